This design comes from an exercise in tuning for small area and a short achievable clock period on the open sky130 flow, not from production work. At most, simulation tests tie the RTL to the original design; equivalence was not proved. Order is by start time. A run may have started before the one above it ended, and the first run may already hold edits. The series may have gaps, and a smaller design here may also do less where the tests do not look. No functional check of the RTL was part of runs 4, 7 to 9, 12 and 15. Power is estimated from default activity; no workload was simulated.

==> flow/design.v <==
module CPU (
    input wire clk,
    input wire rst_n,
    input wire [8-1:0] int_flag,
    output wire [16-1:0] inst_addr,
    input  wire [16-1:0] inst_data,
    output wire [16-1:0] mem_addr,
    output wire [16-1:0] mem_wd,
    input  wire [16-1:0] mem_rd,
    output wire            mem_ctrl
);
    reg [15:0] pc;
    reg [15:0] id_inst, id_addr;
    reg [15:0] ex_a, ex_b;      
    reg [ 7:0] ex_imm;          
    reg [ 2:0] ex_rd;
    reg [ 2:0] ex_op;           
    reg [ 1:0] ex_rwsel;        
    reg        ex_we;           
    reg        ex_mem;          
    reg        ex_sw;           
    reg        ex_csrw;         
    reg        ex_jal, ex_jr;
    reg        ex_beq, ex_ble;
    reg [15:0] rf [1:7];
    reg [ 7:1] rf_v;
    reg [31:0] cycle;
    reg [15:0] mtvec, mcause, mepc, mie, mstatus, mscratch;
    reg        s_write, s_mret;    
    reg        i_entry, i_ret;     
    reg        int_en;
    reg        gie_q;
    wire        sub     = (ex_op == 3'b001);
    wire [15:0] add_b   = ex_sw ? {8'b0, ex_imm} : ex_b;
    wire [15:0] sum     = ex_a + (add_b ^ {16{sub}}) + {15'b0, sub};
    wire [15:0] prod    = ex_a * ex_b;
    wire [15:0] sll_o   = (|ex_b[15:4]) ? 16'b0 : (ex_a << ex_b[3:0]);
    wire [15:0] srl_o   = (|ex_b[15:4]) ? 16'b0 : (ex_a >> ex_b[3:0]);
    reg [15:0] alu;
    always @(*) begin
        case (ex_op)
            3'b000, 3'b001: alu = sum;
            3'b010: alu = prod;
            3'b011: alu = ex_a & ex_b;
            3'b100:  alu = ex_a | ex_b;
            3'b101: alu = ex_a ^ ex_b;
            3'b110: alu = sll_o;
            default: alu = srl_o;
        endcase
    end
    wire eq = (ex_a == ex_b);
    wire lt = ($signed(ex_a) < $signed(ex_b));
    wire int_assert = i_entry | i_ret;
    wire jump_flag  = int_assert | ex_jal | ex_jr | (ex_beq & eq) | (ex_ble & lt);
    wire [15:0] jump_pc = int_assert ? (i_entry ? mtvec : mepc) :
                          ex_jr ? sum : {8'b0, ex_imm};
    reg [15:0] csr_rdata;
    always @(*) begin
        case (ex_imm[4:0])
            5'd0: csr_rdata = cycle[15:0];
            5'd1: csr_rdata = cycle[31:16];
            5'd2: csr_rdata = mtvec;
            5'd3: csr_rdata = mcause;
            5'd4: csr_rdata = mepc;
            5'd5: csr_rdata = mie;
            5'd6: csr_rdata = mstatus;
            5'd7: csr_rdata = mscratch;
            default: csr_rdata = 16'b0;
        endcase
    end
    wire [15:0] wb = (ex_rwsel == 2'b01) ? mem_rd :
                     (ex_rwsel == 2'b10) ? csr_rdata : alu;
    assign mem_addr = sum;
    assign mem_wd   = ex_b;
    assign mem_ctrl = ex_mem;
    wire int_any  = (int_flag != 8'h00) & mstatus[3];
    wire mret_en  = (id_inst == 16'h0000) & int_en & ~gie_q;
    wire idle     = ~s_write & ~s_mret;
    wire take     = idle & mstatus[3] & (int_flag == 8'b00000001);
    wire clear    = int_any | mret_en | ~idle | jump_flag;
    wire [15:0] cap_addr = jump_flag ? (int_assert ? 16'b0 : {8'b0, ex_imm}) : id_addr;
    always @(posedge clk) gie_q <= mstatus[3];
    always @(posedge clk or negedge rst_n) begin
        if (~rst_n) begin
            s_write <= 1'b0;
            s_mret  <= 1'b0;
            i_entry <= 1'b0;
            i_ret   <= 1'b0;
            int_en  <= 1'b0;
        end else begin
            s_write <= take;
            s_mret  <= idle & ~int_any & mret_en;
            i_entry <= s_write;
            i_ret   <= s_mret;
            if (idle & int_any) int_en <= 1'b1;
            else if (idle & mret_en) int_en <= 1'b0;
        end
    end
    wire csr_we = ex_csrw;
    wire [4:0] csr_wa = ex_imm[4:0];
    always @(posedge clk or negedge rst_n) begin
        if (~rst_n) cycle <= 32'b0;
        else cycle <= cycle + 1'b1;
    end
    always @(posedge clk or negedge rst_n) begin
        if (~rst_n) begin
            mtvec <= 16'b0;
            mcause <= 16'b0;
            mepc <= 16'b0;
            mie <= 16'b0;
            mstatus <= 16'b0;
            mscratch <= 16'b0;
        end else begin
            if (csr_we && csr_wa == 5'd2) mtvec <= ex_a;
            if (take) mcause <= 16'h0004;
            else if (csr_we && csr_wa == 5'd3) mcause <= ex_a;
            if (take) mepc <= cap_addr;
            else if (csr_we && csr_wa == 5'd4) mepc <= ex_a;
            if (csr_we && csr_wa == 5'd5) mie <= ex_a;
            if (csr_we && csr_wa == 5'd6) mstatus <= ex_a;
            else if (i_entry) mstatus[3] <= 1'b0;
            else if (i_ret) mstatus[3] <= mstatus[7];
            if (csr_we && csr_wa == 5'd7) mscratch <= ex_a;
        end
    end
    assign inst_addr = pc;
    always @(posedge clk) begin
        if (~rst_n) pc <= 16'b0;
        else if (jump_flag) pc <= jump_pc;
        else if (clear) pc <= pc;
        else if (pc == 1024 - 1 || inst_data == 16'b0) pc <= pc;
        else pc <= pc + 1'b1;
    end
    always @(posedge clk) begin
        if (~rst_n | clear) begin
            id_inst <= 16'b0;
            id_addr <= 16'b0;
        end else begin
            id_inst <= inst_data;
            id_addr <= pc;
        end
    end
    wire [4:0] op = id_inst[4:0];
    wire [2:0] rd = id_inst[7:5];
    wire [2:0] rs = id_inst[10:8];
    wire d_alu  = (op[4:3] == 2'b00);             
    wire d_alui = (op[4:3] == 2'b10);             
    wire d_lw   = (op == 5'b11000);
    wire d_sw   = (op == 5'b11001);
    wire d_csrr = (op == 5'b11010);
    wire d_csrw = (op == 5'b11011);
    wire d_jal  = (op == 5'b11100);
    wire d_jr   = (op == 5'b11101);
    wire d_li   = (op == 5'b11110);
    wire d_rc   = (op == 5'b11111);
    wire d_beq  = (op == 5'b01000);
    wire d_ble  = (op == 5'b01001);
    wire d_immsel = d_jal | d_jr | d_li;
    wire d_immop  = d_alui | d_lw | d_sw | d_csrr | d_csrw | d_jal | d_jr | d_li;
    wire d_we     = d_alu | d_alui | d_lw | d_csrr | d_jal | d_li;
    wire [2:0] d_op = (d_alu | d_alui) ? op[2:0] : 3'b000;
    wire [1:0] d_rwsel = d_lw ? 2'b01 : d_csrr ? 2'b10 : 2'b00;
    wire [7:0] d_imm = d_immsel ? id_inst[15:8] : {3'b0, id_inst[15:11]};
    wire       absel = d_lw | d_sw;
    wire [2:0] ra = absel ? rs : rd;
    wire [2:0] rb = d_sw ? rd : rs;
    wire fwd_a = ex_we & (ra == ex_rd);
    wire fwd_b = ex_we & (rb == ex_rd);
    reg [15:0] rf_a, rf_b;
    integer k;
    always @(*) begin
        rf_a = 16'b0;
        rf_b = 16'b0;
        for (k = 1; k < 8; k = k + 1) begin
            if (ra == k && rf_v[k]) rf_a = rf[k];
            if (rb == k && rf_v[k]) rf_b = rf[k];
        end
    end
    wire [15:0] a_next = fwd_a ? wb : rf_a;
    wire [15:0] b_next = (d_immop & ~d_sw) ? {8'b0, d_imm} : fwd_b ? wb : rf_b;
    always @(posedge clk) begin
        ex_a   <= a_next;
        ex_b   <= b_next;
        ex_imm <= d_imm;
        ex_rd  <= rd;
        ex_op  <= d_op;
        ex_rwsel <= d_rwsel;
        ex_sw  <= d_sw;
        if (~rst_n | clear) begin
            ex_we   <= 1'b0;
            ex_mem  <= 1'b0;
            ex_csrw <= 1'b0;
            ex_jal  <= 1'b0;
            ex_jr   <= 1'b0;
            ex_beq  <= 1'b0;
            ex_ble  <= 1'b0;
        end else begin
            ex_we   <= d_we;
            ex_mem  <= d_sw;
            ex_csrw <= d_csrw;
            ex_jal  <= d_jal;
            ex_jr   <= d_jr;
            ex_beq  <= d_beq;
            ex_ble  <= d_ble;
        end
    end
    always @(posedge clk) begin
        if (~rst_n | d_rc) rf_v <= 7'b0;
        else if (ex_we && ex_rd != 3'd0) rf_v[ex_rd] <= 1'b1;
    end
    always @(posedge clk) begin
        if (ex_we && ex_rd != 3'd0) rf[ex_rd] <= wb;
    end
endmodule
==> flow/run.sh <==
#!/bin/bash
# synth_recipe.tcl (not shown) runs the flow's synth.tcl, then flattens the netlist and writes it again
# the make line also repeats each setting of config.mk as NAME=value (left out here)
make -C /OpenROAD-flow-scripts/flow DESIGN_CONFIG=/design/flow/config.mk WORK_HOME=/design/flow/orfs CLKGATE_MAP_FILE= SYNTH_SCRIPT=/design/flow/synth_recipe.tcl finish
==> flow/config.mk <==
export PLATFORM = sky130hd
export DESIGN_NAME = CPU
export DESIGN_NICKNAME = CPU
export VERILOG_FILES = /design/flow/design.v
export SDC_FILE = /design/flow/constraint.sdc
export NUM_CORES = 4
export LEC_CHECK = 0
export CAP_MARGIN = 20
export CORE_MARGIN = 2
export CORE_UTILIZATION = 40
export SLEW_MARGIN = 20
==> flow/constraint.sdc <==
create_clock -name core_clock -period 10.5 [get_ports {clk}]
set_input_delay 2.1000 -clock core_clock [delete_from_list [all_inputs] [get_ports {clk}]]
set_output_delay 2.1000 -clock core_clock [all_outputs]
set_load 0.01 [all_outputs]
==> out/metrics.cfg, run 1 <==
[outcome]
status=finished clean

[layout]
fin_area_um2=26800
drive_above_1_share=0.0792
nNetsFinal=2805
area_delta_synth_final_pct=12.4

[synthesis]
synth.distinct_cells=105
ys_ff_latch=357
syn_nets=2779
ys_seq_area_frac=0.374
syn-cell-area_um2=23900
synthCells=2533
synth_top_area_frac=0.141
yosys_warnings=1
async_flop_share=0.373
synth_flop_cell=dfrtp_1
yosysTopAreaCell=edfxtp_1
synth-edff-count=112
synth_area_leaders=edfxtp_1, dfrtp_1, dfxtp_1, fa_1, ha_1
synth_area_per_cell_um2=9.43

[die]
dieHeight_um=248
fp.coreArea_um2=59000
dieArea_um2=61700
row_count=89
fp.dieW_um=248
ioPinCount=91
start_util=0.405

[hold_path]
min-delay-path-class=flip-flop to flip-flop
hold_start=s_mret
worst_hold_path.num_cells=0
min_to=i_ret

[detailed_routing]
vias_per_cell=6.07
wl_um=88100
first_iter_violations=2238
avgRoutedWirePerCell_um=26.2
drc_errors=0
vias=20400
firstDrtPassIters=7
drtAntennaViolNets=0

[timing]
finalHoldViolCount=0
setup-tns-final_ns=0
fin_crit_sh=0.706
rsz0062_at_grt=false
min_period_ns=7.41
tightest_slew_ns=1.15
relSlewSlack=0.232
setup_viol=0
fin_worst_skew_ns=0.0172
fmax_ghz=0.135
drv_slew=0

[global_route]
grt_pass1_wl_um=130000
grt_max_degree=81
grt_pass1_vias=20000
track_usage=0.285
grt.overflow.total=0
antenna_found_initial=1

[run]
maxCapViolCount=0

[power_and_ir_drop]
pwr-share-seq=0.432
p_sw_frac=0.282
vdd_drop_max_v=0.000144
power_frac_comb=0.164
p_per_area_nw_per_um2=131
power.clock.fraction=0.404
power_leakage_nw=10.9
p_sw_w=0.000993
p_int_w=0.00253

[clock_tree]
cts.sinks=357
htree_num_levels=2
cts_buffer_depth=3
clock_latency_ns=0.57
post-cts-setup-buffer-count=0
path_clk_slew_ns=0.06
cts_buffers=39
cts_resized=0
holdBufCountCts=0
cts_root_buffer=clkbuf_16
cts_tree=done

[worst_setup_path]
r2r_slack_ns=3.09
crit_start=ex_op[0]
cp.arrival_ns=5.31
timing.rr.start=ex_a[0]
critical_path_class=flip-flop to output port
start_kind=flip-flop
end_kind=output port
r2r_end=ex_b[7]
worstPathRequired_ns=8.40
cp_max_fo=54
reg2reg_depth=23

[place]
portBuffers=90
gp_congestion=0.974
dpl.hpwl_um=63300
dpl-instance-area_um2=25500

==> power groups by stage <==
stage               registers (W)  clock network [W]  logic, W
floorplan                 0.00152                  0  0.000331
global placement          0.00155                  0  0.000559
detailed placement        0.00155                  0  0.000566
CTS                       0.00152            0.00144  0.000569
global route              0.00152            0.00150  0.000613
finish                    0.00152            0.00142  0.000578
==> cells by family after synthesis <==
logic type	share of synthesized area
multiplexers	0.0532
AO/OA/AOI/OAI	0.173
adder cells (fa/ha/maj)	0.135
XOR/XNOR	0.0431
flip-flops	0.374
buffers and inverters	0.0575
AND/OR/NAND/NOR	0.164
==> layer usage <==
layer	vias to the layer above	global-route usage	routed length, um
met2	976	0.454	40500
met4	0	0.109	3490
met3	187	0.0462	6960
li1	9075	-	-
met5	-	0	0
met1	10200	0.388	37100
==> sequential cells by signal, summed over array words and instances (netlist names), 2 cells and up <==
signal,cells
mepc,16
ex_b,16
rf_v,7
ex_imm,8
ex_op,3
mtvec,16
mstatus,16
mie,16
id_addr,16
mscratch,16
mcause,16
cycle,32
ex_a,16
rf,112
id_inst,16
pc,16
ex_rwsel,2
ex_rd,3
==> cell type report <==
type / count / area, um^2
Antenna cell: 1 / 2.50
Clock buffer: 55 / 1130
Clock inverter: 16 / 203
Fill cell: 5650 / 32200
Inverter: 171 / 642
Multi-Input combinational cell: 1842 / 13600
Sequential cell: 357 / 8940
Tap cell: 773 / 967
Timing Repair Buffer: 148 / 1340
==> synth_stat cells, types with 7 or more instances <==
cell type and n:
dfrtp_1 133, edfxtp_1 112, mux2i_1 48, a221oi_1 16, nand2b_1 12, mux2_2 12
nor4_1 15, clkinv_1 8, o22ai_1 10, and4_1 8, inv_1 161, a211oi_1 13
and3_1 35, clkbuf_1 104, a221o_1 14, and2_1 55, a21oi_1 82, a22oi_1 125
o21ai_0 172, a211o_1 9, mux4_2 26, ha_1 123, xor2_1 37, nand2_1 300
buf_6 7, nand3_1 59, o21ai_1 23, dfxtp_1 112, o21a_1 12, a222oi_1 20
a2111oi_0 8, fa_1 81, nor3_1 25, o211ai_1 9, nor2b_1 14, a21o_1 9
xnor2_1 78, nand4_1 19, buf_2 34, buf_1 11, nor2_1 209, a31oi_1 26
a22o_1 7
==> worst max path at each step <==
stage,to,slack [ns],depth (start not counted)
6_report,mem_addr[15],3.09,11
5_1_grt,mem_addr[15],2.78,11
4_1_cts,mem_addr[15],3.08,11
3_5_place_dp,ex_b[7],3.27,23
3_3_place_gp,rf[4][12],3.32,19
2_1_floorplan,ex_a[15],3.85,24
==> cell usage in the layout (no fill, tap or decap), drive strengths merged, types with 57 or more instances in the layout <==
| cell type | n |
|---|---|
| clkdlybuf4s50 | 89 |
| nand2 | 300 |
| a22oi | 125 |
| o21ai | 195 |
| edfxtp | 112 |
| fa | 81 |
| buf | 59 |
| a21oi | 87 |
| and2 | 57 |
| nand3 | 60 |
| xnor2 | 78 |
| nor2 | 209 |
| inv | 165 |
| dfrtp | 133 |
| dfxtp | 112 |
| ha | 123 |
==> stage by stage <==
| stage | utilization | setup WS (ns) | power, W | hold slack, ns | std cells |
|---|---|---|---|---|---|
| floorplan | - | 3.85 | 0.00185 | 0.329 | 2533 |
| global placement | 0.432 | 3.32 | 0.00211 | 0.411 | 3290 |
| global route | 0.455 | 2.78 | 0.00364 | 0.455 | 3362 |
| detailed placement | 0.432 | 3.27 | 0.00212 | 0.422 | 3290 |
| finish | 0.455 | 3.09 | 0.00352 | 0.439 | 3363 |
| CTS | 0.454 | 3.08 | 0.00353 | 0.436 | 3361 |
==> critical path, cell delays in order (launching register included) <==
cell             delay [ns]
dfxtp_2                0.31
buf_4                  0.46
nand2_1                0.71
xor2_1                 0.36
ha_1                   0.44
o21ai_0                0.19
a2111oi_0              0.41
o21ai_1                0.19
o22ai_1                0.24
o21ai_0                0.14
a21oi_1                0.62
clkdlybuf4s50_1        0.67
==> run 2: changes to the inputs <==
--- a/flow/config.mk
+++ b/flow/config.mk
@@ -5,6 +5,7 @@
 export SDC_FILE = /design/flow/constraint.sdc
 export NUM_CORES = 4
 export LEC_CHECK = 0
+export ABC_AREA = 1
 export CAP_MARGIN = 20
 export CORE_MARGIN = 2
 export CORE_UTILIZATION = 40
==> run 2 against run 1 <==
  * Highest routed layer is now met5
  * Final cell count is 19% higher
  * Sequential power about the same
  * Design area grew 2.5%
  * Clock power increased by 11%
  * Die area grew 1.9%
  * Routed wire length is 2.1% lower
  * Area after synthesis rose by 2.0%
  * Still clean on timing, DRC and antenna
  * Critical path depth decreased by 2
  * Utilization up 0.17 points
  * Synthesized cell count grew 24%
  * Sequential cell count unchanged
  * Critical path type unchanged
==> out/metrics.cfg, run 2 <==
[outcome]
status=finished clean

[detailed_routing]
dr_wl_met3_um=6450  ; -7.3%
firstDrtPassIters=6  ; -1
wl_met1_um=37400  ; +0.83%
vias=21800  ; +7.0%
avgRoutedWirePerCell_um=21.5  ; -18%
drc_errors=0  ; unchanged
wl_um=86200  ; -2.1%
vias_per_cell=5.45  ; -10%
drtAntennaViolNets=0  ; unchanged
first_iter_violations=2176  ; -2.8%
wl_met2_um=39000  ; -3.8%
routed.top_layer=met5

[global_route]
grt_pass1_wl_um=131000  ; +0.24%
antenna_found_initial=3  ; +2
track_usage=0.273  ; -0.0115
grt_pass1_vias=20800  ; +4.1%
grt.overflow.total=0  ; unchanged
grt_max_degree=63  ; -22%

[synthesis]
synth-edff-count=112  ; unchanged
synth_flop_cell=dfrtp_1
synth_top_area_frac=0.138  ; -0.00271
syn-cell-area_um2=24400  ; +2.0%
ys_ff_latch=357  ; unchanged
yosysMostFrequentCell=nand2_1
syn_nets=3395  ; +22%
ys_top_cells_by_count=nand2_1, inv_1, o21ai_0
yosys_warnings=1  ; unchanged
async_flop_share=0.373  ; unchanged
synth.distinct_cells=63  ; -40%
synthCells=3149  ; +24%
yosysTopAreaCell=edfxtp_1
synth_area_per_cell_um2=7.73  ; -18%
ys_seq_area_frac=0.367  ; -0.00719
synth_area_leaders=edfxtp_1, dfrtp_1, nand2_1, dfxtp_1, inv_1

[timing]
fin_worst_skew_ns=0.0297  ; +0.0125 ns
setup-tns-final_ns=0  ; unchanged
setup_viol=0  ; unchanged
finalHoldViolCount=0  ; unchanged
min_period_ns=6.51  ; -0.901 ns
tightest_slew_ns=1.06  ; -0.0880 ns
fin_crit_sh=0.620  ; -0.0858
drv_slew=0  ; unchanged
relSlewSlack=0.289  ; +0.0569
rsz0062_at_grt=false
fmax_ghz=0.154  ; +14%

[layout]
reg_top3=rf (112), cycle (32)
seq_area_um2=8930  ; about the same
final_util=0.456  ; +0.00173
final_common_cell=nand2_1
area_delta_synth_final_pct=12.9
layout_common_cells=nand2_1, inv_1, o21ai_0
fill_cells=6056  ; +7.2%
nNetsFinal=3438  ; +23%
largest_register_ffs=112  ; unchanged
drive_above_1_share=0.0546  ; -0.0246
multi_input_comb_area_um2=13000  ; -4.7%
largest-register=rf

[clock_tree]
htree_num_levels=2  ; unchanged
cts_resized=0  ; unchanged
path_clk_slew_ns=0.06  ; about the same
cts_tree=done
cts_buffer_depth=3  ; unchanged
cts.sinks=357  ; unchanged
post-cts-setup-buffer-count=0  ; unchanged
holdBufCountCts=0  ; unchanged
cts_buffers=41  ; +5.1%
cts_root_buffer=clkbuf_16
clock_latency_ns=0.57  ; about the same

[worst_setup_path]
end_kind=output port
cp_slowest_cell=xor2_1
cp_num_buf_inv=1  ; -1
path_delay_family=XOR/XNOR gates
cp_max_fo=17  ; -69%
timing.rr.start=ex_a[5]
r2r_slack_ns=4.08  ; +0.99 ns
critical_path_class=flip-flop to output port
cp.arrival_ns=4.41  ; -0.90 ns
start_kind=flip-flop
max_stage_delay_ns=0.82  ; +0.11 ns
worstPathRequired_ns=8.40  ; about the same
crit_chain=nor2_4 > nand2_4 > xnor2_1 > ha_1 > nand2_1 > o21ai_0 > a21o_1 > xor2_1 > clkdlybuf4s50_1
crit_start=ex_op[2]

[die]
fp.coreArea_um2=60200  ; +2.1%
ioPinCount=91  ; unchanged
start_util=0.404  ; -0.000469
dieArea_um2=62900  ; +1.9%
fp.dieW_um=251  ; +0.96%
row_count=90  ; +1.1%
dieHeight_um=251  ; +0.96%

[run]
maxCapViolCount=0  ; unchanged

[power_and_ir_drop]
power_leakage_nw=12.9  ; +18%
vdd_drop_max_v=0.000134  ; -6.6%
p_per_area_nw_per_um2=132  ; +0.63%

[place]
gp_congestion=0.986  ; +1.2%
dpl.hpwl_um=63800  ; +0.85%
portBuffers=90  ; unchanged

[hold_path]
min-delay-path-class=flip-flop to flip-flop
hold_start=s_write

## run 2: changes by cell type after synthesis, sizes merged, moves of 35 or more
cell    before  now
and2        57    4
o21ai      195  270
mux2i       50    2
and3        35    0
nand3       60  147
a22oi      125   21
inv        163  503
xnor2       78   19
o211ai       9   46
nand2      300  785
## run 2: path summary, 6_finish.rpt
path                                to  cells after the start
min reg2reg                    i_entry                      0
max reg2reg                  rf[5][14]                     21
min                            i_entry                      0
max in group asynchronous    cycle[15]                      3
min in group asynchronous  mscratch[9]                      1
max                        mem_addr[6]                      9
## run 2: layout make-up
| type | count | area share |
|---|---|---|
| Multi-Input combinational cell | 2158 | 0.472 |
| Sequential cell | 357 | 0.325 |
| Inverter | 506 | 0.0692 |
| Clock buffer | 64 | 0.0469 |
| Timing Repair Buffer | 128 | 0.0435 |
| Tap cell | 782 | 0.0356 |
| Clock inverter | 12 | 0.00810 |
| Antenna cell | 1 | 0.0000910 |
## run 2: where the power goes
| part | internal (W) | switching (W) |
|---|---|---|
| Clock | 0.000977 | 0.000607 |
| Sequential | 0.00148 | 0.0000386 |
| Combinational | 0.000158 | 0.000377 |
## run 2: kinds of logic (layout without fill, tap and decap cells)
logic type,count (synthesis),in the layout,share of synthesized area
and+or+nand+nor,1271,1271,0.223
buffers and inverters,634,710,0.102
DFF,357,357,0.367
adders and majority gates,204,204,0.130
AOI/OAI and AO/OA,600,600,0.149
other,0,1,0
xor gates and xnor gates,81,81,0.0294
muxes,2,2,0.000822
## run 2: per-layer routing
metal / vias to the layer above / track usage
met5: - / 0
met4: 2 / 0.102
met3: 161 / 0.0448
met2: 913 / 0.434
met1: 10400 / 0.375
li1: 10400 / -
## run 2: per-stage QoR
step           total power [W]  instances  setup slack, ns  hold slack [ns]  cell area, um^2
3_3_place_gp           0.00206       3929             4.27            0.371            26000
6_report               0.00363       4008             3.99            0.384            27500
3_5_place_dp           0.00206       3930             4.20            0.370            26000
2_1_floorplan          0.00182       3149             4.28            0.351            24400
4_1_cts                0.00363       4006             4.05            0.384            27500
5_1_grt                0.00374       4007             3.73            0.404            27500
==> run 3: changes to the inputs <==
--- a/flow/config.mk
+++ b/flow/config.mk
@@ -5,8 +5,8 @@
 export SDC_FILE = /design/flow/constraint.sdc
 export NUM_CORES = 4
 export LEC_CHECK = 0
-export ABC_AREA = 1
 export CAP_MARGIN = 20
 export CORE_MARGIN = 2
 export CORE_UTILIZATION = 40
+export SETUP_SLACK_MARGIN = 5
 export SLEW_MARGIN = 20
==> run 3 against run 2 <==
  * Design area grew 8.7%
  * Global-route usage is 3.8 points higher
  * First-iteration DRC count up 30%
  * Utilization up 5.0 points
  * Final cell count decreased by 12%
  * Critical path depth is 17 higher
  * Setup slack improved by 0.65 ns
  * Critical path type is now flip-flop to flip-flop
  * Largest power group is now sequential cells
==> out/metrics.cfg, run 3 <==
[synthesis]
yosys_warnings=1  ; unchanged
synth_area_per_cell_um2=9.43  ; +22%
synth_top_area_frac=0.141  ; +0.00271
synthCells=2533  ; -20%
synth-simple-area-share=0.164  ; -0.0590
ys_top_cells_by_count=nand2_1, nor2_1, o21ai_0
syn-cell-area_um2=23900  ; -1.9%
yosysMostFrequentCell=nand2_1
synth_flop_cell=dfrtp_1
synth_mux_area_frac=0.0532  ; +0.0523
synth-adder-area-share=0.135  ; +0.00516
synthXorXnorAreaFrac=0.0431  ; +0.0137
ys_ff_latch=357  ; unchanged
synth_area_leaders=edfxtp_1, dfrtp_1, dfxtp_1, fa_1, ha_1
synth.distinct_cells=105  ; +67%
yosysTopAreaCell=edfxtp_1
syn_nets=2779  ; -18%
synth_top_family_by_area=compound AO/OA/AOI/OAI gates
async_flop_share=0.373  ; unchanged
synth_compound_area_frac=0.173  ; +0.0247
synth-edff-count=112  ; unchanged
ys_seq_area_frac=0.374  ; +0.00719

[detailed_routing]
avgRoutedWirePerCell_um=27.7  ; +29%
firstDrtPassIters=7  ; +1
vias_per_cell=6.13  ; +12%
wl_um=97800  ; +13%
drtAntennaViolNets=0  ; unchanged
vias=21700  ; -0.83%
drc_errors=0  ; unchanged
first_iter_violations=2820  ; +30%

[die]
row_count=89  ; -1.1%
fp.coreArea_um2=59000  ; -2.0%
ioPinCount=91  ; unchanged
dieArea_um2=61700  ; -1.9%
start_util=0.405  ; +0.000469
dieHeight_um=248  ; -0.95%
fp.dieW_um=248  ; -0.95%

[power_and_ir_drop]
p_int_w=0.00258  ; -1.3%
p_sw_w=0.00108  ; +6.0%
power.clock.fraction=0.369  ; -0.067
power_frac_comb=0.217  ; +0.070
p_sw_frac=0.296  ; +0.0145
pwr-share-seq=0.414  ; -0.003
power_w=0.00366  ; +0.75%
p_per_area_nw_per_um2=123  ; -7.3%
vdd_drop_max_v=0.000138  ; +3.1%
power_leakage_nw=12.1  ; -6.4%

[timing]
min_period_ns=5.86  ; -0.649 ns
fmax_ghz=0.171  ; +11%
finalHoldViolCount=0  ; unchanged
tightest_slew_ns=1.19  ; +0.128 ns
fin_worst_skew_ns=0.0338  ; +0.00411 ns
relSlewSlack=0.197  ; -0.0920
setup_viol=0  ; unchanged
drv_slew=0  ; unchanged
fin_crit_sh=0.559  ; -0.0619
rsz0062_at_grt=true
setup-tns-final_ns=0  ; unchanged

[place]
place_inst=3288  ; -16%
gp_congestion=0.978  ; -0.81%
dpl.hpwl_um=64200  ; +0.55%
portBuffers=90  ; unchanged
dpl-instance-area_um2=25600  ; -1.4%

[layout]
final_util=0.506  ; +0.0498
largest-register=rf
drive_above_1_share=0.208  ; +0.154
final_common_cell=nand2_1
reg_top3=rf (112), cycle (32)
largest_register_ffs=112  ; unchanged
fin_area_um2=29900  ; +8.7%
stdcell_count=3534  ; -12%
layout_common_cells=nand2_1, nor2_1, buf_4
nNetsFinal=2975  ; -13%
area_delta_synth_final_pct=25.1

[worst_setup_path]
worstPathRequired_ns=10.96  ; +2.56 ns
start_kind=flip-flop
cp_max_fo=11  ; -6
end_kind=flip-flop
cp.arrival_ns=6.33  ; +1.92 ns
critical_path_class=flip-flop to flip-flop

[clock_tree]
cts_root_buffer=clkbuf_16
clock_latency_ns=0.58  ; about the same
cts_buffer_depth=3  ; unchanged
cts_buffers=39  ; -4.9%
htree_num_levels=2  ; unchanged
cts_tree=done
path_clk_slew_ns=0.06  ; about the same
cts.sinks=357  ; unchanged

[global_route]
grt_pass1_vias=21100  ; +1.5%
track_usage=0.312  ; +0.0385
grt_pass1_wl_um=141000  ; +7.9%
antenna_found_initial=1  ; -2
grt.overflow.total=0  ; unchanged
grt_max_degree=74  ; +17%

[hold_path]
min-delay-path-class=flip-flop to flip-flop

[outcome]
status=finished clean

[run]
maxCapViolCount=0  ; unchanged

-- run 3: changes by cell type after synthesis, moves of 46 or more --
| cell | before | now |
|---|---|---|
| a22oi_1 | 21 | 125 |
| and2_1 | 4 | 55 |
| inv_1 | 491 | 161 |
| mux2i_1 | 2 | 48 |
| nand2_1 | 779 | 300 |
| nand3_1 | 145 | 59 |
| o21ai_0 | 249 | 172 |
| xnor2_1 | 19 | 78 |
-- run 3: metrics by stage --
| stage | setup slack (ns) | hold slack [ns] |
|---|---|---|
| final | 4.64 | 0.430 |
| after global routing | 4.50 | 0.449 |
| after CTS | 4.60 | 0.430 |
| after detailed placement | 3.32 | 0.413 |
| after global placement | 3.43 | 0.413 |
| after floorplan | 4.83 | 0.329 |
-- run 3: layout make-up --
cell class / instances / area (um^2)
Clock buffer: 54 / 1070
Sequential cell: 357 / 9000
Multi-Input combinational cell: 1842 / 14600
Inverter: 171 / 754
Fill cell: 5371 / 29100
Timing Repair Buffer: 318 / 3330
Antenna cell: 3 / 7.51
Tap cell: 773 / 967
Clock inverter: 16 / 175
-- run 3: final timing paths --
check	from	to	slack, ns	cells after the start
min in group asynchronous	rst_n	cycle[31]	1.41	1
worst min-delay path	s_mret	i_ret	0.43	0
worst max register to register	ex_a[3]	ex_a[15]	4.64	26
worst max-delay path	ex_a[3]	ex_a[15]	4.64	26
worst min register to register	s_mret	i_ret	0.43	0
max in group asynchronous	rst_n	mcause[11]	7.84	2
-- run 3: cells by family (layout without fill, tap and decap cells) --
| kind of cell | Yosys count | in the layout |
|---|---|---|
| mux | 91 | 91 |
| flops | 357 | 357 |
| compound gates | 616 | 616 |
| other cells | 0 | 3 |
| buf+inv | 334 | 559 |
| simple gates | 809 | 809 |
| xor+xnor | 116 | 116 |
| fa+ha+maj | 210 | 210 |
-- run 3: what timing repair did --
action	in CTS	in global routing
setup buffers	111	51
resized for setup	247	125
endpoints found under the setup margin	115	102
pin swaps	96	93
hold buffers	0	0
gates cloned	8	2
-- run 3: power by group through the flow --
stage	clock network [W]	registers, W	logic (W)
3_3_place_gp	0	0.00155	0.000571
6_report	0.00135	0.00152	0.000794
5_1_grt	0.00142	0.00152	0.000823
4_1_cts	0.00137	0.00152	0.000716
3_5_place_dp	0	0.00155	0.000578
2_1_floorplan	0	0.00152	0.000345
-- run 3: layer usage --
metal	global-route usage	vias up	part of all wire
li1	-	9410	-
met1	0.413	10700	0.40
met2	0.481	1255	0.45
met4	0.168	0	0.060
met3	0.0595	298	0.094
met5	0	-	0
-- run 3: worst max-delay path, stage by stage (launching register included) --
cell and delay, ns:
dfxtp_2 0.39, buf_12 0.19, clkinvlp_4 0.13, buf_6 0.17, nor2_2 0.13, fa_1 0.43
ha_1 0.29, ha_1 0.14, inv_1 0.05, fa_1 0.54, inv_1 0.05, ha_1 0.26
inv_1 0.05, fa_1 0.53, inv_1 0.06, ha_4 0.26, o21a_1 0.16, o31a_1 0.15
buf_4 0.17, a2111oi_4 0.33, o21bai_1 0.12, a21oi_2 0.24, xnor2_2 0.13, a221oi_2 0.23
buf_4 0.19, nor2_4 0.06, mux2_4 0.29
==> run 4: changes to the inputs <==
--- a/flow/design.v
+++ b/flow/design.v
@@ -10,7 +10,8 @@
     output wire            mem_ctrl
 );
     reg [15:0] pc;
-    reg [15:0] id_inst, id_addr;
+    reg [15:0] id_inst;
+    reg        id_valid, id_inc;    
     reg [15:0] ex_a, ex_b;      
     reg [ 7:0] ex_imm;          
     reg [ 2:0] ex_rd;
@@ -19,6 +20,8 @@
     reg        ex_we;           
     reg        ex_mem;          
     reg        ex_sw;           
+    reg        ex_sub;          
+    reg        ex_mul;          
     reg        ex_csrw;         
     reg        ex_jal, ex_jr;
     reg        ex_beq, ex_ble;
@@ -30,12 +33,17 @@
     reg        i_entry, i_ret;     
     reg        int_en;
     reg        gie_q;
-    wire        sub     = (ex_op == 3'b001);
+    wire        sub     = ex_sub;
     wire [15:0] add_b   = ex_sw ? {8'b0, ex_imm} : ex_b;
     wire [15:0] sum     = ex_a + (add_b ^ {16{sub}}) + {15'b0, sub};
     wire [15:0] prod    = ex_a * ex_b;
-    wire [15:0] sll_o   = (|ex_b[15:4]) ? 16'b0 : (ex_a << ex_b[3:0]);
-    wire [15:0] srl_o   = (|ex_b[15:4]) ? 16'b0 : (ex_a >> ex_b[3:0]);
+    wire        shr     = ex_op[0];
+    reg  [15:0] sh_in, srl_o;
+    integer n;
+    always @(*) for (n = 0; n < 16; n = n + 1) sh_in[n] = shr ? ex_a[15-n] : ex_a[n];
+    wire [15:0] sh_o    = (|ex_b[15:4]) ? 16'b0 : (sh_in << ex_b[3:0]);
+    always @(*) for (n = 0; n < 16; n = n + 1) srl_o[n] = sh_o[15-n];
+    wire [15:0] sll_o   = sh_o;
     reg [15:0] alu;
     always @(*) begin
         case (ex_op)
@@ -68,8 +76,9 @@
             default: csr_rdata = 16'b0;
         endcase
     end
-    wire [15:0] wb = (ex_rwsel == 2'b01) ? mem_rd :
-                     (ex_rwsel == 2'b10) ? csr_rdata : alu;
+    wire [15:0] wb_o = (ex_rwsel == 2'b01) ? mem_rd :
+                       (ex_rwsel == 2'b10) ? csr_rdata : alu;
+    wire [15:0] wb = ex_mul ? prod : wb_o;
     assign mem_addr = sum;
     assign mem_wd   = ex_b;
     assign mem_ctrl = ex_mem;
@@ -78,7 +87,8 @@
     wire idle     = ~s_write & ~s_mret;
     wire take     = idle & mstatus[3] & (int_flag == 8'b00000001);
     wire clear    = int_any | mret_en | ~idle | jump_flag;
-    wire [15:0] cap_addr = jump_flag ? (int_assert ? 16'b0 : {8'b0, ex_imm}) : id_addr;
+    wire [15:0] id_addr = id_valid ? pc - {15'b0, id_inc} : 16'b0;
+    wire [15:0] cap_addr = jump_flag ? {8'b0, ex_imm} : id_addr;
     always @(posedge clk) gie_q <= mstatus[3];
     always @(posedge clk or negedge rst_n) begin
         if (~rst_n) begin
@@ -124,21 +134,22 @@
         end
     end
     assign inst_addr = pc;
+    wire pc_stall = (pc == 1024 - 1) || (inst_data == 16'b0);
     always @(posedge clk) begin
         if (~rst_n) pc <= 16'b0;
         else if (jump_flag) pc <= jump_pc;
-        else if (clear) pc <= pc;
-        else if (pc == 1024 - 1 || inst_data == 16'b0) pc <= pc;
+        else if (clear | pc_stall) pc <= pc;
         else pc <= pc + 1'b1;
     end
     always @(posedge clk) begin
         if (~rst_n | clear) begin
-            id_inst <= 16'b0;
-            id_addr <= 16'b0;
-        end else begin
-            id_inst <= inst_data;
-            id_addr <= pc;
-        end
+            id_inst  <= 16'b0;
+            id_valid <= 1'b0;
+        end else begin
+            id_inst  <= inst_data;
+            id_valid <= 1'b1;
+        end
+        id_inc <= ~pc_stall;
     end
     wire [4:0] op = id_inst[4:0];
     wire [2:0] rd = id_inst[7:5];
@@ -176,8 +187,12 @@
             if (rb == k && rf_v[k]) rf_b = rf[k];
         end
     end
-    wire [15:0] a_next = fwd_a ? wb : rf_a;
-    wire [15:0] b_next = (d_immop & ~d_sw) ? {8'b0, d_imm} : fwd_b ? wb : rf_b;
+    wire [15:0] a_o    = fwd_a ? wb_o : rf_a;
+    wire [15:0] b_o    = (d_immop & ~d_sw) ? {8'b0, d_imm} : fwd_b ? wb_o : rf_b;
+    wire        a_prod = fwd_a & ex_mul;
+    wire        b_prod = fwd_b & ex_mul & ~(d_immop & ~d_sw);
+    wire [15:0] a_next = a_prod ? prod : a_o;
+    wire [15:0] b_next = b_prod ? prod : b_o;
     always @(posedge clk) begin
         ex_a   <= a_next;
         ex_b   <= b_next;
@@ -186,6 +201,8 @@
         ex_op  <= d_op;
         ex_rwsel <= d_rwsel;
         ex_sw  <= d_sw;
+        ex_sub <= (d_alu | d_alui) & (op[2:0] == 3'b001);
+        ex_mul <= (d_alu | d_alui) & (op[2:0] == 3'b010);
         if (~rst_n | clear) begin
             ex_we   <= 1'b0;
             ex_mem  <= 1'b0;
--- a/flow/config.mk
+++ b/flow/config.mk
@@ -5,6 +5,7 @@
 export SDC_FILE = /design/flow/constraint.sdc
 export NUM_CORES = 4
 export LEC_CHECK = 0
+export ABC_AREA = 1
 export CAP_MARGIN = 20
 export CORE_MARGIN = 2
 export CORE_UTILIZATION = 40
==> run 4 against run 3 <==
  * Critical path type unchanged
  * Utilization decreased by 2.4 points
  * Critical endpoint is now rf[1][13]
  * Non-clock buffer count is 82 lower
  * Clock-buffer cell count is 5 lower
  * Design area down 2.9%
==> out/metrics.cfg, run 4 <==
[layout]
nNetsFinal=3606  ; +21%
largest_register_ffs=112  ; unchanged
seq_area_um2=8760  ; -2.7%
drive_above_1_share=0.127  ; -0.0810
reg_top3=rf (112), cycle (32)
multi_input_comb_area_um2=13800  ; -5.4%
layout_common_cells=nand2_1, inv_1, nor2_1
area_delta_synth_final_pct=19.8
largest-register=rf
fill_cells=5929  ; +10%
final_common_cell=nand2_1

[synthesis]
syn-cell-area_um2=24200  ; +1.4%
async_flop_share=0.386  ; +0.0130
yosysMostFrequentCell=nand2_1
synth-edff-count=112  ; unchanged
ys_seq_area_frac=0.359  ; -0.0149
yosys_warnings=1  ; unchanged
synth.distinct_cells=67  ; -36%
synth_top_area_frac=0.139  ; -0.00189
yosysTopAreaCell=edfxtp_1
synth_flop_cell=dfrtp_1
synth_area_per_cell_um2=7.56  ; -20%
synthCells=3201  ; +26%
ys_top_cells_by_count=nand2_1, inv_1, o21ai_0
ys_ff_latch=345  ; -3.4%
syn_nets=3445  ; +24%
synth_area_leaders=edfxtp_1, nand2_1, dfrtp_1, dfxtp_1, inv_1

[detailed_routing]
vias_per_cell=5.47  ; -11%
drc_errors=0  ; unchanged
wl_um=90400  ; -7.6%
firstDrtPassIters=6  ; -1
avgRoutedWirePerCell_um=21.7  ; -22%
drtAntennaViolNets=0  ; unchanged
vias=22900  ; +5.5%
first_iter_violations=2463  ; -13%

[global_route]
grt_pass1_wl_um=134000  ; -4.6%
antenna_found_initial=1  ; unchanged
grt_max_degree=61  ; -18%
grt_pass1_vias=21700  ; +2.9%
grt.overflow.total=0  ; unchanged
track_usage=0.283  ; -0.0290

[place]
dpl.hpwl_um=65600  ; +2.2%
place_ws_ns=4.22  ; +0.900 ns
gp_congestion=1.04  ; +6.6%
portBuffers=90  ; unchanged

[die]
dieArea_um2=62500  ; +1.3%
fp.coreArea_um2=60100  ; +1.9%
ioPinCount=91  ; unchanged
dieHeight_um=250  ; +0.67%
row_count=90  ; +1.1%
fp.dieW_um=250  ; +0.67%
start_util=0.403  ; -0.00208

[clock_tree]
cts_tree=done
cts_root_buffer=clkbuf_16
cts.sinks=345  ; -3.4%
clock_latency_ns=0.55  ; -0.03 ns
path_clk_slew_ns=0.07  ; about the same
cts_buffers=37  ; -5.1%
cts_buffer_depth=3  ; unchanged
htree_num_levels=2  ; unchanged

[timing]
fmax_ghz=0.174  ; +2.1%
fin_worst_skew_ns=0.0150  ; -0.0189 ns
rsz0062_at_grt=true
drv_slew=0  ; unchanged
fin_crit_sh=0.547  ; -0.0113
fin_ws_ns=4.75  ; +0.119 ns
relSlewSlack=0.292  ; +0.0952
tightest_slew_ns=1.05  ; -0.141 ns
setup-tns-final_ns=0  ; unchanged
finalHoldViolCount=0  ; unchanged
min_period_ns=5.75  ; -0.119 ns
setup_viol=0  ; unchanged

[worst_setup_path]
critical_path_class=flip-flop to flip-flop
start_kind=flip-flop
max_stage_delay_ns=0.58  ; +0.04 ns
end_kind=flip-flop
cp.arrival_ns=6.03  ; -0.30 ns
cp_max_fo=7  ; -4
worstPathRequired_ns=10.79  ; -0.17 ns
cp_slowest_cell=fa_1

[outcome]
status=finished clean

[run]
maxCapViolCount=0  ; unchanged

[power_and_ir_drop]
p_per_area_nw_per_um2=124  ; +1.3%
vdd_drop_max_v=0.000122  ; -12%
power_leakage_nw=13.5  ; +12%

[hold_path]
min-delay-path-class=flip-flop to flip-flop

-- run 4: area by class of cell --
class / instances / area share
inverter: 503 / 0.0662
tap: 782 / 0.0337
clock inverter: 19 / 0.00647
timing repair inverter: 1 / 0.000172
timing repair buffer: 236 / 0.0782
sequential: 345 / 0.302
multi-input combinational: 2238 / 0.475
clock buffer: 49 / 0.0381
antenna: 2 / 0.000172
-- run 4: through the flow --
stage          total power, W  instance area (um^2)   util  hold slack, ns  instances
3_3_place_gp          0.00212                 26000  0.433           0.362       3999
5_1_grt               0.00371                 29000  0.482           0.375       4173
4_1_cts               0.00356                 28600  0.475           0.373       4152
6_report              0.00360                 29000  0.483           0.374       4175
2_1_floorplan         0.00185                 24400      -           0.354       3201
3_5_place_dp          0.00212                 26000  0.433           0.360       3999
-- run 4: path summary, 6_finish.rpt --
check | end | cells past startpoint | from | slack (ns)
min in group asynchronous | mscratch[14] | 1 | rst_n | 1.43
worst min-delay path | i_ret | 0 | s_mret | 0.37
worst max-delay path | rf[1][13] | 29 | ex_b[5] | 4.75
worst max register to register | rf[1][13] | 29 | ex_b[5] | 4.75
worst min register to register | i_ret | 0 | s_mret | 0.37
max in group asynchronous | mtvec[5] | 3 | rst_n | 7.29
-- run 4: timing repair --
| item | CTS | global route |
|---|---|---|
| resized for setup | 147 | 87 |
| hold buffers | 0 | 0 |
| pin swaps | 55 | 62 |
| cloned | 2 | 0 |
| buffers inserted | 83 | 20 |
| setup endpoints to repair | 103 | 93 |
| hold endpoints to repair | 0 | 0 |
-- run 4: worst max-delay path, delay by kind of cell, from the launching register on --
kind	cells	cell delay [ns]
adder cells (fa/ha/maj)	7	3.03
AND/OR/NAND/NOR	12	1.05
buffers and inverters	8	0.57
AO/OA/AOI/OAI	2	0.48
flip-flops	1	0.36
-- run 4: cells by family (layout without fill, tap and decap cells) --
| family | count (synthesis) | in the layout | share of synthesized area |
|---|---|---|---|
| flops | 345 | 345 | 0.359 |
| other cells | 0 | 2 | 0 |
| mux | 1 | 1 | 0.000413 |
| buf+inv | 618 | 808 | 0.0989 |
| simple gates | 1420 | 1420 | 0.248 |
| fa+ha+maj | 202 | 202 | 0.130 |
| xor+xnor | 88 | 88 | 0.0318 |
| compound gates | 527 | 527 | 0.133 |
-- run 4: metal layers --
layer,global-route usage,routed length (um)
met1,0.363,36900
met2,0.462,41500
met3,0.0439,6650
met4,0.145,5330
met5,0,0
-- run 4: where the power goes --
group          total, W  internal, W  leakage, nW  switching (W)
Combinational  0.000746     0.000261         9.33       0.000485
Clock           0.00138     0.000821        0.649       0.000559
Sequential      0.00147      0.00143         3.52      0.0000420
Total           0.00360      0.00251         13.5        0.00109
==> run 5: changes to the inputs <==
--- a/flow/design.v
+++ b/flow/design.v
@@ -20,8 +20,6 @@
     reg        ex_we;           
     reg        ex_mem;          
     reg        ex_sw;           
-    reg        ex_sub;          
-    reg        ex_mul;          
     reg        ex_csrw;         
     reg        ex_jal, ex_jr;
     reg        ex_beq, ex_ble;
@@ -33,7 +31,7 @@
     reg        i_entry, i_ret;     
     reg        int_en;
     reg        gie_q;
-    wire        sub     = ex_sub;
+    wire        sub     = (ex_op == 3'b001);
     wire [15:0] add_b   = ex_sw ? {8'b0, ex_imm} : ex_b;
     wire [15:0] sum     = ex_a + (add_b ^ {16{sub}}) + {15'b0, sub};
     wire [15:0] prod    = ex_a * ex_b;
@@ -76,9 +74,8 @@
             default: csr_rdata = 16'b0;
         endcase
     end
-    wire [15:0] wb_o = (ex_rwsel == 2'b01) ? mem_rd :
-                       (ex_rwsel == 2'b10) ? csr_rdata : alu;
-    wire [15:0] wb = ex_mul ? prod : wb_o;
+    wire [15:0] wb = (ex_rwsel == 2'b01) ? mem_rd :
+                     (ex_rwsel == 2'b10) ? csr_rdata : alu;
     assign mem_addr = sum;
     assign mem_wd   = ex_b;
     assign mem_ctrl = ex_mem;
@@ -187,12 +184,8 @@
             if (rb == k && rf_v[k]) rf_b = rf[k];
         end
     end
-    wire [15:0] a_o    = fwd_a ? wb_o : rf_a;
-    wire [15:0] b_o    = (d_immop & ~d_sw) ? {8'b0, d_imm} : fwd_b ? wb_o : rf_b;
-    wire        a_prod = fwd_a & ex_mul;
-    wire        b_prod = fwd_b & ex_mul & ~(d_immop & ~d_sw);
-    wire [15:0] a_next = a_prod ? prod : a_o;
-    wire [15:0] b_next = b_prod ? prod : b_o;
+    wire [15:0] a_next = fwd_a ? wb : rf_a;
+    wire [15:0] b_next = (d_immop & ~d_sw) ? {8'b0, d_imm} : fwd_b ? wb : rf_b;
     always @(posedge clk) begin
         ex_a   <= a_next;
         ex_b   <= b_next;
@@ -201,8 +194,6 @@
         ex_op  <= d_op;
         ex_rwsel <= d_rwsel;
         ex_sw  <= d_sw;
-        ex_sub <= (d_alu | d_alui) & (op[2:0] == 3'b001);
-        ex_mul <= (d_alu | d_alui) & (op[2:0] == 3'b010);
         if (~rst_n | clear) begin
             ex_we   <= 1'b0;
             ex_mem  <= 1'b0;
==> run 5 against run 4 <==
  * Maximum frequency rose by 4.0%
  * Clock power rose by 4%
  * Sequential share of layout area fell by 0.24 points
  * Non-clock buffer count fell by 2
  * Routed wire length fell by 1.2%
  * Clock-buffer cell count rose by 5
  * Combinational power fell by 9.0%
  * Utilization rose by 0.11 points
  * Largest cell class unchanged
  * Largest power group unchanged
==> out/metrics.cfg, run 5 <==
[die]
dieHeight_um=251  ; +0.34%
start_util=0.404  ; +0.00125
dieArea_um2=62900  ; +0.68%
fp.coreArea_um2=60400  ; +0.37%
ioPinCount=91  ; unchanged
fp.dieW_um=251  ; +0.34%
row_count=90  ; unchanged

[detailed_routing]
avgRoutedWirePerCell_um=21.3  ; -1.5%
first_iter_violations=2395  ; -2.8%
drtAntennaViolNets=0  ; unchanged
drc_errors=0  ; unchanged
firstDrtPassIters=7  ; +1
wl_um=89300  ; -1.2%
vias_per_cell=5.48  ; about the same
vias=22900  ; +0.35%

[synthesis]
yosysTopAreaCell=edfxtp_1
ys_ff_latch=343  ; -0.58%
yosys_warnings=1  ; unchanged
synth_area_leaders=edfxtp_1, dfrtp_1, nand2_1, dfxtp_1, inv_1
syn-cell-area_um2=24400  ; +0.69%
synthCells=3223  ; +0.69%
synth_area_per_cell_um2=7.56  ; about the same
synth_flop_cell=dfrtp_1
synth-edff-count=112  ; unchanged
yosysMostFrequentCell=nand2_1
synth_top_area_frac=0.138  ; -0.000948
synth.distinct_cells=62  ; -7.5%
async_flop_share=0.388  ; +0.00225
ys_top_cells_by_count=nand2_1, inv_1, nand3_1
syn_nets=3470  ; +0.73%
ys_seq_area_frac=0.355  ; -0.00409

[timing]
finalHoldViolCount=0  ; unchanged
hold_ws_ns=0.374  ; -0.0000870 ns
rsz0062_at_grt=true
setup-tns-final_ns=0  ; unchanged
fmax_ghz=0.181  ; +4.0%
tightest_slew_ns=1.13  ; +0.0836 ns
relSlewSlack=0.242  ; -0.0506
min_period_ns=5.52  ; -0.223 ns
drv_slew=0  ; unchanged
fin_crit_sh=0.526  ; -0.0213
setup_viol=0  ; unchanged
fin_worst_skew_ns=0.0540  ; +0.0391 ns

[clock_tree]
cts.sinks=343  ; -0.58%
cts_buffers=39  ; +5.4%
path_clk_slew_ns=0.06  ; about the same
htree_num_levels=2  ; unchanged
cts_root_buffer=clkbuf_16
cts_buffer_depth=3  ; unchanged
clock_latency_ns=0.60  ; +0.05 ns
cts_tree=done
holdBufCountCts=0  ; unchanged

[layout]
layout_common_cells=nand2_1, inv_1, nand3_1
reg_top3=rf (112), cycle (32)
fill_cells=5928  ; -0.017%
area_delta_synth_final_pct=19.8  ; about the same
largest-register=rf
nNetsFinal=3619  ; +0.36%
final_common_cell=nand2_1
stdcell_count=4186  ; +0.26%
drive_above_1_share=0.132  ; +0.00484
largest_register_ffs=112  ; unchanged

[place]
dpl.hpwl_um=61600  ; -6.1%
gp_congestion=0.949  ; -9.0%
place_inst=3999  ; unchanged
portBuffers=90  ; unchanged

[global_route]
grt_max_degree=70  ; +15%
grt.overflow.total=0  ; unchanged
antenna_found_initial=1  ; unchanged
grt_pass1_wl_um=134000  ; -0.39%
grt_pass1_vias=22100  ; +1.9%
track_usage=0.279  ; -0.00390

[worst_setup_path]
start_kind=flip-flop
r2r_slack_ns=4.98  ; +0.22 ns
end_kind=flip-flop
cp.arrival_ns=5.86  ; -0.17 ns
critical_path_class=flip-flop to flip-flop
worstPathRequired_ns=10.84  ; +0.05 ns
cp_max_fo=7  ; unchanged

[hold_path]
min-delay-path-class=flip-flop to flip-flop

[power_and_ir_drop]
vdd_drop_max_v=0.000130  ; +7.3%
power_leakage_nw=13.6  ; +0.90%
power_w=0.00358  ; -0.51%
p_per_area_nw_per_um2=123  ; -1.1%

[outcome]
status=finished clean

[run]
maxCapViolCount=0  ; unchanged

run 5: changes by cell type after synthesis, sizes merged, moves of 9 or more:
cell and change:
o221ai +10, buf +10, a21oi -9, nand3 +54
o21ai -21, nand2 -44, or2 +10, nor2 +13
o22ai +19, inv +20, o211ai +12
run 5: where the power goes:
part           internal (W)  total (W)  switching [W]
registers           0.00142    0.00146      0.0000389
logic              0.000235   0.000679       0.000445
clock network      0.000848    0.00144       0.000596
total               0.00250    0.00358        0.00108
run 5: critical path: stages (launching register included):
cell and delay (ns):
dfxtp_4 0.45, nand2_2 0.08, fa_1 0.50, inv_1 0.05, fa_1 0.54, fa_1 0.44
fa_1 0.51, inv_2 0.04, fa_1 0.52, inv_1 0.05, fa_1 0.50, ha_4 0.34
inv_4 0.05, nor4_2 0.31, o21ai_1 0.14, nand3_2 0.13, a21oi_2 0.08, o21ai_4 0.08
nand4_1 0.09, nand2_1 0.10, nand2_2 0.09, nand2_4 0.11, inv_4 0.06
run 5: area by class of cell:
cell class / count / area (um^2) / area share
well taps: 782 / 978 / 0.0335
repair buffers: 234 / 2270 / 0.0778
repair inverters: 1 / 5.00 / 0.000171
flip-flops and latches: 343 / 8740 / 0.300
clock buffers: 54 / 1140 / 0.0392
diodes: 1 / 2.50 / 0.0000857
clock inverters: 18 / 223 / 0.00763
inverters: 515 / 1950 / 0.0669
multi-input cells: 2238 / 13900 / 0.475
run 5: final timing paths:
path / startpoint / endpoint / cells after the start
max in group asynchronous: rst_n / mepc[0] / 3
max: ex_b[2] / rf[1][14] / 22
max reg2reg: ex_b[2] / rf[1][14] / 22
min reg2reg: s_mret / i_ret / 0
min: s_mret / i_ret / 0
min in group asynchronous: rst_n / mepc[9] / 1
run 5: cell families after synthesis:
kind of cell    after synthesis  share of synthesized area
compound gates              500                      0.125
buf+inv                     642                      0.103
fa+ha+maj                   205                      0.130
simple gates               1442                      0.254
flops                       343                      0.355
xor+xnor                     91                     0.0327
run 5: timing repair:
item                       CTS  global route
gates resized for setup    132           133
setup buffers               70            34
pin swaps                   17            67
gates cloned                 4             2
setup endpoints to repair   96            90
run 5: metrics by stage:
| stage | utilization | setup slack, ns | cell area, um^2 |
|---|---|---|---|
| after CTS | 0.471 | 4.90 | 28400 |
| final | 0.484 | 4.98 | 29200 |
| after floorplan | - | 5.00 | 24400 |
| after global placement | 0.430 | 4.15 | 26000 |
| after global routing | 0.484 | 4.84 | 29200 |
| after detailed placement | 0.430 | 4.17 | 26000 |
run 5: routing by layer:
| metal | GRT usage | wire length [um] |
|---|---|---|
| met1 | 0.371 | 36900 |
| met2 | 0.437 | 39900 |
| met3 | 0.0538 | 7930 |
| met4 | 0.135 | 4590 |
| met5 | 0 | 10 |
==> run 6: changes to the inputs <==
==> flow/flow/run.sh (new file) <==
#!/bin/bash
# Standard ORFS layout, but synthesis leaves adders to ABC instead of mapping
# them onto the library's full/half-adder cells (which are slow in sky130hd).
set -euo pipefail
cd "$(dirname "$0")/.."
bash standard.sh ADDER_MAP_FILE= finish > flow_standard.log 2>&1
==> flow/standard.sh (new file) <==
#!/bin/bash
# synth_recipe.tcl (not shown) runs the flow's synth.tcl, then flattens the netlist and writes it again
# the make line also repeats each setting of config.mk as NAME=value (left out here)
make -C /OpenROAD-flow-scripts/flow DESIGN_CONFIG=/design/flow/config.mk WORK_HOME=/design/flow/orfs CLKGATE_MAP_FILE= SYNTH_SCRIPT=/design/flow/synth_recipe.tcl "${@:-finish}"
removed: flow/run.sh
==> run 6 against run 5 <==
  * Setup slack got worse by 0.0090 ns
  * Total power rose by 0.66%
  * Non-clock buffer count decreased by 63
  * Largest cell class unchanged
  * Largest power group unchanged
==> out/metrics.cfg, run 6 <==
[outcome]
status=finished clean

[detailed_routing]
drtAntennaViolNets=0  ; unchanged
first_iter_violations=2544  ; +6.2%
avgRoutedWirePerCell_um=20.4  ; -4.2%
firstDrtPassIters=6  ; -1
vias=23900  ; +4.3%
vias_per_cell=5.47  ; -0.11%
drc_errors=0  ; unchanged
wl_um=89300  ; about the same

[clock_tree]
path_clk_slew_ns=0.06  ; about the same
cts.sinks=343  ; unchanged
htree_num_levels=2  ; unchanged
cts_buffers=40  ; +2.6%
cts_buffer_depth=3  ; unchanged
clock_latency_ns=0.57  ; -0.03 ns
cts_tree=done
cts_root_buffer=clkbuf_16

[synthesis]
synth_top_area_frac=0.180  ; +0.0419
syn_nets=3522  ; +1.5%
ys_top_cells_by_count=nand2_1, inv_1, nor2_1
yosysMostFrequentCell=nand2_1
synth-edff-count=112  ; unchanged
ys_seq_area_frac=0.372  ; +0.0166
yosys_warnings=1  ; unchanged
async_flop_share=0.388  ; unchanged
synth.distinct_cells=58  ; -6.5%
synth_flop_cell=dfrtp_1
ys_ff_latch=343  ; unchanged
synthCells=3480  ; +8.0%
yosysTopAreaCell=nand2_1
synth_area_per_cell_um2=6.69  ; -12%
synth_area_leaders=nand2_1, edfxtp_1, dfrtp_1, dfxtp_1, inv_1
syn-cell-area_um2=23300  ; -4.5%

[worst_setup_path]
cp_max_fo=3  ; -4
end_kind=output port
worstPathRequired_ns=8.40  ; -2.44 ns
critical_path_class=flip-flop to output port
start_kind=flip-flop
cp.arrival_ns=3.43  ; -2.43 ns

[timing]
relSlewSlack=0.227  ; -0.0149
finalHoldViolCount=0  ; unchanged
tightest_slew_ns=1.16  ; +0.0257 ns
min_period_ns=5.53  ; +0.00901 ns
fin_worst_skew_ns=0.0287  ; -0.0254 ns
hold_ws_ns=0.382  ; +0.00718 ns
setup_viol=0  ; unchanged
fin_crit_sh=0.527  ; +0.000858
fin_ws_ns=4.97  ; -0.00901 ns
rsz0062_at_grt=true
setup-tns-final_ns=0  ; unchanged
fmax_ghz=0.181  ; -0.16%
drv_slew=0  ; unchanged

[global_route]
grt_pass1_wl_um=133000  ; -0.55%
grt_max_degree=68  ; -2.9%
antenna_found_initial=4  ; +3
track_usage=0.292  ; +0.0129
grt_pass1_vias=21700  ; -2.0%
grt.overflow.total=0  ; unchanged

[die]
start_util=0.404  ; +0.000564
ioPinCount=91  ; unchanged
dieArea_um2=60200  ; -4.4%
fp.dieW_um=245  ; -2.2%
fp.coreArea_um2=57600  ; -4.6%
dieHeight_um=245  ; -2.2%
row_count=88  ; -2.2%

[power_and_ir_drop]
power_leakage_nw=12.8  ; -6.4%
vdd_drop_max_v=0.000136  ; +3.9%
p_per_area_nw_per_um2=133  ; +8.7%

[place]
dpl-instance-area_um2=25100  ; -3.5%
dpl.hpwl_um=65000  ; +5.5%
portBuffers=90  ; unchanged
gp_congestion=1.01  ; +7.0%
place_ws_ns=4.15  ; -0.0154 ns

[layout]
final_common_cell=nand2_1
largest-register=rf
area_delta_synth_final_pct=16.1
nNetsFinal=3613  ; -0.17%
layout_common_cells=nand2_1, inv_1, nor2_1
fin_area_um2=27000  ; -7.4%
seq_area_um2=8680  ; -0.69%
fill_cells=5956  ; +0.47%
drive_above_1_share=0.0711  ; -0.0609
largest_register_ffs=112  ; unchanged
reg_top3=rf (112), cycle (32)
multi_input_comb_area_um2=12700  ; -8.4%

[run]
maxCapViolCount=0  ; unchanged

[hold_path]
min-delay-path-class=flip-flop to flip-flop

==> run 6: final timing paths <==
| check | start | endpoint | slack (ns) | cells after the start |
|---|---|---|---|---|
| setup / recovery | ex_b[1] | mem_addr[6] | 4.97 | 15 |
| hold / removal | s_mret | i_ret | 0.38 | 0 |
| setup reg to reg | ex_b[2] | pc[13] | 5.35 | 17 |
| hold reg to reg | s_mret | i_ret | 0.38 | 0 |
| max in group asynchronous | rst_n | cycle[15] | 7.29 | 3 |
| min in group asynchronous | rst_n | mtvec[5] | 1.38 | 1 |
==> run 6: critical path, stage by stage (launching register included) <==
cell and delay [ns]:
dfxtp_4 0.36, buf_12 0.10, clkinvlp_4 0.14, o21ai_2 0.19, xor2_2 0.16, inv_1 0.07
nand2_2 0.09, nand3_2 0.09, nand2_2 0.10, a21oi_4 0.07, o21ai_2 0.15, nand3b_1 0.10
and2_4 0.15, buf_4 0.13, xor2_1 0.37, clkdlybuf4s50_1 0.63
==> run 6: where the power goes <==
group,internal (W),leakage [nW],switching (W)
sequential,0.00143,3.57,0.0000486
clock,0.000833,0.657,0.000582
combinational,0.000217,8.52,0.000493
==> run 6: area by class of cell <==
class / count / share of cell area
Antenna cell: 1 / 0.0000925
Clock buffer: 57 / 0.0434
Clock inverter: 17 / 0.00602
Inverter: 461 / 0.0646
Multi-Input combinational cell: 2554 / 0.470
Sequential cell: 343 / 0.321
Tap cell: 765 / 0.0354
Timing Repair Buffer: 171 / 0.0597
==> run 6: stage by stage <==
| step | instances | power, W | utilization |
|---|---|---|---|
| final | 4369 | 0.00361 | 0.470 |
| after floorplan | 3480 | 0.00187 | - |
| after detailed placement | 4263 | 0.00215 | 0.435 |
| after global routing | 4368 | 0.00373 | 0.470 |
| after CTS | 4352 | 0.00359 | 0.466 |
| after global placement | 4263 | 0.00215 | 0.435 |
==> run 6: metal layers <==
layer,routed length (um),vias up,part of all wire,global-route usage
met3,8870,172,0.099,0.0682
li1,-,11700,-,-
met1,39600,11100,0.44,0.413
met4,2980,6,0.033,0.0983
met2,37800,1020,0.42,0.434
met5,28,-,0.00031,0
==> run 6: cell families after synthesis <==
kind of cell | count (synthesis) | synth area share
AO/OA/AOI/OAI | 647 | 0.167
buffers and inverters | 583 | 0.0964
multiplexers | 14 | 0.00602
AND/OR/NAND/NOR | 1802 | 0.323
flip-flops | 343 | 0.372
XOR/XNOR | 91 | 0.0360
==> run 6: repair_timing <==
| item | 4_1_cts | 5_1_grt |
|---|---|---|
| setup endpoints to repair | 15 | 14 |
| hold buffers | 0 | 0 |
| resized for setup | 78 | 27 |
| cloned | 3 | 0 |
| pin swaps | 13 | 12 |
| endpoints found under the hold margin | 0 | 0 |
| buffers inserted | 12 | 15 |
==> run 7: changes to the inputs <==
--- a/flow/design.v
+++ b/flow/design.v
@@ -19,7 +19,7 @@
     reg [ 1:0] ex_rwsel;        
     reg        ex_we;           
     reg        ex_mem;          
-    reg        ex_sw;           
+    reg        ex_sub;          
     reg        ex_csrw;         
     reg        ex_jal, ex_jr;
     reg        ex_beq, ex_ble;
@@ -31,9 +31,10 @@
     reg        i_entry, i_ret;     
     reg        int_en;
     reg        gie_q;
-    wire        sub     = (ex_op == 3'b001);
-    wire [15:0] add_b   = ex_sw ? {8'b0, ex_imm} : ex_b;
-    wire [15:0] sum     = ex_a + (add_b ^ {16{sub}}) + {15'b0, sub};
+    wire        sub     = ex_sub;
+    wire [15:0] bb      = ex_b ^ {16{sub}};    
+    wire [15:0] sum     = ex_a + bb + {15'b0, sub};
+    wire [15:0] addr    = ex_a + {11'b0, ex_imm[4:0]};
     wire [15:0] prod    = ex_a * ex_b;
     wire        shr     = ex_op[0];
     reg  [15:0] sh_in, srl_o;
@@ -47,9 +48,9 @@
         case (ex_op)
             3'b000, 3'b001: alu = sum;
             3'b010: alu = prod;
-            3'b011: alu = ex_a & ex_b;
-            3'b100:  alu = ex_a | ex_b;
-            3'b101: alu = ex_a ^ ex_b;
+            3'b011: alu = ex_a & bb;
+            3'b100:  alu = ex_a | bb;
+            3'b101: alu = ex_a ^ bb;
             3'b110: alu = sll_o;
             default: alu = srl_o;
         endcase
@@ -76,7 +77,7 @@
     end
     wire [15:0] wb = (ex_rwsel == 2'b01) ? mem_rd :
                      (ex_rwsel == 2'b10) ? csr_rdata : alu;
-    assign mem_addr = sum;
+    assign mem_addr = addr;
     assign mem_wd   = ex_b;
     assign mem_ctrl = ex_mem;
     wire int_any  = (int_flag != 8'h00) & mstatus[3];
@@ -132,11 +133,11 @@
     end
     assign inst_addr = pc;
     wire pc_stall = (pc == 1024 - 1) || (inst_data == 16'b0);
+    wire [15:0] pc_inc = pc + 1'b1;
+    wire [15:0] pc_seq = (clear | pc_stall) ? pc : pc_inc;
     always @(posedge clk) begin
         if (~rst_n) pc <= 16'b0;
-        else if (jump_flag) pc <= jump_pc;
-        else if (clear | pc_stall) pc <= pc;
-        else pc <= pc + 1'b1;
+        else pc <= jump_flag ? jump_pc : pc_seq;
     end
     always @(posedge clk) begin
         if (~rst_n | clear) begin
@@ -193,7 +194,7 @@
         ex_rd  <= rd;
         ex_op  <= d_op;
         ex_rwsel <= d_rwsel;
-        ex_sw  <= d_sw;
+        ex_sub <= (d_alu | d_alui) & (op[2:0] == 3'b001);
         if (~rst_n | clear) begin
             ex_we   <= 1'b0;
             ex_mem  <= 1'b0;
==> flow/flow/run.sh (replaced) <==
#!/bin/bash
set -euo pipefail
bash standard.sh ADDER_MAP_FILE= SETUP_SLACK_MARGIN=6.5 finish > flow_standard.log 2>&1
--- a/flow/config.mk
+++ b/flow/config.mk
@@ -9,5 +9,4 @@
 export CAP_MARGIN = 20
 export CORE_MARGIN = 2
 export CORE_UTILIZATION = 40
-export SETUP_SLACK_MARGIN = 5
 export SLEW_MARGIN = 20
==> run 7 against run 6 <==
  * Largest cell class unchanged
  * Routed wire length grew 3.4%
  * Via count grew 6.6%
  * Critical path depth shrank 3
  * Largest power group unchanged
  * Maximum frequency grew 8.9%
  * First-iteration DRC count shrank 20%
  * Clock skew grew 0.0031 ns
  * Non-clock buffer count grew 99
  * Critical endpoint is now mem_addr[5]
  * Design area grew 14%
  * Clock power shrank 9%
  * Still clean
  * Hold slack lost 0.0014 ns
  * Area after synthesis grew 3.0%
==> out/metrics.cfg, run 7 <==
[die]
dieHeight_um=249  ; +1.5%
start_util=0.406  ; +0.00113
dieArea_um2=61900  ; +2.9%
fp.coreArea_um2=59100  ; +2.7%
row_count=89  ; +1.1%
ioPinCount=91  ; unchanged
fp.dieW_um=249  ; +1.5%

[power_and_ir_drop]
vdd_drop_max_v=0.000147  ; +8.3%
p_per_area_nw_per_um2=119  ; -11%
power_leakage_nw=14.2  ; +11%

[layout]
reg_top3=rf (112), cycle (32)
final_common_cell=nand2_1
largest-register=rf
nNetsFinal=3851  ; +6.6%
n_antenna_cell=0  ; -1
fin_area_um2=30900  ; +14%
fill_cells=5729  ; -3.8%
drive_above_1_share=0.227  ; +0.156
largest_register_ffs=112  ; unchanged
layout_common_cells=nand2_1, inv_1, nor2_1
area_delta_synth_final_pct=29.0

[timing]
fin_crit_sh=0.484  ; -0.0431
min_period_ns=5.08  ; -0.453 ns
finalHoldViolCount=0  ; unchanged
tightest_slew_ns=1.05  ; -0.108 ns
fmax_ghz=0.197  ; +8.9%
rsz0062_at_grt=true
fin_worst_skew_ns=0.0318  ; +0.00314 ns
drv_slew=0  ; unchanged
relSlewSlack=0.297  ; +0.0696
setup-tns-final_ns=0  ; unchanged
setup_viol=0  ; unchanged

[synthesis]
ys_top_cells_by_count=nand2_1, inv_1, nor2_1
synth_area_per_cell_um2=6.61  ; -1.3%
synth_flop_cell=dfrtp_1
synth_area_leaders=nand2_1, edfxtp_1, dfrtp_1, dfxtp_1, inv_1
ys_ff_latch=343  ; unchanged
async_flop_share=0.388  ; unchanged
synth-edff-count=112  ; unchanged
syn-cell-area_um2=24000  ; +3.0%
synth_top_area_frac=0.180  ; +0.000602
yosysTopAreaCell=nand2_1
yosysMostFrequentCell=nand2_1
yosys_warnings=1  ; unchanged
ys_seq_area_frac=0.361  ; -0.0107
syn_nets=3672  ; +4.3%
synthCells=3630  ; +4.3%
synth.distinct_cells=64  ; +10%

[global_route]
grt_pass1_vias=22000  ; +1.5%
antenna_found_initial=0  ; -4
track_usage=0.275  ; -0.0170
grt.overflow.total=0  ; unchanged
grt_pass1_wl_um=132000  ; -1.1%
grt_max_degree=74  ; +8.8%

[worst_setup_path]
critical_path_class=flip-flop to output port
cp.arrival_ns=2.98  ; -0.45 ns
end_kind=output port
worstPathRequired_ns=8.40  ; about the same
cp_max_fo=4  ; +1
start_kind=flip-flop

[detailed_routing]
firstDrtPassIters=6  ; unchanged
avgRoutedWirePerCell_um=20.0  ; -2.0%
wl_um=92400  ; +3.4%
drtAntennaViolNets=0  ; unchanged
vias=25500  ; +6.6%
first_iter_violations=2045  ; -20%
drc_errors=0  ; unchanged
vias_per_cell=5.53  ; +1.0%

[clock_tree]
cts_tree=done
holdBufCountCts=0  ; unchanged
path_clk_slew_ns=0.06  ; about the same
cts.sinks=343  ; unchanged
clock_latency_ns=0.57  ; about the same
cts_buffer_depth=3  ; unchanged
cts_root_buffer=clkbuf_16
htree_num_levels=2  ; unchanged
cts_buffers=38  ; -5.0%

[run]
maxCapViolCount=0  ; unchanged

[outcome]
status=finished clean

[place]
dpl-instance-area_um2=25700  ; +2.5%
gp_congestion=1.02  ; +0.69%
dpl.hpwl_um=63100  ; -2.9%
portBuffers=90  ; unchanged

[hold_path]
min-delay-path-class=flip-flop to flip-flop

-- run 7: cell types whose count changed after synthesis, sizes merged, moves of 6 or more --
cell / change
a31oi: +6
nand3b: -15
o211ai: +6
nand4: -12
nand3: +80
xor2: -17
xnor2: +13
nand2: +44
buf: +16
inv: +12
o21ai: +10
nor2: +30
-- run 7: stage by stage --
stage / setup slack, ns / instances / utilization / hold WS [ns] / power, W
3_5_place_dp: 4.61 / 4406 / 0.434 / 0.367 / 0.00218
2_1_floorplan: 5.89 / 3630 / - / 0.354 / 0.00192
6_report: 5.42 / 4611 / 0.523 / 0.380 / 0.00367
4_1_cts: 5.40 / 4527 / 0.473 / 0.381 / 0.00353
3_3_place_gp: 4.63 / 4406 / 0.434 / 0.369 / 0.00218
5_1_grt: 5.34 / 4611 / 0.523 / 0.385 / 0.00381
-- run 7: layer usage --
metal	vias to the layer above	GRT usage	routed length (um)
li1	12300	-	-
met1	11900	0.379	39100
met2	1071	0.427	41200
met3	228	0.0458	7650
met4	0	0.112	4460
met5	-	0	0
-- run 7: layout make-up --
| cell class | instances | area, um^2 | share of cell area |
|---|---|---|---|
| inverters | 469 | 1840 | 0.0596 |
| repair buffers | 270 | 2650 | 0.0858 |
| flip-flops and latches | 343 | 8740 | 0.282 |
| well taps | 773 | 967 | 0.0313 |
| clock buffers | 58 | 1110 | 0.0358 |
| clock inverters | 11 | 82.6 | 0.00267 |
| multi-input cells | 2685 | 15500 | 0.502 |
| repair inverters | 2 | 15.0 | 0.000485 |
-- run 7: final timing paths --
| path | start | to | slack, ns | cells after the start |
|---|---|---|---|---|
| max in group asynchronous | rst_n | mtvec[13] | 7.50 | 2 |
| setup reg to reg | ex_a[1] | ex_b[15] | 6.44 | 36 |
| hold reg to reg | s_write | i_entry | 0.38 | 0 |
| hold / removal | s_write | i_entry | 0.38 | 0 |
| min in group asynchronous | rst_n | s_write | 1.56 | 1 |
| setup / recovery | ex_a[1] | mem_addr[5] | 5.42 | 12 |
-- run 7: cells by family after synthesis --
kind of cell,share of synthesized area
and+or+nand+nor,0.337
muxes,0.00584
xor gates and xnor gates,0.0326
AOI/OAI and AO/OA,0.164
buffers and inverters,0.0997
DFF,0.361
-- run 7: power by group --
part | internal (W) | switching [W] | leakage (nW)
Combinational | 0.000295 | 0.000590 | 10.0
Sequential | 0.00143 | 0.0000560 | 3.61
Clock | 0.000734 | 0.000560 | 0.589
-- run 7: repair_timing --
item / 4_1_cts / 5_1_grt
cloned: 4 / 7
pin swaps: 35 / 154
buffers inserted: 48 / 77
setup endpoints to repair: 176 / 209
gates resized for setup: 238 / 595
-- run 7: critical path: stages (launching register included) --
cell             delay [ns]
dfxtp_4                0.44
inv_8                  0.05
nand2_2                0.05
nand2_2                0.06
o21ai_2                0.14
nand2_1                0.08
nand2_2                0.09
a21oi_4                0.08
o21ai_4                0.19
buf_4                  0.14
buf_4                  0.13
xor2_1                 0.35
clkdlybuf4s50_1        0.61
==> run 8: changes to the inputs <==
==> flow/flow/run.sh (replaced) <==
#!/bin/bash
# Standard ORFS layout, but synthesis leaves adders to ABC instead of mapping
# them onto the library's full/half-adder cells (which are slow in sky130hd).
set -euo pipefail
cd "$(dirname "$0")/.."
bash standard.sh ADDER_MAP_FILE= finish > flow_standard.log 2>&1
--- a/flow/config.mk
+++ b/flow/config.mk
@@ -9,4 +9,5 @@
 export CAP_MARGIN = 20
 export CORE_MARGIN = 2
 export CORE_UTILIZATION = 40
+export SETUP_SLACK_MARGIN = 5
 export SLEW_MARGIN = 20
==> run 8 against run 7 <==
  * Hold slack better by 0.0055 ns
  * First-iteration DRC count grew 3.0%
  * Utilization fell by 6.7 points
  * Combinational power down 22%
  * Maximum frequency is 5.0% lower
  * Critical path depth increased by 5
  * Design area shrank 13%
  * Die area stayed put
  * Area after synthesis is the same
  * Total power shrank 5.0%
  * Clock skew is 0.0034 ns higher
  * Highest routed layer unchanged
==> out/metrics.cfg, run 8 <==
[synthesis]
async_flop_share=0.388  ; unchanged
synth_area_leaders=nand2_1, edfxtp_1, dfrtp_1, dfxtp_1, inv_1
synth-edff-count=112  ; unchanged
yosysTopAreaCell=nand2_1
synthCells=3630  ; unchanged
ys_top_cells_by_count=nand2_1, inv_1, nor2_1
syn_nets=3672  ; unchanged
synth_top_area_frac=0.180  ; unchanged
syn-cell-area_um2=24000  ; unchanged
synth.distinct_cells=64  ; unchanged
ys_ff_latch=343  ; unchanged
yosys_warnings=1  ; unchanged
synth_area_per_cell_um2=6.61  ; unchanged
synth_flop_cell=dfrtp_1
ys_seq_area_frac=0.361  ; unchanged
yosysMostFrequentCell=nand2_1

[layout]
drive_above_1_share=0.0528  ; -0.174
layout_common_cells=nand2_1, inv_1, nor2_1
largest_register_ffs=112  ; unchanged
reg_top3=rf (112), cycle (32)
nNetsFinal=3725  ; -3.3%
largest-register=rf
fin_area_um2=27000  ; -13%
area_delta_synth_final_pct=12.5
final_common_cell=nand2_1

[timing]
relSlewSlack=0.280  ; -0.0161
setup-tns-final_ns=0  ; unchanged
fin_crit_sh=0.509  ; +0.0253
drv_slew=0  ; unchanged
fin_worst_skew_ns=0.0352  ; +0.00339 ns
fin_ws_ns=5.16  ; -0.265 ns
tightest_slew_ns=1.08  ; +0.0234 ns
setup_viol=0  ; unchanged
min_period_ns=5.34  ; +0.265 ns
finalHoldViolCount=0  ; unchanged
rsz0062_at_grt=false
fmax_ghz=0.187  ; -5.0%

[power_and_ir_drop]
power_w=0.00348  ; -5.0%
p_sw_w=0.00109  ; -9.5%
p_sw_frac=0.313  ; -0.0155
p_int_w=0.00239  ; -2.9%
vdd_drop_max_v=0.000137  ; -7.0%
power_frac_comb=0.199  ; -0.042
power_leakage_nw=12.9  ; -9.0%
power.clock.fraction=0.376  ; +0.023
pwr-share-seq=0.425  ; +0.019
p_per_area_nw_per_um2=129  ; +8.9%

[run]
maxCapViolCount=0  ; unchanged

[clock_tree]
cts_buffer_depth=3  ; unchanged
htree_num_levels=2  ; unchanged
clock_latency_ns=0.56  ; about the same
cts_root_buffer=clkbuf_16
path_clk_slew_ns=0.06  ; about the same
cts.sinks=343  ; unchanged
cts_tree=done
cts_buffers=37  ; -2.6%
holdBufCountCts=0  ; unchanged

[worst_setup_path]
r2r_slack_ns=5.51  ; -0.93 ns
worstPathRequired_ns=8.40  ; about the same
cp.arrival_ns=3.24  ; +0.26 ns
end_kind=output port
crit_start=ex_a[1]
cp_max_fo=3  ; -1
start_kind=flip-flop
critical_path_class=flip-flop to output port
timing.rr.start=ex_b[2]

[die]
ioPinCount=91  ; unchanged
row_count=89  ; unchanged
dieHeight_um=249  ; unchanged
start_util=0.406  ; unchanged
fp.dieW_um=249  ; unchanged
dieArea_um2=61900  ; unchanged
fp.coreArea_um2=59100  ; unchanged

[global_route]
grt_max_degree=92  ; +24%
grt_pass1_vias=22000  ; +0.077%
grt.overflow.total=0  ; unchanged
grt_pass1_wl_um=129000  ; -1.8%
antenna_found_initial=0  ; unchanged
track_usage=0.268  ; -0.00675

[detailed_routing]
wl_um=84900  ; -8.1%
first_iter_violations=2107  ; +3.0%
drtAntennaViolNets=0  ; unchanged
vias_per_cell=5.41  ; -2.1%
vias=24300  ; -4.9%
drc_errors=0  ; unchanged
firstDrtPassIters=6  ; unchanged
avgRoutedWirePerCell_um=18.9  ; -5.5%

[outcome]
status=finished clean

[place]
place_ws_ns=4.27  ; -0.343 ns
dpl-instance-area_um2=25600  ; -0.24%
dpl.hpwl_um=62700  ; -0.66%
portBuffers=90  ; unchanged
gp_congestion=1.04  ; +2.0%

[hold_path]
min-delay-path-class=flip-flop to flip-flop
hold_start=s_write

run 8: final timing paths:
path | end | depth (start not counted)
max | mem_addr[14] | 17
min | i_entry | 0
max reg2reg | rf[6][9] | 28
min reg2reg | i_entry | 0
max in group asynchronous | mstatus[2] | 2
min in group asynchronous | i_entry | 1
run 8: layout make-up:
cell class,instances,area (um^2)
clock inverter,7,73.8
clock buffer,58,1130
fill,6125,32100
sequential,343,8660
multi-input combinational,2685,13100
antenna,1,2.50
timing repair buffer,147,1330
tap,773,967
inverter,469,1760
run 8: kinds of logic (layout without fill, tap and decap cells):
logic type,count (synthesis),in the layout,synth area share
xor gates and xnor gates,86,86,0.0326
other,0,1,0
and+or+nand+nor,1929,1929,0.337
AOI/OAI and AO/OA,656,656,0.164
DFF,343,343,0.361
buffers and inverters,602,681,0.0997
muxes,14,14,0.00584
run 8: per-stage QoR:
| step | std cells | hold slack [ns] | utilization |
|---|---|---|---|
| 6_report | 4483 | 0.386 | 0.456 |
| 2_1_floorplan | 3630 | 0.354 | - |
| 3_3_place_gp | 4407 | 0.364 | 0.433 |
| 5_1_grt | 4482 | 0.402 | 0.456 |
| 4_1_cts | 4480 | 0.388 | 0.456 |
| 3_5_place_dp | 4407 | 0.373 | 0.433 |
run 8: per-layer routing:
layer  GRT usage  vias up  routed length [um]  share of wire
met2       0.418      891               37100           0.44
met5           0        -                   0              0
met3      0.0475      186                6740          0.079
li1            -    12100                   -              -
met4       0.119        0                3820          0.045
met1       0.362    11100               37300           0.44
run 8: power groups by stage:
stage               clock network (W)  registers [W]  logic (W)
floorplan                           0        0.00148   0.000429
global placement                    0        0.00150   0.000671
detailed placement                  0        0.00151   0.000673
CTS                           0.00133        0.00148   0.000678
global route                  0.00138        0.00148   0.000755
finish                        0.00131        0.00148   0.000693
run 8: worst max-delay path, stage by stage (launching register included):
cell and delay (ns):
dfxtp_2 0.36, clkinvlp_4 0.14, nand2_1 0.09, nand2_1 0.08, o21ai_2 0.15, nand2_1 0.06, nand2_1 0.10, a21oi_2 0.10
o21ai_4 0.21, nand2_1 0.12, nor2_4 0.16, nand2_2 0.09, nor3_4 0.22, nand2_2 0.13, nor4_4 0.22, buf_4 0.17
xor2_1 0.12, buf_2 0.14
run 8: repair_timing:
item / in CTS / in global routing
pin swaps: 5 / 4
setup endpoints to repair: 9 / 15
gates resized for setup: 29 / 3
buffers inserted: 8 / 1
==> run 9: changes to the inputs <==
==> flow/flow/run.sh (replaced) <==
#!/bin/bash
# Standard ORFS layout, with two changes to how it is made:
#  - synthesis leaves adders to ABC instead of mapping them onto the library's
#    full/half-adder cells (which are slow in sky130hd);
#  - ports are buffered with plain buffers instead of delay buffers.
set -euo pipefail
bash standard.sh ADDER_MAP_FILE= "BUFFER_PORTS_ARGS=-buffer_cell sky130_fd_sc_hd__buf_2" finish > flow_standard.log 2>&1
--- a/flow/config.mk
+++ b/flow/config.mk
@@ -8,6 +8,6 @@
 export ABC_AREA = 1
 export CAP_MARGIN = 20
 export CORE_MARGIN = 2
-export CORE_UTILIZATION = 40
+export CORE_UTILIZATION = 55
 export SETUP_SLACK_MARGIN = 5
 export SLEW_MARGIN = 20
==> run 9 against run 8 <==
  * Die area fell by 27%
  * Utilization is 15 points higher
  * Final cell count down 4.1%
  * First-iteration DRC count grew 32%
  * Non-clock buffer count rose by 1
  * Total power down 0.79%
  * Register-to-register slack gained 0.03 ns
  * Combinational power shrank 3%
  * Clock skew is 0.0092 ns lower
  * Clock-buffer cell count fell by 10
==> out/metrics.cfg, run 9 <==
[synthesis]
synth.distinct_cells=64  ; unchanged
yosysMostFrequentCell=nand2_1
yosys_warnings=1  ; unchanged
ys_ff_latch=343  ; unchanged
synth_top_area_frac=0.180  ; unchanged
synth-edff-count=112  ; unchanged
synth_area_leaders=nand2_1, edfxtp_1, dfrtp_1, dfxtp_1, inv_1
synth_flop_cell=dfrtp_1
ys_top_cells_by_count=nand2_1, inv_1, nor2_1
async_flop_share=0.388  ; unchanged
syn-cell-area_um2=24000  ; unchanged
synthCells=3630  ; unchanged
ys_seq_area_frac=0.361  ; unchanged
yosysTopAreaCell=nand2_1
syn_nets=3672  ; unchanged
synth_area_per_cell_um2=6.61  ; unchanged

[global_route]
antenna_found_initial=3  ; +3
grt_pass1_wl_um=129000  ; about the same
grt_pass1_vias=22900  ; +3.8%
grt_max_degree=88  ; -4.3%
track_usage=0.377  ; +0.109
grt.overflow.total=0  ; unchanged

[outcome]
status=finished clean

[worst_setup_path]
cp_num_buf_inv=3  ; unchanged
worst_path_most_repeated_cell=nand2_1
max_stage_delay_ns=0.39  ; +0.03 ns
cp_max_fo=12  ; +9
r2r_end=rf[4][9]
path_delay_family=simple AND/OR/NAND/NOR gates
worstPathRequired_ns=8.40  ; about the same
timing.rr.start=ex_b[2]
r2r_slack_ns=5.54  ; +0.03 ns
crit_chain=buf_12 > nand2_1 > o21ai_2 > nand2_1 > nand2_1 > a21oi_1 > o21ai_2 > buf_6 > nand2_2 > nor2_4 > nand2_4 > nor3_4 > nand2_2 > nor4_4 > nand2_1 > xor2_1 > buf_2
end_kind=output port
reg2reg_depth=28  ; unchanged
cp_slowest_cell=dfxtp_2
start_kind=flip-flop
critical_path_class=flip-flop to output port
cp.arrival_ns=3.23  ; about the same

[detailed_routing]
drc_errors=0  ; unchanged
avgRoutedWirePerCell_um=20.1  ; +6.2%
vias=25200  ; +3.8%
first_iter_violations=2776  ; +32%
vias_per_cell=5.86  ; +8.3%
firstDrtPassIters=6  ; unchanged
wl_um=86400  ; +1.8%
drtAntennaViolNets=0  ; unchanged

[layout]
layout_common_cells=nand2_1, inv_1, nor2_1
nNetsFinal=3726  ; +0.027%
reg_top3=rf (112), cycle (32)
area_delta_synth_final_pct=9.73
fin_area_um2=26300  ; -2.5%
largest-register=rf
final_common_cell=nand2_1
largest_register_ffs=112  ; unchanged
drive_above_1_share=0.0765  ; +0.0237

[timing]
relSlewSlack=0.268  ; -0.0128
fmax_ghz=0.188  ; +0.27%
rsz0062_at_grt=false
min_period_ns=5.33  ; -0.0142 ns
setup-tns-final_ns=0  ; unchanged
fin_crit_sh=0.508  ; -0.00136
setup_viol=0  ; unchanged
finalHoldViolCount=0  ; unchanged
tightest_slew_ns=1.09  ; +0.0117 ns
fin_worst_skew_ns=0.0260  ; -0.00916 ns
drv_slew=0  ; unchanged

[place]
portBuffers=90  ; unchanged
gp_congestion=1.03  ; -0.76%
dpl-instance-area_um2=24900  ; -2.8%
dpl.hpwl_um=64200  ; +2.4%

[clock_tree]
path_clk_slew_ns=0.06  ; about the same
cts_root_buffer=clkbuf_16
cts_buffers=37  ; unchanged
cts.sinks=343  ; unchanged
clock_latency_ns=0.58  ; +0.02 ns
htree_num_levels=2  ; unchanged
cts_buffer_depth=3  ; unchanged
cts_tree=done

[die]
fp.coreArea_um2=43100  ; -27%
ioPinCount=91  ; unchanged
dieHeight_um=213  ; -14%
fp.dieW_um=213  ; -14%
dieArea_um2=45300  ; -27%
row_count=76  ; -15%
start_util=0.557  ; +0.151

[hold_path]
min_to=i_entry
worst_hold_path.num_cells=0  ; unchanged
min-delay-path-class=flip-flop to flip-flop
hold_start=s_write

[power_and_ir_drop]
power_w=0.00346  ; -0.79%
power_leakage_nw=13.0  ; +0.67%
vdd_drop_max_v=0.000162  ; +19%
p_per_area_nw_per_um2=131  ; +1.7%

[run]
maxCapViolCount=0  ; unchanged

[run 9: changes by cell type in the layout (fill, tap and decap cells not counted), moves of 4 or more]
cell	change
buf_2	+87
clkbuf_8	-7
clkdlybuf4s50_1	-83
clkinv_2	+6
dlygate4sd2_1	-4
nor3_1	+5
nor3_2	-5
[run 9: worst reg2reg max path, delay by kind of cell (launching register included)]
kind	cells	cell delay (ns)
AO/OA/AOI/OAI	6	1.72
AND/OR/NAND/NOR	19	1.60
flip-flops	1	0.31
buffers and inverters	3	1.03
[run 9: cells by family (layout without fill, tap and decap cells)]
group,count (synthesis),count (layout),share of synthesized area
AOI/OAI and AO/OA,656,656,0.164
DFF,343,343,0.361
other,0,1,0
xor gates and xnor gates,86,86,0.0326
and+or+nand+nor,1929,1929,0.337
muxes,14,14,0.00584
buffers and inverters,602,683,0.0997
[run 9: area by class of cell]
| cell class | instances | area [um^2] |
|---|---|---|
| Fill cell | 4001 | 16800 |
| Multi-Input combinational cell | 2685 | 13000 |
| Sequential cell | 343 | 8660 |
| Inverter | 469 | 1760 |
| Clock buffer | 48 | 997 |
| Timing Repair Buffer | 148 | 930 |
| Tap cell | 585 | 732 |
| Clock inverter | 18 | 195 |
| Antenna cell | 1 | 2.50 |
[run 9: how the worst max path moves through the flow]
stage,startpoint,to,cells past startpoint
after floorplan,ex_a[1],mem_addr[15],17
final,ex_a[0],mem_addr[15],17
after detailed placement,ex_a[1],mem_addr[15],17
after CTS,ex_a[1],mem_addr[15],18
after global routing,ex_a[0],mem_addr[15],17
after global placement,ex_a[1],mem_addr[15],17
[run 9: layer usage]
metal,vias to the layer above,wire [um],track usage
met5,-,23,0
met4,4,3630,0.153
met2,1256,37400,0.580
met3,196,9210,0.0930
met1,11700,36200,0.509
li1,12100,-,-
[run 9: stage by stage]
stage,setup slack (ns),util,hold slack (ns),cells
after floorplan,5.48,-,0.354,3630
after global placement,4.24,0.578,0.362,4219
after detailed placement,4.08,0.578,0.370,4219
after CTS,5.03,0.609,0.382,4294
after global routing,4.99,0.611,0.389,4296
final,5.17,0.611,0.382,4297
[run 9: repair_timing]
action	in CTS	in global routing
pin swaps	4	5
setup endpoints to repair	11	5
gates cloned	0	1
hold buffers	0	0
gates resized for setup	17	9
buffers inserted	9	1
[run 9: power by group]
| group | internal [W] | switching, W |
|---|---|---|
| registers | 0.00143 | 0.0000458 |
| clock network | 0.000731 | 0.000570 |
| logic | 0.000180 | 0.000495 |
==> run 10: changes to the inputs <==
--- a/flow/design.v
+++ b/flow/design.v
@@ -20,6 +20,7 @@
     reg        ex_we;           
     reg        ex_mem;          
     reg        ex_sub;          
+    reg        ex_mul;          
     reg        ex_csrw;         
     reg        ex_jal, ex_jr;
     reg        ex_beq, ex_ble;
@@ -47,7 +48,7 @@
     always @(*) begin
         case (ex_op)
             3'b000, 3'b001: alu = sum;
-            3'b010: alu = prod;
+            3'b010: alu = sum;      
             3'b011: alu = ex_a & bb;
             3'b100:  alu = ex_a | bb;
             3'b101: alu = ex_a ^ bb;
@@ -55,8 +56,8 @@
             default: alu = srl_o;
         endcase
     end
-    wire eq = (ex_a == ex_b);
-    wire lt = ($signed(ex_a) < $signed(ex_b));
+    wire eq = (sum == 16'b0);
+    wire lt = (ex_a[15] ^ ex_b[15]) ? ex_a[15] : sum[15];
     wire int_assert = i_entry | i_ret;
     wire jump_flag  = int_assert | ex_jal | ex_jr | (ex_beq & eq) | (ex_ble & lt);
     wire [15:0] jump_pc = int_assert ? (i_entry ? mtvec : mepc) :
@@ -75,8 +76,9 @@
             default: csr_rdata = 16'b0;
         endcase
     end
-    wire [15:0] wb = (ex_rwsel == 2'b01) ? mem_rd :
-                     (ex_rwsel == 2'b10) ? csr_rdata : alu;
+    wire [15:0] wb_o = (ex_rwsel == 2'b01) ? mem_rd :
+                       (ex_rwsel == 2'b10) ? csr_rdata : alu;
+    wire [15:0] wb = ex_mul ? prod : wb_o;
     assign mem_addr = addr;
     assign mem_wd   = ex_b;
     assign mem_ctrl = ex_mem;
@@ -185,8 +187,13 @@
             if (rb == k && rf_v[k]) rf_b = rf[k];
         end
     end
-    wire [15:0] a_next = fwd_a ? wb : rf_a;
-    wire [15:0] b_next = (d_immop & ~d_sw) ? {8'b0, d_imm} : fwd_b ? wb : rf_b;
+    wire        b_imm  = d_immop & ~d_sw;
+    wire [15:0] a_o    = fwd_a ? wb_o : rf_a;
+    wire [15:0] b_o    = b_imm ? {8'b0, d_imm} : fwd_b ? wb_o : rf_b;
+    wire        a_prod = fwd_a & ex_mul;
+    wire        b_prod = fwd_b & ex_mul & ~b_imm;
+    wire [15:0] a_next = a_prod ? prod : a_o;
+    wire [15:0] b_next = b_prod ? prod : b_o;
     always @(posedge clk) begin
         ex_a   <= a_next;
         ex_b   <= b_next;
@@ -194,7 +201,8 @@
         ex_rd  <= rd;
         ex_op  <= d_op;
         ex_rwsel <= d_rwsel;
-        ex_sub <= (d_alu | d_alui) & (op[2:0] == 3'b001);
+        ex_sub <= ((d_alu | d_alui) & (op[2:0] == 3'b001)) | d_beq | d_ble;
+        ex_mul <= (d_alu | d_alui) & (op[2:0] == 3'b010);
         if (~rst_n | clear) begin
             ex_we   <= 1'b0;
             ex_mem  <= 1'b0;
==> run 10 against run 9 <==
  * Critical endpoint is now mem_addr[14]
  * Register-to-register slack lost 0.15 ns
  * Maximum frequency fell by 0.78%
  * Area after synthesis down 1.6%
  * Synthesized cell count decreased by 2.8%
  * Largest power group unchanged
  * Clock-buffer cell count is 3 higher
  * Die area down 1.6%
  * Routed wire length shrank 0.25%
  * Clock skew shrank 0.0021 ns
  * Final cell count down 3.1%
==> out/metrics.cfg, run 10 <==
[place]
gp_congestion=1.05  ; +1.4%
dpl.hpwl_um=63400  ; -1.3%
place_inst=4077  ; -3.4%
portBuffers=90  ; unchanged

[clock_tree]
cts_buffers=39  ; +5.4%
cts_root_buffer=clkbuf_16
cts.sinks=344  ; +0.29%
cts_tree=done
htree_num_levels=2  ; unchanged
cts_buffer_depth=3  ; unchanged
holdBufCountCts=0  ; unchanged
clock_latency_ns=0.57  ; about the same
path_clk_slew_ns=0.05  ; about the same

[power_and_ir_drop]
power_leakage_nw=12.7  ; -2.0%
power_w=0.00342  ; -0.96%
p_per_area_nw_per_um2=131  ; about the same
vdd_drop_max_v=0.000172  ; +6.0%

[worst_setup_path]
worstPathRequired_ns=8.40  ; about the same
critical_path_class=flip-flop to output port
cp.arrival_ns=3.27  ; +0.04 ns
crit_chain=clkinvlp_4 > nand2_1 > nand2_1 > o21ai_4 > nand2_2 > nor2_4 > nand2_2 > nor3_4 > nand2_2 > nor4_4 > buf_4 > xor2_1 > buf_2
max_stage_delay_ns=0.59  ; +0.20 ns
path_delay_family=simple AND/OR/NAND/NOR gates
end_kind=output port
cp_max_fo=15  ; +3
worst_path_most_repeated_cell=nand2_2
cp_num_buf_inv=3  ; unchanged
start_kind=flip-flop
cp_slowest_cell=dfxtp_2

[run]
maxCapViolCount=0  ; unchanged

[synthesis]
async_flop_share=0.387  ; -0.00113
syn_nets=3572  ; -2.7%
synth_area_leaders=nand2_1, edfxtp_1, dfrtp_1, dfxtp_1, inv_1
ys_top_cells_by_count=nand2_1, inv_1, o21ai_0
yosysTopAreaCell=nand2_1
synth_area_per_cell_um2=6.68  ; +1.2%
synth.distinct_cells=57  ; -11%
ys_ff_latch=344  ; +0.29%
synth_top_area_frac=0.196  ; +0.0157
synth_flop_cell=dfrtp_1
yosysMostFrequentCell=nand2_1
yosys_warnings=1  ; unchanged
ys_seq_area_frac=0.368  ; +0.00680
synth-edff-count=112  ; unchanged
syn-cell-area_um2=23600  ; -1.6%
synthCells=3530  ; -2.8%

[layout]
layout_common_cells=nand2_1, inv_1, o21ai_0
seq_area_um2=8680  ; +0.25%
largest_register_ffs=112  ; unchanged
largest-register=rf
stdcell_count=4162  ; -3.1%
drive_above_1_share=0.0748  ; -0.00169
final_common_cell=nand2_1
multi_input_comb_area_um2=12900  ; -1.3%
area_delta_synth_final_pct=10.5
nNetsFinal=3634  ; -2.5%
final_util=0.619  ; +0.00796
reg_top3=rf (112), cycle (32)
fill_cells=3891  ; -2.7%

[outcome]
status=finished clean

[timing]
tightest_slew_ns=1.09  ; +0.000981 ns
finalHoldViolCount=0  ; unchanged
drv_slew=0  ; unchanged
relSlewSlack=0.273  ; +0.00525
fmax_ghz=0.186  ; -0.78%
setup-tns-final_ns=0  ; unchanged
rsz0062_at_grt=false
setup_viol=0  ; unchanged
min_period_ns=5.37  ; +0.0420 ns
fin_worst_skew_ns=0.0239  ; -0.00213 ns
fin_crit_sh=0.512  ; +0.00400

[die]
start_util=0.560  ; +0.00321
fp.dieW_um=211  ; -0.80%
fp.coreArea_um2=42100  ; -2.2%
row_count=75  ; -1.3%
dieArea_um2=44600  ; -1.6%
dieHeight_um=211  ; -0.80%
ioPinCount=91  ; unchanged

[detailed_routing]
drc_errors=0  ; unchanged
vias=25000  ; -0.92%
avgRoutedWirePerCell_um=20.7  ; +3.0%
wl_um=86200  ; -0.25%
drtAntennaViolNets=0  ; unchanged
firstDrtPassIters=8  ; +2
first_iter_violations=3144  ; +13%
vias_per_cell=5.99  ; +2.3%

[global_route]
grt.overflow.total=0  ; unchanged
grt_pass1_wl_um=132000  ; +2.2%
track_usage=0.388  ; +0.0113
antenna_found_initial=3  ; unchanged
grt_max_degree=96  ; +9.1%
grt_pass1_vias=23100  ; +1.1%

[hold_path]
min-delay-path-class=flip-flop to flip-flop

[run 10: changes by cell type after synthesis, moves of 36 or more]
cell / change
a21oi_1: -51
o21ai_0: +43
nand2_1: +80
nand3_1: -74
nor2_1: -82
inv_1: -36
[run 10: logic make-up after synthesis]
kind of cell	share of synthesized area
flip-flops	0.368
XOR/XNOR	0.0419
buffers and inverters	0.0914
multiplexers	0.00297
AO/OA/AOI/OAI	0.163
AND/OR/NAND/NOR	0.333
[run 10: worst reg2reg max path, stage by stage, from the launching register on]
cell and delay [ns]:
dfxtp_1 0.30, buf_4 0.36, inv_1 0.42, nand2_1 0.18, nand3_1 0.17, nand3_1 0.18
nand2_1 0.07, nand3_1 0.08, nand2_1 0.19, nand3_1 0.15, nand3_1 0.19, a21oi_1 0.25
xor2_1 0.46, o21ai_0 0.22, nand3_1 0.16, nand3_2 0.51, a21oi_4 0.59, inv_2 0.26
nand3b_1 0.16, nand2_1 0.06, nor2_1 0.10
[run 10: cell type report]
cell class	count	share of cell area
multi-input combinational	2623	0.493
timing repair buffer	148	0.0357
clock inverter	19	0.00758
tap	539	0.0259
inverter	436	0.0631
sequential	344	0.333
antenna	2	0.000192
clock buffer	51	0.0415
[run 10: where the power goes]
group	internal, W	switching, W
clock	0.000807	0.000566
sequential	0.00144	0.0000430
combinational	0.000144	0.000428
[run 10: per-stage QoR]
stage | hold WS [ns] | area, um^2 | worst slack, ns
after floorplan | 0.354 | 23600 | 5.33
after global placement | 0.360 | 24600 | 3.94
after detailed placement | 0.365 | 24600 | 3.73
after CTS | 0.380 | 26000 | 5.00
after global routing | 0.399 | 26100 | 5.01
final | 0.376 | 26100 | 5.13
[run 10: final timing paths]
check                      startpoint           end  slack, ns  depth (start not counted)
min in group asynchronous       rst_n       mepc[2]       1.59                          1
max in group asynchronous       rst_n     cycle[30]       7.49                          2
hold reg to reg               s_write       i_entry       0.38                          0
hold / removal                s_write       i_entry       0.38                          0
setup reg to reg              ex_b[1]        pc[10]       5.39                         20
setup / recovery              ex_a[4]  mem_addr[14]       5.13                         13
[run 10: timing repair]
action                                  in CTS  in global routing
gates cloned                                 0                  1
endpoints found under the setup margin      11                 21
setup buffers                                7                  4
pin swaps                                    3                  5
gates resized for setup                     22                  7
[run 10: routing by layer]
metal	wire, um	global-route usage
met2	36500	0.584
met3	10200	0.0966
met5	13	0
met4	3560	0.158
met1	35900	0.534
==> run 11: changes to the inputs <==
--- a/flow/config.mk
+++ b/flow/config.mk
@@ -9,5 +9,6 @@
 export CAP_MARGIN = 20
 export CORE_MARGIN = 2
 export CORE_UTILIZATION = 55
+export CTS_BUF_LIST = sky130_fd_sc_hd__clkbuf_8
 export SETUP_SLACK_MARGIN = 5
 export SLEW_MARGIN = 20
==> run 11 against run 10 <==
  * Total power is 4.2% lower
  * Register-to-register slack worse by 0.22 ns
  * Clock power is about 10% lower
  * Final cell count is 0.79% higher
  * Synthesized cell count stayed put
  * Critical endpoint is now mem_addr[15]
  * Largest cell class unchanged
  * Largest power group unchanged
  * Highest routed layer unchanged
==> out/metrics.cfg, run 11 <==
[layout]
area_delta_synth_final_pct=10.3
fill_cells=3949  ; +1.5%
largest-register=rf
drive_above_1_share=0.0810  ; +0.00614
layout_common_cells=nand2_1, inv_1, o21ai_0
largest_register_ffs=112  ; unchanged
reg_top3=rf (112), cycle (32)
final_common_cell=nand2_1
nNetsFinal=3654  ; +0.55%

[timing]
fin_worst_skew_ns=0.0360  ; +0.0121 ns
setup_viol=0  ; unchanged
min_period_ns=5.36  ; -0.00981 ns
fin_crit_sh=0.511  ; -0.000934
relSlewSlack=0.279  ; +0.00607
finalHoldViolCount=0  ; unchanged
rsz0062_at_grt=true
fmax_ghz=0.187  ; +0.18%
tightest_slew_ns=1.07  ; -0.0178 ns
setup-tns-final_ns=0  ; unchanged
drv_slew=0  ; unchanged

[worst_setup_path]
end_kind=output port
max_stage_delay_ns=0.66  ; +0.07 ns
start_kind=flip-flop
cp_max_fo=22  ; +7
critical_path_class=flip-flop to output port
cp_slowest_cell=dfxtp_2
worst_path_most_repeated_cell=nand2_2
timing.rr.start=ex_b[1]
reg2reg_depth=20  ; unchanged
r2r_end=pc[10]
crit_start=ex_a[2]
r2r_slack_ns=5.17  ; -0.22 ns
cp.arrival_ns=3.26  ; about the same
critPathCapture=mem_addr[15]
crit_chain=nor2_1 > inv_1 > nand2_1 > nand2_2 > a21oi_4 > o21ai_4 > nand2_2 > nor2_4 > nand2_2 > nor3_4 > nand2_2 > nor4_4 > nand2_1 > xor2_1 > buf_2
worstPathRequired_ns=8.40  ; about the same

[detailed_routing]
firstDrtPassIters=6  ; -2
avgRoutedWirePerCell_um=20.6  ; -0.41%
wl_um=86600  ; +0.38%
dr_wl_met3_um=9970  ; -2.2%
routed.top_layer=met5
vias=25000  ; +0.012%
drc_errors=0  ; unchanged
drtAntennaViolNets=0  ; unchanged
vias_per_cell=5.95  ; -0.77%
first_iter_violations=3121  ; -0.73%
wl_met2_um=36700  ; +0.45%
wl_met1_um=36200  ; +0.66%

[synthesis]
ys_top_cells_by_count=nand2_1, inv_1, o21ai_0
ys_ff_latch=344  ; unchanged
yosysMostFrequentCell=nand2_1
synth.distinct_cells=57  ; unchanged
syn-cell-area_um2=23600  ; unchanged
synthCells=3530  ; unchanged
synth_area_per_cell_um2=6.68  ; unchanged
syn_nets=3572  ; unchanged
ys_seq_area_frac=0.368  ; unchanged
yosysTopAreaCell=nand2_1
synth_area_leaders=nand2_1, edfxtp_1, dfrtp_1, dfxtp_1, inv_1
async_flop_share=0.387  ; unchanged
yosys_warnings=1  ; unchanged
synth_top_area_frac=0.196  ; unchanged
synth_flop_cell=dfrtp_1
synth-edff-count=112  ; unchanged

[clock_tree]
holdBufCountCts=0  ; unchanged
cts.sinks=344  ; unchanged
cts_root_buffer=clkbuf_8
clock_latency_ns=0.69  ; +0.12 ns
htree_num_levels=2  ; unchanged
cts_buffer_depth=3  ; unchanged
cts_tree=done
path_clk_slew_ns=0.07  ; +0.02 ns
cts_buffers=57  ; +46%

[global_route]
grt_max_degree=96  ; unchanged
track_usage=0.388  ; about the same
grt_pass1_vias=23300  ; +0.75%
grt_pass1_wl_um=132000  ; +0.17%
antenna_found_initial=4  ; +1
grt.overflow.total=0  ; unchanged

[place]
gp_congestion=1.05  ; unchanged
dpl.hpwl_um=63400  ; unchanged
portBuffers=90  ; unchanged

[power_and_ir_drop]
power_leakage_nw=12.8  ; +0.66%
power_w=0.00328  ; -4.2%
p_per_area_nw_per_um2=126  ; -4.0%
vdd_drop_max_v=0.000165  ; -4.4%

[die]
row_count=75  ; unchanged
ioPinCount=91  ; unchanged
fp.coreArea_um2=42100  ; unchanged
fp.dieW_um=211  ; unchanged
dieArea_um2=44600  ; unchanged
dieHeight_um=211  ; unchanged
start_util=0.560  ; unchanged

[run]
maxCapViolCount=0  ; unchanged

[hold_path]
min-delay-path-class=flip-flop to flip-flop

[outcome]
status=finished clean

[run 11: cell types whose count changed in the layout (fill, tap and decap cells not counted), moves of 5 or more]
cell,delta
clkbuf_8,+69
clkbuf_16,-40
inv_1,+20
clkbuf_1,-7
inv_6,-5
[run 11: logic make-up (layout without fill, tap and decap cells)]
family,count (synthesis),count (layout),synth area share
buf+inv,563,688,0.0914
flops,344,344,0.368
simple gates,1876,1876,0.333
mux,7,7,0.00297
compound gates,635,635,0.163
xor+xnor,105,105,0.0419
other cells,0,1,0
[run 11: power by group]
group | total, W | switching [W] | internal [W] | leakage (nW)
logic | 0.000574 | 0.000429 | 0.000145 | 8.52
registers | 0.00148 | 0.0000430 | 0.00144 | 3.61
clock network | 0.00123 | 0.000577 | 0.000652 | 0.682
[run 11: critical path: cells and delay by family, from the launching register on]
kind,cells,cell delay (ns)
DFF,1,0.66
and+or+nand+nor,10,1.17
buffers and inverters,2,0.26
AOI/OAI and AO/OA,2,0.29
xor gates and xnor gates,1,0.21
[run 11: worst min path at each step]
| stage | to | cells past startpoint | startpoint | slack, ns |
|---|---|---|---|---|
| 3_3_place_gp | i_entry | 0 | s_write | 0.36 |
| 5_1_grt | i_entry | 0 | s_write | 0.40 |
| 3_5_place_dp | i_entry | 0 | s_write | 0.37 |
| 4_1_cts | i_entry | 0 | s_write | 0.38 |
| 6_report | i_entry | 0 | s_write | 0.38 |
| 2_1_floorplan | i_ret | 0 | s_mret | 0.35 |
[run 11: metrics by stage]
| stage | instances | setup slack (ns) | cell area (um^2) | util | hold WS (ns) |
|---|---|---|---|---|---|
| floorplan | 3530 | 5.33 | 23600 | - | 0.354 |
| global placement | 4077 | 3.94 | 24600 | 0.583 | 0.360 |
| detailed placement | 4077 | 3.73 | 24600 | 0.583 | 0.365 |
| CTS | 4189 | 5.03 | 25900 | 0.615 | 0.379 |
| global route | 4194 | 4.78 | 26000 | 0.618 | 0.404 |
| finish | 4195 | 5.14 | 26000 | 0.618 | 0.383 |
[run 11: repair_timing]
item / in CTS / in global routing
hold endpoints to repair: 0 / 0
pin swaps: 7 / 5
endpoints found under the setup margin: 11 / 22
cloned: 0 / 1
setup buffers: 10 / 2
resized for setup: 30 / 6
[run 11: final cells by class]
class,count,area (um^2),area share
multi-input combinational,2623,12900,0.495
sequential,344,8690,0.334
inverter,436,1640,0.0631
clock buffer,73,1000,0.0386
timing repair buffer,150,965,0.0371
tap,539,674,0.0259
clock inverter,29,179,0.00687
antenna,1,2.50,0.0000961
[run 11: metal layers]
layer | global-route usage | up-vias
met5 | 0 | -
met4 | 0.163 | 4
met3 | 0.0965 | 220
met2 | 0.584 | 1398
met1 | 0.532 | 11500
li1 | - | 11800
==> run 12: changes to the inputs <==
--- a/flow/design.v
+++ b/flow/design.v
@@ -35,7 +35,9 @@
     wire        sub     = ex_sub;
     wire [15:0] bb      = ex_b ^ {16{sub}};    
     wire [15:0] sum     = ex_a + bb + {15'b0, sub};
-    wire [15:0] addr    = ex_a + {11'b0, ex_imm[4:0]};
+    wire [ 5:0] addr_lo = {1'b0, ex_a[4:0]} + {1'b0, ex_imm[4:0]};
+    wire [10:0] addr_h1 = ex_a[15:5] + 1'b1;
+    wire [15:0] addr    = {addr_lo[5] ? addr_h1 : ex_a[15:5], addr_lo[4:0]};
     wire [15:0] prod    = ex_a * ex_b;
     wire        shr     = ex_op[0];
     reg  [15:0] sh_in, srl_o;
--- a/flow/config.mk
+++ b/flow/config.mk
@@ -9,6 +9,5 @@
 export CAP_MARGIN = 20
 export CORE_MARGIN = 2
 export CORE_UTILIZATION = 55
-export CTS_BUF_LIST = sky130_fd_sc_hd__clkbuf_8
 export SETUP_SLACK_MARGIN = 5
 export SLEW_MARGIN = 20
==> run 12 against run 11 <==
  * Non-clock buffer count grew 2
  * Sequential share of layout area shrank 0.63 points
  * Sequential power is essentially flat
  * Hold slack gained 0.0042 ns
  * Die area grew 2.0%
  * Largest power group unchanged
  * Sequential cell count is the same
  * Design area grew 2.0%
==> out/metrics.cfg, run 12 <==
[outcome]
status=finished clean

[synthesis]
yosys_warnings=1  ; unchanged
synth_compound_area_frac=0.154  ; -0.00902
synth_area_per_cell_um2=6.74  ; +0.83%
ys_top_cells_by_count=nand2_1, inv_1, nor2_1
synth.distinct_cells=68  ; +19%
syn_nets=3613  ; +1.1%
yosysMostFrequentCell=nand2_1
ys_ff_latch=344  ; unchanged
synth_area_leaders=nand2_1, edfxtp_1, dfrtp_1, dfxtp_1, inv_1
synth-adder-area-share=0  ; unchanged
synth_mux_area_frac=0.00166  ; -0.00131
yosysTopAreaCell=nand2_1
syn-cell-area_um2=24100  ; +2.0%
synth_flop_cell=dfrtp_1
synth-edff-count=112  ; unchanged
synth_top_family_by_area=simple AND/OR/NAND/NOR gates
async_flop_share=0.387  ; unchanged
synth_top_area_frac=0.183  ; -0.0132
synthXorXnorAreaFrac=0.0441  ; +0.00219
synth-simple-area-share=0.343  ; +0.0104
ys_seq_area_frac=0.360  ; -0.00721
synthCells=3571  ; +1.2%

[hold_path]
min_to=i_ret
min-delay-path-class=flip-flop to flip-flop
hold_start=s_mret
worst_hold_path.num_cells=0  ; unchanged

[place]
portBuffers=90  ; unchanged
dpl-instance-area_um2=25000  ; +1.8%
place_inst=4166  ; +2.2%
gp_congestion=1.00  ; -4.4%
dpl.hpwl_um=63600  ; +0.23%

[worst_setup_path]
cp_max_fo=12  ; -45%
cp.arrival_ns=3.22  ; -0.04 ns
reg2reg_depth=22  ; +10%
end_kind=output port
timing.rr.start=ex_b[3]
critical_path_class=flip-flop to output port
r2r_slack_ns=5.42  ; +0.25 ns
r2r_end=pc[14]
worstPathRequired_ns=8.40  ; about the same
start_kind=flip-flop

[global_route]
grt_pass1_vias=22800  ; -2.1%
grt_max_degree=82  ; -15%
grt_pass1_wl_um=130000  ; -1.4%
antenna_found_initial=1  ; -3
grt.overflow.total=0  ; unchanged
track_usage=0.378  ; -0.00958

[power_and_ir_drop]
power_leakage_nw=12.7  ; -0.73%
p_sw_frac=0.308  ; -0.0120
pwr-share-seq=0.424  ; -0.027
power.clock.fraction=0.401  ; +0.027
vdd_drop_max_v=0.000151  ; -8.0%
p_int_w=0.00241  ; +7.8%
p_sw_w=0.00107  ; +2.0%
p_per_area_nw_per_um2=131  ; +3.9%
power_frac_comb=0.175  ; about the same

[layout]
largest_register_ffs=112  ; unchanged
largest-register=rf
fin_area_um2=26500  ; +2.0%
area_delta_synth_final_pct=10.3  ; about the same
drive_above_1_share=0.101  ; +0.0200
layout_common_cells=nand2_1, inv_1, nor2_1
final_common_cell=nand2_1
nNetsFinal=3676  ; +0.60%
n_antenna_cell=0  ; -1
final_util=0.615  ; -0.00284
reg_top3=rf (112), cycle (32)
stdcell_count=4248  ; +1.3%

[detailed_routing]
vias_per_cell=5.84  ; -1.8%
avgRoutedWirePerCell_um=20.1  ; -2.5%
vias=24800  ; -0.55%
firstDrtPassIters=8  ; +2
drc_errors=0  ; unchanged
drtAntennaViolNets=0  ; unchanged
first_iter_violations=2831  ; -9.3%
wl_um=85500  ; -1.2%

[timing]
min_period_ns=5.32  ; -0.0411 ns
drv_slew=0  ; unchanged
fin_worst_skew_ns=0.0305  ; -0.00549 ns
rsz0062_at_grt=false
finalHoldViolCount=0  ; unchanged
tightest_slew_ns=1.06  ; -0.00634 ns
fmax_ghz=0.188  ; +0.77%
fin_crit_sh=0.507  ; -0.00391
hold_ws_ns=0.387  ; +0.00422 ns
setup_viol=0  ; unchanged
setup-tns-final_ns=0  ; unchanged
relSlewSlack=0.283  ; +0.00427

[clock_tree]
holdBufCountCts=0  ; unchanged
cts_buffers=38  ; -33%
cts_buffer_depth=3  ; unchanged
cts.sinks=344  ; unchanged
cts_tree=done
cts_root_buffer=clkbuf_16
path_clk_slew_ns=0.06  ; about the same
htree_num_levels=2  ; unchanged
clock_latency_ns=0.58  ; -0.11 ns

[die]
row_count=76  ; +1.3%
dieArea_um2=45400  ; +2.0%
fp.dieW_um=213  ; +0.98%
start_util=0.557  ; -0.00253
dieHeight_um=213  ; +0.98%
ioPinCount=91  ; unchanged
fp.coreArea_um2=43200  ; +2.5%

[run]
maxCapViolCount=0  ; unchanged

-- run 12: cell types whose count changed after synthesis, moves of 18 or more --
| cell | before | now |
|---|---|---|
| inv_2 | 3 | 26 |
| clkbuf_1 | 92 | 70 |
| nand3_2 | 4 | 22 |
| nor2_1 | 263 | 339 |
| nand2_2 | 6 | 28 |
| o21ai_0 | 288 | 255 |
| buf_4 | 4 | 22 |
| nand3_1 | 205 | 181 |
| nand2_1 | 1233 | 1173 |
| o21ai_1 | 2 | 34 |
-- run 12: power by group through the flow --
| stage | Clock [W] | Sequential, W | Combinational (W) |
|---|---|---|---|
| after floorplan | 0 | 0.00148 | 0.000365 |
| after global placement | 0 | 0.00150 | 0.000566 |
| after detailed placement | 0 | 0.00150 | 0.000573 |
| after CTS | 0.00141 | 0.00147 | 0.000584 |
| after global routing | 0.00145 | 0.00148 | 0.000654 |
| final | 0.00139 | 0.00147 | 0.000608 |
-- run 12: how the worst max path moves through the flow --
stage / from / to / depth (start not counted) / slack [ns]
floorplan: ex_a[0] / mem_addr[15] / 19 / 5.64
global placement: ex_a[1] / mem_addr[15] / 20 / 4.50
detailed placement: ex_a[2] / mem_addr[15] / 16 / 4.47
CTS: ex_a[0] / mem_addr[15] / 19 / 5.01
global route: ex_a[0] / mem_addr[15] / 19 / 5.00
finish: ex_a[0] / mem_addr[15] / 19 / 5.18
-- run 12: final cells by class --
type	count	area [um^2]
tap	585	732
inverter	443	1670
sequential	344	8690
clock inverter	19	251
clock buffer	50	1060
timing repair buffer	152	975
fill	4109	16600
multi-input combinational	2655	13200
-- run 12: critical path, stage by stage (launching register included) --
cell and delay [ns]:
dfxtp_4 0.35, buf_12 0.14, nand2_1 0.10, o21ai_2 0.16
nand2_1 0.09, o21ai_2 0.08, nand2_1 0.09, o21ai_2 0.09
nand2_2 0.08, o21ai_4 0.12, nand2_2 0.12, nor3_4 0.16
nand2_2 0.09, nor2_4 0.14, inv_2 0.06, nor3_4 0.21
nand3_2 0.11, nor2_2 0.14, xor2_1 0.15, buf_2 0.15
-- run 12: metal layers --
layer  global-route usage  part of all wire  up-vias
met5                    0           0.00015        -
met4                0.160             0.045        2
met3               0.0712              0.11      203
met2                0.561              0.42     1268
met1                0.540              0.43    11500
li1                     -                 -    11800
-- run 12: cell families after synthesis --
logic type | after synthesis
flops | 344
mux | 4
simple gates | 1918
compound gates | 619
xor+xnor | 114
buf+inv | 572
-- run 12: through the flow --
step | worst slack, ns | power [W]
after floorplan | 5.64 | 0.00185
after global placement | 4.50 | 0.00207
after detailed placement | 4.47 | 0.00207
after CTS | 5.01 | 0.00346
after global routing | 5.00 | 0.00358
final | 5.18 | 0.00348
-- run 12: what timing repair did --
item / CTS / global route
endpoints found under the hold margin: 0 / 0
setup endpoints to repair: 9 / 5
gates resized for setup: 19 / 13
pin swaps: 1 / 5
setup buffers: 4 / 7
gates cloned: 1 / 0
==> run 13: changes to the inputs <==
--- a/flow/design.v
+++ b/flow/design.v
@@ -58,7 +58,7 @@
             default: alu = srl_o;
         endcase
     end
-    wire eq = (sum == 16'b0);
+    wire eq = &(ex_a ^ bb);    
     wire lt = (ex_a[15] ^ ex_b[15]) ? ex_a[15] : sum[15];
     wire int_assert = i_entry | i_ret;
     wire jump_flag  = int_assert | ex_jal | ex_jr | (ex_beq & eq) | (ex_ble & lt);
==> flow/flow/run.sh (replaced) <==
#!/bin/bash
set -euo pipefail
bash standard.sh ADDER_MAP_FILE= "BUFFER_PORTS_ARGS=-buffer_cell sky130_fd_sc_hd__buf_2" SETUP_SLACK_MARGIN=6 finish > flow_standard.log 2>&1
--- a/flow/config.mk
+++ b/flow/config.mk
@@ -9,5 +9,4 @@
 export CAP_MARGIN = 20
 export CORE_MARGIN = 2
 export CORE_UTILIZATION = 55
-export SETUP_SLACK_MARGIN = 5
 export SLEW_MARGIN = 20
==> run 13 against run 12 <==
  * Highest routed layer unchanged
  * Area after synthesis is 1.1% lower
  * Non-clock buffer count is 25 higher
  * Utilization is 0.67 points higher
  * Still clean on timing, DRC and antenna
==> out/metrics.cfg, run 13 <==
[clock_tree]
path_clk_slew_ns=0.07  ; about the same
cts_buffer_depth=3  ; unchanged
clock_latency_ns=0.58  ; about the same
htree_num_levels=2  ; unchanged
cts_buffers=39  ; +2.6%
cts_tree=done
cts.sinks=344  ; unchanged
cts_root_buffer=clkbuf_16

[synthesis]
ys_seq_area_frac=0.365  ; +0.00413
synth.distinct_cells=65  ; -4.4%
synth_area_leaders=nand2_1, edfxtp_1, dfrtp_1, dfxtp_1, inv_1
synth_top_area_frac=0.176  ; -0.00658
syn_nets=3591  ; -0.61%
synth_flop_cell=dfrtp_1
async_flop_share=0.387  ; unchanged
synth-edff-count=112  ; unchanged
ys_top_cells_by_count=nand2_1, inv_1, nor2_1
syn-cell-area_um2=23800  ; -1.1%
yosysMostFrequentCell=nand2_1
synth_area_per_cell_um2=6.70  ; -0.52%
yosys_warnings=1  ; unchanged
ys_ff_latch=344  ; unchanged
yosysTopAreaCell=nand2_1
synthCells=3549  ; -0.62%

[detailed_routing]
drc_errors=0  ; unchanged
vias=25300  ; +2.1%
firstDrtPassIters=8  ; unchanged
vias_per_cell=5.96  ; +2.0%
drtAntennaViolNets=0  ; unchanged
wl_um=89200  ; +4.3%
first_iter_violations=2943  ; +4.0%
avgRoutedWirePerCell_um=21.0  ; +4.1%

[timing]
finalHoldViolCount=0  ; unchanged
setup_viol=0  ; unchanged
relSlewSlack=0.221  ; -0.0621
rsz0062_at_grt=true
fin_ws_ns=5.18  ; -0.00179 ns
tightest_slew_ns=1.16  ; +0.0922 ns
fmax_ghz=0.188  ; about the same
setup-tns-final_ns=0  ; unchanged
fin_worst_skew_ns=0.0261  ; -0.00433 ns
min_period_ns=5.32  ; +0.00179 ns
drv_slew=0  ; unchanged
fin_crit_sh=0.507  ; about the same

[worst_setup_path]
start_kind=flip-flop
cp_max_fo=3  ; -9
r2r_slack_ns=6.12  ; +0.70 ns
path_delay_family=simple AND/OR/NAND/NOR gates
worst_path_most_repeated_cell=nand2_2
end_kind=output port
cp.arrival_ns=3.22  ; about the same
cp_num_buf_inv=3  ; unchanged
max_stage_delay_ns=0.37  ; +0.02 ns
worstPathRequired_ns=8.40  ; about the same
crit_chain=buf_6 > nand2_4 > nand2_4 > o21ai_4 > nand2_2 > o21ai_2 > nand2_1 > o21ai_2 > nand2_2 > o21ai_4 > nand2_2 > nor3_4 > nand2_1 > nor2_2 > inv_2 > nor3_4 > nand2_2 > nor2_4 > xor2_2 > buf_2
cp_slowest_cell=dfxtp_4
critical_path_class=flip-flop to output port

[power_and_ir_drop]
power_leakage_nw=13.0  ; +2.3%
power_frac_comb=0.173  ; -0.002
p_sw_w=0.00110  ; +2.6%
power.clock.fraction=0.404  ; +0.003
p_int_w=0.00242  ; +0.59%
p_per_area_nw_per_um2=132  ; +0.77%
vdd_drop_max_v=0.000153  ; +1.3%
p_sw_frac=0.312  ; +0.00423
pwr-share-seq=0.423  ; about the same

[place]
portBuffers=90  ; unchanged
dpl.hpwl_um=66000  ; +3.8%
place_ws_ns=5.00  ; +0.532 ns
gp_congestion=1.05  ; +4.9%
place_inst=4126  ; -0.96%

[die]
fp.coreArea_um2=42900  ; -0.66%
start_util=0.555  ; -0.00265
row_count=76  ; unchanged
dieHeight_um=212  ; -0.56%
dieArea_um2=44900  ; -1.1%
fp.dieW_um=212  ; -0.56%
ioPinCount=91  ; unchanged

[outcome]
status=finished clean

[layout]
reg_top3=rf (112), cycle (32)
nNetsFinal=3677  ; +0.027%
layout_common_cells=nand2_1, inv_1, nor2_1
area_delta_synth_final_pct=12.1
drive_above_1_share=0.0974  ; -0.00363
largest-register=rf
final_util=0.622  ; +0.00675
stdcell_count=4255  ; +0.16%
largest_register_ffs=112  ; unchanged
final_common_cell=nand2_1

[global_route]
grt_use_met2=0.587  ; +0.0263
track_usage=0.396  ; +0.0177
grt_pass1_vias=23100  ; +1.6%
grt.met3_usage=0.0892  ; +0.0180
grt_max_degree=75  ; -8.5%
antenna_found_initial=4  ; +3
grt_pass1_wl_um=134000  ; +3.0%
grtUsageMet1=0.557  ; +0.0167
grt.overflow.total=0  ; unchanged
gr-max-usage-layer=met2

[run]
maxCapViolCount=0  ; unchanged

[hold_path]
min-delay-path-class=flip-flop to flip-flop

## run 13: routing by layer
layer  vias to the layer above  part of all wire
li1                      11900                 -
met1                     11800              0.43
met2                      1438              0.42
met3                       205              0.11
met4                         4             0.044
met5                         -           0.00035
## run 13: final timing paths
kind | start | endpoint | cells past startpoint
worst max register to register | ex_imm[3] | rf[6][9] | 9
worst min-delay path | s_write | i_entry | 0
worst max-delay path | ex_a[1] | mem_addr[14] | 20
worst min register to register | s_write | i_entry | 0
max in group asynchronous | rst_n | cycle[1] | 2
min in group asynchronous | rst_n | mepc[14] | 1
## run 13: per-stage QoR
stage	total power, W	area [um^2]	hold WS (ns)
detailed placement	0.00208	24700	0.371
global route	0.00363	26600	0.404
CTS	0.00349	26300	0.383
floorplan	0.00186	23800	0.354
global placement	0.00207	24700	0.360
finish	0.00352	26700	0.386
## run 13: power by group through the flow
| stage | clock network, W | registers, W | logic (W) |
|---|---|---|---|
| 2_1_floorplan | 0 | 0.00148 | 0.000373 |
| 3_3_place_gp | 0 | 0.00152 | 0.000551 |
| 3_5_place_dp | 0 | 0.00152 | 0.000561 |
| 4_1_cts | 0.00143 | 0.00149 | 0.000572 |
| 5_1_grt | 0.00148 | 0.00149 | 0.000659 |
| 6_report | 0.00142 | 0.00149 | 0.000610 |
## run 13: final cells by class
type	count	area (um^2)
Clock inverter	27	299
Clock buffer	45	1040
Multi-Input combinational cell	2592	12900
Tap cell	585	732
Timing Repair Buffer	177	1180
Antenna cell	4	10.0
Fill cell	3876	16200
Inverter	481	1830
Sequential cell	344	8710
## run 13: what timing repair did
| item | CTS | global route |
|---|---|---|
| pin swaps | 10 | 8 |
| setup endpoints to repair | 54 | 149 |
| gates resized for setup | 35 | 48 |
| setup buffers | 30 | 23 |
| hold buffers | 0 | 0 |
## run 13: kinds of logic after synthesis
group / after synthesis / synth area share
buffers and inverters: 613 / 0.103
multiplexers: 2 / 0.000842
adder cells (fa/ha/maj): 1 / 0.000421
flip-flops: 344 / 0.365
AND/OR/NAND/NOR: 1806 / 0.318
XOR/XNOR: 104 / 0.0412
AO/OA/AOI/OAI: 679 / 0.173
==> run 14: changes to the inputs <==
==> flow/flow/run.sh (replaced) <==
#!/bin/bash
# Standard ORFS layout, with two changes to how it is made:
#  - synthesis leaves adders to ABC instead of mapping them onto the library's
#    full/half-adder cells (which are slow in sky130hd);
#  - ports are buffered with plain buffers instead of delay buffers.
set -euo pipefail
bash standard.sh ADDER_MAP_FILE= "BUFFER_PORTS_ARGS=-buffer_cell sky130_fd_sc_hd__buf_2" finish > flow_standard.log 2>&1
--- a/flow/config.mk
+++ b/flow/config.mk
@@ -5,8 +5,8 @@
 export SDC_FILE = /design/flow/constraint.sdc
 export NUM_CORES = 4
 export LEC_CHECK = 0
-export ABC_AREA = 1
 export CAP_MARGIN = 20
 export CORE_MARGIN = 2
 export CORE_UTILIZATION = 55
+export SETUP_SLACK_MARGIN = 5
 export SLEW_MARGIN = 20
==> run 14 against run 13 <==
  * Area after synthesis up 0.22%
  * Synthesized cell count down 23%
  * Clock skew up 0.0056 ns
  * Setup slack worse by 0.11 ns
  * Sequential share of layout area up 0.28 points
  * Design area down 1.1%
  * Register-to-register slack worse by 0.95 ns
  * Hold slack better by 0.017 ns
  * Total power up 2.8%
  * Sequential cell count unchanged
  * Final cell count down 21%
  * First-iteration DRC count down 1.2%
==> out/metrics.cfg, run 14 <==
[worst_setup_path]
path_delay_family=adder cells
critical_path_class=flip-flop to output port
cp_max_fo=4  ; +1
start_kind=flip-flop
cp_num_buf_inv=2  ; -1
worstPathRequired_ns=8.40  ; about the same
crit_chain=buf_12 > a31oi_4 > a21oi_4 > maj3_2 > maj3_2 > maj3_2 > and2_4 > nand3_2 > nor2_2 > and2_4 > and3_4 > nand4_1 > xnor2_1 > buf_2
worst_path_most_repeated_cell=maj3_2
max_stage_delay_ns=0.35  ; -0.02 ns
cp.arrival_ns=3.33  ; +0.11 ns
cp_slowest_cell=dfxtp_4
end_kind=output port

[layout]
area_delta_synth_final_pct=10.6
seq_area_um2=8690  ; -0.22%
multi_input_comb_area_um2=14300  ; +11%
drive_above_1_share=0.132  ; +0.0351
fin_area_um2=26400  ; -1.1%
largest-register=rf
fill_cells=3777  ; -2.6%
nNetsFinal=2768  ; -25%
largest_register_ffs=112  ; unchanged
reg_top3=rf (112), cycle (32)
final_common_cell=nand2_1
layout_common_cells=nand2_1, nor2_1, xnor2_1

[clock_tree]
clock_latency_ns=0.57  ; about the same
cts_buffers=38  ; -2.6%
cts_buffer_depth=3  ; unchanged
holdBufCountCts=0  ; unchanged
cts_tree=done
cts.sinks=344  ; unchanged
cts_root_buffer=clkbuf_16
path_clk_slew_ns=0.06  ; about the same
htree_num_levels=2  ; unchanged

[global_route]
gr-max-usage-layer=met2
grt_use_met2=0.565  ; -0.0222
grt_max_degree=77  ; +2.7%
antenna_found_initial=4  ; unchanged
grt_pass1_vias=20700  ; -11%
track_usage=0.381  ; -0.0149
grtUsageMet1=0.524  ; -0.0325
grt_pass1_wl_um=128000  ; -4.5%
grt.overflow.total=0  ; unchanged
grt.met3_usage=0.0935  ; +0.00428

[synthesis]
synth_flop_cell=dfrtp_1
async_flop_share=0.387  ; unchanged
ys_top_cells_by_count=nand2_1, nor2_1, xnor2_1
yosysMostFrequentCell=nand2_1
synth_area_leaders=edfxtp_1, dfrtp_1, dfxtp_1, xnor2_1, nand2_1
syn-cell-area_um2=23800  ; +0.22%
ys_seq_area_frac=0.364  ; -0.000784
synth_top_area_frac=0.141  ; -0.0353
yosys_warnings=1  ; unchanged
synth-edff-count=112  ; unchanged
synthCells=2728  ; -23%
ys_ff_latch=344  ; unchanged
syn_nets=2770  ; -23%
yosysTopAreaCell=edfxtp_1
synth_area_per_cell_um2=8.74  ; +30%
synth.distinct_cells=99  ; +52%

[timing]
min_period_ns=5.43  ; +0.111 ns
fmax_ghz=0.184  ; -2.1%
fin_worst_skew_ns=0.0317  ; +0.00560 ns
setup-tns-final_ns=0  ; unchanged
setup_viol=0  ; unchanged
fin_crit_sh=0.518  ; +0.0106
relSlewSlack=0.262  ; +0.0412
rsz0062_at_grt=false
tightest_slew_ns=1.09  ; -0.0612 ns
finalHoldViolCount=0  ; unchanged
drv_slew=0  ; unchanged
hold_ws_ns=0.402  ; +0.0167 ns

[die]
fp.dieW_um=212  ; +0.10%
dieHeight_um=212  ; +0.10%
fp.coreArea_um2=42900  ; unchanged
row_count=76  ; unchanged
dieArea_um2=45000  ; +0.21%
start_util=0.556  ; +0.00120
ioPinCount=91  ; unchanged

[detailed_routing]
vias=22100  ; -13%
vias_per_cell=6.60  ; +11%
drtAntennaViolNets=0  ; unchanged
firstDrtPassIters=6  ; -2
wl_um=86700  ; -2.8%
avgRoutedWirePerCell_um=25.9  ; +24%
first_iter_violations=2908  ; -1.2%
drc_errors=0  ; unchanged

[power_and_ir_drop]
power.clock.fraction=0.395  ; -0.009
p_per_area_nw_per_um2=137  ; +3.9%
vdd_drop_max_v=0.000183  ; +19%
power_frac_comb=0.198  ; +0.025
pwr-share-seq=0.407  ; -0.016
power_leakage_nw=9.91  ; -24%
power_w=0.00362  ; +2.8%
p_sw_frac=0.301  ; -0.0109
p_sw_w=0.00109  ; -0.80%
p_int_w=0.00253  ; +4.4%

[place]
portBuffers=90  ; unchanged
gp_congestion=1.03  ; -2.0%
dpl-instance-area_um2=24700  ; +0.19%
dpl.hpwl_um=59400  ; -9.9%

[outcome]
status=finished clean

[run]
maxCapViolCount=0  ; unchanged

[hold_path]
min-delay-path-class=flip-flop to flip-flop

## run 14: cell count changes after synthesis, sizes merged, moves of 46 or more
cell    before  now
and2         1   47
a22oi       17  122
nor2       320  213
xnor2       28  209
nand2     1129  379
nand3      231   78
maj3         1   73
mux2         0   62
o21ai      296  166
clkbuf      80  136
inv        477   57
## run 14: repair_timing
action                     4_1_cts  5_1_grt
cloned                           1        0
gates resized for setup         23       28
hold endpoints to repair         0        0
setup endpoints to repair       35       90
pin swaps                        1        5
buffers inserted                 4        6
## run 14: power groups by stage
stage | logic [W] | clock network, W | registers [W]
global placement | 0.000666 | 0 | 0.00149
global route | 0.000754 | 0.00150 | 0.00147
finish | 0.000717 | 0.00143 | 0.00147
detailed placement | 0.000672 | 0 | 0.00150
floorplan | 0.000444 | 0 | 0.00148
CTS | 0.000683 | 0.00144 | 0.00147
## run 14: through the flow
step / std cells / setup slack [ns] / util
2_1_floorplan: 2728 / 5.03 / -
3_3_place_gp: 3260 / 4.71 / 0.576
3_5_place_dp: 3260 / 4.51 / 0.576
4_1_cts: 3334 / 4.99 / 0.611
5_1_grt: 3340 / 5.00 / 0.615
6_report: 3344 / 5.07 / 0.615
## run 14: routing by layer
layer,share of wire,up-vias
li1,-,9874
met1,0.41,10700
met2,0.43,1282
met3,0.11,246
met4,0.050,2
met5,0.000081,-
## run 14: final cells by class
type                    count  share of cell area
clock buffers              52              0.0404
diodes                      4            0.000380
repair buffers            158              0.0395
well taps                 585              0.0278
multi-input cells        2124               0.543
flip-flops and latches    344               0.330
inverters                  60             0.00882
clock inverters            17              0.0103
## run 14: path summary, 6_finish.rpt
| check | startpoint | slack [ns] | depth (start not counted) | endpoint |
|---|---|---|---|---|
| max | ex_a[1] | 5.07 | 14 | mem_addr[15] |
| min | id_inst[7] | 0.40 | 0 | ex_rd[2] |
| min reg2reg | id_inst[7] | 0.40 | 0 | ex_rd[2] |
| min in group asynchronous | rst_n | 1.52 | 1 | mepc[13] |
| max in group asynchronous | rst_n | 7.57 | 2 | mscratch[4] |
| max reg2reg | ex_sub | 5.17 | 16 | rf[7][14] |
## run 14: cells by family after synthesis
group           after synthesis  synth area share
flops                       344             0.364
fa+ha+maj                    73            0.0308
xor+xnor                    334             0.138
simple gates                909             0.174
buf+inv                     260            0.0437
compound gates              715             0.204
mux                          93            0.0447
## run 14: worst register-to-register path, cell delays in order, from the launching register on
cell and delay (ns):
dfxtp_2 0.32, buf_6 0.39, clkinv_1 0.69, or3_1 0.54
nand4_1 0.19, nand3_1 0.12, maj3_1 0.39, mux2_2 0.29
a31oi_1 0.23, o21bai_1 0.19, o22ai_1 0.15, xnor2_2 0.39
o22ai_1 0.15, a311oi_1 0.48, nor2_1 0.16, a21oi_1 0.21
inv_1 0.15
==> run 15: changes to the inputs <==
--- a/flow/design.v
+++ b/flow/design.v
@@ -14,6 +14,7 @@
     reg        id_valid, id_inc;    
     reg [15:0] ex_a, ex_b;      
     reg [ 7:0] ex_imm;          
+    reg [15:0] ex_ab;           
     reg [ 2:0] ex_rd;
     reg [ 2:0] ex_op;           
     reg [ 1:0] ex_rwsel;        
@@ -35,9 +36,9 @@
     wire        sub     = ex_sub;
     wire [15:0] bb      = ex_b ^ {16{sub}};    
     wire [15:0] sum     = ex_a + bb + {15'b0, sub};
-    wire [ 5:0] addr_lo = {1'b0, ex_a[4:0]} + {1'b0, ex_imm[4:0]};
-    wire [10:0] addr_h1 = ex_a[15:5] + 1'b1;
-    wire [15:0] addr    = {addr_lo[5] ? addr_h1 : ex_a[15:5], addr_lo[4:0]};
+    wire [ 5:0] addr_lo = {1'b0, ex_ab[4:0]} + {1'b0, ex_imm[4:0]};
+    wire [10:0] addr_h1 = ex_ab[15:5] + 1'b1;
+    wire [15:0] addr    = {addr_lo[5] ? addr_h1 : ex_ab[15:5], addr_lo[4:0]};
     wire [15:0] prod    = ex_a * ex_b;
     wire        shr     = ex_op[0];
     reg  [15:0] sh_in, srl_o;
@@ -198,6 +199,7 @@
     wire [15:0] b_next = b_prod ? prod : b_o;
     always @(posedge clk) begin
         ex_a   <= a_next;
+        ex_ab  <= absel ? a_next : 16'b0;
         ex_b   <= b_next;
         ex_imm <= d_imm;
         ex_rd  <= rd;
==> flow/flow/run.sh (replaced) <==
#!/bin/bash
set -euo pipefail
bash standard.sh ADDER_MAP_FILE= "BUFFER_PORTS_ARGS=-buffer_cell sky130_fd_sc_hd__buf_2" SETUP_SLACK_MARGIN=6 finish > flow_standard.log 2>&1
--- a/flow/config.mk
+++ b/flow/config.mk
@@ -5,8 +5,8 @@
 export SDC_FILE = /design/flow/constraint.sdc
 export NUM_CORES = 4
 export LEC_CHECK = 0
+export ABC_AREA = 1
 export CAP_MARGIN = 20
 export CORE_MARGIN = 2
 export CORE_UTILIZATION = 55
-export SETUP_SLACK_MARGIN = 5
 export SLEW_MARGIN = 20
==> run 15 against run 14 <==
  * Still clean
  * Design area is 3.1% higher
  * Sequential share of layout area is 0.37 points higher
  * Critical path depth is 5 higher
  * Setup slack better by 0.19 ns
  * Clock skew is 0.00057 ns lower
  * Critical path type unchanged
  * Critical endpoint is now mem_addr[14]
  * Largest power group is now the clock network
==> out/metrics.cfg, run 15 <==
[timing]
fin_worst_skew_ns=0.0312  ; -0.000575 ns
setup-tns-final_ns=0  ; unchanged
tightest_slew_ns=1.12  ; +0.0256 ns
fin_crit_sh=0.500  ; -0.0180
relSlewSlack=0.252  ; -0.0102
finalHoldViolCount=0  ; unchanged
rsz0062_at_grt=true
setup_viol=0  ; unchanged
min_period_ns=5.24  ; -0.189 ns
fmax_ghz=0.191  ; +3.6%
drv_slew=0  ; unchanged

[detailed_routing]
drc_errors=0  ; unchanged
wl_um=87900  ; +1.4%
firstDrtPassIters=6  ; unchanged
avgRoutedWirePerCell_um=20.5  ; -21%
vias=25100  ; +14%
drtAntennaViolNets=0  ; unchanged
first_iter_violations=2852  ; -1.9%
vias_per_cell=5.87  ; -11%

[synthesis]
synthCells=3591  ; +32%
ys_ff_latch=360  ; +4.7%
yosysTopAreaCell=nand2_1
yosys_warnings=1  ; unchanged
syn_nets=3633  ; +31%
synth_flop_cell=dfrtp_1
synth-edff-count=112  ; unchanged
synth_area_per_cell_um2=6.74  ; -23%
yosysMostFrequentCell=nand2_1
syn-cell-area_um2=24200  ; +1.5%
synth_area_leaders=nand2_1, edfxtp_1, dfrtp_1, dfxtp_1, inv_1
synth_top_area_frac=0.185  ; +0.0435
ys_seq_area_frac=0.372  ; +0.00782
synth.distinct_cells=70  ; -29%
ys_top_cells_by_count=nand2_1, inv_1, o21ai_0
async_flop_share=0.369  ; -0.0172

[layout]
reg_top3=rf (112), cycle (32)
n_antenna_cell=0  ; -4
nNetsFinal=3705  ; +34%
layout_common_cells=nand2_1, inv_1, o21ai_0
drive_above_1_share=0.0988  ; -0.0337
final_util=0.629  ; +0.0136
largest-register=rf
final_common_cell=nand2_1
area_delta_synth_final_pct=12.4
largest_register_ffs=112  ; unchanged

[worst_setup_path]
critical_path_class=flip-flop to output port
worstPathRequired_ns=8.40  ; about the same
cp.arrival_ns=3.14  ; -0.19 ns
start_kind=flip-flop
end_kind=output port
cp_max_fo=3  ; -1

[clock_tree]
cts_tree=done
path_clk_slew_ns=0.06  ; about the same
cts_root_buffer=clkbuf_16
htree_num_levels=2  ; unchanged
cts_buffers=40  ; +5.3%
clock_latency_ns=0.59  ; +0.02 ns
cts_buffer_depth=3  ; unchanged
holdBufCountCts=0  ; unchanged
cts.sinks=360  ; +4.7%

[global_route]
grt_max_degree=75  ; -2.6%
antenna_found_initial=2  ; -2
track_usage=0.381  ; about the same
grt.overflow.total=0  ; unchanged
grt_pass1_vias=23000  ; +11%
grt_pass1_wl_um=131000  ; +2.4%

[die]
start_util=0.559  ; +0.00344
dieArea_um2=45700  ; +1.5%
fp.dieW_um=214  ; +0.74%
fp.coreArea_um2=43300  ; +0.89%
ioPinCount=91  ; unchanged
dieHeight_um=214  ; +0.74%
row_count=76  ; unchanged

[place]
portBuffers=90  ; unchanged
dpl.hpwl_um=64400  ; +8.4%
gp_congestion=1.02  ; -0.52%

[power_and_ir_drop]
p_per_area_nw_per_um2=134  ; -2.1%
power_leakage_nw=12.9  ; +31%
vdd_drop_max_v=0.000163  ; -11%

[outcome]
status=finished clean

[hold_path]
min-delay-path-class=flip-flop to flip-flop

[run]
maxCapViolCount=0  ; unchanged

-- run 15: worst paths after layout --
check | from | end | slack, ns | cells after the start
min in group asynchronous | rst_n | s_write | 1.52 | 1
min reg2reg | s_mret | i_ret | 0.37 | 0
max reg2reg | ex_b[0] | rf[4][6] | 6.28 | 18
max in group asynchronous | rst_n | mcause[0] | 7.59 | 2
min | s_mret | i_ret | 0.37 | 0
max | ex_ab[1] | mem_addr[14] | 5.26 | 19
-- run 15: area by class of cell --
type | instances | area [um^2]
clock inverter | 24 | 368
tap | 585 | 732
inverter | 471 | 1790
multi-input combinational | 2632 | 13100
timing repair inverter | 3 | 15.0
sequential | 360 | 9060
fill | 3916 | 16100
clock buffer | 49 | 1110
timing repair buffer | 155 | 1000
-- run 15: layer usage --
layer	up-vias	global-route usage	wire (um)
li1	11900	-	-
met5	-	0	27
met4	4	0.199	4940
met3	271	0.0927	9630
met2	1368	0.578	37400
met1	11500	0.505	35800
-- run 15: where the power goes --
part | leakage (nW) | internal [W] | switching [W]
logic | 8.51 | 0.000141 | 0.000395
registers | 3.71 | 0.00150 | 0.0000588
clock network | 0.723 | 0.000940 | 0.000620
-- run 15: cells by family (layout without fill, tap and decap cells) --
| kind of cell | Yosys count | in the layout | share of synthesized area |
|---|---|---|---|
| XOR/XNOR | 109 | 109 | 0.0423 |
| buffers and inverters | 599 | 702 | 0.0972 |
| adder cells (fa/ha/maj) | 3 | 3 | 0.00124 |
| multiplexers | 6 | 6 | 0.00248 |
| AO/OA/AOI/OAI | 688 | 688 | 0.169 |
| flip-flops | 360 | 360 | 0.372 |
| AND/OR/NAND/NOR | 1826 | 1826 | 0.317 |
-- run 15: what timing repair did --
item	4_1_cts	5_1_grt
hold endpoints to repair	0	0
cloned	0	3
pin swaps	12	13
resized for setup	36	69
setup buffers	12	21
endpoints found under the setup margin	122	171
-- run 15: stage by stage --
step	cells	area (um^2)	total power, W	hold slack (ns)	setup WS [ns]
after detailed placement	4168	25100	0.00208	0.363	5.20
after floorplan	3591	24300	0.00188	0.354	5.96
after CTS	4253	26800	0.00363	0.377	5.21
final	4279	27200	0.00365	0.374	5.26
after global routing	4279	27200	0.00377	0.406	5.12
after global placement	4168	25100	0.00207	0.359	5.48
-- run 15: worst max-delay path, stage by stage, from the launching register on --
cell	delay (ns)
dfxtp_4	0.36
xnor2_4	0.20
o21ai_4	0.09
maj3_2	0.32
maj3_2	0.36
a21oi_4	0.16
inv_2	0.06
nand2_2	0.06
nor2_2	0.04
inv_1	0.06
nor2_2	0.04
and2_4	0.14
nand2_4	0.06
inv_2	0.04
nand2_2	0.05
nor2_2	0.04
and2_4	0.17
a21oi_2	0.16
nor2_2	0.05
buf_2	0.13
==> run 16: changes to the inputs <==
--- a/flow/design.v
+++ b/flow/design.v
@@ -14,7 +14,6 @@
     reg        id_valid, id_inc;    
     reg [15:0] ex_a, ex_b;      
     reg [ 7:0] ex_imm;          
-    reg [15:0] ex_ab;           
     reg [ 2:0] ex_rd;
     reg [ 2:0] ex_op;           
     reg [ 1:0] ex_rwsel;        
@@ -36,9 +35,7 @@
     wire        sub     = ex_sub;
     wire [15:0] bb      = ex_b ^ {16{sub}};    
     wire [15:0] sum     = ex_a + bb + {15'b0, sub};
-    wire [ 5:0] addr_lo = {1'b0, ex_ab[4:0]} + {1'b0, ex_imm[4:0]};
-    wire [10:0] addr_h1 = ex_ab[15:5] + 1'b1;
-    wire [15:0] addr    = {addr_lo[5] ? addr_h1 : ex_ab[15:5], addr_lo[4:0]};
+    wire [15:0] addr    = ex_a + {11'b0, ex_imm[4:0]};
     wire [15:0] prod    = ex_a * ex_b;
     wire        shr     = ex_op[0];
     reg  [15:0] sh_in, srl_o;
@@ -59,7 +56,7 @@
             default: alu = srl_o;
         endcase
     end
-    wire eq = &(ex_a ^ bb);    
+    wire eq = (sum == 16'b0);
     wire lt = (ex_a[15] ^ ex_b[15]) ? ex_a[15] : sum[15];
     wire int_assert = i_entry | i_ret;
     wire jump_flag  = int_assert | ex_jal | ex_jr | (ex_beq & eq) | (ex_ble & lt);
@@ -199,7 +196,6 @@
     wire [15:0] b_next = b_prod ? prod : b_o;
     always @(posedge clk) begin
         ex_a   <= a_next;
-        ex_ab  <= absel ? a_next : 16'b0;
         ex_b   <= b_next;
         ex_imm <= d_imm;
         ex_rd  <= rd;
==> flow/flow/run.sh (replaced) <==
#!/bin/bash
# Standard ORFS layout, with two changes to how it is made:
#  - synthesis leaves adders to ABC instead of mapping them onto the library's
#    full/half-adder cells (which are slow in sky130hd);
#  - ports are buffered with plain buffers instead of delay buffers.
set -euo pipefail
bash standard.sh ADDER_MAP_FILE= "BUFFER_PORTS_ARGS=-buffer_cell sky130_fd_sc_hd__buf_2" finish > flow_standard.log 2>&1
--- a/flow/config.mk
+++ b/flow/config.mk
@@ -8,5 +8,6 @@
 export ABC_AREA = 1
 export CAP_MARGIN = 20
 export CORE_MARGIN = 2
-export CORE_UTILIZATION = 55
+export CORE_UTILIZATION = 70
+export SETUP_SLACK_MARGIN = 5
 export SLEW_MARGIN = 20
==> run 16 against run 15 <==
  * Via count increased by 6.0%
  * Setup slack got worse by 0.29 ns
  * Sequential power decreased by 4%
  * Sequential share of layout area increased by 0.37 points
  * Maximum frequency decreased by 5.2%
  * Largest power group is now sequential cells
  * First-iteration DRC count increased by 50%
  * Clock power decreased by 15%
==> out/metrics.cfg, run 16 <==
[timing]
fin_worst_skew_ns=0.0294  ; -0.00180 ns
finalHoldViolCount=0  ; unchanged
tightest_slew_ns=1.37  ; +0.247 ns
fin_ws_ns=4.97  ; -0.288 ns
drv_slew=0  ; unchanged
setup_viol=0  ; unchanged
min_period_ns=5.53  ; +0.288 ns
rsz0062_at_grt=false
relSlewSlack=0.0785  ; -0.174
fmax_ghz=0.181  ; -5.2%
fin_crit_sh=0.527  ; +0.0274
setup-tns-final_ns=0  ; unchanged

[synthesis]
synth_area_per_cell_um2=6.68  ; -0.84%
synth_area_leaders=nand2_1, edfxtp_1, dfrtp_1, dfxtp_1, inv_1
syn_nets=3572  ; -1.7%
synth_flop_cell=dfrtp_1
synth_top_area_frac=0.196  ; +0.0116
async_flop_share=0.387  ; +0.0172
yosys_warnings=1  ; unchanged
ys_top_cells_by_count=nand2_1, inv_1, o21ai_0
ys_ff_latch=344  ; -4.4%
ys_seq_area_frac=0.368  ; -0.00396
synthCells=3530  ; -1.7%
yosysMostFrequentCell=nand2_1
yosysTopAreaCell=nand2_1
syn-cell-area_um2=23600  ; -2.5%
synth-edff-count=112  ; unchanged
synth.distinct_cells=57  ; -19%

[layout]
reg_top3=rf (112), cycle (32)
layout_common_cells=nand2_1, inv_1, o21ai_0
final_common_cell=nand2_1
nNetsFinal=3619  ; -2.3%
drive_above_1_share=0.0710  ; -0.0278
area_delta_synth_final_pct=9.19
largest_register_ffs=112  ; unchanged
largest-register=rf

[die]
dieArea_um2=35200  ; -23%
fp.coreArea_um2=33400  ; -23%
ioPinCount=91  ; unchanged
fp.dieW_um=188  ; -12%
dieHeight_um=188  ; -12%
start_util=0.707  ; +0.148
row_count=67  ; -12%

[worst_setup_path]
start_kind=flip-flop
worstPathRequired_ns=8.40  ; about the same
cp.arrival_ns=3.43  ; +0.29 ns
timing.rr.start=ex_b[0]
end_kind=output port
r2r_end=pc[10]
cp_max_fo=7  ; +4
r2r_slack_ns=5.41  ; -0.87 ns
critical_path_class=flip-flop to output port
reg2reg_depth=20  ; +2

[global_route]
grt.overflow.total=0  ; unchanged
gr-max-usage-layer=met2
grt_pass1_wl_um=136000  ; +3.8%
grtUsageMet1=0.623  ; +0.118
antenna_found_initial=5  ; +3
grt_use_met2=0.735  ; +0.157
track_usage=0.500  ; +0.119
grt.met3_usage=0.188  ; +0.0952
grt_pass1_vias=24600  ; +7.3%
grt_max_degree=83  ; +11%

[clock_tree]
cts_tree=done
path_clk_slew_ns=0.06  ; about the same
cts.sinks=344  ; -4.4%
cts_buffer_depth=3  ; unchanged
cts_root_buffer=clkbuf_16
htree_num_levels=2  ; unchanged
clock_latency_ns=0.59  ; about the same
cts_buffers=36  ; -10%

[hold_path]
min-delay-path-class=flip-flop to flip-flop
worst_hold_path.num_cells=0  ; unchanged
hold_start=s_write
min_to=i_entry

[place]
place_ws_ns=4.08  ; -1.12 ns
dpl.hpwl_um=61800  ; -4.0%
gp_congestion=1.11  ; +8.5%
portBuffers=90  ; unchanged

[detailed_routing]
avgRoutedWirePerCell_um=22.1  ; +7.7%
drtAntennaViolNets=0  ; unchanged
firstDrtPassIters=12  ; +6
vias_per_cell=6.56  ; +12%
drc_errors=0  ; unchanged
wl_um=89700  ; +2.1%
vias=26600  ; +6.0%
first_iter_violations=4283  ; +50%

[outcome]
status=finished clean

[power_and_ir_drop]
power_leakage_nw=12.6  ; -2.3%
vdd_drop_max_v=0.000162  ; -0.73%
p_per_area_nw_per_um2=131  ; -2.3%

[run]
maxCapViolCount=0  ; unchanged

## run 16: worst max path at each step
stage	from	slack, ns	endpoint	cells past startpoint
4_1_cts	ex_a[1]	5.00	mem_addr[15]	17
3_5_place_dp	ex_a[1]	4.08	mem_addr[15]	17
6_report	ex_a[1]	4.97	mem_addr[15]	17
5_1_grt	ex_a[1]	4.95	mem_addr[15]	17
2_1_floorplan	ex_a[1]	5.33	mem_addr[15]	18
3_3_place_gp	ex_a[1]	4.38	mem_addr[15]	17
## run 16: critical path, cell delays in order, from the launching register on
cell	delay [ns]
dfxtp_4	0.37
buf_4	0.17
nand2_2	0.09
nand2_2	0.07
o21ai_2	0.16
nand2_1	0.08
nand2_2	0.09
a21oi_2	0.08
o21ai_2	0.23
nand2_2	0.10
nor2_4	0.19
nand2_4	0.09
nor3_4	0.16
nand2_2	0.11
nor4_4	0.31
nand2_1	0.14
xor2_1	0.22
buf_2	0.18
## run 16: logic make-up (layout without fill, tap and decap cells)
logic type,after synthesis,count (layout),share of synthesized area
multiplexers,7,7,0.00297
other,0,5,0
buffers and inverters,563,637,0.0914
XOR/XNOR,105,105,0.0419
flip-flops,344,344,0.368
AND/OR/NAND/NOR,1876,1876,0.333
AO/OA/AOI/OAI,635,635,0.163
## run 16: metal layers
layer  up-vias  wire length [um]
li1      11800                 -
met1     11900             30700
met2      2364             36800
met3       634             14800
met4         6              7160
met5         -               125
## run 16: where the power goes
group / switching, W / internal [W]
Sequential: 0.0000506 / 0.00143
Combinational: 0.000423 / 0.000140
Clock: 0.000598 / 0.000733
Total: 0.00107 / 0.00231
## run 16: timing repair
action | 4_1_cts | 5_1_grt
gates resized for setup | 16 | 11
endpoints found under the setup margin | 10 | 5
hold buffers | 0 | 0
pin swaps | 2 | 5
buffers inserted | 5 | 3
## run 16: stage by stage
| stage | hold slack [ns] | cells | total power, W | cell area (um^2) | utilization |
|---|---|---|---|---|---|
| CTS | 0.387 | 4049 | 0.00332 | 25700 | 0.770 |
| finish | 0.387 | 4057 | 0.00338 | 25800 | 0.772 |
| global route | 0.390 | 4054 | 0.00344 | 25800 | 0.772 |
| global placement | 0.365 | 3979 | 0.00201 | 24400 | 0.731 |
| floorplan | 0.354 | 3530 | 0.00182 | 23600 | - |
| detailed placement | 0.372 | 3979 | 0.00203 | 24400 | 0.731 |
## run 16: area by class of cell
class                      instances  area [um^2]
sequential                       344         8680
timing repair buffer             136          813
multi-input combinational       2623        12900
tap                              448          561
antenna                            5         12.5
clock inverter                    20          236
fill                            2421         7600
inverter                         436         1640
clock buffer                      45          955
==> run 17: changes to the inputs <==
--- a/flow/design.v
+++ b/flow/design.v
@@ -35,7 +35,9 @@
     wire        sub     = ex_sub;
     wire [15:0] bb      = ex_b ^ {16{sub}};    
     wire [15:0] sum     = ex_a + bb + {15'b0, sub};
-    wire [15:0] addr    = ex_a + {11'b0, ex_imm[4:0]};
+    wire [ 5:0] addr_lo = {1'b0, ex_a[4:0]} + {1'b0, ex_imm[4:0]};
+    wire [10:0] addr_h1 = ex_a[15:5] + 1'b1;
+    wire [15:0] addr    = {addr_lo[5] ? addr_h1 : ex_a[15:5], addr_lo[4:0]};
     wire [15:0] prod    = ex_a * ex_b;
     wire        shr     = ex_op[0];
     reg  [15:0] sh_in, srl_o;
@@ -56,7 +58,7 @@
             default: alu = srl_o;
         endcase
     end
-    wire eq = (sum == 16'b0);
+    wire eq = &(ex_a ^ bb);    
     wire lt = (ex_a[15] ^ ex_b[15]) ? ex_a[15] : sum[15];
     wire int_assert = i_entry | i_ret;
     wire jump_flag  = int_assert | ex_jal | ex_jr | (ex_beq & eq) | (ex_ble & lt);
==> run 17 against run 16 <==
  * Maximum frequency shrank 0.80%
  * Clock skew is essentially flat
  * Largest power group unchanged
  * Critical path type unchanged
  * Hold slack lost 0.0038 ns
  * Still clean
  * Largest cell class unchanged
==> out/metrics.cfg, run 17 <==
[detailed_routing]
wl_um=90100  ; +0.45%
firstDrtPassIters=10  ; -2
avgRoutedWirePerCell_um=22.1  ; about the same
drc_errors=0  ; unchanged
vias_per_cell=6.55  ; -0.28%
drtAntennaViolNets=0  ; unchanged
vias=26700  ; +0.14%
first_iter_violations=4424  ; +3.3%

[die]
fp.coreArea_um2=33500  ; +0.50%
fp.dieW_um=188  ; +0.41%
row_count=67  ; unchanged
start_util=0.709  ; +0.00240
ioPinCount=91  ; unchanged
dieArea_um2=35500  ; +0.83%
dieHeight_um=188  ; +0.41%

[timing]
fin_crit_sh=0.531  ; +0.00427
drv_slew=0  ; unchanged
setup_viol=0  ; unchanged
rsz0062_at_grt=true
relSlewSlack=0.155  ; +0.0764
tightest_slew_ns=1.25  ; -0.113 ns
fin_worst_skew_ns=0.0296  ; +0.000223 ns
setup-tns-final_ns=0  ; unchanged
fmax_ghz=0.179  ; -0.80%
finalHoldViolCount=0  ; unchanged
hold_ws_ns=0.383  ; -0.00384 ns
min_period_ns=5.58  ; +0.0449 ns

[place]
dpl.hpwl_um=62400  ; +0.87%
dpl-instance-area_um2=24400  ; about the same
gp_congestion=1.10  ; -1.3%
portBuffers=90  ; unchanged

[power_and_ir_drop]
p_int_w=0.00242  ; +4.7%
p_sw_w=0.00112  ; +4.2%
pwr-share-seq=0.423  ; -0.016
power_frac_comb=0.169  ; +0.002
vdd_drop_max_v=0.000174  ; +7.6%
p_sw_frac=0.316  ; -0.00109
p_per_area_nw_per_um2=136  ; +3.5%
power_leakage_nw=12.8  ; +1.1%
power.clock.fraction=0.408  ; +0.014
power_w=0.00353  ; +4.5%

[layout]
n_antenna_cell=0  ; -5
drive_above_1_share=0.0778  ; +0.00674
largest_register_ffs=112  ; unchanged
reg_top3=rf (112), cycle (32)
largest-register=rf
area_delta_synth_final_pct=9.31
final_util=0.776  ; +0.00349
final_common_cell=nand2_1
nNetsFinal=3638  ; +0.53%
fin_area_um2=26000  ; +0.96%
fill_cells=2348  ; -3.0%
layout_common_cells=nand2_1, inv_1, nor2_1

[synthesis]
synth_top_area_frac=0.176  ; -0.0198
async_flop_share=0.387  ; unchanged
yosys_warnings=1  ; unchanged
synth_area_leaders=nand2_1, edfxtp_1, dfrtp_1, dfxtp_1, inv_1
synth-edff-count=112  ; unchanged
synth.distinct_cells=65  ; +14%
ys_ff_latch=344  ; unchanged
yosysTopAreaCell=nand2_1
synth_flop_cell=dfrtp_1
synthCells=3549  ; +0.54%
synth_area_per_cell_um2=6.70  ; +0.30%
ys_seq_area_frac=0.365  ; -0.00307
syn_nets=3591  ; +0.53%
yosysMostFrequentCell=nand2_1
syn-cell-area_um2=23800  ; +0.84%
ys_top_cells_by_count=nand2_1, inv_1, nor2_1

[outcome]
status=finished clean

[global_route]
grt_pass1_vias=24600  ; -0.27%
grt.overflow.total=0  ; unchanged
grt_use_met2=0.748  ; +0.0138
grtUsageMet1=0.635  ; +0.0116
grt_pass1_wl_um=137000  ; +0.38%
grt.met3_usage=0.173  ; -0.0147
track_usage=0.499  ; -0.000587
grt_max_degree=74  ; -11%
gr-max-usage-layer=met2
antenna_found_initial=0  ; -5

[worst_setup_path]
worstPathRequired_ns=8.40  ; about the same
critical_path_class=flip-flop to output port
start_kind=flip-flop
cp_max_fo=3  ; -4
end_kind=output port
cp.arrival_ns=3.48  ; +0.05 ns

[clock_tree]
cts_root_buffer=clkbuf_16
cts_buffer_depth=3  ; unchanged
cts_buffers=38  ; +5.6%
clock_latency_ns=0.59  ; about the same
htree_num_levels=2  ; unchanged
cts.sinks=344  ; unchanged
holdBufCountCts=0  ; unchanged
path_clk_slew_ns=0.06  ; about the same
cts_tree=done

[run]
maxCapViolCount=0  ; unchanged

[hold_path]
min-delay-path-class=flip-flop to flip-flop

## run 17: changes by cell type after synthesis, sizes merged, moves of 12 or more
cell / change
nand2: -110
nor2: +53
inv: +50
o22ai: +24
a21oi: +22
nand3: +21
buf: +17
and3: -16
clkbuf: -12
## run 17: what timing repair did
action	in CTS	in global routing
gates resized for setup	27	8
pin swaps	6	8
cloned	1	0
buffers inserted	7	10
setup endpoints to repair	10	4
## run 17: final cells by class
cell class / instances / area (um^2) / area share
clock buffer: 49 / 1020 / 0.0394
clock inverter: 21 / 295 / 0.0114
inverter: 481 / 1810 / 0.0696
multi-input combinational: 2592 / 12800 / 0.491
sequential: 344 / 8690 / 0.334
tap: 448 / 561 / 0.0216
timing repair buffer: 139 / 862 / 0.0331
## run 17: worst paths after layout
check	startpoint	endpoint	slack (ns)	cells past startpoint
worst min-delay path	s_mret	i_ret	0.38	0
worst min register to register	s_mret	i_ret	0.38	0
worst max-delay path	ex_a[1]	mem_addr[15]	4.92	20
max in group asynchronous	rst_n	mie[9]	7.58	2
min in group asynchronous	rst_n	s_write	1.53	1
worst max register to register	ex_b[0]	rf[1][12]	5.39	26
## run 17: power groups by stage
stage	Clock [W]	Combinational, W	Sequential, W
floorplan	0	0.000371	0.00148
global placement	0	0.000524	0.00151
detailed placement	0	0.000539	0.00152
CTS	0.00142	0.000553	0.00149
global route	0.00147	0.000635	0.00149
finish	0.00144	0.000596	0.00150
## run 17: critical path, cell delays in order (launching register included)
cell and delay (ns):
dfxtp_4 0.39, clkinvlp_4 0.10, nand2_2 0.06, nand2_2 0.05, o21ai_2 0.12, nand2_1 0.08
o21ai_2 0.07, nand2_1 0.08, o21ai_2 0.08, nand2_2 0.09, o21ai_4 0.11, nand2_2 0.12
nor3_4 0.15, nand2_1 0.11, nor2_2 0.18, inv_2 0.10, nor3_4 0.32, nand2_2 0.16
nor3_2 0.21, xor2_1 0.16, buf_2 0.15
## run 17: cell families after synthesis
family | after synthesis | share of synthesized area
buffers and inverters | 613 | 0.103
flip-flops | 344 | 0.365
XOR/XNOR | 104 | 0.0412
adder cells (fa/ha/maj) | 1 | 0.000421
AO/OA/AOI/OAI | 679 | 0.173
multiplexers | 2 | 0.000842
AND/OR/NAND/NOR | 1806 | 0.318
## run 17: per-layer routing
metal  up-vias  share of wire
li1      11800              -
met3       537           0.16
met2      2328           0.42
met4         0          0.071
met5         -              0
met1     12000           0.35
## run 17: metrics by stage
stage | std cells | setup WS (ns)
6_report | 4074 | 4.92
5_1_grt | 4074 | 4.85
4_1_cts | 4064 | 5.01
3_5_place_dp | 3986 | 4.50
3_3_place_gp | 3986 | 4.73
2_1_floorplan | 3549 | 5.64
==> run 18: changes to the inputs <==
--- a/flow/design.v
+++ b/flow/design.v
@@ -35,9 +35,7 @@
     wire        sub     = ex_sub;
     wire [15:0] bb      = ex_b ^ {16{sub}};    
     wire [15:0] sum     = ex_a + bb + {15'b0, sub};
-    wire [ 5:0] addr_lo = {1'b0, ex_a[4:0]} + {1'b0, ex_imm[4:0]};
-    wire [10:0] addr_h1 = ex_a[15:5] + 1'b1;
-    wire [15:0] addr    = {addr_lo[5] ? addr_h1 : ex_a[15:5], addr_lo[4:0]};
+    wire [15:0] addr    = ex_a + {11'b0, ex_imm[4:0]};
     wire [15:0] prod    = ex_a * ex_b;
     wire        shr     = ex_op[0];
     reg  [15:0] sh_in, srl_o;
@@ -58,7 +56,7 @@
             default: alu = srl_o;
         endcase
     end
-    wire eq = &(ex_a ^ bb);    
+    wire eq = (sum == 16'b0);
     wire lt = (ex_a[15] ^ ex_b[15]) ? ex_a[15] : sum[15];
     wire int_assert = i_entry | i_ret;
     wire jump_flag  = int_assert | ex_jal | ex_jr | (ex_beq & eq) | (ex_ble & lt);
--- a/flow/config.mk
+++ b/flow/config.mk
@@ -8,6 +8,8 @@
 export ABC_AREA = 1
 export CAP_MARGIN = 20
 export CORE_MARGIN = 2
-export CORE_UTILIZATION = 70
+export CORE_UTILIZATION = 55
+export CTS_CLUSTER_DIAMETER = 60
+export CTS_CLUSTER_SIZE = 30
 export SETUP_SLACK_MARGIN = 5
 export SLEW_MARGIN = 20
==> run 18 against run 17 <==
  * Still clean on timing, DRC and antenna
  * Clock-buffer cell count down 22
  * Total power down 9.0%
  * Routed wire length down 4.8%
  * Setup slack better by 0.23 ns
  * First-iteration DRC count down 30%
  * Synthesized cell count down 0.54%
  * Die area up 26%
  * Via count down 6.9%
  * Utilization down 16 points
  * Combinational power down 4.0%
  * Sequential power about the same
  * Largest cell class unchanged
==> out/metrics.cfg, run 18 <==
[outcome]
status=finished clean

[worst_setup_path]
end_kind=output port
cp.arrival_ns=3.25  ; -0.23 ns
r2r_end=pc[10]
cp_slowest_cell=dfxtp_2
r2r_slack_ns=5.35  ; -0.04 ns
reg2reg_depth=20  ; -23%
cp_max_fo=15  ; +12
crit_chain=clkinv_2 > nand2_1 > nand2_1 > o21ai_4 > nand2_2 > nor2_4 > nand2_2 > nor3_4 > nand2_2 > nor4_4 > buf_4 > xor2_1 > buf_2
critical_path_class=flip-flop to output port
max_stage_delay_ns=0.60  ; +0.21 ns
start_kind=flip-flop
worstPathRequired_ns=8.40  ; about the same
timing.rr.start=ex_b[1]
worst_path_most_repeated_cell=nand2_2

[synthesis]
syn-cell-area_um2=23600  ; -0.84%
synth_top_area_frac=0.196  ; +0.0198
yosysTopAreaCell=nand2_1
synthXorXnorAreaFrac=0.0419  ; +0.000719
yosysMostFrequentCell=nand2_1
synth_top_family_by_area=simple AND/OR/NAND/NOR gates
ys_ff_latch=344  ; unchanged
synth_compound_area_frac=0.163  ; -0.00926
synth_flop_cell=dfrtp_1
synth.distinct_cells=57  ; -12%
async_flop_share=0.387  ; unchanged
synthCells=3530  ; -0.54%
ys_top_cells_by_count=nand2_1, inv_1, o21ai_0
synth-edff-count=112  ; unchanged
synth_area_leaders=nand2_1, edfxtp_1, dfrtp_1, dfxtp_1, inv_1
ys_seq_area_frac=0.368  ; +0.00307
yosys_warnings=1  ; unchanged
synth-simple-area-share=0.333  ; +0.0153
synth-adder-area-share=0  ; -0.000421
syn_nets=3572  ; -0.53%
synth_area_per_cell_um2=6.68  ; -0.30%
synth_mux_area_frac=0.00297  ; +0.00213

[timing]
relSlewSlack=0.244  ; +0.0892
fin_worst_skew_ns=0.0384  ; +0.00881 ns
rsz0062_at_grt=false
min_period_ns=5.35  ; -0.225 ns
fmax_ghz=0.187  ; +4.2%
finalHoldViolCount=0  ; unchanged
setup-tns-final_ns=0  ; unchanged
fin_ws_ns=5.15  ; +0.225 ns
drv_slew=0  ; unchanged
hold_ws_ns=0.385  ; +0.00186 ns
setup_viol=0  ; unchanged
fin_crit_sh=0.510  ; -0.0215
tightest_slew_ns=1.13  ; -0.123 ns

[power_and_ir_drop]
power_leakage_nw=12.6  ; -1.4%
vdd_drop_max_v=0.000187  ; +7.6%
p_per_area_nw_per_um2=125  ; -8.3%

[place]
gp_congestion=1.05  ; -4.3%
place_ws_ns=3.73  ; -0.772 ns
place_inst=4077  ; +2.3%
dpl.hpwl_um=63400  ; +1.7%
portBuffers=90  ; unchanged

[detailed_routing]
avgRoutedWirePerCell_um=20.7  ; -6.2%
drc_errors=0  ; unchanged
drtAntennaViolNets=0  ; unchanged
vias=24800  ; -6.9%
firstDrtPassIters=8  ; -2
vias_per_cell=6.00  ; -8.3%
first_iter_violations=3089  ; -30%
wl_um=85800  ; -4.8%

[die]
fp.dieW_um=211  ; +12%
fp.coreArea_um2=42100  ; +26%
ioPinCount=91  ; unchanged
dieArea_um2=44600  ; +26%
start_util=0.560  ; -0.150
dieHeight_um=211  ; +12%
row_count=75  ; +12%

[layout]
drive_above_1_share=0.0720  ; -0.00579
final_common_cell=nand2_1
largest-register=rf
largest_register_ffs=112  ; unchanged
area_delta_synth_final_pct=9.34  ; about the same
reg_top3=rf (112), cycle (32)
nNetsFinal=3620  ; -0.49%
layout_common_cells=nand2_1, inv_1, o21ai_0
stdcell_count=4138  ; +1.6%

[clock_tree]
cts_root_buffer=clkbuf_16
holdBufCountCts=0  ; unchanged
cts.sinks=344  ; unchanged
htree_num_levels=1  ; -1
cts_tree=done
path_clk_slew_ns=0.09  ; +0.03 ns
clock_latency_ns=0.62  ; +0.03 ns
cts_buffers=26  ; -32%
cts_buffer_depth=3  ; unchanged

[global_route]
antenna_found_initial=4  ; +4
track_usage=0.384  ; -0.115
grt.overflow.total=0  ; unchanged
grt_max_degree=96  ; +30%
grt_pass1_vias=22900  ; -6.9%
grt_pass1_wl_um=131000  ; -4.1%

[run]
maxCapViolCount=0  ; unchanged

[hold_path]
worst_hold_path.num_cells=0  ; unchanged
min-delay-path-class=flip-flop to flip-flop
min_to=i_entry
hold_start=s_write

[run 18: kinds of logic after synthesis]
family	count (synthesis)
and+or+nand+nor	1876
muxes	7
xor gates and xnor gates	105
DFF	344
buffers and inverters	563
AOI/OAI and AO/OA	635
[run 18: routing by layer]
metal,part of all wire,track usage,wire length [um],vias to the layer above
met3,0.12,0.0908,10100,196
met2,0.42,0.584,36400,1391
met1,0.42,0.534,36000,11500
met5,0.00031,0,27,-
met4,0.038,0.138,3290,4
li1,-,-,-,11700
[run 18: cell type report]
| cell class | instances | area, um^2 |
|---|---|---|
| fill | 3951 | 16300 |
| sequential | 344 | 8690 |
| antenna | 1 | 2.50 |
| multi-input combinational | 2623 | 12900 |
| tap | 539 | 674 |
| timing repair buffer | 147 | 922 |
| clock inverter | 21 | 334 |
| clock buffer | 27 | 676 |
| inverter | 436 | 1640 |
[run 18: stage by stage]
stage          area [um^2]  power, W  utilization
2_1_floorplan        23600   0.00182            -
3_3_place_gp         24600   0.00204        0.583
3_5_place_dp         24600   0.00204        0.583
4_1_cts              25700   0.00320        0.610
5_1_grt              25800   0.00331        0.612
6_report             25800   0.00321        0.612
[run 18: where the power goes]
part / switching [W] / internal [W] / total (W)
Combinational: 0.000428 / 0.000144 / 0.000572
Clock: 0.000597 / 0.000569 / 0.00117
Sequential: 0.0000430 / 0.00143 / 0.00148
Total: 0.00107 / 0.00215 / 0.00321
[run 18: critical path, delay by kind of cell (launching register included)]
| kind | cells | cell delay, ns |
|---|---|---|
| AO/OA/AOI/OAI | 1 | 0.25 |
| XOR/XNOR | 1 | 0.16 |
| buffers and inverters | 3 | 0.59 |
| flip-flops | 1 | 0.60 |
| AND/OR/NAND/NOR | 8 | 1.04 |
[run 18: how the worst max path moves through the flow]
stage                        from      endpoint  slack [ns]  depth (start not counted)
after floorplan           ex_a[1]  mem_addr[15]        5.33                         18
after global placement    ex_a[1]  mem_addr[15]        3.94                         17
after detailed placement  ex_a[1]  mem_addr[15]        3.73                         17
after CTS                 ex_a[1]  mem_addr[14]        5.00                         17
after global routing      ex_a[1]  mem_addr[13]        4.99                         18
final                     ex_a[4]  mem_addr[14]        5.15                         13
[run 18: timing repair]
item / in CTS / in global routing
buffers inserted: 9 / 1
resized for setup: 24 / 8
pin swaps: 4 / 3
cloned: 0 / 1
setup endpoints to repair: 11 / 21
==> run 19: changes to the inputs <==
--- a/flow/design.v
+++ b/flow/design.v
@@ -35,7 +35,9 @@
     wire        sub     = ex_sub;
     wire [15:0] bb      = ex_b ^ {16{sub}};    
     wire [15:0] sum     = ex_a + bb + {15'b0, sub};
-    wire [15:0] addr    = ex_a + {11'b0, ex_imm[4:0]};
+    wire [ 5:0] addr_lo = {1'b0, ex_a[4:0]} + {1'b0, ex_imm[4:0]};
+    wire [10:0] addr_h1 = ex_a[15:5] + 1'b1;
+    wire [15:0] addr    = {addr_lo[5] ? addr_h1 : ex_a[15:5], addr_lo[4:0]};
     wire [15:0] prod    = ex_a * ex_b;
     wire        shr     = ex_op[0];
     reg  [15:0] sh_in, srl_o;
@@ -56,7 +58,7 @@
             default: alu = srl_o;
         endcase
     end
-    wire eq = (sum == 16'b0);
+    wire eq = &(ex_a ^ bb);    
     wire lt = (ex_a[15] ^ ex_b[15]) ? ex_a[15] : sum[15];
     wire int_assert = i_entry | i_ret;
     wire jump_flag  = int_assert | ex_jal | ex_jr | (ex_beq & eq) | (ex_ble & lt);
==> run 19 against run 18 <==
  * Critical path depth grew 7
  * Setup slack worse by 0.023 ns
  * First-iteration DRC count shrank 0.97%
  * Area after synthesis rose by 0.84%
  * Register-to-register slack better by 0.03 ns
  * Final cell count increased by 1.4%
  * Sequential power barely moved
  * Design area is 0.93% higher
  * Routed wire length up 0.41%
  * Sequential cell count stayed put
==> out/metrics.cfg, run 19 <==
[outcome]
status=finished clean

[synthesis]
synth_flop_cell=dfrtp_1
ys_ff_latch=344  ; unchanged
syn_nets=3591  ; +0.53%
async_flop_share=0.387  ; unchanged
syn-cell-area_um2=23800  ; +0.84%
yosys_warnings=1  ; unchanged
yosysMostFrequentCell=nand2_1
yosysTopAreaCell=nand2_1
ys_top_cells_by_count=nand2_1, inv_1, nor2_1
synth_area_leaders=nand2_1, edfxtp_1, dfrtp_1, dfxtp_1, inv_1
synth-edff-count=112  ; unchanged
synth_area_per_cell_um2=6.70  ; +0.30%
synth.distinct_cells=65  ; +14%
synthCells=3549  ; +0.54%
synth_top_area_frac=0.176  ; -0.0198
ys_seq_area_frac=0.365  ; -0.00307

[detailed_routing]
firstDrtPassIters=5  ; -3
first_iter_violations=3059  ; -0.97%
vias=24600  ; -0.79%
avgRoutedWirePerCell_um=20.5  ; -1.0%
drtAntennaViolNets=0  ; unchanged
drc_errors=0  ; unchanged
wl_met2_um=35200  ; -3.3%
routed.top_layer=met4
dr_wl_met3_um=10000  ; -0.87%
wl_met1_um=36500  ; +1.6%
vias_per_cell=5.87  ; -2.2%
wl_um=86100  ; +0.41%

[run]
maxCapViolCount=0  ; unchanged

[place]
portBuffers=90  ; unchanged
gp_congestion=1.05  ; +0.46%
place_ws_ns=4.48  ; +0.749 ns
dpl.hpwl_um=64300  ; +1.4%

[layout]
reg_top3=rf (112), cycle (32)
final_common_cell=nand2_1
final_util=0.607  ; -0.00513
fill_cells=4089  ; +3.5%
area_delta_synth_final_pct=9.44  ; about the same
seq_area_um2=8690  ; +0.10%
nNetsFinal=3629  ; +0.25%
largest-register=rf
drive_above_1_share=0.0770  ; +0.00502
largest_register_ffs=112  ; unchanged
multi_input_comb_area_um2=12800  ; -0.66%
layout_common_cells=nand2_1, inv_1, nor2_1

[timing]
rsz0062_at_grt=true
fin_ws_ns=5.12  ; -0.0234 ns
relSlewSlack=0.240  ; -0.00375
min_period_ns=5.38  ; +0.0234 ns
finalHoldViolCount=0  ; unchanged
fin_worst_skew_ns=0.0345  ; -0.00394 ns
tightest_slew_ns=1.13  ; -0.00356 ns
setup_viol=0  ; unchanged
fin_crit_sh=0.512  ; +0.00223
setup-tns-final_ns=0  ; unchanged
fmax_ghz=0.186  ; -0.44%
drv_slew=0  ; unchanged
hold_ws_ns=0.384  ; -0.000981 ns

[die]
ioPinCount=91  ; unchanged
fp.coreArea_um2=42900  ; +1.8%
dieArea_um2=44900  ; +0.83%
row_count=76  ; +1.3%
start_util=0.555  ; -0.00518
dieHeight_um=212  ; +0.41%
fp.dieW_um=212  ; +0.41%

[worst_setup_path]
worstPathRequired_ns=8.40  ; about the same
end_kind=output port
cp_max_fo=3  ; -12
critical_path_class=flip-flop to output port
start_kind=flip-flop
cp.arrival_ns=3.28  ; +0.03 ns

[global_route]
track_usage=0.379  ; -0.00500
grt.overflow.total=0  ; unchanged
grt_pass1_wl_um=130000  ; -1.2%
grt_pass1_vias=22400  ; -1.9%
antenna_found_initial=4  ; unchanged
grt_max_degree=76  ; -21%

[clock_tree]
cts_root_buffer=clkbuf_16
path_clk_slew_ns=0.08  ; about the same
cts_tree=done
cts.sinks=344  ; unchanged
clock_latency_ns=0.62  ; about the same
cts_buffer_depth=3  ; unchanged
holdBufCountCts=0  ; unchanged
htree_num_levels=1  ; unchanged
cts_buffers=30  ; +15%

[power_and_ir_drop]
p_per_area_nw_per_um2=129  ; +3.8%
power_w=0.00337  ; +4.7%
vdd_drop_max_v=0.000193  ; +2.9%
power_leakage_nw=12.7  ; +0.92%

[hold_path]
min-delay-path-class=flip-flop to flip-flop

==> run 19: cell types whose count changed after synthesis, sizes merged, moves of 8 or more <==
cell	before	now
nor2	267	320
buf	35	52
a21oi	118	140
nand4	44	34
clkbuf	92	80
nand2	1239	1129
nand3	210	231
o22ai	15	39
and3	16	0
inv	427	477
nand3b	37	29
==> run 19: cell type report <==
| cell class | count | area share |
|---|---|---|
| multi-input combinational | 2592 | 0.491 |
| sequential | 344 | 0.334 |
| inverter | 481 | 0.0695 |
| timing repair buffer | 138 | 0.0331 |
| clock buffer | 32 | 0.0308 |
| tap | 585 | 0.0281 |
| clock inverter | 23 | 0.0137 |
| antenna | 2 | 0.000192 |
==> run 19: logic make-up (layout without fill, tap and decap cells) <==
group | Yosys count | in the layout | synth area share
DFF | 344 | 344 | 0.365
muxes | 2 | 2 | 0.000842
other | 0 | 2 | 0
AOI/OAI and AO/OA | 679 | 679 | 0.173
buffers and inverters | 613 | 674 | 0.103
and+or+nand+nor | 1806 | 1806 | 0.318
xor gates and xnor gates | 104 | 104 | 0.0412
adders and majority gates | 1 | 1 | 0.000421
==> run 19: through the flow <==
| step | cells | instance area (um^2) |
|---|---|---|
| 2_1_floorplan | 3549 | 23800 |
| 3_3_place_gp | 4127 | 24600 |
| 3_5_place_dp | 4127 | 24600 |
| 4_1_cts | 4186 | 25900 |
| 5_1_grt | 4195 | 26000 |
| 6_report | 4197 | 26000 |
==> run 19: worst paths after layout <==
check	startpoint	endpoint	slack, ns	depth (start not counted)
worst max-delay path	ex_a[1]	mem_addr[15]	5.12	20
worst min-delay path	s_write	i_entry	0.38	0
worst max register to register	ex_b[0]	rf[5][11]	5.38	20
min in group asynchronous	rst_n	mepc[14]	1.51	1
max in group asynchronous	rst_n	mie[1]	7.59	2
worst min register to register	s_write	i_entry	0.38	0
==> run 19: where the power goes <==
part	internal, W	total [W]	switching (W)
logic	0.000153	0.000598	0.000445
clock network	0.000640	0.00129	0.000647
registers	0.00144	0.00148	0.0000458
==> run 19: layer usage <==
metal	vias up	global-route usage
met2	1289	0.549
met4	0	0.171
li1	11700	-
met5	-	0
met1	11400	0.539
met3	203	0.0838
==> run 19: repair_timing <==
action | 4_1_cts | 5_1_grt
cloned | 1 | 0
setup endpoints to repair | 10 | 5
setup buffers | 3 | 8
pin swaps | 0 | 8
resized for setup | 22 | 15
==> run 19: critical path, cell delays in order (launching register included) <==
cell        delay, ns
dfxtp_4          0.38
clkinvlp_4       0.10
nand2_2          0.06
nand2_2          0.06
o21ai_2          0.17
nand2_1          0.08
o21ai_2          0.07
nand2_1          0.08
o21ai_2          0.08
nand2_2          0.08
o21ai_4          0.10
nand2_2          0.11
nor3_4           0.20
nand2_2          0.09
nor2_4           0.15
inv_2            0.08
nor3_4           0.18
nand2_2          0.11
nor3_2           0.18
xor2_1           0.17
buf_2            0.15

static timing again, ports no longer ideal:
No port has a modelled driver above. Below, the same layouts with a new extraction and two added sets of constraints.
Step 1, drivers: a clkbuf_16 drives clk and a buf_2 each remaining input, both assumed.
Step 2 times the ports against the registers' clock, not the clock port: input delays grow and output delays shrink by t, the midpoint of the rising clock arrivals with the driver on.
a / b / c = ideal ports / drivers / drivers and shift; a / b = the first two.
run	shift t [ns]	slack for setup (ns)	worst data-port slew with drivers (ns)	cell pins on the clock port's net
run 1	0.618	3.085 / 3.026 / 3.091	0.05	1
run 2	0.619	3.986 / 3.926 / 4.076	0.09	1
run 3	0.621	4.636 / 4.636 / 4.636	0.05	1
run 4	0.597	4.754 / 4.754 / 4.754	0.04	1
run 5	0.639	4.978 / 4.969 / 4.978	0.05	1
run 6	0.620	4.969 / 4.906 / 5.345	0.04	1
run 7	0.619	5.421 / 5.361 / 5.980	0.04	1
run 8	0.605	5.156 / 5.097 / 5.507	0.04	1
run 9	0.627	5.170 / 5.109 / 5.542	0.04	1
run 10	0.619	5.128 / 5.067 / 5.385	0.04	1
run 11	0.722	5.138 / 5.085 / 5.169	0.04	1
run 12	0.626	5.179 / 5.121 / 5.423	0.04	1
run 13	0.625	5.177 / 5.116 / 5.741	0.05	1
run 14	0.617	5.066 / 5.000 / 5.173	0.04	1
run 15	0.629	5.255 / 5.196 / 5.825	0.04	1
run 16	0.632	4.967 / 4.910 / 5.411	0.04	1
run 17	0.639	4.922 / 4.863 / 5.299	0.04	1
run 18	0.658	5.147 / 5.089 / 5.351	0.04	1
run 19	0.667	5.124 / 5.062 / 5.382	0.04	1
After both steps setup and hold are still met in every run listed.
